What follows belongs to an exercise in optimizing a design on an open flow for small area; a production flow would make more cautious choices. At most, simulation tests tie the RTL to the original design; equivalence was not proved. The runs stand in the order in which they began. Some may have run side by side, so a run need not build on the results above it, and the first need not be the original design. The series may have gaps, and a smaller design here may also do less where the tests do not look. The RTL of runs 2 and 10 was laid out without a check of its function. The clock cells of runs 7 to 17 come from the design's own scripts or RTL, not from TritonCTS. The clock input has no modelled driver; a real chip could not lean on it and would need a root buffer or a full tree. Power and IR drop assume default switching activity.

**constraint.sdc**
```tcl
create_clock -name core_clock -period 60.0 [get_ports {clk}]
set_input_delay 12.0000 -clock core_clock [delete_from_list [all_inputs] [get_ports {clk}]]
set_output_delay 12.0000 -clock core_clock [all_outputs]
set_load 0.01 [all_outputs]
```
**config.mk**
```make
export PLATFORM = sky130hd
export DESIGN_NAME = parking_meter
export DESIGN_NICKNAME = parking_meter
export VERILOG_FILES = /design/flow/design.v
export SDC_FILE = /design/flow/constraint.sdc
export NUM_CORES = 4
export LEC_CHECK = 0
export CAP_MARGIN = 20
export CORE_MARGIN = 2
export CORE_UTILIZATION = 40
export SLEW_MARGIN = 20
```
**run.sh**
```bash
#!/bin/bash
# synth_recipe.tcl (not shown) runs the flow's synth.tcl, then flattens the netlist and writes it again
# the make line also repeats each setting of config.mk as NAME=value (left out here)
make -C /OpenROAD-flow-scripts/flow DESIGN_CONFIG=/design/flow/config.mk WORK_HOME=/design/flow/orfs CLKGATE_MAP_FILE= SYNTH_SCRIPT=/design/flow/synth_recipe.tcl finish
```
**design.v**
```verilog
module parking_meter(clk, rst, rst1, rst2, add1, add2, add3, add4, led_seg, a1, a2, a3, a4, val1, val2, val3, val4);
    input clk, rst, rst1, rst2, add1, add2, add3, add4;
    output [6:0] led_seg;
    output a1, a2, a3, a4;
    output [3:0] val1, val2, val3, val4;
    localparam S_IDLE = 4'd0, S_P16 = 4'd1, S_P150 = 4'd2, S_A60 = 4'd3, S_A120 = 4'd4,
               S_A180 = 4'd5, S_A300 = 4'd6, S_RUN = 4'd7, S_EXP = 4'd9;
    reg [3:0] st;
    reg [6:0] cnt;
    reg [3:0] d3, d2, d1, d0;      
    reg [5:0] fc;
    reg fclk;
    reg [1:0] ap;                  
    reg first;                     
    reg blank;
    reg [3:0] dig;                 
    wire tick = (cnt == 7'd100);
    wire zero = ({d3, d2, d1, d0} == 16'd0);
    wire lt180 = (d3 == 4'd0) && ((d2 == 4'd0) || (d2 == 4'd1 && d1 < 4'd8));
    wire anyadd = add1 | add2 | add3 | add4;
    wire [3:0] addst = add1 ? S_A60 : add2 ? S_A120 : add3 ? S_A180 : S_A300;
    reg [3:0] nst;
    always @(*) begin
        case (st)
            S_IDLE:                          nst = anyadd ? addst : S_IDLE;
            S_P16, S_P150:                   nst = anyadd ? addst : S_RUN;
            S_A60, S_A120, S_A180, S_A300:   nst = S_RUN;
            S_RUN:                           nst = anyadd ? addst : (zero ? S_EXP : S_RUN);
            default:                         nst = anyadd ? addst : S_IDLE;
        endcase
    end
    always @(posedge clk) begin
        if (rst) st <= S_IDLE;
        else if (rst1) st <= S_P16;
        else if (rst2) st <= S_P150;
        else st <= nst;
    end
    always @(posedge clk) begin
        if (rst || tick) cnt <= 7'd1;
        else if (st == S_IDLE) cnt <= 7'd0;
        else if (st == S_P16 || st == S_P150) cnt <= 7'd1;
        else cnt <= cnt + 7'd1;
    end
    reg [3:0] k2, k1;
    always @(*) begin
        case (st)
            S_A60:   begin k2 = 4'd0; k1 = 4'd6; end
            S_A120:  begin k2 = 4'd1; k1 = 4'd2; end
            S_A180:  begin k2 = 4'd1; k1 = 4'd8; end
            S_A300:  begin k2 = 4'd3; k1 = 4'd0; end
            default: begin k2 = 4'd0; k1 = 4'd0; end
        endcase
    end
    wire [4:0] t1 = d1 + k1;
    wire c1 = t1 > 5'd9;
    wire [3:0] s1 = c1 ? t1 - 5'd10 : t1[3:0];
    wire [4:0] t2 = d2 + k2 + c1;
    wire c2 = t2 > 5'd9;
    wire [3:0] s2 = c2 ? t2 - 5'd10 : t2[3:0];
    wire [4:0] t3 = d3 + c2;
    wire c3 = t3 > 5'd9;
    wire [3:0] s3 = c3 ? 4'd0 : t3[3:0];
    reg [15:0] x;
    always @(*) begin
        case (st)
            S_P16:  x = 16'h0016;
            S_P150: x = 16'h0150;
            S_A60, S_A120, S_A180, S_A300: x = {s3, s2, s1, d0};
            default: x = {d3, d2, d1, d0};
        endcase
    end
    wire b0 = tick && x[3:0] == 4'd0;
    wire b1 = b0 && x[7:4] == 4'd0;
    wire b2 = b1 && x[11:8] == 4'd0;
    wire [3:0] y0 = !tick ? x[3:0] : (x[3:0] == 4'd0 ? 4'd9 : x[3:0] - 4'd1);
    wire [3:0] y1 = !b0 ? x[7:4] : (x[7:4] == 4'd0 ? 4'd9 : x[7:4] - 4'd1);
    wire [3:0] y2 = !b1 ? x[11:8] : (x[11:8] == 4'd0 ? 4'd9 : x[11:8] - 4'd1);
    wire [3:0] y3 = !b2 ? x[15:12] : x[15:12] - 4'd1;
    wire isadd = (st == S_A60 || st == S_A120 || st == S_A180 || st == S_A300);
    always @(posedge clk) begin
        if (st == S_IDLE || st == S_EXP) {d3, d2, d1, d0} <= 16'd0;
        else if (isadd && c3) {d3, d2, d1, d0} <= 16'h9999;
        else {d3, d2, d1, d0} <= {y3, y2, y1, y0};
    end
    always @(posedge clk) begin
        if (rst || st == S_EXP || fc == 6'd49) fc <= 6'd0;
        else fc <= fc + 6'd1;
        if (rst) fclk <= 1'b1;
        else if (fc == 6'd49) fclk <= ~fclk;
    end
    wire nblank = zero ? !fclk : (lt180 && d0[0]);
    wire [1:0] ap_n = first ? ap : ap + 2'd1;
    reg [3:0] seld;
    always @(*) begin
        case (ap_n)
            2'd0: seld = d3;
            2'd1: seld = d2;
            2'd2: seld = d1;
            default: seld = d0;
        endcase
    end
    always @(posedge clk) begin
        if (rst) begin
            ap <= 2'd0;
            first <= 1'b1;
            blank <= 1'b0;
            dig <= 4'd0;
        end else begin
            ap <= ap_n;
            first <= 1'b0;
            blank <= nblank;
            if (!nblank) dig <= seld;
        end
    end
    assign a1 = blank | (ap != 2'd0);
    assign a2 = blank | (ap != 2'd1);
    assign a3 = blank | (ap != 2'd2);
    assign a4 = blank | (ap != 2'd3);
    reg [6:0] seg;
    always @(*) begin
        case (dig)
            4'd0: seg = 7'b0000001;
            4'd1: seg = 7'b1001111;
            4'd2: seg = 7'b0010010;
            4'd3: seg = 7'b0000110;
            4'd4: seg = 7'b1001100;
            4'd5: seg = 7'b0100100;
            4'd6: seg = 7'b0100000;
            4'd7: seg = 7'b0001111;
            4'd8: seg = 7'b0000000;
            4'd9: seg = 7'b0000100;
            default: seg = 7'bxxxxxxx;
        endcase
    end
    assign led_seg = seg;
    assign val1 = d3;
    assign val2 = d2;
    assign val3 = d1;
    assign val4 = d0;
endmodule
```
==> results of run 1 <==
[per-layer routing]
metal | global-route usage [%] | share of wire [%]
met1 | 26.1 | 48
met2 | 32.9 | 47
met3 | 2.41 | 3.8
met4 | 3.58 | 0.88
met5 | 0 | 0
[state kept, by name, summed over array words and instances, names as in the netlist]
name and count:
blank 1, fc 6, led_seg 7, d3 4
cnt 7, dig 4, first 1, ap 2
d2 4, fclk 1, d1 4, st 4
d0 4
[synth_stat cells, drive strengths merged (10+ instances only)]
cell	count	area [um2]
nand2	32	120
o21ai	22	110
mux2i	14	140
nor2	54	203
clkbuf	13	48.8
nand3	14	70.1
xnor2	10	87.6
inv	25	93.8
dfxtp	49	981
nor3	15	75.1
ha	23	288
a21oi	29	145
[through the flow]
stage / utilization [%] / instances / power, mW
5_1_grt: 46.8 / 571 / 0.0759
4_1_cts: 46.8 / 571 / 0.0724
3_3_place_gp: 45.7 / 563 / 0.0515
2_1_floorplan: - / 439 / 0.0466
3_5_place_dp: 45.7 / 563 / 0.0518
6_report: 46.8 / 571 / 0.0721
[worst max-delay path: stages]
cell and delay, ps:
clkdlybuf4s50_1 440, nor3_1 290, nor4b_1 240, nor4bb_1 430
o21ai_0 140, o21ai_0 100, a21oi_1 90, o21a_1 170
[how the worst max path moves through the flow]
stage                           startpoint               end  slack, ps
final                                 add2  st[1]$_SDFF_PP0_      46320
after global routing                  add2  st[1]$_SDFF_PP0_      46150
after CTS                 ap[0]$_SDFF_PP0_                a3      46350
after detailed placement              add2  st[1]$_SDFF_PP0_      46030
after global placement                add2  st[1]$_SDFF_PP0_      46130
after floorplan                       add2  st[1]$_SDFF_PP0_      46740
[where the power goes]
| group | internal, mW | leakage (nW) | switching, mW | total [mW] |
|---|---|---|---|---|
| Combinational | 0.00691 | 1.13 | 0.00833 | 0.0152 |
| Sequential | 0.0338 | 0.399 | 0.00200 | 0.0358 |
| Clock | 0.00851 | 0.0423 | 0.0125 | 0.0211 |
| Total | 0.0493 | 1.58 | 0.0229 | 0.0721 |
[cell type report]
type	count	area [um2]	share of cell area (%)
Multi-Input combinational cell	345	2420	59.3
Sequential cell	49	981	24.0
Clock buffer	5	68.8	1.69
Tap cell	108	135	3.31
Clock inverter	3	26.3	0.644
Timing Repair Buffer	36	355	8.70
Inverter	25	93.8	2.30
[cell families (layout without fill, tap and decap cells)]
logic type	Yosys count	count (layout)	share of synthesized area, %
adders and majority gates	29	29	10.5
muxes	20	20	7.04
xor gates and xnor gates	19	19	4.64
DFF	49	49	27.3
AOI/OAI and AO/OA	111	111	22.1
and+or+nand+nor	166	166	23.0
buffers and inverters	45	69	5.26
==> summary.md, run 1 <==
| Metric | Value |
|---|---|
| Cell area power density | `17.7 mW/mm2` |
| CTS tree | `yes` |
| Final setup violating endpoints | `0` |
| Worst clock skew on the final layout | `7.90 ps` |
| Status | `no timing/DRC/antenna violations` |
| Post-synth top flop | `dfxtp_1` |
| Die span in x | `98.7 um` |
| Maximum clock insertion buffer count | `2` |
| Number of storage elements in the synthesis netlist | `49` |
| Via count | `3301` |
| Startpoint Class | `input pin` |
| Net count of the mapped netlist | `473` |
| Clock latency of the later-clocked register in the worst-skew pair | `310 ps` |
| Hold path endpoint | `fc[0]$_SDFF_PP0_` |
| Detail Placement HPWL | `6710 um` |
| Start point of the worst hold path | `fc[0]$_SDFF_PP0_` |
| Min-Delay Path Depth | `1` |
| Max Freq | `73.1 MHz` |
| Number of CTS-inserted buffers | `5` |
| Violation count after the first detailed-routing iteration | `170` |
| Data required time at the worst endpoint | `60210 ps` |
| Post-Route Hold Slack | `491 ps` |
| Number of port buffers | `34` |
| Worst-path clk slew | `100 ps` |
| Sinks on Clock Net | `49` |
| First-pass iteration count of the detailed router | `5` |
| Capture instance of the worst register-to-register path | `d3[2]$_SDFF_PP0_` |
| Syn. warnings | `1` |
| Critical Path AT | `13890 ps` |
| Maximum number of pins on one net before global-route repair | `24` |
| Final Instance Area | `0.00408 mm2` |
| Number of antenna violations at the first check in global routing | `0` |
| Antenna diode count | `0` |
| Maximum capacitance violations | `0` |
| Number of setup buffers added after CTS | `0` |
| Unrepaired setup endpoints after global routing | `no` |
| Setup TNS | `0 ps` |
| Synth cell types | `66` |
| Most common cell after layout, fill and taps aside | `nor2_1` |
| Die ar. | `0.00974 mm2` |
| Core outline area | `0.00872 mm2` |
| Count of boundary I/O pins | `35` |
| Vias in the first global route | `3126` |
| Actual slew at the worst max-slew pin | `919 ps` |
| Fraction of registers with async set or reset after synthesis | `0%` |
| Worst Setup Slack, final | `46320 ps` |
| Fillers | `862` |
| GP Congestion | `0.844` |
| Final Cycle Share | `22.8%` |
| Aggregate routed wire length | `8910 um` |
| Number of gates given a new drive strength after cts | `0` |
| Global-route wire length before repair | `15400 um` |
| Net count of the finished layout | `496` |
| Hold WC Path Type | `register to register` |
| R2r setup slk | `53140 ps` |
| Count of cells along the worst register-to-register path | `28` |
| FP Rows | `34` |
| WL/cell | `15.6 um` |
| Initial Util | `41.1%` |
| Number of synthesized flops with an enable pin | `0` |
| GRT Util Overall | `19.1%` |
| Total cell area at the placement stage | `0.00398 mm2` |
| Total overflow reported by the global router | `0` |
| Area Overhead vs Synth | `13.8%` |
| Post-Synthesis Mean Instance Area | `8.17 um2` |
| Deepest level of the CTS H-tree | `2` |
| Post-Place Worst Slack | `46030 ps` |
| Vertical die dimension | `98.7 um` |
| Final critical path time including I/O delays and setup | `13680 ps` |
| CP max FO | `3` |
| Endpoint class of the critical path | `register` |
| Detail Route Antenna Nets | `0` |
| Slew Limit Fails | `0` |
| WS Path Type | `input pin to register` |
| LEAKAGE | `1.58 nW` |
| Number of hold buffers added after cts | `0` |
| Portion of the post-synthesis area used by sequential elements | `27.3%` |
| Fraction of layout instances using a drive strength above 1 | `6.48%` |
| Max-Slew Margin vs Limit | `38.6%` |
| Worst IR Drop VDD | `0.00946 mV` |
| Via-per-instance ratio | `5.78` |
| Number of DRC violations after detailed routing | `0` |
| Reg2reg start | `st[1]$_SDFF_PP0_` |
| Number of cells produced by synthesis | `439` |
| Highest-count cells in the layout ignoring fill and taps | `54 x nor2_1, 49 x dfxtp_1, 34 x clkdlybuf4s50_1, 32 x nand2_1, 29 x a21oi_1` |
| Post-synthesis cell area | `0.00359 mm2` |
| Hold Vio Cnt, Final | `0` |
| CTS root buf | `clkbuf_8` |
==> inputs of run 2 (changes only) <==
==> design.v (replaced) <==
module parking_meter(clk, rst, rst1, rst2, add1, add2, add3, add4, led_seg, a1, a2, a3, a4, val1, val2, val3, val4);
    input clk, rst, rst1, rst2, add1, add2, add3, add4;
    output [6:0] led_seg;
    output a1, a2, a3, a4;
    output [3:0] val1, val2, val3, val4;
    reg [3:0] st;
    wire isadd = st[3];
    wire run   = st[2];
    wire pre   = ~st[3] & st[1];
    wire zst   = ~st[3] & ~st[2] & ~st[1];      
    wire idle  = zst & ~st[0];
    wire expd  = zst & st[0];
    wire tick, zero;
    wire [3:0] d3, d2, d1, d0;
    wire anyadd = add1 | add2 | add3 | add4;
    wire [1:0] k = add1 ? 2'd0 : add2 ? 2'd1 : add3 ? 2'd2 : 2'd3;
    always @(posedge clk) begin
        if (rst) st <= 4'b0000;
        else if (rst1) st <= 4'b0010;
        else if (rst2) st <= 4'b0011;
        else if (anyadd && !isadd) st <= {2'b10, k};
        else if (isadd || pre || (run && !zero)) st <= 4'b0100;
        else if (run) st <= 4'b0001;
        else st <= 4'b0000;
    end
    pm_tick u_tick(.clk(clk), .rst(rst), .load1(pre), .load0(idle), .tick(tick));
    pm_secs u_secs(.clk(clk), .tick(tick), .zst(zst), .pre(pre), .p150(st[0]), .isadd(isadd), .k(st[1:0]),
                   .d3(d3), .d2(d2), .d1(d1), .d0(d0), .zero(zero));
    pm_disp u_disp(.clk(clk), .rst(rst), .expd(expd), .zero(zero), .d3(d3), .d2(d2), .d1(d1), .d0(d0),
                   .led_seg(led_seg), .a1(a1), .a2(a2), .a3(a3), .a4(a4));
    assign val1 = d3;
    assign val2 = d2;
    assign val3 = d1;
    assign val4 = d0;
endmodule
module pm_tick(input clk, input rst, input load1, input load0, output tick);
    reg [6:0] cnt;
    assign tick = (cnt == 7'b1001011);
    always @(posedge clk) begin
        if (rst || tick || load1) cnt <= 7'b0000000;
        else if (load0) cnt <= 7'b1000000;
        else cnt <= {cnt[5:0], ~(cnt[6] ^ cnt[5])};
    end
endmodule
module pm_secs(input clk, input tick, input zst, input pre, input p150, input isadd, input [1:0] k,
               output reg [3:0] d3, output reg [3:0] d2, output reg [3:0] d1, output reg [3:0] d0,
               output zero);
    assign zero = ({d3, d2, d1, d0} == 16'd0);
    reg [3:0] k2, k1;
    always @(*) begin
        case (k)
            2'd0: begin k2 = 4'd0; k1 = 4'd6; end
            2'd1: begin k2 = 4'd1; k1 = 4'd2; end
            2'd2: begin k2 = 4'd1; k1 = 4'd8; end
            default: begin k2 = 4'd3; k1 = 4'd0; end
        endcase
        if (!isadd) begin k2 = 4'd0; k1 = 4'd0; end
    end
    wire [4:0] t1 = d1 + k1;
    wire c1 = t1 > 5'd9;
    wire [3:0] s1 = c1 ? t1 - 5'd10 : t1[3:0];
    wire [4:0] t2 = d2 + k2 + c1;
    wire c2 = t2 > 5'd9;
    wire [3:0] s2 = c2 ? t2 - 5'd10 : t2[3:0];
    wire c3 = c2 && d3 == 4'd9;
    wire [3:0] s3 = c2 ? d3 + 4'd1 : d3;
    wire [15:0] x = pre ? (p150 ? 16'h0150 : 16'h0016) : {s3, s2, s1, d0};
    wire b0 = tick && x[3:0] == 4'd0;
    wire b1 = b0 && x[7:4] == 4'd0;
    wire b2 = b1 && x[11:8] == 4'd0;
    wire [3:0] y0 = !tick ? x[3:0] : (x[3:0] == 4'd0 ? 4'd9 : x[3:0] - 4'd1);
    wire [3:0] y1 = !b0 ? x[7:4] : (x[7:4] == 4'd0 ? 4'd9 : x[7:4] - 4'd1);
    wire [3:0] y2 = !b1 ? x[11:8] : (x[11:8] == 4'd0 ? 4'd9 : x[11:8] - 4'd1);
    wire [3:0] y3 = !b2 ? x[15:12] : x[15:12] - 4'd1;
    always @(posedge clk) begin
        if (zst) {d3, d2, d1, d0} <= 16'd0;
        else if (c3) {d3, d2, d1, d0} <= 16'h9999;
        else {d3, d2, d1, d0} <= {y3, y2, y1, y0};
    end
endmodule
module pm_disp(input clk, input rst, input expd, input zero, input [3:0] d3, input [3:0] d2,
               input [3:0] d1, input [3:0] d0, output [6:0] led_seg, output a1, output a2,
               output a3, output a4);
    reg [5:0] fc;
    reg fclk;
    wire fwrap = (fc == 6'b001001);
    always @(posedge clk) begin
        if (rst || expd || fwrap) fc <= 6'd0;
        else fc <= {fc[4:0], ~(fc[5] ^ fc[4])};
        if (rst) fclk <= 1'b1;
        else if (fwrap) fclk <= ~fclk;
    end
    wire lt180 = (d3 == 4'd0) && ((d2 == 4'd0) || (d2 == 4'd1 && !d1[3]));
    wire nblank = zero ? !fclk : (lt180 && d0[0]);
    reg [1:0] ap;                  
    reg first;                     
    reg blank;
    reg [3:0] dig;                 
    wire [1:0] ap_n = first ? ap : ap + 2'd1;
    wire [3:0] seld = ap_n[1] ? (ap_n[0] ? d0 : d1) : (ap_n[0] ? d2 : d3);
    always @(posedge clk) begin
        if (rst) begin
            ap <= 2'd0;
            first <= 1'b1;
            blank <= 1'b0;
            dig <= 4'd0;
        end else begin
            ap <= ap_n;
            first <= 1'b0;
            blank <= nblank;
            if (!nblank) dig <= seld;
        end
    end
    assign a1 = blank | (ap != 2'd0);
    assign a2 = blank | (ap != 2'd1);
    assign a3 = blank | (ap != 2'd2);
    assign a4 = blank | (ap != 2'd3);
    assign led_seg = (dig == 4'd0) ? 7'b0000001 :
                     (dig == 4'd1) ? 7'b1001111 :
                     (dig == 4'd2) ? 7'b0010010 :
                     (dig == 4'd3) ? 7'b0000110 :
                     (dig == 4'd4) ? 7'b1001100 :
                     (dig == 4'd5) ? 7'b0100100 :
                     (dig == 4'd6) ? 7'b0100000 :
                     (dig == 4'd7) ? 7'b0001111 :
                     (dig == 4'd8) ? 7'b0000000 : 7'b0000100;
endmodule
==> flow/run.sh (new file) <==
#!/bin/bash
# ORFS layout via standard.sh, with: an area-oriented ABC script and no adder
# extraction in synthesis (registers untouched), the smallest buffer on each port,
# and a small clock tree without dummy loads.
set -euo pipefail
W=$(pwd)
export FLOW_WORK=$W
export FLOW_ABC_SCRIPT=$W/flow/area.abc
bash standard.sh \
  SYNTH_SCRIPT=$W/flow/synth.tcl \
  BUFFER_PORTS_ARGS="-buffer_cell sky130_fd_sc_hd__buf_1" \
  CTS_ARGS="-sink_clustering_enable -repair_clock_nets -dont_use_dummy_load -buf_list {sky130_fd_sc_hd__clkbuf_8}" \
  finish > standard_flow.log 2>&1
==> flow/area.abc (new file) <==
strash
&get -n
&deepsyn -T 120
&put
&get -n
&dch -f
&nf -a
&put
==> flow/synth.tcl (new file) <==
# The standard synthesis (synth_recipe.tcl, sourced below) with two changes:
# no half/full-adder extraction, and an area-oriented ABC script of our own.
proc extract_fa {args} { }
proc abc {args} {
  set i [lsearch -exact $args -script]
  if { $i >= 0 } { lset args [expr {$i + 1}] $::env(FLOW_ABC_SCRIPT) }
  set j [lsearch -exact $args -D]
  if { $j >= 0 } { set args [lreplace $args $j [expr {$j + 1}]] }
  yosys abc {*}$args
}
source $::env(FLOW_WORK)/synth_recipe.tcl
==> standard.sh (new file) <==
#!/bin/bash
# synth_recipe.tcl (not shown) runs the flow's synth.tcl, then flattens the netlist and writes it again
# the make line also repeats each setting of config.mk as NAME=value (left out here)
make -C /OpenROAD-flow-scripts/flow DESIGN_CONFIG=/design/flow/config.mk WORK_HOME=/design/flow/orfs CLKGATE_MAP_FILE= SYNTH_SCRIPT=/design/flow/synth_recipe.tcl "${@:-finish}"
--- a/config.mk
+++ b/config.mk
@@ -7,5 +7,5 @@
 export LEC_CHECK = 0
 export CAP_MARGIN = 20
 export CORE_MARGIN = 2
-export CORE_UTILIZATION = 40
+export CORE_UTILIZATION = 70
 export SLEW_MARGIN = 20
removed: run.sh
==> run 2 against run 1 <==
Register-to-register slack better by 3300 ps. Sequential cell count is 7 lower. Critical path depth is 1 lower. Die area is 63% lower. Global-route usage is 11 points higher. Maximum frequency is 0.68% higher. Worst setup slack better by 93 ps. Via count is 34% lower. Count of clock-buffer cells in the layout stayed put. Highest routed layer unchanged. Non-clock buffer count is 2 lower. Core utilization is 35 points higher.
==> summary.md, run 2 <==
| Metric | Value |
|---|---|
| Status | `no timing/DRC/antenna violations` |
| Core outline area | `0.00303 mm2 (-65%)` |
| Deepest level of the CTS H-tree | `2 (unchanged)` |
| Number of DRC violations after detailed routing | `0 (unchanged)` |
| Net count of the mapped netlist | `285 (-40%)` |
| First-pass iteration count of the detailed router | `5 (unchanged)` |
| Unrepaired setup endpoints after global routing | `no` |
| Sinks on Clock Net | `42 (-14%)` |
| R2r setup slk | `56390 ps (+3250 ps)` |
| Worst IR Drop VDD | `0.0164 mV (+73%)` |
| Synth cell types | `43 (-35%)` |
| Fraction of the mapped netlist area in compound gates | `22.3% (+0.15 points)` |
| Detail Route Antenna Nets | `0 (unchanged)` |
| Library cell with the highest instance count after synthesis | `dfxtp_1` |
| Clock latency of the later-clocked register in the worst-skew pair | `300 ps (about the same)` |
| Top cell types by occurrence after synthesis | `42 x dfxtp_1, 32 x nor2_1, 18 x nand2_1, 18 x o21ai_0, 15 x and2_0` |
| Die span in x | `60.3 um (-39%)` |
| Detail Placement HPWL | `3720 um (-45%)` |
| Hold Vio Cnt, Final | `0 (unchanged)` |
| Number of cells produced by synthesis | `277 (-37%)` |
| Hold path endpoint | `u_tick.cnt[4]$_SDFF_PP0_` |
| Min-Delay Path Depth | `1 (unchanged)` |
| Multiplexer share of the synthesized area | `1.35% (-5.7 points)` |
| Highest-count cells in the layout ignoring fill and taps | `42 x dfxtp_1, 34 x buf_1, 32 x nor2_1, 18 x nand2_1, 18 x o21ai_0` |
| Actual slew at the worst max-slew pin | `830 ps (-88.3 ps)` |
| Share of the synthesized area in the top cell type | `37.9% (+11 points)` |
| Number of storage elements in the synthesis netlist | `42 (-14%)` |
| Data required time at the worst endpoint | `48000 ps (-12210 ps)` |
| Largest cells by area after synthesis | `dfxtp_1 38%, nor2_1 5.4%, and2_0 4.2%` |
| Worst clock skew on the final layout | `12.8 ps (+4.89 ps)` |
| Max-Slew Margin vs Limit | `44.1% (+5.4 points)` |
| Endpoint class of the critical path | `output port` |
| Area Overhead vs Synth | `11.3%` |
| Number of antenna violations at the first check in global routing | `0 (unchanged)` |
| Via-per-instance ratio | `6.05 (+4.7%)` |
| Synthesized-area fraction occupied by xor and xnor cells | `5.14% (+0.50 points)` |
| Vertical die dimension | `60.3 um (-39%)` |
| Number of hold buffers added after cts | `0 (unchanged)` |
| Largest register FFs | `7` |
| Most common cell after layout, fill and taps aside | `dfxtp_1` |
| Final Instance Area | `0.00247 mm2 (-40%)` |
| Cell accounting for the most synthesized area | `dfxtp_1` |
| Arithmetic-cell share of the synthesized area counting full adders, half adders and majority gates | `0% (-11 points)` |
| Maximum capacitance violations | `0 (unchanged)` |
| CTS root buf | `clkbuf_8` |
| Post-synthesis cell area | `0.00222 mm2 (-38%)` |
| Global-route wire length before repair | `8040 um (-48%)` |
| Post-layout total power | `0.0592 mW (-18%)` |
| Slew Limit Fails | `0 (unchanged)` |
| Setup TNS | `0 ps (unchanged)` |
| Syn. warnings | `4 (+3)` |
| Start point of the worst hold path | `u_tick.cnt[3]$_SDFF_PP0_` |
| Max Freq | `73.6 MHz (+0.68%)` |
| Post-Synthesis Mean Instance Area | `8.00 um2 (-2.1%)` |
| Startpoint Class | `register` |
| Worst-path clk slew | `70 ps (-30 ps)` |
| Aggregate routed wire length | `4980 um (-44%)` |
| Non-filler cells, final | `360 (-37%)` |
| Net count of the finished layout | `326 (-34%)` |
| Reg2reg start | `st[3]$_SDFF_PP0_` |
| Initial Util | `73.2% (+32 points)` |
| Critical path launch point | `u_disp.dig[2]$_SDFFE_PP0N_` |
| LEAKAGE | `0.900 nW (-43%)` |
| Worst Setup Slack, final | `46410 ps (+92.8 ps)` |
| Via count | `2179 (-34%)` |
| Number of synthesized flops with an enable pin | `0 (unchanged)` |
| WS Path Type | `register to output port` |
| Number of CTS-inserted buffers | `5 (unchanged)` |
| Number of setup buffers added after CTS | `0 (unchanged)` |
| Post-synth top flop | `dfxtp_1` |
| Die ar. | `0.00363 mm2 (-63%)` |
| GP Congestion | `0.962 (+14%)` |
| GRT Util Overall | `30.1% (+11 points)` |
| WL/cell | `13.8 um (-11%)` |
| Portion of the post-synthesis area used by sequential elements | `37.9% (+11 points)` |
| Hold WC Path Type | `register to register` |
| Violation count after the first detailed-routing iteration | `200 (+18%)` |
| Total cell area at the placement stage | `0.00240 mm2 (-40%)` |
| Critical Path AT | `1590 ps (-12300 ps)` |
| Largest reg by FF count | `u_tick.cnt` |
| Count of boundary I/O pins | `35 (unchanged)` |
| Post-Synth Simple-Gate Area | `31.6% (+8.6 points)` |
| Final setup violating endpoints | `0 (unchanged)` |
| Cell area power density | `24.0 mW/mm2 (+36%)` |
| Count of cells along the worst register-to-register path | `10 (-64%)` |
| Vias in the first global route | `1833 (-41%)` |
| Antenna diode count | `0 (unchanged)` |
| Fraction of registers with async set or reset after synthesis | `0% (unchanged)` |
| Fraction of layout instances using a drive strength above 1 | `1.58% (-4.9 points)` |
| Largest family of logic cells by synthesized area | `simple AND/OR/NAND/NOR gates` |
| FP Rows | `20 (-41%)` |
| CP max FO | `10 (+7)` |
| Final Cycle Share | `22.7% (-0.15 points)` |
| Fillers | `224 (-74%)` |
| Number of placed cells counting well taps | `355 (-37%)` |
| Maximum number of pins on one net before global-route repair | `16 (-33%)` |
| Post-Place Worst Slack | `46580 ps (+549 ps)` |
| Number of port buffers | `34 (unchanged)` |
| Final critical path time including I/O delays and setup | `13590 ps (-92.8 ps)` |
| Maximum clock insertion buffer count | `2 (unchanged)` |
| Total overflow reported by the global router | `0 (unchanged)` |
| CTS tree | `yes` |
| Capture instance of the worst register-to-register path | `u_secs.d3[3]$_SDFF_PP0_` |
| Number of gates given a new drive strength after cts | `0 (unchanged)` |
[run 2: power by group]
part           internal, mW  switching (mW)  leakage (nW)
logic               0.00483         0.00664         0.521
clock network       0.00749         0.00844        0.0359
registers            0.0294         0.00241         0.344
total                0.0417          0.0175         0.900
[run 2: area by class of cell]
type                            count  area (um2)  area share [%]
Timing Repair Buffer               34         128            5.17
Inverter                           10        37.5            1.52
Clock buffer                        5        68.8            2.79
Tap cell                           44        55.1            2.23
Multi-Input combinational cell    225        1340            54.2
Sequential cell                    42         841            34.1
[run 2: worst max-delay path, stage by stage, from the launching register on]
cell and delay [ps]:
dfxtp_1 500, a211oi_1 120, o21a_1 130, a31oi_1 180, nand2_1 90, nand2_1 80, o21ai_0 70, buf_1 130
[run 2: how the worst max path moves through the flow]
stage | to | slack (ps) | cells past startpoint
2_1_floorplan | led_seg[1] | 46840 | 6
3_3_place_gp | u_disp.dig[3]$_SDFFE_PP0N_ | 46640 | 5
3_5_place_dp | u_disp.dig[3]$_SDFFE_PP0N_ | 46580 | 5
4_1_cts | led_seg[1] | 46420 | 7
5_1_grt | led_seg[1] | 46240 | 7
6_report | led_seg[1] | 46410 | 7
[run 2: metal layers]
layer	track usage (%)	wire length, um	up-vias
met4	10.2	97	0
met1	40.4	2280	1001
met5	0	0	-
li1	-	-	1095
met3	7.79	366	11
met2	46.7	2230	72
[run 2: stage by stage]
stage	util [%]	hold slack [ps]
6_report	81.5	460
4_1_cts	81.5	465
5_1_grt	81.5	493
3_5_place_dp	79.3	448
3_3_place_gp	79.3	439
2_1_floorplan	-	422
[run 2: cell families after synthesis]
group | Yosys count
AOI/OAI and AO/OA | 75
xor gates and xnor gates | 13
buffers and inverters | 10
DFF | 42
muxes | 3
and+or+nand+nor | 134
==> inputs of run 3 (changes only) <==
--- a/design.v
+++ b/design.v
@@ -99,29 +99,20 @@
     wire [1:0] ap_n = first ? ap : ap + 2'd1;
     wire [3:0] seld = ap_n[1] ? (ap_n[0] ? d0 : d1) : (ap_n[0] ? d2 : d3);
     always @(posedge clk) begin
-        if (rst) begin
-            ap <= 2'd0;
-            first <= 1'b1;
-            blank <= 1'b0;
-            dig <= 4'd0;
-        end else begin
-            ap <= ap_n;
-            first <= 1'b0;
-            blank <= nblank;
-            if (!nblank) dig <= seld;
-        end
+        ap <= rst ? 2'd0 : ap_n;
+        first <= rst;
+        blank <= nblank;
+        if (!nblank) dig <= seld;
     end
     assign a1 = blank | (ap != 2'd0);
     assign a2 = blank | (ap != 2'd1);
     assign a3 = blank | (ap != 2'd2);
     assign a4 = blank | (ap != 2'd3);
-    assign led_seg = (dig == 4'd0) ? 7'b0000001 :
-                     (dig == 4'd1) ? 7'b1001111 :
-                     (dig == 4'd2) ? 7'b0010010 :
-                     (dig == 4'd3) ? 7'b0000110 :
-                     (dig == 4'd4) ? 7'b1001100 :
-                     (dig == 4'd5) ? 7'b0100100 :
-                     (dig == 4'd6) ? 7'b0100000 :
-                     (dig == 4'd7) ? 7'b0001111 :
-                     (dig == 4'd8) ? 7'b0000000 : 7'b0000100;
+    assign led_seg[0] = (~dig[1] & ~dig[2] & ~dig[3]) | (dig[0] & dig[1] & dig[2]);
+    assign led_seg[1] = (dig[0] & ~dig[2] & ~dig[3]) | (dig[1] & ~dig[2]) | (dig[0] & dig[1]);
+    assign led_seg[2] = dig[0] | (~dig[1] & dig[2]);
+    assign led_seg[3] = (dig[0] & ~dig[1] & ~dig[2] & ~dig[3]) | (~dig[0] & ~dig[1] & dig[2]) | (dig[0] & dig[1] & dig[2]);
+    assign led_seg[4] = ~dig[0] & dig[1] & ~dig[2];
+    assign led_seg[5] = (dig[0] & ~dig[1] & dig[2]) | (~dig[0] & dig[1] & dig[2]);
+    assign led_seg[6] = (dig[0] & ~dig[1] & ~dig[2] & ~dig[3]) | (~dig[0] & ~dig[1] & dig[2]);
 endmodule
==> run 3 against run 2 <==
Final area decreased by 1.6%. Total power decreased by 3.1%. Still clean on timing, DRC and antenna. Critical endpoint unchanged. Highest routed layer unchanged. Area after synthesis decreased by 1.4%.
==> summary.md, run 3 <==
| Metric | Value |
|---|---|
| Detail Route Antenna Nets | `0 (unchanged)` |
| Net count of the mapped netlist | `265 (-7.0%)` |
| Maximum clock insertion buffer count | `2 (unchanged)` |
| Hold path endpoint | `u_tick.cnt[4]$_SDFF_PP0_` |
| Count of boundary I/O pins | `35 (unchanged)` |
| Antenna diode count | `0 (unchanged)` |
| Post-Route Hold Slack | `457 ps (-3.92 ps)` |
| Number of synthesized flops with an enable pin | `4 (+4)` |
| Detail Placement HPWL | `3590 um (-3.7%)` |
| Hold Vio Cnt, Final | `0 (unchanged)` |
| Number of CTS-inserted buffers | `5 (unchanged)` |
| Unrepaired setup endpoints after global routing | `no` |
| Core outline area | `0.00300 mm2 (-0.83%)` |
| Setup TNS | `0 ps (unchanged)` |
| Aggregate routed wire length | `4820 um (-3.2%)` |
| CTS tree | `yes` |
| Vias in the first global route | `1780 (-2.9%)` |
| GP Congestion | `0.870 (-9.5%)` |
| Syn. warnings | `4 (unchanged)` |
| GRT Util Overall | `29.1% (-0.96 points)` |
| Highest-count cells in the layout ignoring fill and taps | `38 x dfxtp_1, 34 x buf_1, 28 x nor2_1, 20 x nand2_1, 18 x a21oi_1` |
| Max Freq | `73.0 MHz (-0.74%)` |
| Largest reg by FF count | `u_tick.cnt` |
| Number of cells produced by synthesis | `257 (-7.2%)` |
| Final setup violating endpoints | `0 (unchanged)` |
| Number of storage elements in the synthesis netlist | `42 (unchanged)` |
| Data required time at the worst endpoint | `48000 ps (about the same)` |
| Deepest level of the CTS H-tree | `2 (unchanged)` |
| Fraction of layout instances using a drive strength above 1 | `3.37% (+1.8 points)` |
| Worst-path clk slew | `80 ps (about the same)` |
| Violation count after the first detailed-routing iteration | `95 (-53%)` |
| Cell accounting for the most synthesized area | `dfxtp_1` |
| Worst clock skew on the final layout | `21.0 ps (+8.25 ps)` |
| Portion of the post-synthesis area used by sequential elements | `40.3% (+2.4 points)` |
| Number of gates given a new drive strength after cts | `0 (unchanged)` |
| Actual slew at the worst max-slew pin | `758 ps (-71.9 ps)` |
| Vertical die dimension | `59.9 um (-0.66%)` |
| Min-Delay Path Depth | `1 (unchanged)` |
| Number of DRC violations after detailed routing | `0 (unchanged)` |
| Worst Setup Slack, final | `46310 ps (-101 ps)` |
| Final critical path time including I/O delays and setup | `13690 ps (+101 ps)` |
| Via-per-instance ratio | `6.13 (+1.2%)` |
| Library cell with the highest instance count after synthesis | `dfxtp_1` |
| Largest cells by area after synthesis | `dfxtp_1 35%, edfxtp_1 5.5%, nor2_1 4.8%` |
| Status | `no timing/DRC/antenna violations` |
| Die span in x | `59.9 um (-0.66%)` |
| First-pass iteration count of the detailed router | `5 (unchanged)` |
| Post-synth top flop | `dfxtp_1` |
| Fraction of registers with async set or reset after synthesis | `0% (unchanged)` |
| Die ar. | `0.00359 mm2 (-1.3%)` |
| Hold WC Path Type | `register to register` |
| Fillers | `220 (-1.8%)` |
| FP Rows | `20 (unchanged)` |
| Startpoint Class | `register` |
| Most common cell after layout, fill and taps aside | `dfxtp_1` |
| Largest register FFs | `7 (unchanged)` |
| Clock latency of the later-clocked register in the worst-skew pair | `300 ps (about the same)` |
| R2r setup slk | `55190 ps (-1200 ps)` |
| Synth cell types | `40 (-7.0%)` |
| Maximum capacitance violations | `0 (unchanged)` |
| WS Path Type | `register to output port` |
| Top cell types by occurrence after synthesis | `38 x dfxtp_1, 28 x nor2_1, 20 x nand2_1` |
| Post-Synthesis Mean Instance Area | `8.51 um2 (+6.3%)` |
| Via count | `2022 (-7.2%)` |
| Worst IR Drop VDD | `0.0149 mV (-8.9%)` |
| Area Overhead vs Synth | `11.2%` |
| Critical Path AT | `1690 ps (+100 ps)` |
| CTS root buf | `clkbuf_8` |
| Post-synthesis cell area | `0.00219 mm2 (-1.4%)` |
| Maximum number of pins on one net before global-route repair | `21 (+5)` |
| Number of port buffers | `34 (unchanged)` |
| CP max FO | `7 (-3)` |
| Slew Limit Fails | `0 (unchanged)` |
| WL/cell | `14.6 um (+5.6%)` |
| Total overflow reported by the global router | `0 (unchanged)` |
| Start point of the worst hold path | `u_tick.cnt[3]$_SDFF_PP0_` |
| Sinks on Clock Net | `42 (unchanged)` |
| Global-route wire length before repair | `7860 um (-2.2%)` |
| Count of cells along the worst register-to-register path | `12 (+2)` |
| Final Cycle Share | `22.8% (+0.17 points)` |
| LEAKAGE | `0.847 nW (-6.0%)` |
| Number of antenna violations at the first check in global routing | `0 (unchanged)` |
| Net count of the finished layout | `307 (-5.8%)` |
| Cell area power density | `23.6 mW/mm2 (-1.6%)` |
| Endpoint class of the critical path | `output port` |
| Reg2reg start | `st[3]$_SDFF_PP0_` |
| Number of setup buffers added after CTS | `0 (unchanged)` |
| Number of hold buffers added after cts | `0 (unchanged)` |
| Initial Util | `72.8% (-0.43 points)` |
| Share of the synthesized area in the top cell type | `34.8% (-3.1 points)` |
| Max-Slew Margin vs Limit | `49.3% (+5.3 points)` |
| Capture instance of the worst register-to-register path | `u_secs.d3[3]$_SDFF_PP0_` |
| Post-layout total power | `0.0573 mW (-3.1%)` |
| Post-Place Worst Slack | `46560 ps (-14.1 ps)` |
-- run 3: changes by cell type after synthesis, sizes merged, moves of 4 or more --
cell,before,now
a21oi,14,18
a31oi,4,8
dfxtp,42,38
edfxtp,0,4
mux4,0,4
nand2b,8,4
nor2,32,28
nor2b,13,6
o21ai,18,14
-- run 3: stage by stage --
| stage | cell area (um2) | util, % | cells |
|---|---|---|---|
| 2_1_floorplan | 2190 | - | 257 |
| 3_3_place_gp | 2350 | 78.4 | 324 |
| 3_5_place_dp | 2360 | 78.6 | 325 |
| 4_1_cts | 2430 | 80.9 | 330 |
| 5_1_grt | 2430 | 80.9 | 330 |
| 6_report | 2430 | 80.9 | 330 |
-- run 3: area by class of cell --
type	count	area (um2)	area share [%]
Clock buffer	5	68.8	2.83
Inverter	8	30.0	1.24
Multi-Input combinational cell	207	1280	52.5
Sequential cell	42	881	36.3
Tap cell	33	41.3	1.70
Timing Repair Buffer	35	133	5.46
-- run 3: cell families (layout without fill, tap and decap cells) --
family	Yosys count	count (layout)	share of synthesized area (%)
AO/OA/AOI/OAI	63	63	17.8
multiplexers	4	4	4.12
flip-flops	42	42	40.3
XOR/XNOR	14	14	5.61
buffers and inverters	8	48	1.37
AND/OR/NAND/NOR	126	126	30.8
-- run 3: routing by layer --
layer  vias to the layer above  global-route usage (%)  wire length (um)
li1                       1027                       -                 -
met1                       922                    38.1              2140
met2                        64                    49.1              2320
met3                         9                    4.76               288
met4                         0                    8.89                61
met5                         -                       0                 0
-- run 3: worst max-delay path by stage --
stage,slack [ps],end,cells after the start,startpoint
2_1_floorplan,46640,led_seg[1],3,u_disp.dig[1]$_DFFE_PN_
3_3_place_gp,46650,led_seg[1],4,u_disp.dig[1]$_DFFE_PN_
3_5_place_dp,46560,st[0]$_SDFF_PP0_,6,add2
4_1_cts,46290,led_seg[1],4,u_disp.dig[1]$_DFFE_PN_
5_1_grt,46180,led_seg[1],4,u_disp.dig[1]$_DFFE_PN_
6_report,46310,led_seg[1],4,u_disp.dig[1]$_DFFE_PN_
-- run 3: where the power goes --
group | internal [mW] | leakage, nW | switching [mW] | total (mW)
registers | 0.0295 | 0.359 | 0.00170 | 0.0313
clock network | 0.00750 | 0.0359 | 0.00860 | 0.0161
logic | 0.00401 | 0.452 | 0.00599 | 0.0100
-- run 3: worst max-delay path, cell delays in order (launching register included) --
cell and delay (ps):
edfxtp_1 470, or3_1 430, a21oi_1 240, o21a_1 140, buf_1 140
==> inputs of run 4 (changes only) <==
--- a/flow/run.sh
+++ b/flow/run.sh
@@ -9,5 +9,5 @@
 bash standard.sh \
   SYNTH_SCRIPT=$W/flow/synth.tcl \
   BUFFER_PORTS_ARGS="-buffer_cell sky130_fd_sc_hd__buf_1" \
-  CTS_ARGS="-sink_clustering_enable -repair_clock_nets -dont_use_dummy_load -buf_list {sky130_fd_sc_hd__clkbuf_8}" \
+  CTS_ARGS="-sink_clustering_enable -repair_clock_nets -dont_use_dummy_load -sink_clustering_size 50 -sink_clustering_max_diameter 300 -buf_list {sky130_fd_sc_hd__clkbuf_16}" \
   finish > standard_flow.log 2>&1
--- a/config.mk
+++ b/config.mk
@@ -7,5 +7,5 @@
 export LEC_CHECK = 0
 export CAP_MARGIN = 20
 export CORE_MARGIN = 2
-export CORE_UTILIZATION = 70
+export CORE_UTILIZATION = 85
 export SLEW_MARGIN = 20
==> run 4 against run 3 <==
The flow now stops in 3_1_place_gp_skip_io. Synthesized cell count is the same. Area after synthesis is the same.
==> summary.md, run 4 <==
| Metric | Value |
|---|---|
| Status | `did not finish` |
| Last stage reached | `3_1_place_gp_skip_io` |
| Error Message | `[ERROR GPL-0301] Utilization 101.198 % exceeds 100%.` |
| Initial Util | `89.0% (+16 points)` |
| Syn. warnings | `4 (unchanged)` |
| Library cell with the highest instance count after synthesis | `dfxtp_1` |
| Cell accounting for the most synthesized area | `dfxtp_1` |
| Number of synthesized flops with an enable pin | `4 (unchanged)` |
| Vertical die dimension | `54.7 um (-8.6%)` |
| Portion of the post-synthesis area used by sequential elements | `40.3% (unchanged)` |
| Post-Synthesis Mean Instance Area | `8.51 um2 (unchanged)` |
| Synth cell types | `40 (unchanged)` |
| Net count of the mapped netlist | `265 (unchanged)` |
| Post-synth top flop | `dfxtp_1` |
| Number of storage elements in the synthesis netlist | `42 (unchanged)` |
| Die span in x | `54.7 um (-8.6%)` |
| Top cell types by occurrence after synthesis | `38 x dfxtp_1, 28 x nor2_1, 20 x nand2_1` |
| Post-synthesis cell area | `0.00219 mm2 (unchanged)` |
| FP Rows | `18 (-10%)` |
| Share of the synthesized area in the top cell type | `34.8% (unchanged)` |
| Largest cells by area after synthesis | `dfxtp_1 35%, edfxtp_1 5.5%, nor2_1 4.8%` |
| Fraction of registers with async set or reset after synthesis | `0% (unchanged)` |
| Number of cells produced by synthesis | `257 (unchanged)` |
run 4: kinds of logic after synthesis:
logic type / synth area share (%)
compound gates: 17.8
xor+xnor: 5.61
buf+inv: 1.37
flops: 40.3
mux: 4.12
simple gates: 30.8
==> inputs of run 5 (changes only) <==
--- a/config.mk
+++ b/config.mk
@@ -7,5 +7,5 @@
 export LEC_CHECK = 0
 export CAP_MARGIN = 20
 export CORE_MARGIN = 2
-export CORE_UTILIZATION = 85
+export CORE_UTILIZATION = 75
 export SLEW_MARGIN = 20
==> run 5 against run 4 <==
The run now finishes clean. Synthesized cell count unchanged. Area after synthesis unchanged.
==> summary.md, run 5 <==
| Metric | Value |
|---|---|
| Crit. path cell count | `4` |
| Largest cells by area after synthesis | `dfxtp_1 35%, edfxtp_1 5.5%, nor2_1 4.8%` |
| Antenna diode count | `0` |
| Number of port buffers | `34` |
| Critical path cell sequence | `or3_1 > a21oi_1 > o21a_1 > buf_1` |
| Post-synthesis cell area | `0.00219 mm2 (unchanged)` |
| Startpoint Class | `register` |
| Syn. warnings | `4 (unchanged)` |
| Die ar. | `0.00336 mm2` |
| Unrepaired setup endpoints after global routing | `no` |
| Grt met3 use | `9.15%` |
| Number of antenna violations at the first check in global routing | `0` |
| FP Rows | `19 (+1)` |
| Slew Limit Fails | `0` |
| Clock latency of the later-clocked register in the worst-skew pair | `280 ps` |
| Maximum capacitance violations | `0` |
| Detail Placement HPWL | `3920 um` |
| GP Congestion | `0.948` |
| Number of synthesized flops with an enable pin | `4 (unchanged)` |
| WS Path Type | `register to output port` |
| Max stage delay cell, worst path | `edfxtp_1` |
| Number of gates given a new drive strength after cts | `0` |
| Post-layout total power | `0.0665 mW` |
| Actual slew at the worst max-slew pin | `1010 ps` |
| Library cell with the highest instance count after synthesis | `dfxtp_1` |
| Core outline area | `0.00276 mm2` |
| Highest-count cells in the layout ignoring fill and taps | `38 x dfxtp_1, 34 x buf_1, 28 x nor2_1, 20 x nand2_1, 18 x a21oi_1` |
| Most used routing layer in global routing | `met2` |
| Portion of the post-synthesis area used by sequential elements | `40.3% (unchanged)` |
| Vertical die dimension | `58.0 um (+6.0%)` |
| Via count | `2227` |
| CP max FO | `7` |
| Final setup violating endpoints | `0` |
| LEAKAGE | `0.869 nW` |
| CTS root buf | `clkbuf_16` |
| Maximum number of pins on one net before global-route repair | `21` |
| Maximum clock insertion buffer count | `2` |
| Share of the synthesized area in the top cell type | `34.8% (unchanged)` |
| Max Freq | `72.3 MHz` |
| Slowest stage delay, CP | `500 ps` |
| WP buf/inv | `1` |
| Total cell area at the placement stage | `0.00235 mm2` |
| Net count of the mapped netlist | `265 (unchanged)` |
| Net count of the finished layout | `306` |
| Fraction of registers with async set or reset after synthesis | `0% (unchanged)` |
| Met1 demand-to-capacity share in global routing | `45.0%` |
| Number of cells produced by synthesis | `257 (unchanged)` |
| Aggregate routed wire length | `5810 um` |
| First-pass iteration count of the detailed router | `5` |
| Die span in x | `58.0 um (+6.0%)` |
| Cell accounting for the most synthesized area | `dfxtp_1` |
| Global-route wire length before repair | `9660 um` |
| Area Overhead vs Synth | `13.6%` |
| Hold Vio Cnt, Final | `0` |
| Critical Path AT | `1840 ps` |
| Largest reg by FF count | `u_tick.cnt` |
| Number of setup buffers added after CTS | `0` |
| Top cell types by occurrence after synthesis | `38 x dfxtp_1, 28 x nor2_1, 20 x nand2_1` |
| CTS tree | `yes` |
| GRT Util Overall | `37.8%` |
| Worst-path clk slew | `60 ps` |
| Violation count after the first detailed-routing iteration | `187` |
| Initial Util | `79.3% (-9.8 points)` |
| Setup TNS | `0 ps` |
| Largest delay share family, worst path | `flip-flops` |
| Number of storage elements in the synthesis netlist | `42 (unchanged)` |
| Endpoint class of the critical path | `output port` |
| Largest register FFs | `7` |
| Total overflow reported by the global router | `0` |
| Most common cell after layout, fill and taps aside | `dfxtp_1` |
| Data required time at the worst endpoint | `48000 ps` |
| Cell area power density | `26.8 mW/mm2` |
| Via-per-instance ratio | `6.81` |
| Worst IR Drop VDD | `0.0330 mV` |
| Status | `no timing/DRC/antenna violations` |
| Count of cells along the worst register-to-register path | `12` |
| Sinks on Clock Net | `42` |
| Max-Slew Margin vs Limit | `31.2%` |
| Fraction of layout instances using a drive strength above 1 | `3.38%` |
| Final Instance Area | `0.00248 mm2` |
| Number of DRC violations after detailed routing | `0` |
| Post-synth top flop | `dfxtp_1` |
| Post-Synthesis Mean Instance Area | `8.51 um2 (unchanged)` |
| Worst clock skew on the final layout | `11.7 ps` |
| Final Cycle Share | `23.1%` |
| Number of hold buffers added after cts | `0` |
| Detail Route Antenna Nets | `0` |
| Deepest level of the CTS H-tree | `2` |
| Count of boundary I/O pins | `35` |
| Synth cell types | `40 (unchanged)` |
| Hold WC Path Type | `register to register` |
| Min-Delay Path Depth | `1` |
| WL/cell | `17.8 um` |
| Met2 layer usage reported by global route | `64.3%` |
| Vias in the first global route | `2132` |
| Final critical path time including I/O delays and setup | `13840 ps` |
| Number of CTS-inserted buffers | `5` |
==> run 5: cell counts after synthesis <==
Identical to the previous run, type by type.
==> run 5: worst register-to-register path, delay by kind of cell (launching register included) <==
| kind | cells | cell delay [ps] |
|---|---|---|
| compound gates | 7 | 2340 |
| simple gates | 4 | 1580 |
| xor+xnor | 1 | 310 |
| flops | 1 | 600 |
==> run 5: final timing paths <==
| check | from | end | slack (ps) |
|---|---|---|---|
| worst max-delay path | u_disp.dig[1]$_DFFE_PN_ | led_seg[1] | 46160 |
| worst min-delay path | u_tick.cnt[0]$_SDFF_PP0_ | u_tick.cnt[1]$_SDFF_PP0_ | 470 |
| worst max register to register | st[3]$_SDFF_PP0_ | u_secs.d3[3]$_SDFF_PP0_ | 55090 |
| worst min register to register | u_tick.cnt[0]$_SDFF_PP0_ | u_tick.cnt[1]$_SDFF_PP0_ | 470 |
==> run 5: power breakdown <==
group	switching, mW	internal (mW)
Clock	0.00977	0.0147
Sequential	0.00189	0.0296
Combinational	0.00655	0.00397
Total	0.0182	0.0482
==> run 5: kinds of logic after synthesis <==
kind of cell	synth area share, %
mux	4.12
simple gates	30.8
xor+xnor	5.61
compound gates	17.8
buf+inv	1.37
flops	40.3
==> run 5: final cells by class <==
cell class | count | area [um2]
Clock buffer | 5 | 125
Fill cell | 139 | 275
Timing Repair Buffer | 34 | 128
Tap cell | 31 | 38.8
Inverter | 8 | 30.0
Multi-Input combinational cell | 207 | 1280
Sequential cell | 42 | 881
==> run 5: routing by layer <==
layer,vias to the layer above,share of wire [%]
met5,-,0
met4,0,3.7
met3,39,9.2
met2,147,49
met1,1012,38
li1,1029,-
==> run 5: per-stage QoR <==
step                hold slack (ps)  setup slack, ps  util (%)  std cells
floorplan                       422            46640         -        257
global placement                424            46650      85.3        322
detailed placement              451            46500      85.3        322
CTS                             471            46170      89.8        327
global route                    494            46120      90.0        327
finish                          470            46160      90.0        327
==> inputs of run 6 (changes only) <==
--- a/flow/run.sh
+++ b/flow/run.sh
@@ -9,5 +9,5 @@
 bash standard.sh \
   SYNTH_SCRIPT=$W/flow/synth.tcl \
   BUFFER_PORTS_ARGS="-buffer_cell sky130_fd_sc_hd__buf_1" \
-  CTS_ARGS="-sink_clustering_enable -repair_clock_nets -dont_use_dummy_load -sink_clustering_size 50 -sink_clustering_max_diameter 300 -buf_list {sky130_fd_sc_hd__clkbuf_16}" \
+  CTS_ARGS="-sink_clustering_enable -repair_clock_nets -dont_use_dummy_load -buf_list {sky130_fd_sc_hd__clkbuf_8}" \
   finish > standard_flow.log 2>&1
==> flow/area.abc (replaced) <==
strash
balance
rewrite
refactor
balance
rewrite
rewrite -z
balance
refactor -z
rewrite -z
balance
balance
rewrite
refactor
balance
rewrite
rewrite -z
balance
refactor -z
rewrite -z
balance
&get -n
&deepsyn -T 60
&put
dch -f
amap
--- a/config.mk
+++ b/config.mk
@@ -7,5 +7,5 @@
 export LEC_CHECK = 0
 export CAP_MARGIN = 20
 export CORE_MARGIN = 2
-export CORE_UTILIZATION = 75
+export CORE_UTILIZATION = 70
 export SLEW_MARGIN = 20
==> run 6 against run 5 <==
Clock skew up 6.6 ps. Maximum frequency up 3.4%. Highest routed layer unchanged. Routed wire length down 15%. Cell count up 9.5%. Core utilization down 6.3 points. Critical endpoint is now led_seg[3]. Largest cell class unchanged.
==> summary.md, run 6 <==
| Metric | Value |
|---|---|
| Number of cells produced by synthesis | `286 (+11%)` |
| Maximum capacitance violations | `0 (unchanged)` |
| Die ar. | `0.00342 mm2 (+1.7%)` |
| Slew Limit Fails | `0 (unchanged)` |
| Net count of the finished layout | `337 (+10%)` |
| Largest reg by FF count | `u_tick.cnt` |
| LEAKAGE | `0.825 nW (-5.1%)` |
| Cell accounting for the most synthesized area | `dfxtp_1` |
| Core outline area | `0.00278 mm2 (+0.86%)` |
| WL/cell | `13.8 um (-22%)` |
| Fillers | `193 (+39%)` |
| Area Overhead vs Synth | `12.0%` |
| Number of storage elements in the synthesis netlist | `42 (unchanged)` |
| Number of DRC violations after detailed routing | `0 (unchanged)` |
| R2r setup slk | `55250 ps (+160 ps)` |
| Start point of the worst hold path | `u_disp.fc[0]$_SDFF_PP0_` |
| Portion of the post-synthesis area used by sequential elements | `42.4% (+2.1 points)` |
| Final setup violating endpoints | `0 (unchanged)` |
| Total overflow reported by the global router | `0 (unchanged)` |
| Global-route wire length before repair | `8370 um (-13%)` |
| Initial Util | `74.7% (-4.5 points)` |
| Max Freq | `74.7 MHz (+3.4%)` |
| Final critical path time including I/O delays and setup | `13380 ps (-455 ps)` |
| Top cell types by occurrence after synthesis | `62 x nor2_1, 45 x clkinv_1, 38 x dfxtp_1` |
| Worst-path clk slew | `80 ps (+20 ps)` |
| Hold Vio Cnt, Final | `0 (unchanged)` |
| Setup TNS | `0 ps (unchanged)` |
| Post-synthesis cell area | `0.00208 mm2 (-4.9%)` |
| Count of cells along the worst register-to-register path | `24 (+12)` |
| Maximum clock insertion buffer count | `2 (unchanged)` |
| Final Cycle Share | `22.3% (-0.76 points)` |
| Violation count after the first detailed-routing iteration | `136 (-27%)` |
| Clock latency of the later-clocked register in the worst-skew pair | `300 ps (+20 ps)` |
| Number of antenna violations at the first check in global routing | `0 (unchanged)` |
| Most common cell after layout, fill and taps aside | `nor2_1` |
| Via count | `2135 (-4.1%)` |
| Antenna diode count | `0 (unchanged)` |
| Count of boundary I/O pins | `35 (unchanged)` |
| Min-Delay Path Depth | `2 (+1)` |
| Storage cell area | `881 um2 (unchanged)` |
| Critical Path AT | `1380 ps (-460 ps)` |
| Sinks on Clock Net | `42 (unchanged)` |
| CTS tree | `yes` |
| CP max FO | `5 (-2)` |
| Vertical die dimension | `58.5 um (+0.86%)` |
| Highest-count cells in the layout ignoring fill and taps | `62 x nor2_1, 45 x clkinv_1, 38 x dfxtp_1, 34 x buf_1` |
| Data required time at the worst endpoint | `48000 ps (about the same)` |
| Aggregate routed wire length | `4940 um (-15%)` |
| Number of CTS-inserted buffers | `5 (unchanged)` |
| Post-synth top flop | `dfxtp_1` |
| Hold path endpoint | `u_disp.fc[1]$_SDFF_PP0_` |
| Largest cells by area after synthesis | `dfxtp_1 37%, nor2_1 11%, clkinv_1 8.1%` |
| Detail Placement HPWL | `3720 um (-5.2%)` |
| Worst clock skew on the final layout | `18.3 ps (+6.57 ps)` |
| Capture instance of the worst register-to-register path | `u_secs.d3[3]$_SDFF_PP0_` |
| Library cell with the highest instance count after synthesis | `nor2_1` |
| Syn. warnings | `4 (unchanged)` |
| Via-per-instance ratio | `5.96 (-12%)` |
| Number of setup buffers added after CTS | `0 (unchanged)` |
| Status | `no timing/DRC/antenna violations` |
| Largest register FFs | `7 (unchanged)` |
| GRT Util Overall | `32.1% (-5.7 points)` |
| Synth cell types | `34 (-15%)` |
| Maximum number of pins on one net before global-route repair | `14 (-33%)` |
| Fraction of registers with async set or reset after synthesis | `0% (unchanged)` |
| Worst Setup Slack, final | `46620 ps (+455 ps)` |
| Reg2reg start | `st[0]$_SDFF_PP0_` |
| Detail Route Antenna Nets | `0 (unchanged)` |
| Number of placed cells counting well taps | `353 (+9.6%)` |
| Fraction of layout instances using a drive strength above 1 | `2.14% (-1.2 points)` |
| Unrepaired setup endpoints after global routing | `no` |
| Hold WC Path Type | `register to register` |
| Endpoint class of the critical path | `output port` |
| FP Rows | `19 (unchanged)` |
| CTS root buf | `clkbuf_8` |
| Non-filler cells, final | `358 (+9.5%)` |
| Worst IR Drop VDD | `0.0241 mV (-27%)` |
| Actual slew at the worst max-slew pin | `715 ps (-291 ps)` |
| Net count of the mapped netlist | `294 (+11%)` |
| Deepest level of the CTS H-tree | `2 (unchanged)` |
| Vias in the first global route | `1941 (-9.0%)` |
| Startpoint Class | `register` |
| First-pass iteration count of the detailed router | `5 (unchanged)` |
| Cell area power density | `25.0 mW/mm2 (-6.7%)` |
| Post-Place Worst Slack | `46870 ps (+373 ps)` |
| Number of gates given a new drive strength after cts | `0 (unchanged)` |
| Number of hold buffers added after cts | `0 (unchanged)` |
| GP Congestion | `0.913 (-3.7%)` |
| Share of the synthesized area in the top cell type | `36.6% (+1.8 points)` |
| Multi-input logic area | `0.00103 mm2 (-20%)` |
| WS Path Type | `register to output port` |
| Max-Slew Margin vs Limit | `51.7% (+20 points)` |
| Number of synthesized flops with an enable pin | `4 (unchanged)` |
| Post-Synthesis Mean Instance Area | `7.27 um2 (-15%)` |
| Number of port buffers | `34 (unchanged)` |
| Die span in x | `58.5 um (+0.86%)` |
## run 6: changes by cell type in the layout (fill, tap and decap cells not counted), moves of 4 or more
cell,previous run,this run
o21ai_0,14,20
nand3_1,10,4
xnor2_1,9,0
clkinv_1,8,45
and2_0,13,0
xor2_1,5,0
a22oi_1,0,6
nor2_1,28,62
clkbuf_16,5,0
a21oi_1,18,22
mux4_2,4,0
clkbuf_8,0,5
nor3_1,11,6
## run 6: critical path, cell delays in order, from the launching register on
cell      delay [ps]
edfxtp_1         420
clkinv_1         140
o221a_1          250
o21bai_1         150
buf_1            130
## run 6: stage by stage
step	util (%)	cell area [um2]	total power, mW	hold slack, ps
floorplan	-	2080	0.0391	403
global placement	81.2	2260	0.0420	418
detailed placement	81.2	2260	0.0425	424
CTS	83.7	2330	0.0582	440
global route	83.7	2330	0.0609	460
finish	83.7	2330	0.0581	437
## run 6: kinds of logic after synthesis
group / synth area share, %
AND/OR/NAND/NOR: 25.6
AO/OA/AOI/OAI: 23.8
buffers and inverters: 8.13
flip-flops: 42.4
## run 6: worst max-delay path by stage
stage                                  from                       end  slack, ps  cells after the start
finish              u_disp.dig[0]$_DFFE_PN_                led_seg[3]      46620                      4
global route        u_disp.dig[2]$_DFFE_PN_                led_seg[1]      46520                      5
CTS                 u_disp.dig[0]$_DFFE_PN_                led_seg[3]      46620                      4
detailed placement                      rst  u_tick.cnt[0]$_SDFF_PP0_      46870                      4
global placement    u_disp.dig[0]$_DFFE_PN_                led_seg[3]      46970                      4
floorplan           u_disp.dig[0]$_DFFE_PN_                led_seg[3]      47020                      3
## run 6: layer usage
| layer | part of all wire (%) | global-route usage (%) | vias to the layer above | wire [um] |
|---|---|---|---|---|
| met1 | 41 | 40.3 | 939 | 2010 |
| met2 | 47 | 53.1 | 95 | 2340 |
| met3 | 9.0 | 6.37 | 21 | 443 |
| met5 | 0 | 0 | - | 0 |
| li1 | - | - | 1080 | - |
| met4 | 3.0 | 14.6 | 0 | 146 |
## run 6: cell type report
cell class                 instances  share of cell area [%]
sequential                        42                    37.8
inverter                          45                    7.25
timing repair buffer              36                    6.13
tap                               31                    1.67
multi-input combinational        199                    44.2
clock buffer                       5                    2.96
## run 6: power by group
part | internal (mW) | switching (mW) | leakage, nW
clock | 0.00749 | 0.00849 | 0.0359
combinational | 0.00398 | 0.00710 | 0.433
sequential | 0.0298 | 0.00131 | 0.356
total | 0.0412 | 0.0169 | 0.825
==> inputs of run 7 (changes only) <==
==> flow/run.sh (replaced) <==
#!/bin/bash
# ORFS layout via standard.sh, with: an area-oriented ABC script and no adder
# extraction in synthesis (registers untouched), the smallest buffer on each port,
# and three clock buffers in place of ORFS's clock tree (flow/cts_pre.tcl).
set -euo pipefail
W=$(pwd)
export FLOW_WORK=$W
export FLOW_ABC_SCRIPT=$W/flow/area.abc
export PRE_CTS_TCL=$W/flow/cts_pre.tcl
bash standard.sh \
  SYNTH_SCRIPT=$W/flow/synth.tcl \
  BUFFER_PORTS_ARGS="-buffer_cell sky130_fd_sc_hd__buf_1" \
  finish > standard_flow.log 2>&1
==> flow/clkbuf.tcl (new file) <==
# Drive the clock sinks through K buffers of type CB, one per group of sinks, each group
# a band of sinks sorted by x (K-means-free, simple and deterministic).
proc manual_clock_buffers {cb k} {
  set block [ord::get_db_block]
  set net [$block findNet clk]
  set sinks {}
  foreach it [$net getITerms] {
    set b [[$it getInst] getBBox]
    lappend sinks [list [expr {([$b xMin] + [$b xMax]) / 2}] [expr {([$b yMin] + [$b yMax]) / 2}] [$it getInst] [[$it getMTerm] getName]]
  }
  set sinks [lsort -integer -index 0 $sinks]
  set n [llength $sinks]
  for {set g 0} {$g < $k} {incr g} {
    set lo [expr {$g * $n / $k}]; set hi [expr {($g + 1) * $n / $k - 1}]
    set grp [lrange $sinks $lo $hi]
    set sx 0; set sy 0; set pins {}
    foreach s $grp {
      set sx [expr {$sx + [lindex $s 0]}]; set sy [expr {$sy + [lindex $s 1]}]
      lappend pins [get_pins "[[lindex $s 2] getName]/[lindex $s 3]"]
    }
    set x [expr {$sx / [llength $grp] / 1000.0}]; set y [expr {$sy / [llength $grp] / 1000.0}]
    insert_buffer -buffer_cell $cb -net clk -load_pins $pins -location [list $x $y] -buffer_name clkbuf_$g -net_name clknet_$g
  }
}
==> flow/cts_pre.tcl (new file) <==
# Runs before ORFS's CTS step: replace its clock tree with a few clock buffers that
# each drive one band of the registers straight from the clock port.
source $::env(FLOW_WORK)/flow/clkbuf.tcl
proc clock_tree_synthesis {args} {
  manual_clock_buffers sky130_fd_sc_hd__clkbuf_8 3
  set_propagated_clock [all_clocks]
}
==> run 7 against run 6 <==
Still clean. Sequential power barely moved. Synthesized cell count did not move. Sequential share of layout area rose by 0.45 points. Total power fell by 7.9%. Clock power fell by 28%. Area after synthesis did not move. Core utilization fell by 0.99 points. First-iteration DRC count fell by 21%. Maximum frequency rose by 1.1%. Cell count fell by 0.56%. Critical path depth did not move. Critical path type unchanged. Largest cell class unchanged.
==> summary.md, run 7 <==
| Metric | Value |
|---|---|
| Status | `no timing/DRC/antenna violations` |
| Number of hold buffers added after cts | `0 (unchanged)` |
| Post-synthesis cell area | `0.00208 mm2 (unchanged)` |
| Total overflow reported by the global router | `0 (unchanged)` |
| Actual slew at the worst max-slew pin | `710 ps (-5.05 ps)` |
| Detail Placement HPWL | `3720 um (unchanged)` |
| Largest reg by FF count | `u_tick.cnt` |
| Most common cell after layout, fill and taps aside | `nor2_1` |
| WS Path Type | `register to output port` |
| Syn. warnings | `4 (unchanged)` |
| Area Overhead vs Synth | `10.7%` |
| Largest cells by area after synthesis | `dfxtp_1 37%, nor2_1 11%, clkinv_1 8.1%` |
| Maximum number of pins on one net before global-route repair | `15 (+1)` |
| Worst IR Drop VDD | `0.0269 mV (+12%)` |
| Fraction of registers with async set or reset after synthesis | `0% (unchanged)` |
| Number of port buffers | `34 (unchanged)` |
| Unrepaired setup endpoints after global routing | `no` |
| Share of the synthesized area in the top cell type | `36.6% (unchanged)` |
| Antenna diode count | `0 (unchanged)` |
| Worst-path clk slew | `80 ps (about the same)` |
| FP Rows | `19 (unchanged)` |
| Fraction of layout instances using a drive strength above 1 | `1.54% (-0.60 points)` |
| Via count | `2147 (+0.56%)` |
| Non-filler cells, final | `356 (-0.56%)` |
| Detail Route Antenna Nets | `0 (unchanged)` |
| Count of cells along the worst register-to-register path | `24 (unchanged)` |
| Hold path endpoint | `u_disp.fc[4]$_SDFF_PP0_` |
| Hold Vio Cnt, Final | `0 (unchanged)` |
| Clock latency of the later-clocked register in the worst-skew pair | `150 ps (-150 ps)` |
| Reg2reg start | `st[0]$_SDFF_PP0_` |
| CP max FO | `5 (unchanged)` |
| Number of storage elements in the synthesis netlist | `42 (unchanged)` |
| Synth cell types | `34 (unchanged)` |
| GP Congestion | `0.913 (unchanged)` |
| LEAKAGE | `0.811 nW (-1.7%)` |
| Top cell types by occurrence after synthesis | `62 x nor2_1, 45 x clkinv_1, 38 x dfxtp_1` |
| WL/cell | `13.8 um (about the same)` |
| Number of placed cells counting well taps | `353 (unchanged)` |
| Final Cycle Share | `22.1% (-0.24 points)` |
| Number of cells produced by synthesis | `286 (unchanged)` |
| Net count of the mapped netlist | `294 (unchanged)` |
| Endpoint class of the critical path | `output port` |
| Violation count after the first detailed-routing iteration | `108 (-21%)` |
| GRT Util Overall | `30.8% (-1.2 points)` |
| Initial Util | `74.7% (unchanged)` |
| Portion of the post-synthesis area used by sequential elements | `42.4% (unchanged)` |
| Final critical path time including I/O delays and setup | `13240 ps (-145 ps)` |
| Number of antenna violations at the first check in global routing | `0 (unchanged)` |
| Global-route wire length before repair | `8470 um (+1.2%)` |
| Data required time at the worst endpoint | `48000 ps (about the same)` |
| Maximum capacitance violations | `0 (unchanged)` |
| Final setup violating endpoints | `0 (unchanged)` |
| Hold WC Path Type | `register to register` |
| Min-Delay Path Depth | `2 (unchanged)` |
| Post-Synthesis Mean Instance Area | `7.27 um2 (unchanged)` |
| Aggregate routed wire length | `4920 um (-0.51%)` |
| Startpoint Class | `register` |
| Net count of the finished layout | `335 (-0.59%)` |
| Max-Slew Margin vs Limit | `52.0% (+0.34 points)` |
| Die span in x | `58.5 um (unchanged)` |
| Cell area power density | `23.3 mW/mm2 (-6.8%)` |
| Max Freq | `75.6 MHz (+1.1%)` |
| Library cell with the highest instance count after synthesis | `nor2_1` |
| Count of boundary I/O pins | `35 (unchanged)` |
| First-pass iteration count of the detailed router | `5 (unchanged)` |
| Number of synthesized flops with an enable pin | `4 (unchanged)` |
| Vias in the first global route | `1940 (-0.052%)` |
| R2r setup slk | `55360 ps (+110 ps)` |
| Post-synth top flop | `dfxtp_1` |
| Vertical die dimension | `58.5 um (unchanged)` |
| Largest register FFs | `7 (unchanged)` |
| Highest-count cells in the layout ignoring fill and taps | `62 x nor2_1, 45 x clkinv_1, 38 x dfxtp_1, 34 x buf_1` |
| Critical Path AT | `1240 ps (-140 ps)` |
| Number of setup buffers added after CTS | `0 (unchanged)` |
| Number of gates given a new drive strength after cts | `0 (unchanged)` |
| Capture instance of the worst register-to-register path | `u_secs.d3[3]$_SDFF_PP0_` |
| Setup TNS | `0 ps (unchanged)` |
| Post-Route Hold Slack | `446 ps (+8.53 ps)` |
| Core outline area | `0.00278 mm2 (unchanged)` |
| Slew Limit Fails | `0 (unchanged)` |
| Number of DRC violations after detailed routing | `0 (unchanged)` |
| Start point of the worst hold path | `u_disp.fc[3]$_SDFF_PP0_` |
| Via-per-instance ratio | `6.03 (+1.1%)` |
| Die ar. | `0.00342 mm2 (unchanged)` |
| Cell accounting for the most synthesized area | `dfxtp_1` |
| Worst clock skew on the final layout | `3.46 ps (-14.8 ps)` |
| Post-layout total power | `0.0536 mW (-7.9%)` |
==> run 7: cell counts after synthesis <==
No cell type changed its count.
==> run 7: how the worst max path moves through the flow <==
stage | cells past startpoint | endpoint | start | slack, ps
after floorplan | 3 | led_seg[3] | u_disp.dig[0]$_DFFE_PN_ | 47020
after global placement | 4 | led_seg[3] | u_disp.dig[0]$_DFFE_PN_ | 46970
after detailed placement | 4 | u_tick.cnt[0]$_SDFF_PP0_ | rst | 46870
after CTS | 4 | led_seg[3] | u_disp.dig[0]$_DFFE_PN_ | 46760
after global routing | 5 | led_seg[1] | u_disp.dig[2]$_DFFE_PN_ | 46630
final | 4 | led_seg[3] | u_disp.dig[0]$_DFFE_PN_ | 46760
==> run 7: cell families (layout without fill, tap and decap cells) <==
| kind of cell | after synthesis | in the layout | share of synthesized area [%] |
|---|---|---|---|
| and+or+nand+nor | 120 | 120 | 25.6 |
| AOI/OAI and AO/OA | 79 | 79 | 23.8 |
| buffers and inverters | 45 | 84 | 8.13 |
| DFF | 42 | 42 | 42.4 |
==> run 7: metal layers <==
layer  vias to the layer above  global-route usage (%)  wire, um
met4                         0                    7.64        76
li1                       1078                       -         -
met5                         -                       0         0
met3                        12                    2.64       416
met1                       960                    39.8      2070
met2                        97                    55.5      2360
==> run 7: critical path, cell delays in order, from the launching register on <==
cell and delay [ps]:
edfxtp_1 420, clkinv_1 140, o221a_1 250, o21bai_1 150, buf_1 130
==> run 7: area by class of cell, clock buffers not listed <==
cell class	count	area, um2
Multi-Input combinational cell	199	1030
Sequential cell	42	881
Fill cell	195	480
Inverter	45	169
Timing Repair Buffer	36	143
Tap cell	31	38.8
==> run 7: where the power goes <==
group / leakage, nW / internal (mW) / switching, mW
Clock: 0.0216 / 0.00461 / 0.00686
Sequential: 0.356 / 0.0298 / 0.00133
Combinational: 0.433 / 0.00398 / 0.00702
Total: 0.811 / 0.0383 / 0.0152
==> run 7: stage by stage <==
step / utilization, % / worst slack (ps) / area [um2]
final: 82.7 / 46760 / 2300
after global routing: 82.7 / 46630 / 2300
after CTS: 82.7 / 46760 / 2300
after detailed placement: 81.2 / 46870 / 2260
after global placement: 81.2 / 46970 / 2260
after floorplan: - / 47020 / 2080
==> inputs of run 8 (changes only) <==
--- a/design.v
+++ b/design.v
@@ -37,7 +37,7 @@
     reg [6:0] cnt;
     assign tick = (cnt == 7'b1001011);
     always @(posedge clk) begin
-        if (rst || tick || load1) cnt <= 7'b0000000;
+        if (tick || load1) cnt <= 7'b0000000;
         else if (load0) cnt <= 7'b1000000;
         else cnt <= {cnt[5:0], ~(cnt[6] ^ cnt[5])};
     end
@@ -96,10 +96,10 @@
     reg first;                     
     reg blank;
     reg [3:0] dig;                 
-    wire [1:0] ap_n = first ? ap : ap + 2'd1;
+    wire [1:0] ap_n = first ? 2'd0 : ap + 2'd1;
     wire [3:0] seld = ap_n[1] ? (ap_n[0] ? d0 : d1) : (ap_n[0] ? d2 : d3);
     always @(posedge clk) begin
-        ap <= rst ? 2'd0 : ap_n;
+        ap <= ap_n;
         first <= rst;
         blank <= nblank;
         if (!nblank) dig <= seld;
--- a/flow/area.abc
+++ b/flow/area.abc
@@ -23,4 +23,4 @@
 &deepsyn -T 60
 &put
 dch -f
-amap
+amap -F 100 -A 100 -C 1000
--- a/config.mk
+++ b/config.mk
@@ -6,6 +6,6 @@
 export NUM_CORES = 4
 export LEC_CHECK = 0
 export CAP_MARGIN = 20
-export CORE_MARGIN = 2
-export CORE_UTILIZATION = 70
+export CORE_AREA = 2.3 2.72 57.5 57.12
+export DIE_AREA = 0 0 59.88 59.88
 export SLEW_MARGIN = 20
==> run 8 against run 7 <==
Largest power group unchanged. Sequential cell count did not move. Critical path type unchanged. Still clean on timing, DRC and antenna. Global-route usage fell by 3.3 points. Routed wire length shrank 7.2%. Die area is 4.8% higher.
==> summary.md, run 8 <==
| Metric | Value |
|---|---|
| Status | `no timing/DRC/antenna violations` |
| Cell accounting for the most synthesized area | `dfxtp_1` |
| Synthesized-area fraction occupied by xor and xnor cells | `0% (unchanged)` |
| Storage cell area | `881 um2 (unchanged)` |
| Multi-input logic area | `0.00100 mm2 (-2.4%)` |
| Slew Limit Fails | `0 (unchanged)` |
| Top cell types by occurrence after synthesis | `56 x nor2_1, 41 x clkinv_1, 38 x dfxtp_1` |
| Library cell with the highest instance count after synthesis | `nor2_1` |
| Syn. warnings | `4 (unchanged)` |
| CP max FO | `8 (+3)` |
| Aggregate routed wire length | `4560 um (-7.2%)` |
| Post-synth top flop | `dfxtp_1` |
| Detail Placement HPWL | `3510 um (-5.5%)` |
| WP buf/inv | `2 (unchanged)` |
| Post-synthesis cell area | `0.00204 mm2 (-1.9%)` |
| Number of hold buffers added after cts | `0 (unchanged)` |
| Vias in the first global route | `1822 (-6.1%)` |
| Total overflow reported by the global router | `0 (unchanged)` |
| Setup TNS | `0 ps (unchanged)` |
| Reg2reg start | `st[3]$_SDFF_PP0_` |
| Clock network power share | `22.0% (+0.6 points)` |
| WL/cell | `13.2 um (-4.6%)` |
| Worst IR Drop VDD | `0.0181 mV (-33%)` |
| Global-route wire length before repair | `7850 um (-7.4%)` |
| Arithmetic-cell share of the synthesized area counting full adders, half adders and majority gates | `0% (unchanged)` |
| Critical Path AT | `1360 ps (+120 ps)` |
| Detail Route Antenna Nets | `0 (unchanged)` |
| Number of DRC violations after detailed routing | `0 (unchanged)` |
| Final setup violating endpoints | `0 (unchanged)` |
| Via count | `2017 (-6.1%)` |
| Post-Synth Simple-Gate Area | `24.9% (-0.72 points)` |
| Number of cells produced by synthesis | `273 (-4.5%)` |
| Vertical die dimension | `59.9 um (+2.4%)` |
| Number of antenna violations at the first check in global routing | `0 (unchanged)` |
| Unrepaired setup endpoints after global routing | `no` |
| Clock latency of the later-clocked register in the worst-skew pair | `150 ps (about the same)` |
| Critical path launch point | `u_disp.ap[1]$_DFF_P_` |
| Slowest stage delay, CP | `450 ps (+30 ps)` |
| Final critical path time including I/O delays and setup | `13360 ps (+129 ps)` |
| Die span in x | `59.9 um (+2.4%)` |
| Fillers | `246 (+26%)` |
| Power share of the sequential group | `59.2% (+1.2 points)` |
| Fraction of registers with async set or reset after synthesis | `0% (unchanged)` |
| GRT Util Overall | `27.5% (-3.3 points)` |
| Post-Synthesis Mean Instance Area | `7.47 um2 (+2.7%)` |
| Die ar. | `0.00359 mm2 (+4.8%)` |
| Max stage delay cell, worst path | `dfxtp_1` |
| Largest delay share family, worst path | `flip-flops` |
| Number of setup buffers added after CTS | `0 (unchanged)` |
| First-pass iteration count of the detailed router | `4 (-1)` |
| Worst-path clk slew | `80 ps (about the same)` |
| Startpoint Class | `register` |
| Number of synthesized flops with an enable pin | `4 (unchanged)` |
| Portion of the post-synthesis area used by sequential elements | `43.2% (+0.83 points)` |
| R2r setup slk | `55460 ps (+100 ps)` |
| Number of port buffers | `34 (unchanged)` |
| Number of storage elements in the synthesis netlist | `42 (unchanged)` |
| Hold Vio Cnt, Final | `0 (unchanged)` |
| Cell-internal power | `0.0381 mW (-0.65%)` |
| Fraction of the mapped netlist area in compound gates | `24.3% (+0.47 points)` |
| Largest family of logic cells by synthesized area | `simple AND/OR/NAND/NOR gates` |
| Post-layout total power | `0.0530 mW (-1.1%)` |
| Critical path cell sequence | `clkinv_1 > or3_1 > buf_1` |
| Share of total power in combinational logic | `18.8% (-1.7 points)` |
| Net count of the finished layout | `323 (-3.6%)` |
| Highest-count cells in the layout ignoring fill and taps | `56 x nor2_1, 41 x clkinv_1, 38 x dfxtp_1, 34 x buf_1, 20 x o21ai_0` |
| Via-per-instance ratio | `5.83 (-3.3%)` |
| Core outline area | `0.00300 mm2 (+8.0%)` |
| Worst clock skew on the final layout | `10.9 ps (+7.44 ps)` |
| Synth cell types | `33 (-2.9%)` |
| Fraction of layout instances using a drive strength above 1 | `1.92% (+0.38 points)` |
| Max-Slew Margin vs Limit | `55.4% (+3.4 points)` |
| GP Congestion | `0.835 (-8.5%)` |
| Maximum number of pins on one net before global-route repair | `15 (unchanged)` |
| FP Rows | `20 (+1)` |
| Count of boundary I/O pins | `35 (unchanged)` |
| Net count of the mapped netlist | `281 (-4.4%)` |
| LEAKAGE | `0.798 nW (-1.5%)` |
| Max Freq | `74.8 MHz (-0.96%)` |
| Largest reg by FF count | `u_tick.cnt` |
| Violation count after the first detailed-routing iteration | `106 (-1.9%)` |
| Net switching share of the total power | `28.1% (-0.34 points)` |
| Actual slew at the worst max-slew pin | `660 ps (-49.9 ps)` |
| Area Overhead vs Synth | `11.4%` |
| Cell area power density | `23.3 mW/mm2 (+0.19%)` |
| Largest cells by area after synthesis | `dfxtp_1 37%, nor2_1 10%, clkinv_1 7.6%` |
| Share of the synthesized area in the top cell type | `37.3% (+0.72 points)` |
| Most common cell after layout, fill and taps aside | `nor2_1` |
| Maximum capacitance violations | `0 (unchanged)` |
| Antenna diode count | `0 (unchanged)` |
| Initial Util | `67.9% (-6.8 points)` |
| Switching power summed over all nets | `0.0149 mW (-2.3%)` |
| WS Path Type | `register to output port` |
| Final Cycle Share | `22.3% (+0.21 points)` |
| Largest register FFs | `7 (unchanged)` |
| Hold WC Path Type | `register to register` |
| Endpoint class of the critical path | `output port` |
| Data required time at the worst endpoint | `48000 ps (about the same)` |
| Multiplexer share of the synthesized area | `0% (unchanged)` |
| Number of gates given a new drive strength after cts | `0 (unchanged)` |
| Start point of the worst hold path | `u_tick.cnt[2]$_SDFF_PP0_` |
## run 8: cell count changes after synthesis, moves of 3 or more
cell      previous run  this run
a21oi_1             22        19
a31oi_1              6         2
clkinv_1            45        41
nand2_1             22        17
nand3_1              4         1
nor2_1              62        56
nor3_1               6         9
o221ai_1             1         4
o22ai_1              4         7
## run 8: logic make-up (layout without fill, tap and decap cells)
logic type	Yosys count	in the layout
flops	42	42
buf+inv	41	81
compound gates	78	78
simple gates	112	112
## run 8: worst reg2reg max path, stage by stage (launching register included)
cell and delay [ps]:
dfxtp_1 410, clkinv_1 170, nor2_1 180, o21ai_0 140
o21bai_1 190, nor2_1 100, a21oi_1 50, and2_0 180
o21ai_0 340, nor2_1 100, a21oi_1 230, nor2_1 70
a21oi_1 220, clkinv_1 150, o31ai_1 360, nor2_1 100
o21ai_0 240, nand2_1 130, nor2_1 210, nand2_1 120
or2_0 270, nor2_1 190, o21ai_0 110, a21oi_1 130
nor2_1 50
## run 8: layer usage
layer / share of wire (%) / vias up / global-route usage, % / routed length, um
li1: - / 1042 / - / -
met1: 45 / 902 / 35.2 / 2060
met5: 0 / - / 0 / 0
met3: 5.3 / 9 / 1.95 / 241
met2: 47 / 64 / 50.3 / 2160
met4: 2.2 / 0 / 5.71 / 99
## run 8: per-stage QoR
step / area [um2] / hold WS, ps / instances / utilization [%] / setup slack (ps)
finish: 2270 / 433 / 346 / 75.6 / 46640
global placement: 2230 / 422 / 343 / 74.3 / 46770
floorplan: 2040 / 403 / 273 / - / 46930
CTS: 2270 / 437 / 346 / 75.6 / 46630
global route: 2270 / 464 / 346 / 75.6 / 46520
detailed placement: 2230 / 424 / 343 / 74.3 / 46590
## run 8: worst paths after layout
check,to,depth (start not counted)
max,a4,3
min,u_tick.cnt[3]$_SDFF_PP0_,2
max reg2reg,u_secs.d3[3]$_SDFF_PP0_,24
min reg2reg,u_tick.cnt[3]$_SDFF_PP0_,2
## run 8: power groups by stage
| stage | logic (mW) | clock network [mW] | registers [mW] |
|---|---|---|---|
| 2_1_floorplan | 0.00693 | 0 | 0.0317 |
| 3_3_place_gp | 0.00963 | 0 | 0.0319 |
| 3_5_place_dp | 0.00991 | 0 | 0.0319 |
| 4_1_cts | 0.00996 | 0.0119 | 0.0313 |
| 5_1_grt | 0.0114 | 0.0129 | 0.0315 |
| 6_report | 0.00996 | 0.0117 | 0.0314 |
## run 8: layout make-up, clock buffers not listed
class | instances | area share [%]
Timing Repair Buffer | 37 | 6.61
Inverter | 41 | 6.78
Multi-Input combinational cell | 190 | 44.2
Tap cell | 33 | 1.82
Sequential cell | 42 | 38.8
==> inputs of run 9 (changes only) <==
==> flow/run.sh (replaced) <==
#!/bin/bash
# ORFS layout via standard.sh, with: several area-oriented ABC scripts (the smallest kept) and no adder
# extraction in synthesis (registers untouched), the smallest buffer on each port,
# and three clock buffers in place of ORFS's clock tree (flow/cts_pre.tcl).
set -euo pipefail
W=$(pwd)
export FLOW_WORK=$W
export PRE_CTS_TCL=$W/flow/cts_pre.tcl
bash standard.sh \
  SYNTH_SCRIPT=$W/flow/synth.tcl \
  BUFFER_PORTS_ARGS="-buffer_cell sky130_fd_sc_hd__buf_1" \
  finish > standard_flow.log 2>&1
==> flow/area1.abc (new file) <==
strash
balance
rewrite
refactor
balance
rewrite
rewrite -z
balance
refactor -z
rewrite -z
balance
balance
rewrite
refactor
balance
rewrite
rewrite -z
balance
refactor -z
rewrite -z
balance
&get -n
&deepsyn -T 30
&put
dch -f
amap -F 100 -A 100 -C 1000
==> flow/area2.abc (new file) <==
strash
balance
rewrite
refactor
balance
rewrite
rewrite -z
balance
refactor -z
rewrite -z
balance
balance
rewrite
refactor
balance
rewrite
rewrite -z
balance
refactor -z
rewrite -z
balance
&get -n
&deepsyn -T 30 -S 1
&put
dch -f
amap -F 100 -A 100 -C 1000
==> flow/area3.abc (new file) <==
strash
balance
rewrite
refactor
balance
rewrite
rewrite -z
balance
refactor -z
rewrite -z
balance
balance
rewrite
refactor
balance
rewrite
rewrite -z
balance
refactor -z
rewrite -z
balance
&get -n
&deepsyn -T 30 -S 2
&put
dch -f
amap -F 100 -A 100 -C 1000
==> flow/area4.abc (new file) <==
strash
balance
rewrite
refactor
balance
rewrite
rewrite -z
balance
refactor -z
rewrite -z
balance
balance
rewrite
refactor
balance
rewrite
rewrite -z
balance
refactor -z
rewrite -z
balance
dch -f
amap -F 100 -A 100 -C 1000
==> flow/area5.abc (new file) <==
strash
balance
rewrite
refactor
balance
rewrite
rewrite -z
balance
refactor -z
rewrite -z
balance
balance
rewrite
refactor
balance
rewrite
rewrite -z
balance
refactor -z
rewrite -z
balance
dch -f
amap
==> flow/area6.abc (new file) <==
strash
&get -n
&deepsyn -T 30
&put
dch -f
amap -F 100 -A 100 -C 1000
==> flow/synth.tcl (replaced) <==
# The standard synthesis (synth_recipe.tcl, sourced below) with two changes:
# no half/full-adder extraction, and technology mapping by several area-oriented ABC
# scripts (flow/area*.abc), keeping the smallest result. Registers are untouched.
proc extract_fa {args} { }
proc abc_area_of {lib} {
  set f $::env(FLOW_WORK)/abc_stat.txt
  yosys tee -q -o $f stat -liberty $lib
  set fh [open $f]; set txt [read $fh]; close $fh
  if {[regexp {Chip area for module '[^']*': ([0-9.]+)} $txt -> a]} { return $a }
  return 1e12
}
proc abc {args} {
  set j [lsearch -exact $args -D]
  if { $j >= 0 } { set args [lreplace $args $j [expr {$j + 1}]] }
  set i [lsearch -exact $args -script]
  yosys design -save flow_pre_abc
  set best 1e12
  foreach s [lsort [glob $::env(FLOW_WORK)/flow/area*.abc]] {
    yosys design -load flow_pre_abc
    lset args [expr {$i + 1}] $s
    yosys abc {*}$args
    set a [abc_area_of [lindex $args [expr {[lsearch -exact $args -liberty] + 1}]]]
    puts "flow: ABC script [file tail $s] gives area $a"
    if { $a < $best } { set best $a; yosys design -save flow_best_abc }
  }
  yosys design -load flow_best_abc
  puts "flow: kept area $best"
}
source $::env(FLOW_WORK)/synth_recipe.tcl
removed: flow/area.abc
==> run 9 against run 8 <==
Worst setup slack better by 160 ps. Sequential share of layout area is 0.41 points higher. Maximum frequency is 1.2% higher. Hold slack better by 13 ps. Critical path depth is 2 higher. Register-to-register slack better by 320 ps. Final area is 1.0% lower. Total power is 3.6% lower. Clock power hardly changed. Cell count is 0.87% lower. Critical path type unchanged. Critical endpoint is now led_seg[3]. Largest cell class unchanged. Highest routed layer unchanged.
==> summary.md, run 9 <==
| Metric | Value |
|---|---|
| Number of port buffers | `34 (unchanged)` |
| Via count | `2019 (+0.099%)` |
| Number of cells produced by synthesis | `272 (-0.37%)` |
| Non-filler cells, final | `343 (-0.87%)` |
| Worst clock skew on the final layout | `11.2 ps (+0.339 ps)` |
| Largest cells by area after synthesis | `dfxtp_1 38%, nor2_1 9.3%, clkinv_1 6.7%` |
| Portion of the post-synthesis area used by sequential elements | `43.5% (+0.29 points)` |
| Highest metal layer with signal wires | `met4` |
| Largest delay share family, worst path | `flip-flops` |
| Max Freq | `75.8 MHz (+1.2%)` |
| Startpoint Class | `register` |
| Violation count after the first detailed-routing iteration | `88 (-17%)` |
| Cell area power density | `22.7 mW/mm2 (-2.5%)` |
| Worst-path clk slew | `90 ps (about the same)` |
| Hold Vio Cnt, Final | `0 (unchanged)` |
| Synth cell types | `33 (unchanged)` |
| Max stage delay cell, worst path | `edfxtp_1` |
| Number of storage elements in the synthesis netlist | `42 (unchanged)` |
| Number of synthesized flops with an enable pin | `4 (unchanged)` |
| Die ar. | `0.00359 mm2 (unchanged)` |
| Library cell with the highest instance count after synthesis | `nor2_1` |
| Post-synth top flop | `dfxtp_1` |
| Actual slew at the worst max-slew pin | `716 ps (+55.6 ps)` |
| Unrepaired setup endpoints after global routing | `no` |
| Highest-count cells in the layout ignoring fill and taps | `50 x nor2_1, 38 x dfxtp_1, 36 x clkinv_1, 34 x buf_1, 21 x nand2_1` |
| Vertical die dimension | `59.9 um (unchanged)` |
| Critical path cell sequence | `clkinv_1 > nor3_1 > a21oi_1 > o21ai_0 > buf_1` |
| Die span in x | `59.9 um (unchanged)` |
| Global-route wire length before repair | `7200 um (-8.2%)` |
| Critical Path AT | `1200 ps (-160 ps)` |
| Storage cell area | `881 um2 (unchanged)` |
| Detail Placement HPWL | `3480 um (-0.81%)` |
| Fillers | `263 (+6.9%)` |
| Antenna diode count | `0 (unchanged)` |
| Total overflow reported by the global router | `0 (unchanged)` |
| WL/cell | `13.1 um (-0.74%)` |
| Worst IR Drop VDD | `0.0217 mV (+20%)` |
| Status | `no timing/DRC/antenna violations` |
| Routed length on met1 | `1950 um (-5.4%)` |
| Endpoint class of the critical path | `output port` |
| GP Congestion | `0.888 (+6.3%)` |
| GRT Util Overall | `25.3% (-2.2 points)` |
| Largest register FFs | `7 (unchanged)` |
| Number of placed cells counting well taps | `340 (-0.87%)` |
| Detail Route Antenna Nets | `0 (unchanged)` |
| Number of antenna violations at the first check in global routing | `0 (unchanged)` |
| Aggregate routed wire length | `4490 um (-1.6%)` |
| Maximum number of pins on one net before global-route repair | `15 (unchanged)` |
| Number of hold buffers added after cts | `0 (unchanged)` |
| Final Instance Area | `0.00225 mm2 (-1.0%)` |
| Post-Route Hold Slack | `446 ps (+13.2 ps)` |
| Post-synthesis cell area | `0.00202 mm2 (-0.68%)` |
| Number of DRC violations after detailed routing | `0 (unchanged)` |
| Hold WC Path Type | `register to register` |
| Count of boundary I/O pins | `35 (unchanged)` |
| Vias in the first global route | `1739 (-4.6%)` |
| Top cell types by occurrence after synthesis | `50 x nor2_1, 38 x dfxtp_1, 36 x clkinv_1` |
| Setup TNS | `0 ps (unchanged)` |
| Final setup violating endpoints | `0 (unchanged)` |
| Syn. warnings | `4 (unchanged)` |
| Most common cell after layout, fill and taps aside | `nor2_1` |
| Post-Synthesis Mean Instance Area | `7.44 um2 (-0.31%)` |
| Via-per-instance ratio | `5.89 (+0.97%)` |
| Maximum capacitance violations | `0 (unchanged)` |
| Fraction of layout instances using a drive strength above 1 | `1.61% (-0.30 points)` |
| Final critical path time including I/O delays and setup | `13200 ps (-163 ps)` |
| Area Overhead vs Synth | `11.0%` |
| Slew Limit Fails | `0 (unchanged)` |
| Final Cycle Share | `22.0% (-0.27 points)` |
| First-pass iteration count of the detailed router | `6 (+2)` |
| Total cell area at the placement stage | `0.00220 mm2 (-1.3%)` |
| Net count of the mapped netlist | `280 (-0.36%)` |
| WS Path Type | `register to output port` |
| Max-Slew Margin vs Limit | `51.7% (-3.8 points)` |
| Detailed route wirelength on metal2 | `2280 um (+5.7%)` |
| Clock latency of the later-clocked register in the worst-skew pair | `150 ps (about the same)` |
| Initial Util | `67.4% (-0.46 points)` |
| Post-layout total power | `0.0511 mW (-3.6%)` |
| Largest reg by FF count | `u_tick.cnt` |
| CP max FO | `5 (-3)` |
| LEAKAGE | `0.790 nW (-1.0%)` |
| Fraction of registers with async set or reset after synthesis | `0% (unchanged)` |
| Data required time at the worst endpoint | `48000 ps (about the same)` |
| Number of gates given a new drive strength after cts | `0 (unchanged)` |
| Number of setup buffers added after CTS | `0 (unchanged)` |
| FP Rows | `20 (unchanged)` |
| Slowest stage delay, CP | `360 ps (-90 ps)` |
| WP buf/inv | `2 (unchanged)` |
| Core outline area | `0.00300 mm2 (unchanged)` |
| Multi-input logic area | `0.00101 mm2 (+1.0%)` |
| Amount of wire on met3 after detailed routing | `212 um (-12%)` |
| Net count of the finished layout | `320 (-0.93%)` |
| Share of the synthesized area in the top cell type | `37.6% (+0.25 points)` |
| Cell accounting for the most synthesized area | `dfxtp_1` |
[run 9: cell types whose count changed after synthesis, moves of 2 or more]
cell      previous run  this run
o32ai_1              3         0
clkinv_1            41        36
a211oi_1             4         2
or3_1                7         5
a22oi_1              4         1
a31oi_1              2         6
nor2_1              56        50
o21a_1               2         4
o221ai_1             4         0
nand2_1             17        21
o22ai_1              7        15
o21ai_0             20        16
nor3_1               9        16
[run 9: logic make-up (layout without fill, tap and decap cells)]
kind of cell / after synthesis / count (layout) / share of synthesized area [%]
AND/OR/NAND/NOR: 117 / 117 / 26.3
AO/OA/AOI/OAI: 76 / 76 / 23.1
flip-flops: 42 / 42 / 43.5
buffers and inverters: 36 / 74 / 6.67
XOR/XNOR: 1 / 1 / 0.433
[run 9: final timing paths]
check | start | endpoint | slack (ps) | cells after the start
setup reg to reg | st[0]$_SDFF_PP0_ | u_secs.d0[1]$_SDFF_PP0_ | 55780 | 16
hold reg to reg | u_tick.cnt[3]$_SDFF_PP0_ | u_tick.cnt[4]$_SDFF_PP0_ | 450 | 2
hold / removal | u_tick.cnt[3]$_SDFF_PP0_ | u_tick.cnt[4]$_SDFF_PP0_ | 450 | 2
setup / recovery | u_disp.dig[0]$_DFFE_PN_ | led_seg[3] | 46800 | 5
[run 9: final cells by class, clock buffers not listed]
class / count / area share [%]
inverter: 36 / 6.01
multi-input combinational: 194 / 45.1
sequential: 42 / 39.2
tap: 33 / 1.84
timing repair buffer: 35 / 6.01
[run 9: routing by layer]
layer  vias up  GRT usage, %
met1       912          31.6
met4         0          3.17
met3         4          2.60
met5         -             0
met2        57          47.7
li1       1046             -
[run 9: worst min-delay path: cells and delay by family, from the launching register on]
| kind | cells | cell delay [ps] |
|---|---|---|
| and+or+nand+nor | 1 | 40 |
| DFF | 1 | 310 |
| buffers and inverters | 1 | 50 |
[run 9: power by group]
| group | internal (mW) | switching, mW |
|---|---|---|
| Clock | 0.00460 | 0.00680 |
| Sequential | 0.0297 | 0.00142 |
| Combinational | 0.00312 | 0.00539 |
| Total | 0.0375 | 0.0136 |
[run 9: through the flow]
stage	worst slack, ps	util, %
detailed placement	46650	73.3
finish	46800	74.8
global route	46590	74.8
floorplan	46910	-
global placement	46700	73.3
CTS	46780	74.7
==> inputs of run 10 (changes only) <==
--- a/design.v
+++ b/design.v
@@ -56,25 +56,22 @@
         endcase
         if (!isadd) begin k2 = 4'd0; k1 = 4'd0; end
     end
-    wire [4:0] t1 = d1 + k1;
-    wire c1 = t1 > 5'd9;
-    wire [3:0] s1 = c1 ? t1 - 5'd10 : t1[3:0];
-    wire [4:0] t2 = d2 + k2 + c1;
-    wire c2 = t2 > 5'd9;
-    wire [3:0] s2 = c2 ? t2 - 5'd10 : t2[3:0];
-    wire c3 = c2 && d3 == 4'd9;
-    wire [3:0] s3 = c2 ? d3 + 4'd1 : d3;
-    wire [15:0] x = pre ? (p150 ? 16'h0150 : 16'h0016) : {s3, s2, s1, d0};
-    wire b0 = tick && x[3:0] == 4'd0;
-    wire b1 = b0 && x[7:4] == 4'd0;
-    wire b2 = b1 && x[11:8] == 4'd0;
-    wire [3:0] y0 = !tick ? x[3:0] : (x[3:0] == 4'd0 ? 4'd9 : x[3:0] - 4'd1);
-    wire [3:0] y1 = !b0 ? x[7:4] : (x[7:4] == 4'd0 ? 4'd9 : x[7:4] - 4'd1);
-    wire [3:0] y2 = !b1 ? x[11:8] : (x[11:8] == 4'd0 ? 4'd9 : x[11:8] - 4'd1);
-    wire [3:0] y3 = !b2 ? x[15:12] : x[15:12] - 4'd1;
+    wire bw0 = tick && d0 == 4'd0;
+    wire [3:0] y0 = bw0 ? 4'd9 : d0 - {3'd0, tick};
+    wire signed [5:0] r1 = $signed({2'b0, d1}) + $signed({2'b0, k1}) - $signed({5'b0, bw0});
+    wire cy1 = r1 > 6'sd9;
+    wire bw1 = r1 < 6'sd0;
+    wire [3:0] y1 = cy1 ? r1[3:0] - 4'd10 : bw1 ? r1[3:0] + 4'd10 : r1[3:0];
+    wire signed [5:0] r2 = $signed({2'b0, d2}) + $signed({2'b0, k2}) + $signed({5'b0, cy1}) - $signed({5'b0, bw1});
+    wire cy2 = r2 > 6'sd9;
+    wire bw2 = r2 < 6'sd0;
+    wire [3:0] y2 = cy2 ? r2[3:0] - 4'd10 : bw2 ? r2[3:0] + 4'd10 : r2[3:0];
+    wire cy3 = cy2 && d3 == 4'd9;
+    wire [3:0] y3 = cy2 ? d3 + 4'd1 : bw2 ? d3 - 4'd1 : d3;
     always @(posedge clk) begin
         if (zst) {d3, d2, d1, d0} <= 16'd0;
-        else if (c3) {d3, d2, d1, d0} <= 16'h9999;
+        else if (pre) {d3, d2, d1, d0} <= p150 ? (tick ? 16'h0149 : 16'h0150) : (tick ? 16'h0015 : 16'h0016);
+        else if (cy3) {d3, d2, d1, d0} <= 16'h9999;
         else {d3, d2, d1, d0} <= {y3, y2, y1, y0};
     end
 endmodule
==> run 10 against run 9 <==
Still clean. Routed wire length shrank 2.5%. Clock power is essentially flat. Via count shrank 5.0%. Maximum frequency shrank 2.2%. Cell count shrank 4.4%. Clock skew grew 5.0 ps. Sequential power is essentially flat. Worst setup slack lost 300 ps. Register-to-register slack lost 1200 ps. Combinational power grew 26%. Die area is the same. Final area shrank 2.2%. Critical endpoint is now led_seg[6]. Largest cell class unchanged.
==> summary.md, run 10 <==
| Metric | Value |
|---|---|
| Status | `no timing/DRC/antenna violations` |
| Via-per-instance ratio | `5.85 (-0.66%)` |
| GRT Util Overall | `24.9% (-0.37 points)` |
| Cell area power density | `24.3 mW/mm2 (+6.8%)` |
| Max stage delay cell, worst path | `edfxtp_1` |
| Maximum number of pins on one net before global-route repair | `15 (unchanged)` |
| Net count of the mapped netlist | `265 (-5.4%)` |
| Highest-count cells in the layout ignoring fill and taps | `46 x nor2_1, 40 x clkinv_1, 38 x dfxtp_1, 34 x buf_1, 17 x o21ai_0` |
| Multi-input logic area | `950 um2 (-6.3%)` |
| LEAKAGE | `0.750 nW (-5.1%)` |
| GP Congestion | `0.960 (+8.1%)` |
| Synth cell types | `32 (-3.0%)` |
| Actual slew at the worst max-slew pin | `562 ps (-153 ps)` |
| Number of port buffers | `34 (unchanged)` |
| Detail Placement HPWL | `3460 um (-0.55%)` |
| Number of setup buffers added after CTS | `0 (unchanged)` |
| Clock latency of the later-clocked register in the worst-skew pair | `150 ps (about the same)` |
| Max Freq | `74.1 MHz (-2.2%)` |
| Fillers | `260 (-1.1%)` |
| Critical path cell sequence | `or3_1 > o21ai_0 > nor2b_1 > buf_1` |
| Net count of the finished layout | `305 (-4.7%)` |
| Die span in x | `59.9 um (unchanged)` |
| Worst IR Drop VDD | `0.0295 mV (+36%)` |
| Area Overhead vs Synth | `11.0% (about the same)` |
| Final critical path time including I/O delays and setup | `13500 ps (+296 ps)` |
| Detail Route Antenna Nets | `0 (unchanged)` |
| Vias in the first global route | `1656 (-4.8%)` |
| Antenna diode count | `0 (unchanged)` |
| Setup TNS | `0 ps (unchanged)` |
| Portion of the post-synthesis area used by sequential elements | `44.5% (+0.96 points)` |
| Number of antenna violations at the first check in global routing | `0 (unchanged)` |
| Initial Util | `66.0% (-1.5 points)` |
| Critical path launch point | `u_disp.dig[2]$_DFFE_PN_` |
| Final Cycle Share | `22.5% (+0.49 points)` |
| Critical Path AT | `1500 ps (+300 ps)` |
| Total overflow reported by the global router | `0 (unchanged)` |
| Via count | `1918 (-5.0%)` |
| Max-Slew Margin vs Limit | `62.2% (+11 points)` |
| Violation count after the first detailed-routing iteration | `89 (+1.1%)` |
| Post-Synthesis Mean Instance Area | `7.71 um2 (+3.5%)` |
| Number of gates given a new drive strength after cts | `0 (unchanged)` |
| Share of total power in combinational logic | `20.1% (+3.4 points)` |
| Top cell types by occurrence after synthesis | `46 x nor2_1, 40 x clkinv_1, 38 x dfxtp_1` |
| Library cell with the highest instance count after synthesis | `nor2_1` |
| Post-layout total power | `0.0534 mW (+4.5%)` |
| Reg2reg start | `u_tick.cnt[6]$_SDFF_PP0_` |
| Net switching share of the total power | `28.4% (+1.8 points)` |
| CP max FO | `6 (+1)` |
| Slowest stage delay, CP | `470 ps (+110 ps)` |
| Switching power summed over all nets | `0.0152 mW (+11%)` |
| Largest delay share family, worst path | `simple AND/OR/NAND/NOR gates` |
| Fraction of registers with async set or reset after synthesis | `0% (unchanged)` |
| Vertical die dimension | `59.9 um (unchanged)` |
| Unrepaired setup endpoints after global routing | `no` |
| Largest cells by area after synthesis | `dfxtp_1 38%, nor2_1 8.7%, clkinv_1 7.6%` |
| Final setup violating endpoints | `0 (unchanged)` |
| Data required time at the worst endpoint | `48000 ps (about the same)` |
| Endpoint class of the critical path | `output port` |
| Post-Route Hold Slack | `430 ps (-16.1 ps)` |
| Slew Limit Fails | `0 (unchanged)` |
| Share of the synthesized area in the top cell type | `38.4% (+0.83 points)` |
| Die ar. | `0.00359 mm2 (unchanged)` |
| Number of hold buffers added after cts | `0 (unchanged)` |
| Hold Vio Cnt, Final | `0 (unchanged)` |
| Worst clock skew on the final layout | `16.2 ps (+4.97 ps)` |
| WL/cell | `13.3 um (+1.9%)` |
| Start point of the worst hold path | `u_tick.cnt[0]$_SDFF_PP0_` |
| Number of cells produced by synthesis | `257 (-5.5%)` |
| WS Path Type | `register to output port` |
| Count of boundary I/O pins | `35 (unchanged)` |
| Core outline area | `0.00300 mm2 (unchanged)` |
| Number of synthesized flops with an enable pin | `4 (unchanged)` |
| Post-synth top flop | `dfxtp_1` |
| FP Rows | `20 (unchanged)` |
| Largest register FFs | `7 (unchanged)` |
| Syn. warnings | `4 (unchanged)` |
| Power share of the sequential group | `58.3% (-2.7 points)` |
| Startpoint Class | `register` |
| Aggregate routed wire length | `4370 um (-2.5%)` |
| WP buf/inv | `1 (-1)` |
| Maximum capacitance violations | `0 (unchanged)` |
| Number of DRC violations after detailed routing | `0 (unchanged)` |
| Cell-internal power | `0.0382 mW (+1.9%)` |
| Worst-path clk slew | `90 ps (about the same)` |
| Most common cell after layout, fill and taps aside | `nor2_1` |
| First-pass iteration count of the detailed router | `5 (-1)` |
| Utilization of the core after routing | `73.2% (-1.6 points)` |
| Number of storage elements in the synthesis netlist | `42 (unchanged)` |
| Cell accounting for the most synthesized area | `dfxtp_1` |
| Largest reg by FF count | `u_tick.cnt` |
| Storage cell area | `881 um2 (unchanged)` |
| Global-route wire length before repair | `7020 um (-2.6%)` |
| Post-synthesis cell area | `0.00198 mm2 (-2.2%)` |
| Clock network power share | `21.6% (-0.7 points)` |
| Fraction of layout instances using a drive strength above 1 | `1.36% (-0.26 points)` |
| Hold WC Path Type | `register to register` |
## run 10: changes by cell type after synthesis, sizes merged, moves of 5 or more
cell	change
or3	+5
nand2	-9
o22ai	-5
a31oi	-5
o221ai	+5
a211oi	+5
## run 10: cells by family after synthesis
family	share of synthesized area [%]
DFF	44.5
and+or+nand+nor	24.4
AOI/OAI and AO/OA	23.5
buffers and inverters	7.58
## run 10: worst paths after layout
check,slack (ps),cells after the start,to
worst max-delay path,46500,4,led_seg[6]
worst min-delay path,430,2,u_tick.cnt[1]$_SDFF_PP0_
worst max register to register,54610,29,u_secs.d0[2]$_SDFF_PP0_
worst min register to register,430,2,u_tick.cnt[1]$_SDFF_PP0_
## run 10: power groups by stage
| stage | sequential, mW | combinational (mW) | clock, mW |
|---|---|---|---|
| after floorplan | 0.0315 | 0.00777 | 0 |
| after global placement | 0.0316 | 0.0105 | 0 |
| after detailed placement | 0.0317 | 0.0107 | 0 |
| after CTS | 0.0311 | 0.0107 | 0.0117 |
| after global routing | 0.0313 | 0.0122 | 0.0128 |
| final | 0.0311 | 0.0107 | 0.0115 |
## run 10: area by class of cell, clock buffers not listed
cell class                      count  share of cell area, %
Multi-Input combinational cell    175                   43.2
Sequential cell                    42                   40.1
Inverter                           40                   6.83
Timing Repair Buffer               35                   6.15
Tap cell                           33                   1.88
## run 10: routing by layer
| layer | track usage, % | vias to the layer above | routed length, um |
|---|---|---|---|
| met5 | 0 | - | 0 |
| met1 | 31.4 | 844 | 1950 |
| met4 | 6.35 | 0 | 118 |
| met2 | 45.2 | 57 | 2100 |
| li1 | - | 1003 | - |
| met3 | 2.60 | 14 | 200 |
## run 10: worst register-to-register path: cells and delay by family (launching register included)
family,cells,cell delay [ps]
and+or+nand+nor,19,3230
buffers and inverters,4,770
DFF,1,370
AOI/OAI and AO/OA,6,920
## run 10: through the flow
step | setup slack, ps | instances | area (um2)
finish | 46500 | 328 | 2200
global route | 46390 | 328 | 2200
CTS | 46490 | 328 | 2200
detailed placement | 46670 | 325 | 2160
global placement | 46710 | 325 | 2160
floorplan | 46600 | 257 | 1980
==> inputs of run 11 (changes only) <==
--- a/design.v
+++ b/design.v
@@ -58,13 +58,13 @@
     end
     wire bw0 = tick && d0 == 4'd0;
     wire [3:0] y0 = bw0 ? 4'd9 : d0 - {3'd0, tick};
-    wire signed [5:0] r1 = $signed({2'b0, d1}) + $signed({2'b0, k1}) - $signed({5'b0, bw0});
-    wire cy1 = r1 > 6'sd9;
-    wire bw1 = r1 < 6'sd0;
+    wire [5:0] r1 = {2'b0, d1} + {2'b0, k1} - {5'b0, bw0};    
+    wire bw1 = r1[5];
+    wire cy1 = !r1[5] && r1 > 6'd9;
     wire [3:0] y1 = cy1 ? r1[3:0] - 4'd10 : bw1 ? r1[3:0] + 4'd10 : r1[3:0];
-    wire signed [5:0] r2 = $signed({2'b0, d2}) + $signed({2'b0, k2}) + $signed({5'b0, cy1}) - $signed({5'b0, bw1});
-    wire cy2 = r2 > 6'sd9;
-    wire bw2 = r2 < 6'sd0;
+    wire [5:0] r2 = {2'b0, d2} + {2'b0, k2} + {5'b0, cy1} - {5'b0, bw1};    
+    wire bw2 = r2[5];
+    wire cy2 = !r2[5] && r2 > 6'd9;
     wire [3:0] y2 = cy2 ? r2[3:0] - 4'd10 : bw2 ? r2[3:0] + 4'd10 : r2[3:0];
     wire cy3 = cy2 && d3 == 4'd9;
     wire [3:0] y3 = cy2 ? d3 + 4'd1 : bw2 ? d3 - 4'd1 : d3;
==> flow/area0.abc (new file) <==
strash
balance
rewrite
refactor
balance
rewrite
rewrite -z
balance
refactor -z
rewrite -z
balance
balance
rewrite
refactor
balance
rewrite
rewrite -z
balance
refactor -z
rewrite -z
balance
&get -n
&deepsyn -T 30 -S 0
&put
dch -f
amap -F 100 -A 100 -C 1000
--- a/flow/area1.abc
+++ b/flow/area1.abc
@@ -20,7 +20,7 @@
 rewrite -z
 balance
 &get -n
-&deepsyn -T 30
+&deepsyn -T 30 -S 1
 &put
 dch -f
 amap -F 100 -A 100 -C 1000
--- a/flow/area2.abc
+++ b/flow/area2.abc
@@ -20,7 +20,7 @@
 rewrite -z
 balance
 &get -n
-&deepsyn -T 30 -S 1
+&deepsyn -T 30 -S 2
 &put
 dch -f
 amap -F 100 -A 100 -C 1000
--- a/flow/area3.abc
+++ b/flow/area3.abc
@@ -20,7 +20,7 @@
 rewrite -z
 balance
 &get -n
-&deepsyn -T 30 -S 2
+&deepsyn -T 30 -S 3
 &put
 dch -f
 amap -F 100 -A 100 -C 1000
--- a/flow/area4.abc
+++ b/flow/area4.abc
@@ -19,5 +19,8 @@
 refactor -z
 rewrite -z
 balance
+&get -n
+&deepsyn -T 30 -S 4
+&put
 dch -f
 amap -F 100 -A 100 -C 1000
--- a/flow/area5.abc
+++ b/flow/area5.abc
@@ -19,5 +19,8 @@
 refactor -z
 rewrite -z
 balance
+&get -n
+&deepsyn -T 30 -S 5
+&put
 dch -f
-amap
+amap -F 100 -A 100 -C 1000
==> flow/area6.abc (replaced) <==
strash
balance
rewrite
refactor
balance
rewrite
rewrite -z
balance
refactor -z
rewrite -z
balance
balance
rewrite
refactor
balance
rewrite
rewrite -z
balance
refactor -z
rewrite -z
balance
&get -n
&deepsyn -T 30
&put
dch -f
amap
==> flow/area7.abc (new file) <==
strash
&get -n
&deepsyn -T 30
&put
dch -f
amap -F 100 -A 100 -C 1000
==> run 11 against run 10 <==
Still clean. First-iteration DRC count increased by 53%. Maximum frequency is 0.51% lower. Area after synthesis is 0.19% higher. Cell count is 1.2% higher. Worst setup slack worse by 69 ps. Sequential share of layout area decreased by 0.068 points. Routed wire length is 2.8% higher. Via count increased by 2.8%. Register-to-register slack improved by 60 ps. Hold slack got worse by 2.5 ps.
==> summary.md, run 11 <==
| Metric | Value |
|---|---|
| Status | `no timing/DRC/antenna violations` |
| Antenna diode count | `0 (unchanged)` |
| Largest family of logic cells by synthesized area | `simple AND/OR/NAND/NOR gates` |
| Clock latency of the later-clocked register in the worst-skew pair | `150 ps (about the same)` |
| Worst clock skew on the final layout | `13.1 ps (-3.14 ps)` |
| Syn. warnings | `4 (unchanged)` |
| Largest reg by FF count | `u_tick.cnt` |
| Cell accounting for the most synthesized area | `dfxtp_1` |
| Actual slew at the worst max-slew pin | `753 ps (+191 ps)` |
| Non-filler cells, final | `332 (+1.2%)` |
| Via count | `1971 (+2.8%)` |
| Max-Slew Margin vs Limit | `49.8% (-12 points)` |
| FP Rows | `20 (unchanged)` |
| Arithmetic-cell share of the synthesized area counting full adders, half adders and majority gates | `0% (unchanged)` |
| Hold WC Path Type | `register to register` |
| Largest register FFs | `7 (unchanged)` |
| Storage cell area | `881 um2 (unchanged)` |
| Post-Synth Simple-Gate Area | `24.0% (-0.49 points)` |
| Total cell area at the placement stage | `0.00216 mm2 (+0.17%)` |
| Worst-path clk slew | `90 ps (about the same)` |
| Net count of the mapped netlist | `269 (+1.5%)` |
| Final setup violating endpoints | `0 (unchanged)` |
| Number of storage elements in the synthesis netlist | `42 (unchanged)` |
| Worst Setup Slack, final | `46430 ps (-69.3 ps)` |
| Multi-input logic area | `942 um2 (-0.79%)` |
| Utilization of the core after routing | `73.3% (+0.12 points)` |
| Fillers | `256 (-1.5%)` |
| Count of boundary I/O pins | `35 (unchanged)` |
| Met2 layer usage reported by global route | `45.8% (+0.62 points)` |
| Multiplexer share of the synthesized area | `0% (unchanged)` |
| Post-synthesis cell area | `0.00198 mm2 (+0.19%)` |
| Number of port buffers | `34 (unchanged)` |
| Met1 demand-to-capacity share in global routing | `37.3% (+5.9 points)` |
| Final critical path time including I/O delays and setup | `13570 ps (+69.3 ps)` |
| Final Cycle Share | `22.6% (+0.12 points)` |
| Die span in x | `59.9 um (unchanged)` |
| Startpoint Class | `register` |
| Die ar. | `0.00359 mm2 (unchanged)` |
| Library cell with the highest instance count after synthesis | `nor2_1` |
| Initial Util | `66.1% (+0.12 points)` |
| WS Path Type | `register to output port` |
| Grt met3 use | `1.73% (-0.87 points)` |
| Largest cells by area after synthesis | `dfxtp_1 38%, nor2_1 9.5%, clkinv_1 8.1%` |
| Worst IR Drop VDD | `0.0198 mV (-33%)` |
| Synth cell types | `29 (-9.4%)` |
| Final Instance Area | `0.00220 mm2 (+0.17%)` |
| Area Overhead vs Synth | `11.0% (about the same)` |
| CP max FO | `5 (-1)` |
| Post-Synthesis Mean Instance Area | `7.60 um2 (-1.3%)` |
| Most used routing layer in global routing | `met2` |
| Number of gates given a new drive strength after cts | `0 (unchanged)` |
| WL/cell | `13.5 um (+1.5%)` |
| GRT Util Overall | `26.5% (+1.5 points)` |
| Most common cell after layout, fill and taps aside | `nor2_1` |
| Vertical die dimension | `59.9 um (unchanged)` |
| Data required time at the worst endpoint | `48000 ps (about the same)` |
| Portion of the post-synthesis area used by sequential elements | `44.4% (-0.084 points)` |
| Number of setup buffers added after CTS | `0 (unchanged)` |
| Fraction of registers with async set or reset after synthesis | `0% (unchanged)` |
| Fraction of layout instances using a drive strength above 1 | `1.34% (-0.018 points)` |
| Post-Route Hold Slack | `427 ps (-2.55 ps)` |
| Fraction of the mapped netlist area in compound gates | `23.5% (about the same)` |
| Synthesized-area fraction occupied by xor and xnor cells | `0% (unchanged)` |
| Global-route wire length before repair | `7530 um (+7.4%)` |
| Number of placed cells counting well taps | `329 (+1.2%)` |
| Aggregate routed wire length | `4490 um (+2.8%)` |
| Vias in the first global route | `1696 (+2.4%)` |
| Post-Place Worst Slack | `46610 ps (-64.2 ps)` |
| Number of cells produced by synthesis | `261 (+1.6%)` |
| Share of the synthesized area in the top cell type | `38.3% (-0.073 points)` |
| Max Freq | `73.7 MHz (-0.51%)` |
| First-pass iteration count of the detailed router | `7 (+2)` |
| Net count of the finished layout | `309 (+1.3%)` |
| Detail Route Antenna Nets | `0 (unchanged)` |
| Slew Limit Fails | `0 (unchanged)` |
| Unrepaired setup endpoints after global routing | `no` |
| Violation count after the first detailed-routing iteration | `136 (+53%)` |
| Post-layout total power | `0.0509 mW (-4.7%)` |
| Cell area power density | `23.1 mW/mm2 (-4.8%)` |
| Total overflow reported by the global router | `0 (unchanged)` |
| GP Congestion | `0.873 (-9.1%)` |
| Core outline area | `0.00300 mm2 (unchanged)` |
| Highest-count cells in the layout ignoring fill and taps | `50 x nor2_1, 43 x clkinv_1, 38 x dfxtp_1, 34 x buf_1, 19 x o21ai_0` |
| Top cell types by occurrence after synthesis | `50 x nor2_1, 43 x clkinv_1, 38 x dfxtp_1` |
| Number of hold buffers added after cts | `0 (unchanged)` |
| Maximum number of pins on one net before global-route repair | `15 (unchanged)` |
| Maximum capacitance violations | `0 (unchanged)` |
| Number of antenna violations at the first check in global routing | `0 (unchanged)` |
| Number of synthesized flops with an enable pin | `4 (unchanged)` |
| Number of DRC violations after detailed routing | `0 (unchanged)` |
| LEAKAGE | `0.772 nW (+3.0%)` |
| Critical Path AT | `1570 ps (+70 ps)` |
| Hold Vio Cnt, Final | `0 (unchanged)` |
| Setup TNS | `0 ps (unchanged)` |
| Endpoint class of the critical path | `output port` |
| Via-per-instance ratio | `5.94 (+1.5%)` |
| Post-synth top flop | `dfxtp_1` |
| Detail Placement HPWL | `3570 um (+3.1%)` |
==> run 11: path summary, 6_finish.rpt <==
path / startpoint / to / slack [ps] / depth (start not counted)
max reg2reg: u_tick.cnt[6]$_SDFF_PP0_ / u_secs.d0[1]$_SDFF_PP0_ / 54670 / 25
min: u_tick.cnt[4]$_SDFF_PP0_ / u_tick.cnt[5]$_SDFF_PP0_ / 430 / 2
max: u_disp.dig[0]$_DFFE_PN_ / led_seg[6] / 46430 / 5
min reg2reg: u_tick.cnt[4]$_SDFF_PP0_ / u_tick.cnt[5]$_SDFF_PP0_ / 430 / 2
==> run 11: cells by family (layout without fill, tap and decap cells) <==
logic type	count (synthesis)	count (layout)
AOI/OAI and AO/OA	71	71
buffers and inverters	43	81
DFF	42	42
and+or+nand+nor	105	105
==> run 11: worst max-delay path: stages, from the launching register on <==
cell	delay, ps
edfxtp_1	400
clkinv_1	150
or3_1	340
o21ai_0	200
nor2b_1	170
buf_1	160
==> run 11: area by class of cell, clock buffers not listed <==
cell class	count	share of cell area (%)
flip-flops and latches	42	40.0
multi-input cells	176	42.8
well taps	33	1.88
inverters	43	7.33
repair buffers	35	6.14
==> run 11: routing by layer <==
layer	up-vias	part of all wire, %	routed length (um)
li1	1000	-	-
met1	889	43	1930
met2	75	48	2160
met3	7	7.8	349
met4	0	1.0	46
met5	-	0	0
==> run 11: power breakdown <==
group	internal [mW]	total [mW]	switching (mW)	leakage, nW
registers	0.0295	0.0308	0.00128	0.358
logic	0.00316	0.00854	0.00538	0.393
clock network	0.00461	0.0115	0.00693	0.0216
==> inputs of run 12 (changes only) <==
--- a/flow/run.sh
+++ b/flow/run.sh
@@ -1,7 +1,7 @@
 #!/bin/bash
 # ORFS layout via standard.sh, with: several area-oriented ABC scripts (the smallest kept) and no adder
 # extraction in synthesis (registers untouched), the smallest buffer on each port,
-# and three clock buffers in place of ORFS's clock tree (flow/cts_pre.tcl).
+# and four clock buffers in place of ORFS's clock tree (flow/cts_pre.tcl).
 set -euo pipefail
 W=$(pwd)
 export FLOW_WORK=$W
==> flow/areas6.abc (new file) <==
strash
balance
rewrite
refactor
balance
rewrite
rewrite -z
balance
refactor -z
rewrite -z
balance
balance
rewrite
refactor
balance
rewrite
rewrite -z
balance
refactor -z
rewrite -z
balance
&get -n
&deepsyn -T 30 -S 6
&put
dch -f
amap -F 100 -A 100 -C 1000
==> flow/areas7.abc (new file) <==
strash
balance
rewrite
refactor
balance
rewrite
rewrite -z
balance
refactor -z
rewrite -z
balance
balance
rewrite
refactor
balance
rewrite
rewrite -z
balance
refactor -z
rewrite -z
balance
&get -n
&deepsyn -T 30 -S 7
&put
dch -f
amap -F 100 -A 100 -C 1000
==> flow/areas8.abc (new file) <==
strash
balance
rewrite
refactor
balance
rewrite
rewrite -z
balance
refactor -z
rewrite -z
balance
balance
rewrite
refactor
balance
rewrite
rewrite -z
balance
refactor -z
rewrite -z
balance
&get -n
&deepsyn -T 30 -S 8
&put
dch -f
amap -F 100 -A 100 -C 1000
==> flow/areas9.abc (new file) <==
strash
balance
rewrite
refactor
balance
rewrite
rewrite -z
balance
refactor -z
rewrite -z
balance
balance
rewrite
refactor
balance
rewrite
rewrite -z
balance
refactor -z
rewrite -z
balance
&get -n
&deepsyn -T 30 -S 9
&put
dch -f
amap -F 100 -A 100 -C 1000
==> flow/clkbuf.tcl (replaced) <==
# Drive the clock sinks through buffers of type cb: the sinks split into nx bands by x,
# each band into ny groups by y, one buffer per group at the group's centre.
proc manual_clock_buffers {cb nx ny} {
  set block [ord::get_db_block]
  set net [$block findNet clk]
  set sinks {}
  foreach it [$net getITerms] {
    set b [[$it getInst] getBBox]
    lappend sinks [list [expr {([$b xMin] + [$b xMax]) / 2}] [expr {([$b yMin] + [$b yMax]) / 2}] [$it getInst] [[$it getMTerm] getName]]
  }
  set sinks [lsort -integer -index 0 $sinks]
  set n [llength $sinks]
  set g 0
  for {set i 0} {$i < $nx} {incr i} {
    set band [lsort -integer -index 1 [lrange $sinks [expr {$i * $n / $nx}] [expr {($i + 1) * $n / $nx - 1}]]]
    set m [llength $band]
    for {set j 0} {$j < $ny} {incr j} {
      set grp [lrange $band [expr {$j * $m / $ny}] [expr {($j + 1) * $m / $ny - 1}]]
      set sx 0; set sy 0; set pins {}
      foreach s $grp {
        set sx [expr {$sx + [lindex $s 0]}]; set sy [expr {$sy + [lindex $s 1]}]
        lappend pins [get_pins "[[lindex $s 2] getName]/[lindex $s 3]"]
      }
      set x [expr {$sx / [llength $grp] / 1000.0}]; set y [expr {$sy / [llength $grp] / 1000.0}]
      insert_buffer -buffer_cell $cb -net clk -load_pins $pins -location [list $x $y] -buffer_name clkbuf_$g -net_name clknet_$g
      incr g
    }
  }
}
==> flow/cts_pre.tcl (replaced) <==
# Runs before ORFS's CTS step: replace its clock tree with four clock buffers, each
# driving one quadrant of the registers straight from the clock port.
source $::env(FLOW_WORK)/flow/clkbuf.tcl
proc clock_tree_synthesis {args} {
  manual_clock_buffers sky130_fd_sc_hd__clkbuf_4 2 2
  set_propagated_clock [all_clocks]
}
==> run 12 against run 11 <==
Worst setup slack better by 0.90 ps. Total power about the same. Critical path type unchanged. Global-route usage down 0.81 points. Largest cell class unchanged. Combinational power up 13%. Clock skew up 1.1 ps. Synthesized cell count unchanged. Highest routed layer unchanged.
==> summary.md, run 12 <==
| Metric | Value |
|---|---|
| WL/cell | `13.4 um (-1.2%)` |
| Unrepaired setup endpoints after global routing | `no` |
| Post-layout total power | `0.0509 mW (about the same)` |
| Fraction of layout instances using a drive strength above 1 | `1.34% (unchanged)` |
| Syn. warnings | `4 (unchanged)` |
| Portion of the post-synthesis area used by sequential elements | `44.4% (unchanged)` |
| R2r setup slk | `54950 ps (+280 ps)` |
| Detail Route Antenna Nets | `0 (unchanged)` |
| Number of gates given a new drive strength after cts | `0 (unchanged)` |
| Fraction of registers with async set or reset after synthesis | `0% (unchanged)` |
| Violation count after the first detailed-routing iteration | `90 (-34%)` |
| Hold Vio Cnt, Final | `0 (unchanged)` |
| Clock network power share | `19.8% (-2.9 points)` |
| Utilization of the core after routing | `72.7% (-0.62 points)` |
| Area Overhead vs Synth | `10.0%` |
| Antenna diode count | `0 (unchanged)` |
| Cell area power density | `23.3 mW/mm2 (+0.95%)` |
| Number of cells produced by synthesis | `261 (unchanged)` |
| GRT Util Overall | `25.7% (-0.81 points)` |
| Post-Route Hold Slack | `430 ps (+2.69 ps)` |
| First-pass iteration count of the detailed router | `4 (-3)` |
| Net switching share of the total power | `28.5% (+1.8 points)` |
| Largest reg by FF count | `u_tick.cnt` |
| Cell accounting for the most synthesized area | `dfxtp_1` |
| Aggregate routed wire length | `4440 um (-1.2%)` |
| WS Path Type | `register to output port` |
| FP Rows | `20 (unchanged)` |
| Worst-path clk slew | `110 ps (+20 ps)` |
| Startpoint Class | `register` |
| Worst Setup Slack, final | `46430 ps (+0.900 ps)` |
| Power share of the sequential group | `61.3% (+0.8 points)` |
| Worst IR Drop VDD | `0.0177 mV (-11%)` |
| Number of hold buffers added after cts | `0 (unchanged)` |
| Final Cycle Share | `22.6% (about the same)` |
| Detail Placement HPWL | `3530 um (-1.2%)` |
| Maximum capacitance violations | `0 (unchanged)` |
| Post-synth top flop | `dfxtp_1` |
| Number of storage elements in the synthesis netlist | `42 (unchanged)` |
| Number of port buffers | `34 (unchanged)` |
| Via-per-instance ratio | `5.90 (-0.56%)` |
| Core outline area | `0.00300 mm2 (unchanged)` |
| Total cell area at the placement stage | `0.00215 mm2 (-0.35%)` |
| Number of DRC violations after detailed routing | `0 (unchanged)` |
| Number of synthesized flops with an enable pin | `4 (unchanged)` |
| Library cell with the highest instance count after synthesis | `nor2_1` |
| Global-route wire length before repair | `7280 um (-3.4%)` |
| Vias in the first global route | `1664 (-1.9%)` |
| LEAKAGE | `0.747 nW (-3.2%)` |
| Actual slew at the worst max-slew pin | `677 ps (-76.3 ps)` |
| CP max FO | `7 (+2)` |
| Post-synthesis cell area | `0.00198 mm2 (unchanged)` |
| Die ar. | `0.00359 mm2 (unchanged)` |
| Critical path launch point | `u_disp.dig[2]$_DFFE_PN_` |
| Count of boundary I/O pins | `35 (unchanged)` |
| Reg2reg start | `u_tick.cnt[0]$_SDFF_PP0_` |
| Setup TNS | `0 ps (unchanged)` |
| Number of antenna violations at the first check in global routing | `0 (unchanged)` |
| Post-Place Worst Slack | `46630 ps (+20.8 ps)` |
| Synth cell types | `28 (-3.4%)` |
| Data required time at the worst endpoint | `48000 ps (about the same)` |
| Share of total power in combinational logic | `18.9% (+2.1 points)` |
| Die span in x | `59.9 um (unchanged)` |
| Critical Path AT | `1570 ps (about the same)` |
| Hold WC Path Type | `register to register` |
| Share of the synthesized area in the top cell type | `38.3% (unchanged)` |
| Maximum number of pins on one net before global-route repair | `12 (-3)` |
| Highest-count cells in the layout ignoring fill and taps | `47 x nor2_1, 40 x clkinv_1, 38 x dfxtp_1, 34 x buf_1, 23 x o21ai_0` |
| Number of placed cells counting well taps | `328 (-0.30%)` |
| Total overflow reported by the global router | `0 (unchanged)` |
| GP Congestion | `0.889 (+1.8%)` |
| Non-filler cells, final | `332 (unchanged)` |
| Cell-internal power | `0.0364 mW (-2.4%)` |
| Net count of the mapped netlist | `269 (unchanged)` |
| Endpoint class of the critical path | `output port` |
| Slew Limit Fails | `0 (unchanged)` |
| Most common cell after layout, fill and taps aside | `nor2_1` |
| Post-Synthesis Mean Instance Area | `7.60 um2 (unchanged)` |
| Status | `no timing/DRC/antenna violations` |
| Clock latency of the later-clocked register in the worst-skew pair | `170 ps (+20 ps)` |
| Net count of the finished layout | `309 (unchanged)` |
| Final setup violating endpoints | `0 (unchanged)` |
| Via count | `1960 (-0.56%)` |
| Number of setup buffers added after CTS | `0 (unchanged)` |
| Switching power summed over all nets | `0.0145 mW (+6.8%)` |
| Largest register FFs | `7 (unchanged)` |
| Final Instance Area | `0.00218 mm2 (-0.85%)` |
| Vertical die dimension | `59.9 um (unchanged)` |
| Max-Slew Margin vs Limit | `54.5% (+4.7 points)` |
| Worst clock skew on the final layout | `14.2 ps (+1.10 ps)` |
| Top cell types by occurrence after synthesis | `47 x nor2_1, 40 x clkinv_1, 38 x dfxtp_1` |
| Final critical path time including I/O delays and setup | `13570 ps (-0.900 ps)` |
| Max Freq | `73.7 MHz (about the same)` |
| Initial Util | `66.1% (unchanged)` |
| Largest cells by area after synthesis | `dfxtp_1 38%, nor2_1 8.9%, clkinv_1 7.6%` |
| Start point of the worst hold path | `u_tick.cnt[1]$_SDFF_PP0_` |
==> run 12: cell count changes in the layout (fill, tap and decap cells not counted), sizes merged, moves of 3 or more <==
cell    before  now
a22oi        5    2
nor2        50   47
clkinv      43   40
a21oi       11   14
a211oi      10    7
o21ai       19   23
==> run 12: critical path, cell delays in order (launching register included) <==
cell and delay (ps):
edfxtp_1 480, or3_1 420, o21ai_0 200, nor2b_1 150, buf_1 150
==> run 12: final timing paths <==
kind | cells past startpoint | to
hold / removal | 2 | u_tick.cnt[2]$_SDFF_PP0_
setup / recovery | 4 | led_seg[6]
setup reg to reg | 26 | u_secs.d2[0]$_SDFF_PP0_
hold reg to reg | 2 | u_tick.cnt[2]$_SDFF_PP0_
==> run 12: area by class of cell, clock buffers not listed <==
type                            count  area, um2
Fill cell                         257        820
Multi-Input combinational cell    179        953
Tap cell                           33       41.3
Timing Repair Buffer               34        128
Sequential cell                    42        881
Inverter                           40        150
==> run 12: cells by family after synthesis <==
group	share of synthesized area (%)
compound gates	23.4
simple gates	24.7
flops	44.4
buf+inv	7.57
==> run 12: metal layers <==
metal | GRT usage [%] | routed length (um) | vias up
met5 | 0 | 0 | -
met4 | 3.49 | 74 | 0
met3 | 3.25 | 258 | 10
met2 | 43.6 | 2060 | 60
met1 | 35.7 | 2050 | 883
li1 | - | - | 1007
==> run 12: power groups by stage <==
stage          combinational (mW)  sequential (mW)  clock [mW]
2_1_floorplan             0.00680           0.0316           0
3_3_place_gp              0.00930           0.0318           0
3_5_place_dp              0.00952           0.0318           0
4_1_cts                   0.00957           0.0312      0.0102
5_1_grt                    0.0109           0.0314      0.0113
6_report                  0.00962           0.0312      0.0101
==> inputs of run 13 (changes only) <==
--- a/design.v
+++ b/design.v
@@ -3,28 +3,26 @@
     output [6:0] led_seg;
     output a1, a2, a3, a4;
     output [3:0] val1, val2, val3, val4;
-    reg [3:0] st;
-    wire isadd = st[3];
-    wire run   = st[2];
-    wire pre   = ~st[3] & st[1];
-    wire zst   = ~st[3] & ~st[2] & ~st[1];      
-    wire idle  = zst & ~st[0];
-    wire expd  = zst & st[0];
-    wire tick, zero;
+    reg [2:0] st;
+    wire isadd = st[2];
+    wire pre   = ~st[2] & st[1];
+    wire run   = ~st[2] & ~st[1] & st[0];
+    wire idle  = ~st[2] & ~st[1] & ~st[0];
+    wire tick, zero, cnt0;
+    wire expd = run & zero & cnt0;
     wire [3:0] d3, d2, d1, d0;
     wire anyadd = add1 | add2 | add3 | add4;
     wire [1:0] k = add1 ? 2'd0 : add2 ? 2'd1 : add3 ? 2'd2 : 2'd3;
     always @(posedge clk) begin
-        if (rst) st <= 4'b0000;
-        else if (rst1) st <= 4'b0010;
-        else if (rst2) st <= 4'b0011;
-        else if (anyadd && !isadd) st <= {2'b10, k};
-        else if (isadd || pre || (run && !zero)) st <= 4'b0100;
-        else if (run) st <= 4'b0001;
-        else st <= 4'b0000;
+        if (rst) st <= 3'b000;
+        else if (rst1) st <= 3'b010;
+        else if (rst2) st <= 3'b011;
+        else if (anyadd && !isadd) st <= {1'b1, k};
+        else if (isadd || pre || (run && !expd)) st <= 3'b001;
+        else st <= 3'b000;
     end
-    pm_tick u_tick(.clk(clk), .rst(rst), .load1(pre), .load0(idle), .tick(tick));
-    pm_secs u_secs(.clk(clk), .tick(tick), .zst(zst), .pre(pre), .p150(st[0]), .isadd(isadd), .k(st[1:0]),
+    pm_tick u_tick(.clk(clk), .rst(rst), .load1(pre), .load0(idle), .tick(tick), .cnt0(cnt0));
+    pm_secs u_secs(.clk(clk), .rst(rst), .tick(tick), .pre(pre), .p150(st[0]), .isadd(isadd), .k(st[1:0]),
                    .d3(d3), .d2(d2), .d1(d1), .d0(d0), .zero(zero));
     pm_disp u_disp(.clk(clk), .rst(rst), .expd(expd), .zero(zero), .d3(d3), .d2(d2), .d1(d1), .d0(d0),
                    .led_seg(led_seg), .a1(a1), .a2(a2), .a3(a3), .a4(a4));
@@ -33,16 +31,17 @@
     assign val3 = d1;
     assign val4 = d0;
 endmodule
-module pm_tick(input clk, input rst, input load1, input load0, output tick);
+module pm_tick(input clk, input rst, input load1, input load0, output tick, output cnt0);
     reg [6:0] cnt;
     assign tick = (cnt == 7'b1001011);
+    assign cnt0 = cnt[0];
     always @(posedge clk) begin
         if (tick || load1) cnt <= 7'b0000000;
         else if (load0) cnt <= 7'b1000000;
         else cnt <= {cnt[5:0], ~(cnt[6] ^ cnt[5])};
     end
 endmodule
-module pm_secs(input clk, input tick, input zst, input pre, input p150, input isadd, input [1:0] k,
+module pm_secs(input clk, input rst, input tick, input pre, input p150, input isadd, input [1:0] k,
                output reg [3:0] d3, output reg [3:0] d2, output reg [3:0] d1, output reg [3:0] d0,
                output zero);
     assign zero = ({d3, d2, d1, d0} == 16'd0);
@@ -69,7 +68,7 @@
     wire cy3 = cy2 && d3 == 4'd9;
     wire [3:0] y3 = cy2 ? d3 + 4'd1 : bw2 ? d3 - 4'd1 : d3;
     always @(posedge clk) begin
-        if (zst) {d3, d2, d1, d0} <= 16'd0;
+        if (rst) {d3, d2, d1, d0} <= 16'd0;    
         else if (pre) {d3, d2, d1, d0} <= p150 ? (tick ? 16'h0149 : 16'h0150) : (tick ? 16'h0015 : 16'h0016);
         else if (cy3) {d3, d2, d1, d0} <= 16'h9999;
         else {d3, d2, d1, d0} <= {y3, y2, y1, y0};
==> run 13 against run 12 <==
Core utilization down 1.2 points. Area after synthesis down 1.8%. Register-to-register slack worse by 570 ps. Via count down 0.71%. Global-route usage down 1.2 points. Critical path depth unchanged. Total power up 5.5%. Sequential cell count down 1. Hold slack better by 10 ps. Combinational power up 25%. Critical path type unchanged. Largest cell class unchanged. Largest power group unchanged.
==> summary.md, run 13 <==
| Metric | Value |
|---|---|
| Detail Route Antenna Nets | `0 (unchanged)` |
| Antenna diode count | `0 (unchanged)` |
| Fraction of layout instances using a drive strength above 1 | `1.39% (+0.051 points)` |
| Final critical path time including I/O delays and setup | `13450 ps (-113 ps)` |
| Power share of the sequential group | `58.9% (-2.4 points)` |
| Global-route wire length before repair | `6930 um (-4.7%)` |
| Highest-count cells in the layout ignoring fill and taps | `43 x nor2_1, 39 x clkinv_1, 37 x dfxtp_1, 34 x buf_1, 18 x o21ai_0` |
| Critical path cell sequence | `o32ai_1 > clkinv_1 > o22ai_1 > buf_1` |
| Switching power summed over all nets | `0.0168 mW (+15%)` |
| Post-Synthesis Mean Instance Area | `7.79 um2 (+2.5%)` |
| Detailed route wirelength on metal2 | `2080 um (+1.3%)` |
| Via-per-instance ratio | `6.06 (+2.7%)` |
| Hold WC Path Type | `register to register` |
| Final setup violating endpoints | `0 (unchanged)` |
| Fraction of registers with async set or reset after synthesis | `0% (unchanged)` |
| Cell area power density | `25.0 mW/mm2 (+7.3%)` |
| Max Freq | `74.3 MHz (+0.84%)` |
| Worst clock skew on the final layout | `22.7 ps (+8.49 ps)` |
| Total overflow reported by the global router | `0 (unchanged)` |
| Syn. warnings | `4 (unchanged)` |
| Die ar. | `0.00359 mm2 (unchanged)` |
| Initial Util | `64.9% (-1.2 points)` |
| Top cell types by occurrence after synthesis | `43 x nor2_1, 39 x clkinv_1, 37 x dfxtp_1` |
| CP max FO | `6 (-1)` |
| GRT Util Overall | `24.4% (-1.2 points)` |
| Number of hold buffers added after cts | `0 (unchanged)` |
| Number of synthesized flops with an enable pin | `4 (unchanged)` |
| First-pass iteration count of the detailed router | `4 (unchanged)` |
| Worst-path clk slew | `110 ps (about the same)` |
| Largest reg by FF count | `u_tick.cnt` |
| Count of boundary I/O pins | `35 (unchanged)` |
| Die span in x | `59.9 um (unchanged)` |
| Capture instance of the worst register-to-register path | `u_secs.d1[0]$_SDFF_PP0_` |
| Net count of the mapped netlist | `258 (-4.1%)` |
| Startpoint Class | `register` |
| Slew Limit Fails | `0 (unchanged)` |
| Number of gates given a new drive strength after cts | `0 (unchanged)` |
| Start point of the worst hold path | `u_tick.cnt[2]$_SDFF_PP0_` |
| Number of antenna violations at the first check in global routing | `0 (unchanged)` |
| Post-Route Hold Slack | `440 ps (+10.3 ps)` |
| Setup TNS | `0 ps (unchanged)` |
| Data required time at the worst endpoint | `48000 ps (about the same)` |
| Portion of the post-synthesis area used by sequential elements | `44.2% (-0.20 points)` |
| Unrepaired setup endpoints after global routing | `no` |
| Count of cells along the worst register-to-register path | `26 (unchanged)` |
| Final Cycle Share | `22.4% (-0.19 points)` |
| LEAKAGE | `0.740 nW (-1.0%)` |
| Min-Delay Path Depth | `2 (unchanged)` |
| Cell accounting for the most synthesized area | `dfxtp_1` |
| Largest cells by area after synthesis | `dfxtp_1 38%, nor2_1 8.3%, clkinv_1 7.5%` |
| Via count | `1946 (-0.71%)` |
| Utilization of the core after routing | `71.5% (-1.2 points)` |
| Largest delay share family, worst path | `flip-flops` |
| Post-synth top flop | `dfxtp_1` |
| FP Rows | `20 (unchanged)` |
| Number of DRC violations after detailed routing | `0 (unchanged)` |
| Max-Slew Margin vs Limit | `33.1% (-21 points)` |
| Number of port buffers | `34 (unchanged)` |
| Vertical die dimension | `59.9 um (unchanged)` |
| Worst IR Drop VDD | `0.0191 mV (+8.2%)` |
| WP buf/inv | `2 (+1)` |
| Cell-internal power | `0.0370 mW (+1.6%)` |
| Number of setup buffers added after CTS | `0 (unchanged)` |
| Actual slew at the worst max-slew pin | `991 ps (+314 ps)` |
| Max stage delay cell, worst path | `edfxtp_1` |
| Highest metal layer with signal wires | `met4` |
| Aggregate routed wire length | `4330 um (-2.5%)` |
| Library cell with the highest instance count after synthesis | `nor2_1` |
| Detail Placement HPWL | `3310 um (-6.2%)` |
| Largest register FFs | `7 (unchanged)` |
| Routed length on met1 | `1970 um (-4.0%)` |
| GP Congestion | `0.886 (-0.34%)` |
| Net count of the finished layout | `298 (-3.6%)` |
| Area Overhead vs Synth | `10.2%` |
| Amount of wire on met3 after detailed routing | `230 um (-11%)` |
| Hold path endpoint | `u_tick.cnt[3]$_SDFF_PP0_` |
| WS Path Type | `register to output port` |
| Maximum number of pins on one net before global-route repair | `12 (unchanged)` |
| Critical Path AT | `1450 ps (-120 ps)` |
| Slowest stage delay, CP | `490 ps (about the same)` |
| Endpoint class of the critical path | `output port` |
| Most common cell after layout, fill and taps aside | `nor2_1` |
| Share of the synthesized area in the top cell type | `38.0% (-0.31 points)` |
| R2r setup slk | `54380 ps (-570 ps)` |
| Clock latency of the later-clocked register in the worst-skew pair | `180 ps (about the same)` |
| Clock network power share | `18.8% (-1.0 points)` |
| Violation count after the first detailed-routing iteration | `88 (-2.2%)` |
| Vias in the first global route | `1573 (-5.5%)` |
| Number of storage elements in the synthesis netlist | `41 (-2.4%)` |
| WL/cell | `13.5 um (+0.89%)` |
| Number of cells produced by synthesis | `250 (-4.2%)` |
| Reg2reg start | `u_tick.cnt[6]$_SDFF_PP0_` |
| Maximum capacitance violations | `0 (unchanged)` |
| Core outline area | `0.00300 mm2 (unchanged)` |
| Post-synthesis cell area | `0.00195 mm2 (-1.8%)` |
| Status | `no timing/DRC/antenna violations` |
| Hold Vio Cnt, Final | `0 (unchanged)` |
| Synth cell types | `31 (+11%)` |
| Net switching share of the total power | `31.2% (+2.7 points)` |
| Share of total power in combinational logic | `22.3% (+3.4 points)` |
-- run 13: cell types whose count changed after synthesis, sizes merged, moves of 4 or more --
cell and change:
o221ai -4, nor3 -4, nand4 +4, o21ai -5, nor2b -4, nor2 -4
-- run 13: power by group through the flow --
stage / sequential (mW) / combinational, mW / clock (mW)
3_5_place_dp: 0.0322 / 0.0118 / 0
4_1_cts: 0.0316 / 0.0119 / 0.0100
5_1_grt: 0.0320 / 0.0137 / 0.0110
3_3_place_gp: 0.0322 / 0.0117 / 0
2_1_floorplan: 0.0319 / 0.00842 / 0
6_report: 0.0316 / 0.0120 / 0.0101
-- run 13: worst max-delay path by stage --
stage | from | endpoint | slack [ps] | cells past startpoint
2_1_floorplan | u_disp.dig[2]$_DFFE_PN_ | led_seg[6] | 46820 | 4
6_report | u_disp.dig[1]$_DFFE_PN_ | led_seg[1] | 46550 | 4
5_1_grt | u_disp.dig[1]$_DFFE_PN_ | led_seg[6] | 46470 | 4
3_5_place_dp | u_disp.dig[1]$_DFFE_PN_ | led_seg[0] | 46770 | 4
3_3_place_gp | u_disp.dig[1]$_DFFE_PN_ | led_seg[0] | 46810 | 4
4_1_cts | u_disp.dig[1]$_DFFE_PN_ | led_seg[1] | 46540 | 4
-- run 13: cell type report, clock buffers not listed --
class	count	area, um2
fillers	259	856
repair buffers	34	128
multi-input cells	170	941
flip-flops and latches	41	861
well taps	33	41.3
inverters	39	146
-- run 13: metal layers --
| metal | global-route usage [%] | vias up |
|---|---|---|
| met2 | 41.9 | 61 |
| met1 | 34.0 | 890 |
| met5 | 0 | - |
| met3 | 1.73 | 5 |
| li1 | - | 990 |
| met4 | 4.44 | 0 |
-- run 13: cells by family (layout without fill, tap and decap cells) --
kind of cell	after synthesis	after routing	synth area share, %
flops	41	41	44.2
compound gates	74	74	25.0
buf+inv	39	77	7.51
simple gates	96	96	23.3
-- run 13: worst min-delay path, stage by stage (launching register included) --
cell and delay [ps]:
dfxtp_1 320, clkinv_1 50, nor2_1 40
-- run 13: per-stage QoR --
| step | total power, mW | area, um2 | setup slack (ps) | cells |
|---|---|---|---|---|
| after floorplan | 0.0403 | 1950 | 46820 | 250 |
| after global placement | 0.0439 | 2120 | 46810 | 317 |
| after detailed placement | 0.0440 | 2120 | 46770 | 317 |
| after CTS | 0.0535 | 2150 | 46540 | 321 |
| after global routing | 0.0567 | 2150 | 46470 | 321 |
| final | 0.0537 | 2150 | 46550 | 321 |
==> inputs of run 14 (changes only) <==
--- a/design.v
+++ b/design.v
@@ -8,7 +8,8 @@
     wire pre   = ~st[2] & st[1];
     wire run   = ~st[2] & ~st[1] & st[0];
     wire idle  = ~st[2] & ~st[1] & ~st[0];
-    wire tick, zero, cnt0;
+    wire tick, zero, cnt0, cnt6;
+    wire first = idle & ~cnt6 & ~cnt0;
     wire expd = run & zero & cnt0;
     wire [3:0] d3, d2, d1, d0;
     wire anyadd = add1 | add2 | add3 | add4;
@@ -21,22 +22,23 @@
         else if (isadd || pre || (run && !expd)) st <= 3'b001;
         else st <= 3'b000;
     end
-    pm_tick u_tick(.clk(clk), .rst(rst), .load1(pre), .load0(idle), .tick(tick), .cnt0(cnt0));
+    pm_tick u_tick(.clk(clk), .rst(rst), .load1(pre), .load0(idle), .tick(tick), .cnt0(cnt0), .cnt6(cnt6));
     pm_secs u_secs(.clk(clk), .rst(rst), .tick(tick), .pre(pre), .p150(st[0]), .isadd(isadd), .k(st[1:0]),
                    .d3(d3), .d2(d2), .d1(d1), .d0(d0), .zero(zero));
-    pm_disp u_disp(.clk(clk), .rst(rst), .expd(expd), .zero(zero), .d3(d3), .d2(d2), .d1(d1), .d0(d0),
+    pm_disp u_disp(.clk(clk), .rst(rst), .first(first), .expd(expd), .zero(zero), .d3(d3), .d2(d2), .d1(d1), .d0(d0),
                    .led_seg(led_seg), .a1(a1), .a2(a2), .a3(a3), .a4(a4));
     assign val1 = d3;
     assign val2 = d2;
     assign val3 = d1;
     assign val4 = d0;
 endmodule
-module pm_tick(input clk, input rst, input load1, input load0, output tick, output cnt0);
+module pm_tick(input clk, input rst, input load1, input load0, output tick, output cnt0, output cnt6);
     reg [6:0] cnt;
     assign tick = (cnt == 7'b1001011);
     assign cnt0 = cnt[0];
+    assign cnt6 = cnt[6];
     always @(posedge clk) begin
-        if (tick || load1) cnt <= 7'b0000000;
+        if (rst || tick || load1) cnt <= 7'b0000000;
         else if (load0) cnt <= 7'b1000000;
         else cnt <= {cnt[5:0], ~(cnt[6] ^ cnt[5])};
     end
@@ -74,7 +76,7 @@
         else {d3, d2, d1, d0} <= {y3, y2, y1, y0};
     end
 endmodule
-module pm_disp(input clk, input rst, input expd, input zero, input [3:0] d3, input [3:0] d2,
+module pm_disp(input clk, input rst, input first, input expd, input zero, input [3:0] d3, input [3:0] d2,
                input [3:0] d1, input [3:0] d0, output [6:0] led_seg, output a1, output a2,
                output a3, output a4);
     reg [5:0] fc;
@@ -89,14 +91,12 @@
     wire lt180 = (d3 == 4'd0) && ((d2 == 4'd0) || (d2 == 4'd1 && !d1[3]));
     wire nblank = zero ? !fclk : (lt180 && d0[0]);
     reg [1:0] ap;                  
-    reg first;                     
     reg blank;
     reg [3:0] dig;                 
     wire [1:0] ap_n = first ? 2'd0 : ap + 2'd1;
     wire [3:0] seld = ap_n[1] ? (ap_n[0] ? d0 : d1) : (ap_n[0] ? d2 : d3);
     always @(posedge clk) begin
         ap <= ap_n;
-        first <= rst;
         blank <= nblank;
         if (!nblank) dig <= seld;
     end
==> run 14 against run 13 <==
Critical endpoint is now led_seg[6]. Critical path type unchanged. Largest cell class unchanged. Area after synthesis shrank 1.2%. Critical path depth is the same. Clock power shrank 5%. Via count shrank 2.8%.
==> summary.md, run 14 <==
| Metric | Value |
|---|---|
| Post-Synthesis Mean Instance Area | `7.61 um2 (-2.3%)` |
| Endpoint class of the critical path | `output port` |
| Final Instance Area | `0.00213 mm2 (-0.70%)` |
| Worst-path clk slew | `100 ps (about the same)` |
| Net count of the finished layout | `302 (+1.3%)` |
| Synth cell types | `30 (-3.2%)` |
| Capture instance of the worst register-to-register path | `u_secs.d1[1]$_SDFF_PP0_` |
| Clock latency of the later-clocked register in the worst-skew pair | `170 ps (about the same)` |
| Aggregate routed wire length | `4240 um (-2.1%)` |
| Worst IR Drop VDD | `0.0283 mV (+48%)` |
| Violation count after the first detailed-routing iteration | `116 (+32%)` |
| Number of hold buffers added after cts | `0 (unchanged)` |
| Critical path cell sequence | `or3_1 > o21ai_0 > nor2b_1 > buf_1` |
| FP Rows | `20 (unchanged)` |
| Cell accounting for the most synthesized area | `dfxtp_1` |
| Total cell area at the placement stage | `0.00210 mm2 (-0.71%)` |
| Number of setup buffers added after CTS | `0 (unchanged)` |
| Global-route wire length before repair | `7200 um (+3.8%)` |
| Unrepaired setup endpoints after global routing | `no` |
| GP Congestion | `0.876 (-1.1%)` |
| Via count | `1892 (-2.8%)` |
| Share of the synthesized area in the top cell type | `37.4% (-0.59 points)` |
| LEAKAGE | `0.730 nW (-1.2%)` |
| Count of cells along the worst register-to-register path | `22 (-15%)` |
| Vertical die dimension | `59.9 um (unchanged)` |
| Number of antenna violations at the first check in global routing | `0 (unchanged)` |
| Post-synth top flop | `dfxtp_1` |
| Number of cells produced by synthesis | `253 (+1.2%)` |
| Worst clock skew on the final layout | `13.2 ps (-9.45 ps)` |
| Syn. warnings | `4 (unchanged)` |
| Max stage delay cell, worst path | `edfxtp_1` |
| Total overflow reported by the global router | `0 (unchanged)` |
| WP buf/inv | `1 (-1)` |
| Vias in the first global route | `1652 (+5.0%)` |
| Reg2reg start | `st[2]$_SDFF_PP0_` |
| Setup TNS | `0 ps (unchanged)` |
| Max-Slew Margin vs Limit | `47.3% (+14 points)` |
| Count of boundary I/O pins | `35 (unchanged)` |
| Number of port buffers | `34 (unchanged)` |
| Library cell with the highest instance count after synthesis | `nor2_1` |
| First-pass iteration count of the detailed router | `4 (unchanged)` |
| Number of synthesized flops with an enable pin | `4 (unchanged)` |
| Largest register FFs | `7 (unchanged)` |
| Post-synthesis cell area | `0.00193 mm2 (-1.2%)` |
| Cell area power density | `35.0 mW/mm2 (+40%)` |
| Fraction of layout instances using a drive strength above 1 | `1.71% (+0.32 points)` |
| WS Path Type | `register to output port` |
| Detail Placement HPWL | `3370 um (+1.8%)` |
| Detail Route Antenna Nets | `0 (unchanged)` |
| Die span in x | `59.9 um (unchanged)` |
| Final Cycle Share | `22.6% (+0.15 points)` |
| GRT Util Overall | `25.5% (+1.1 points)` |
| Largest cells by area after synthesis | `dfxtp_1 37%, nor2_1 9.4%, clkinv_1 6.6%` |
| Data required time at the worst endpoint | `48000 ps (about the same)` |
| Hold WC Path Type | `register to register` |
| Number of storage elements in the synthesis netlist | `40 (-2.4%)` |
| R2r setup slk | `55280 ps (+900 ps)` |
| Top cell types by occurrence after synthesis | `48 x nor2_1, 36 x dfxtp_1, 34 x clkinv_1` |
| Largest reg by FF count | `u_tick.cnt` |
| Highest-count cells in the layout ignoring fill and taps | `48 x nor2_1, 36 x dfxtp_1, 34 x clkinv_1, 34 x buf_1, 21 x o21ai_0` |
| Number of gates given a new drive strength after cts | `0 (unchanged)` |
| Hold path endpoint | `u_tick.cnt[4]$_SDFF_PP0_` |
| Initial Util | `64.1% (-0.75 points)` |
| Final critical path time including I/O delays and setup | `13540 ps (+90.6 ps)` |
| Final setup violating endpoints | `0 (unchanged)` |
| WL/cell | `13.0 um (-3.3%)` |
| Fraction of registers with async set or reset after synthesis | `0% (unchanged)` |
| Startpoint Class | `register` |
| Min-Delay Path Depth | `2 (unchanged)` |
| Net count of the mapped netlist | `261 (+1.2%)` |
| Max Freq | `73.8 MHz (-0.67%)` |
| Most common cell after layout, fill and taps aside | `nor2_1` |
| Critical Path AT | `1540 ps (+90 ps)` |
| Maximum capacitance violations | `0 (unchanged)` |
| Via-per-instance ratio | `5.82 (-4.0%)` |
| Slowest stage delay, CP | `460 ps (-30 ps)` |
| Slew Limit Fails | `0 (unchanged)` |
| CP max FO | `6 (unchanged)` |
| Actual slew at the worst max-slew pin | `778 ps (-213 ps)` |
| Area Overhead vs Synth | `10.7%` |
| Number of DRC violations after detailed routing | `0 (unchanged)` |
| Antenna diode count | `0 (unchanged)` |
| Status | `no timing/DRC/antenna violations` |
| Hold Vio Cnt, Final | `0 (unchanged)` |
| Start point of the worst hold path | `u_tick.cnt[3]$_SDFF_PP0_` |
| Portion of the post-synthesis area used by sequential elements | `43.7% (-0.52 points)` |
| Core outline area | `0.00300 mm2 (unchanged)` |
| Die ar. | `0.00359 mm2 (unchanged)` |
| Fillers | `271 (+4.6%)` |
| Largest delay share family, worst path | `simple AND/OR/NAND/NOR gates` |
| Maximum number of pins on one net before global-route repair | `11 (-1)` |
-- run 14: cell count changes after synthesis, moves of 3 or more --
| cell | previous run | this run |
|---|---|---|
| nor2b_1 | 6 | 12 |
| clkinv_1 | 39 | 34 |
| nor2_1 | 43 | 48 |
| a21oi_1 | 12 | 16 |
| nand3_1 | 3 | 7 |
| a221oi_1 | 0 | 3 |
| o21ai_0 | 18 | 21 |
| o22ai_1 | 12 | 9 |
| o32ai_1 | 4 | 1 |
-- run 14: worst max path at each step --
stage	slack, ps	cells after the start	startpoint	to
6_report	46460	4	u_disp.dig[2]$_DFFE_PN_	led_seg[6]
3_5_place_dp	46650	4	u_disp.dig[2]$_DFFE_PN_	led_seg[6]
4_1_cts	46450	4	u_disp.dig[2]$_DFFE_PN_	led_seg[6]
2_1_floorplan	46600	3	u_disp.dig[2]$_DFFE_PN_	led_seg[6]
5_1_grt	46340	5	u_disp.dig[0]$_DFFE_PN_	led_seg[6]
3_3_place_gp	46710	4	u_disp.dig[2]$_DFFE_PN_	led_seg[6]
-- run 14: logic make-up (layout without fill, tap and decap cells) --
kind of cell / Yosys count / count (layout) / synth area share [%]
simple gates: 107 / 107 / 26.0
compound gates: 72 / 72 / 23.7
flops: 40 / 40 / 43.7
buf+inv: 34 / 73 / 6.63
-- run 14: area by class of cell, clock buffers not listed --
class                      count  area, um2  share of cell area, %
inverter                      34        128                   5.99
multi-input combinational    179        957                   44.9
sequential                    40        841                   39.4
tap                           33       41.3                   1.94
timing repair buffer          35        135                   6.34
-- run 14: report_power, final --
part,switching (mW),leakage [nW],internal [mW]
Combinational,0.0185,0.371,0.0111
Clock,0.00640,0.0184,0.00320
Sequential,0.00449,0.341,0.0310
Total,0.0294,0.730,0.0453
-- run 14: tightest hold or removal path: stages, from the launching register on --
cell	delay (ps)
dfxtp_1	320
clkinv_1	50
nor2_1	40
-- run 14: metrics by stage --
step	total power [mW]	cells	worst slack [ps]	utilization, %	hold slack, ps
after floorplan	0.0569	253	46600	-	404
after global placement	0.0648	321	46710	70.0	422
after detailed placement	0.0654	321	46650	70.0	430
after CTS	0.0746	325	46450	71.0	445
after global routing	0.0807	325	46340	71.0	468
final	0.0746	325	46460	71.0	439
-- run 14: layer usage --
metal	vias to the layer above	global-route usage [%]	share of wire, %
met1	829	38.6	48
li1	996	-	-
met2	63	40.5	44
met3	4	1.73	7.3
met5	-	0	0
met4	0	4.13	1.2
==> inputs of run 15 (changes only) <==
==> flow/areas10.abc (new file) <==
strash
balance
rewrite
refactor
balance
rewrite
rewrite -z
balance
refactor -z
rewrite -z
balance
balance
rewrite
refactor
balance
rewrite
rewrite -z
balance
refactor -z
rewrite -z
balance
&get -n
&deepsyn -T 30 -S 10
&put
dch -f
amap -F 100 -A 100 -C 1000
==> flow/areas11.abc (new file) <==
strash
balance
rewrite
refactor
balance
rewrite
rewrite -z
balance
refactor -z
rewrite -z
balance
balance
rewrite
refactor
balance
rewrite
rewrite -z
balance
refactor -z
rewrite -z
balance
&get -n
&deepsyn -T 30 -S 11
&put
dch -f
amap -F 100 -A 100 -C 1000
==> flow/areas12.abc (new file) <==
strash
balance
rewrite
refactor
balance
rewrite
rewrite -z
balance
refactor -z
rewrite -z
balance
balance
rewrite
refactor
balance
rewrite
rewrite -z
balance
refactor -z
rewrite -z
balance
&get -n
&deepsyn -T 30 -S 12
&put
dch -f
amap -F 100 -A 100 -C 1000
==> flow/areas13.abc (new file) <==
strash
balance
rewrite
refactor
balance
rewrite
rewrite -z
balance
refactor -z
rewrite -z
balance
balance
rewrite
refactor
balance
rewrite
rewrite -z
balance
refactor -z
rewrite -z
balance
&get -n
&deepsyn -T 30 -S 13
&put
dch -f
amap -F 100 -A 100 -C 1000
==> flow/areas14.abc (new file) <==
strash
balance
rewrite
refactor
balance
rewrite
rewrite -z
balance
refactor -z
rewrite -z
balance
balance
rewrite
refactor
balance
rewrite
rewrite -z
balance
refactor -z
rewrite -z
balance
&get -n
&deepsyn -T 30 -S 14
&put
dch -f
amap -F 100 -A 100 -C 1000
==> flow/areas15.abc (new file) <==
strash
balance
rewrite
refactor
balance
rewrite
rewrite -z
balance
refactor -z
rewrite -z
balance
balance
rewrite
refactor
balance
rewrite
rewrite -z
balance
refactor -z
rewrite -z
balance
&get -n
&deepsyn -T 30 -S 15
&put
dch -f
amap -F 100 -A 100 -C 1000
--- a/flow/clkbuf.tcl
+++ b/flow/clkbuf.tcl
@@ -27,3 +27,21 @@
     }
   }
 }
+
+# After manual_clock_buffers: replace each buffer by the larger type big whose sinks see a
+# clock slew above limit (ns) in the placement estimate (the final layout measures ~10% more).
+proc upsize_slow_clock_buffers {big limit} {
+  set_propagated_clock [all_clocks]
+  estimate_parasitics -placement
+  foreach inst [get_cells clkbuf_*] {
+    set out [get_nets -of_objects [get_pins -of_objects $inst -filter "direction == output"]]
+    set w 0
+    foreach p [get_pins -of_objects $out -filter "direction == input"] {
+      set s [get_property $p slew_max]; if {$s > $w} { set w $s }
+    }
+    if {$w > $limit} {
+      puts "flow: [get_full_name $inst] drives a clock slew of $w ns; using $big"
+      replace_cell $inst $big
+    }
+  }
+}
==> flow/cts_pre.tcl (replaced) <==
# Runs before ORFS's CTS step: replace its clock tree with four clock buffers, each
# driving one quadrant of the registers straight from the clock port; a buffer whose
# registers would see a slow clock edge is made a size larger.
source $::env(FLOW_WORK)/flow/clkbuf.tcl
proc clock_tree_synthesis {args} {
  manual_clock_buffers sky130_fd_sc_hd__clkbuf_4 2 2
  upsize_slow_clock_buffers sky130_fd_sc_hd__clkbuf_8 0.105
}
==> run 15 against run 14 <==
Still clean on timing, DRC and antenna. Routed wire length increased by 4.2%. Register-to-register slack lost 300 ps. Die area stayed put. Worst setup slack got worse by 9.3 ps. Via count increased by 0.48%. Sequential power fell by 14%. Clock power grew 9%.
==> summary.md, run 15 <==
| Metric | Value |
|---|---|
| Final Cycle Share | `22.6% (about the same)` |
| Routed length on met1 | `2050 um (+0.99%)` |
| Number of storage elements in the synthesis netlist | `40 (unchanged)` |
| Slowest stage delay, CP | `480 ps (+20 ps)` |
| Antenna diode count | `0 (unchanged)` |
| Post-Place Worst Slack | `46500 ps (-144 ps)` |
| Library cell with the highest instance count after synthesis | `nor2_1` |
| Cell area power density | `24.6 mW/mm2 (-30%)` |
| Actual slew at the worst max-slew pin | `834 ps (+56.3 ps)` |
| WP buf/inv | `1 (unchanged)` |
| Total cell area at the placement stage | `0.00209 mm2 (-0.77%)` |
| Number of DRC violations after detailed routing | `0 (unchanged)` |
| Maximum capacitance violations | `0 (unchanged)` |
| Post-Route Hold Slack | `430 ps (-8.70 ps)` |
| Fraction of registers with async set or reset after synthesis | `0% (unchanged)` |
| First-pass iteration count of the detailed router | `4 (unchanged)` |
| Data required time at the worst endpoint | `48000 ps (about the same)` |
| Via-per-instance ratio | `5.89 (+1.1%)` |
| Clock latency of the later-clocked register in the worst-skew pair | `160 ps (about the same)` |
| Fillers | `289 (+6.6%)` |
| Max stage delay cell, worst path | `edfxtp_1` |
| Post-Synthesis Mean Instance Area | `7.61 um2 (about the same)` |
| Count of boundary I/O pins | `35 (unchanged)` |
| Via count | `1901 (+0.48%)` |
| Worst Setup Slack, final | `46450 ps (-9.30 ps)` |
| Max Freq | `73.8 MHz (about the same)` |
| Unrepaired setup endpoints after global routing | `no` |
| Vertical die dimension | `59.9 um (unchanged)` |
| Worst IR Drop VDD | `0.0116 mV (-59%)` |
| Slew Limit Fails | `0 (unchanged)` |
| Crit. path cell count | `4 (unchanged)` |
| Critical Path AT | `1550 ps (about the same)` |
| Share of the synthesized area in the top cell type | `37.6% (+0.17 points)` |
| Min-Delay Path Depth | `2 (unchanged)` |
| Aggregate routed wire length | `4420 um (+4.2%)` |
| Critical path cell sequence | `or3_1 > o21ai_0 > nor2b_1 > buf_1` |
| Worst-path clk slew | `100 ps (about the same)` |
| CP max FO | `7 (+1)` |
| Max-Slew Margin vs Limit | `43.9% (-3.4 points)` |
| GP Congestion | `0.884 (+0.90%)` |
| Top cell types by occurrence after synthesis | `44 x nor2_1, 38 x clkinv_1, 36 x dfxtp_1` |
| Highest metal layer with signal wires | `met4` |
| Fraction of layout instances using a drive strength above 1 | `1.38% (-0.33 points)` |
| Setup TNS | `0 ps (unchanged)` |
| Number of gates given a new drive strength after cts | `0 (unchanged)` |
| Count of cells along the worst register-to-register path | `21 (-4.5%)` |
| FP Rows | `20 (unchanged)` |
| Post-layout total power | `0.0522 mW (-30%)` |
| Die ar. | `0.00359 mm2 (unchanged)` |
| Violation count after the first detailed-routing iteration | `84 (-28%)` |
| Cell accounting for the most synthesized area | `dfxtp_1` |
| Final setup violating endpoints | `0 (unchanged)` |
| Largest delay share family, worst path | `simple AND/OR/NAND/NOR gates` |
| Global-route wire length before repair | `7060 um (-1.9%)` |
| Amount of wire on met3 after detailed routing | `272 um (-12%)` |
| GRT Util Overall | `25.1% (-0.45 points)` |
| Net count of the finished layout | `300 (-0.66%)` |
| Area Overhead vs Synth | `10.7% (about the same)` |
| Number of antenna violations at the first check in global routing | `0 (unchanged)` |
| Core outline area | `0.00300 mm2 (unchanged)` |
| Most common cell after layout, fill and taps aside | `nor2_1` |
| Number of cells produced by synthesis | `252 (-0.40%)` |
| Total overflow reported by the global router | `0 (unchanged)` |
| Status | `no timing/DRC/antenna violations` |
| Net count of the mapped netlist | `260 (-0.38%)` |
| WL/cell | `13.7 um (+4.8%)` |
| Post-synth top flop | `dfxtp_1` |
| Portion of the post-synthesis area used by sequential elements | `43.9% (+0.20 points)` |
| Number of hold buffers added after cts | `0 (unchanged)` |
| Largest register FFs | `7 (unchanged)` |
| Number of setup buffers added after CTS | `0 (unchanged)` |
| Final critical path time including I/O delays and setup | `13550 ps (+9.30 ps)` |
| Detail Placement HPWL | `3460 um (+2.7%)` |
| LEAKAGE | `0.725 nW (-0.73%)` |
| Vias in the first global route | `1586 (-4.0%)` |
| Synth cell types | `32 (+6.7%)` |
| Final Instance Area | `0.00212 mm2 (-0.47%)` |
| Number of synthesized flops with an enable pin | `4 (unchanged)` |
| Endpoint class of the critical path | `output port` |
| Post-synthesis cell area | `0.00192 mm2 (-0.45%)` |
| WS Path Type | `register to output port` |
| Largest reg by FF count | `u_tick.cnt` |
| Initial Util | `63.8% (-0.29 points)` |
| Number of port buffers | `34 (unchanged)` |
| Maximum number of pins on one net before global-route repair | `11 (unchanged)` |
| Worst clock skew on the final layout | `33.0 ps (+19.8 ps)` |
| Startpoint Class | `register` |
| Highest-count cells in the layout ignoring fill and taps | `44 x nor2_1, 38 x clkinv_1, 36 x dfxtp_1, 34 x buf_1, 18 x o21ai_0` |
| Hold WC Path Type | `register to register` |
| Die span in x | `59.9 um (unchanged)` |
| Detail Route Antenna Nets | `0 (unchanged)` |
| Detailed route wirelength on metal2 | `2020 um (+9.5%)` |
| Largest cells by area after synthesis | `dfxtp_1 38%, nor2_1 8.6%, clkinv_1 7.4%` |
| Hold Vio Cnt, Final | `0 (unchanged)` |
| Syn. warnings | `4 (unchanged)` |
run 15: cell count changes in the layout (fill, tap and decap cells not counted), sizes merged, moves of 4 or more:
cell,previous run,this run
nand3,7,3
a31oi,1,7
nand2,12,17
nor3,10,14
nor2,48,44
a21oi,16,10
clkinv,34,38
run 15: final timing paths:
kind | startpoint | to | slack, ps
min | u_tick.cnt[4]$_SDFF_PP0_ | u_tick.cnt[5]$_SDFF_PP0_ | 430
min reg2reg | u_tick.cnt[4]$_SDFF_PP0_ | u_tick.cnt[5]$_SDFF_PP0_ | 430
max reg2reg | u_tick.cnt[0]$_SDFF_PP0_ | u_secs.d0[1]$_SDFF_PP0_ | 54980
max | u_disp.dig[2]$_DFFE_PN_ | led_seg[6] | 46450
run 15: per-stage QoR:
step / std cells / util, %
2_1_floorplan: 252 / -
3_3_place_gp: 319 / 69.5
3_5_place_dp: 319 / 69.5
4_1_cts: 323 / 70.7
5_1_grt: 323 / 70.7
6_report: 323 / 70.7
run 15: layer usage:
metal  up-vias  track usage [%]
li1        975                -
met3         8             2.60
met5         -                0
met1       854             34.8
met4         0             3.81
met2        64             42.9
run 15: report_power, final:
part / total (mW) / internal [mW] / switching (mW)
sequential: 0.0307 / 0.0286 / 0.00219
combinational: 0.0109 / 0.00415 / 0.00674
clock: 0.0105 / 0.00392 / 0.00662
total: 0.0522 / 0.0366 / 0.0155
run 15: kinds of logic after synthesis:
logic type	count (synthesis)	share of synthesized area, %
buf+inv	38	7.44
flops	40	43.9
compound gates	65	22.2
simple gates	109	26.5
run 15: tightest hold or removal path, cell delays in order, from the launching register on:
cell and delay, ps:
dfxtp_1 310, clkinv_1 50, nor2_1 40
run 15: final cells by class, clock buffers not listed:
cell class              count  area, um2  area share, %
well taps                  33       41.3           1.95
inverters                  38        143           6.72
multi-input cells         174        933           44.0
repair buffers             34        128           6.01
flip-flops and latches     40        841           39.6
==> inputs of run 16 (changes only) <==
--- a/design.v
+++ b/design.v
@@ -67,7 +67,7 @@
     wire bw2 = r2[5];
     wire cy2 = !r2[5] && r2 > 6'd9;
     wire [3:0] y2 = cy2 ? r2[3:0] - 4'd10 : bw2 ? r2[3:0] + 4'd10 : r2[3:0];
-    wire cy3 = cy2 && d3 == 4'd9;
+    wire cy3 = cy2 && d3[3] && d3[0];    
     wire [3:0] y3 = cy2 ? d3 + 4'd1 : bw2 ? d3 - 4'd1 : d3;
     always @(posedge clk) begin
         if (rst) {d3, d2, d1, d0} <= 16'd0;    
@@ -81,10 +81,10 @@
                output a3, output a4);
     reg [5:0] fc;
     reg fclk;
-    wire fwrap = (fc == 6'b001001);
+    wire fwrap = fc[5] & fc[4] & fc[1] & fc[0];    
     always @(posedge clk) begin
         if (rst || expd || fwrap) fc <= 6'd0;
-        else fc <= {fc[4:0], ~(fc[5] ^ fc[4])};
+        else fc <= {fc[4:0], ~(fc[5] ^ fc[0])};
         if (rst) fclk <= 1'b1;
         else if (fwrap) fclk <= ~fclk;
     end
==> run 16 against run 15 <==
Still clean on timing, DRC and antenna. Die area stayed put. Total power grew 36%. Final area is 0.41% higher. Critical endpoint unchanged. Largest power group unchanged.
==> summary.md, run 16 <==
| Metric | Value |
|---|---|
| Power share of the sequential group | `48.8% (-10 points)` |
| Number of gates given a new drive strength after cts | `0 (unchanged)` |
| Max-Slew Margin vs Limit | `33.4% (-10 points)` |
| Actual slew at the worst max-slew pin | `986 ps (+152 ps)` |
| Die span in x | `59.9 um (unchanged)` |
| Post-synth top flop | `dfxtp_1` |
| Worst-path clk slew | `100 ps (about the same)` |
| Via count | `1872 (-1.5%)` |
| Critical path cell sequence | `or3_1 > o22ai_1 > nor2b_1 > buf_1` |
| Switching power summed over all nets | `0.0267 mW (+72%)` |
| Share of total power in combinational logic | `36.5% (+16 points)` |
| Cell area power density | `33.2 mW/mm2 (+35%)` |
| Post-synthesis cell area | `0.00193 mm2 (+0.46%)` |
| Largest cells by area after synthesis | `dfxtp_1 37%, nor2_1 11%, clkinv_1 7.6%` |
| Most common cell after layout, fill and taps aside | `nor2_1` |
| Net count of the finished layout | `304 (+1.3%)` |
| Antenna diode count | `0 (unchanged)` |
| Number of port buffers | `34 (unchanged)` |
| Final Instance Area | `0.00213 mm2 (+0.41%)` |
| Total overflow reported by the global router | `0 (unchanged)` |
| Slowest stage delay, CP | `440 ps (-40 ps)` |
| Count of boundary I/O pins | `35 (unchanged)` |
| Detail Placement HPWL | `3350 um (-3.0%)` |
| Number of setup buffers added after CTS | `0 (unchanged)` |
| First-pass iteration count of the detailed router | `5 (+1)` |
| Startpoint Class | `register` |
| CP max FO | `4 (-3)` |
| Portion of the post-synthesis area used by sequential elements | `43.7% (-0.20 points)` |
| Largest register FFs | `7 (unchanged)` |
| Data required time at the worst endpoint | `48000 ps (about the same)` |
| Number of storage elements in the synthesis netlist | `40 (unchanged)` |
| Hold WC Path Type | `register to register` |
| Final Cycle Share | `22.5% (-0.11 points)` |
| Area Overhead vs Synth | `10.7% (about the same)` |
| Aggregate routed wire length | `4280 um (-3.0%)` |
| Unrepaired setup endpoints after global routing | `no` |
| Vertical die dimension | `59.9 um (unchanged)` |
| Fraction of layout instances using a drive strength above 1 | `1.36% (-0.019 points)` |
| Max Freq | `74.2 MHz (+0.50%)` |
| Fillers | `277 (-4.2%)` |
| Slew Limit Fails | `0 (unchanged)` |
| Critical Path AT | `1480 ps (-70 ps)` |
| WS Path Type | `register to output port` |
| Clock network power share | `14.7% (-5.5 points)` |
| Clock latency of the later-clocked register in the worst-skew pair | `160 ps (about the same)` |
| Cell-internal power | `0.0441 mW (+20%)` |
| Worst Setup Slack, final | `46520 ps (+67.2 ps)` |
| Hold Vio Cnt, Final | `0 (unchanged)` |
| Number of hold buffers added after cts | `0 (unchanged)` |
| R2r setup slk | `52990 ps (-1990 ps)` |
| Hold path endpoint | `u_tick.cnt[5]$_SDFF_PP0_` |
| Net count of the mapped netlist | `264 (+1.5%)` |
| Largest delay share family, worst path | `simple AND/OR/NAND/NOR gates` |
| Endpoint class of the critical path | `output port` |
| Status | `no timing/DRC/antenna violations` |
| Total cell area at the placement stage | `0.00209 mm2 (+0.42%)` |
| GRT Util Overall | `25.0% (-0.079 points)` |
| Syn. warnings | `4 (unchanged)` |
| Final critical path time including I/O delays and setup | `13480 ps (-67.2 ps)` |
| WP buf/inv | `1 (unchanged)` |
| Initial Util | `64.1% (+0.29 points)` |
| Start point of the worst hold path | `u_tick.cnt[4]$_SDFF_PP0_` |
| Maximum capacitance violations | `0 (unchanged)` |
| Number of DRC violations after detailed routing | `0 (unchanged)` |
| GP Congestion | `0.936 (+6.0%)` |
| Highest-count cells in the layout ignoring fill and taps | `54 x nor2_1, 39 x clkinv_1, 36 x dfxtp_1, 34 x buf_1, 21 x o21ai_0` |
| Min-Delay Path Depth | `2 (unchanged)` |
| Vias in the first global route | `1552 (-2.1%)` |
| Via-per-instance ratio | `5.72 (-2.7%)` |
| Fraction of registers with async set or reset after synthesis | `0% (unchanged)` |
| Synth cell types | `32 (unchanged)` |
| Number of antenna violations at the first check in global routing | `0 (unchanged)` |
| Largest reg by FF count | `u_tick.cnt` |
| Die ar. | `0.00359 mm2 (unchanged)` |
| FP Rows | `20 (unchanged)` |
| Number of synthesized flops with an enable pin | `4 (unchanged)` |
| Core outline area | `0.00300 mm2 (unchanged)` |
| Maximum number of pins on one net before global-route repair | `11 (unchanged)` |
| Count of cells along the worst register-to-register path | `34 (+62%)` |
| Max stage delay cell, worst path | `edfxtp_1` |
| Net switching share of the total power | `37.7% (+7.9 points)` |
| LEAKAGE | `0.752 nW (+3.7%)` |
| Share of the synthesized area in the top cell type | `37.4% (-0.17 points)` |
| Detail Route Antenna Nets | `0 (unchanged)` |
| Reg2reg start | `u_tick.cnt[0]$_SDFF_PP0_` |
| Setup TNS | `0 ps (unchanged)` |
| Number of cells produced by synthesis | `256 (+1.6%)` |
| Capture instance of the worst register-to-register path | `u_secs.d1[2]$_SDFF_PP0_` |
| Post-Synthesis Mean Instance Area | `7.52 um2 (-1.1%)` |
| Worst IR Drop VDD | `0.0269 mV (+130%)` |
| Post-Place Worst Slack | `46430 ps (-75.0 ps)` |
| Worst clock skew on the final layout | `25.8 ps (-7.25 ps)` |
| Cell accounting for the most synthesized area | `dfxtp_1` |
| Violation count after the first detailed-routing iteration | `131 (+56%)` |
| WL/cell | `13.1 um (-4.2%)` |
| Global-route wire length before repair | `7020 um (-0.58%)` |
| Final setup violating endpoints | `0 (unchanged)` |
| Library cell with the highest instance count after synthesis | `nor2_1` |
| Top cell types by occurrence after synthesis | `54 x nor2_1, 39 x clkinv_1, 36 x dfxtp_1` |
[run 16: worst max-delay path by stage]
| stage | endpoint | cells past startpoint | slack (ps) | startpoint |
|---|---|---|---|---|
| floorplan | led_seg[6] | 3 | 46690 | u_disp.dig[1]$_DFFE_PN_ |
| global placement | u_secs.d1[2]$_SDFF_PP0_ | 9 | 46520 | rst |
| detailed placement | u_secs.d1[2]$_SDFF_PP0_ | 9 | 46430 | rst |
| CTS | led_seg[6] | 4 | 46510 | u_disp.dig[1]$_DFFE_PN_ |
| global route | led_seg[6] | 4 | 46390 | u_disp.dig[1]$_DFFE_PN_ |
| finish | led_seg[6] | 4 | 46520 | u_disp.dig[1]$_DFFE_PN_ |
[run 16: area by class of cell, clock buffers not listed]
class                           instances  area [um2]  area share, %
Multi-Input combinational cell        177         938           44.0
Sequential cell                        40         841           39.5
Inverter                               39         146           6.87
Timing Repair Buffer                   34         128           5.99
Tap cell                               33        41.3           1.94
[run 16: tightest hold or removal path, cell delays in order (launching register included)]
cell and delay, ps:
dfxtp_1 310, clkinv_1 50, nor2_1 40
[run 16: through the flow]
step / hold WS, ps / utilization [%] / std cells / power [mW]
floorplan: 402 / - / 256 / 0.0532
global placement: 414 / 69.8 / 323 / 0.0602
detailed placement: 416 / 69.8 / 323 / 0.0606
CTS: 432 / 71.0 / 327 / 0.0707
global route: 450 / 71.0 / 327 / 0.0760
finish: 430 / 71.0 / 327 / 0.0708
[run 16: cell families (layout without fill, tap and decap cells)]
group	count (synthesis)	count (layout)	share of synthesized area [%]
compound gates	65	65	22.0
buf+inv	39	77	7.60
simple gates	112	112	26.8
flops	40	40	43.7
[run 16: per-layer routing]
metal | track usage [%] | wire length (um) | vias up
met5 | 0 | 0 | -
met4 | 3.81 | 57 | 0
met3 | 2.38 | 294 | 5
met2 | 40.4 | 1890 | 64
met1 | 37.0 | 2040 | 817
li1 | - | - | 986
[run 16: power by group through the flow]
stage	sequential [mW]	combinational [mW]	clock (mW)
after CTS	0.0345	0.0257	0.0106
after floorplan	0.0348	0.0184	0
final	0.0346	0.0258	0.0104
after global routing	0.0351	0.0293	0.0116
after global placement	0.0350	0.0251	0
after detailed placement	0.0351	0.0255	0
==> inputs of run 17 (changes only) <==
--- a/design.v
+++ b/design.v
@@ -13,7 +13,7 @@
     wire expd = run & zero & cnt0;
     wire [3:0] d3, d2, d1, d0;
     wire anyadd = add1 | add2 | add3 | add4;
-    wire [1:0] k = add1 ? 2'd0 : add2 ? 2'd1 : add3 ? 2'd2 : 2'd3;
+    wire [1:0] k = add1 ? 2'b01 : add2 ? 2'b11 : add3 ? 2'b10 : 2'b00;
     always @(posedge clk) begin
         if (rst) st <= 3'b000;
         else if (rst1) st <= 3'b010;
@@ -50,9 +50,9 @@
     reg [3:0] k2, k1;
     always @(*) begin
         case (k)
-            2'd0: begin k2 = 4'd0; k1 = 4'd6; end
-            2'd1: begin k2 = 4'd1; k1 = 4'd2; end
-            2'd2: begin k2 = 4'd1; k1 = 4'd8; end
+            2'b01: begin k2 = 4'd0; k1 = 4'd6; end
+            2'b11: begin k2 = 4'd1; k1 = 4'd2; end
+            2'b10: begin k2 = 4'd1; k1 = 4'd8; end
             default: begin k2 = 4'd3; k1 = 4'd0; end
         endcase
         if (!isadd) begin k2 = 4'd0; k1 = 4'd0; end
@@ -67,7 +67,7 @@
     wire bw2 = r2[5];
     wire cy2 = !r2[5] && r2 > 6'd9;
     wire [3:0] y2 = cy2 ? r2[3:0] - 4'd10 : bw2 ? r2[3:0] + 4'd10 : r2[3:0];
-    wire cy3 = cy2 && d3[3] && d3[0];    
+    wire cy3 = cy2 && d3 == 4'd9;
     wire [3:0] y3 = cy2 ? d3 + 4'd1 : bw2 ? d3 - 4'd1 : d3;
     always @(posedge clk) begin
         if (rst) {d3, d2, d1, d0} <= 16'd0;    
@@ -81,10 +81,10 @@
                output a3, output a4);
     reg [5:0] fc;
     reg fclk;
-    wire fwrap = fc[5] & fc[4] & fc[1] & fc[0];    
+    wire fwrap = (fc == 6'b001001);
     always @(posedge clk) begin
         if (rst || expd || fwrap) fc <= 6'd0;
-        else fc <= {fc[4:0], ~(fc[5] ^ fc[0])};
+        else fc <= {fc[4:0], ~(fc[5] ^ fc[4])};
         if (rst) fclk <= 1'b1;
         else if (fwrap) fclk <= ~fclk;
     end
==> run 17 against run 16 <==
Highest routed layer unchanged. Synthesized cell count is the same. Largest cell class unchanged. Worst setup slack lost 69 ps. Largest power group unchanged. Total power shrank 1.4%. Critical endpoint unchanged. Critical path depth is the same. Clock skew grew 9.1 ps. Final area grew 1.5%.
==> summary.md, run 17 <==
| Metric | Value |
|---|---|
| Status | `no timing/DRC/antenna violations` |
| Number of DRC violations after detailed routing | `0 (unchanged)` |
| Maximum capacitance violations | `0 (unchanged)` |
| Total overflow reported by the global router | `0 (unchanged)` |
| GRT Util Overall | `26.7% (+1.7 points)` |
| GP Congestion | `0.851 (-9.2%)` |
| Die span in x | `59.9 um (unchanged)` |
| Worst-path clk slew | `110 ps (about the same)` |
| Vertical die dimension | `59.9 um (unchanged)` |
| Initial Util | `64.9% (+0.79 points)` |
| Multi-input logic area | `958 um2 (+2.1%)` |
| Synth cell types | `31 (-3.1%)` |
| Clock latency of the later-clocked register in the worst-skew pair | `170 ps (about the same)` |
| Most common cell after layout, fill and taps aside | `nor2_1` |
| Post-Route Hold Slack | `431 ps (+1.31 ps)` |
| Cell accounting for the most synthesized area | `dfxtp_1` |
| Post-synth top flop | `dfxtp_1` |
| Worst clock skew on the final layout | `34.8 ps (+9.09 ps)` |
| Critical Path AT | `1550 ps (+70 ps)` |
| Aggregate routed wire length | `4590 um (+7.1%)` |
| Unrepaired setup endpoints after global routing | `no` |
| Number of gates given a new drive strength after cts | `0 (unchanged)` |
| Final critical path time including I/O delays and setup | `13550 ps (+69.5 ps)` |
| Area Overhead vs Synth | `10.9%` |
| Syn. warnings | `4 (unchanged)` |
| Number of antenna violations at the first check in global routing | `0 (unchanged)` |
| Max-Slew Margin vs Limit | `49.2% (+16 points)` |
| WL/cell | `14.0 um (+6.8%)` |
| Number of synthesized flops with an enable pin | `4 (unchanged)` |
| First-pass iteration count of the detailed router | `6 (+1)` |
| Largest cells by area after synthesis | `dfxtp_1 37%, nor2_1 9.4%, clkinv_1 7.7%` |
| Via-per-instance ratio | `6.00 (+4.8%)` |
| Share of the synthesized area in the top cell type | `37.0% (-0.46 points)` |
| Antenna diode count | `0 (unchanged)` |
| Vias in the first global route | `1611 (+3.8%)` |
| Slew Limit Fails | `0 (unchanged)` |
| Fraction of registers with async set or reset after synthesis | `0% (unchanged)` |
| Largest reg by FF count | `u_tick.cnt` |
| Post-synthesis cell area | `0.00195 mm2 (+1.2%)` |
| Setup TNS | `0 ps (unchanged)` |
| Hold WC Path Type | `register to register` |
| LEAKAGE | `0.725 nW (-3.6%)` |
| Highest-count cells in the layout ignoring fill and taps | `49 x nor2_1, 40 x clkinv_1, 36 x dfxtp_1, 34 x buf_1, 19 x o21ai_0` |
| Largest register FFs | `7 (unchanged)` |
| Post-Synthesis Mean Instance Area | `7.61 um2 (+1.2%)` |
| Number of cells produced by synthesis | `256 (unchanged)` |
| Fraction of layout instances using a drive strength above 1 | `1.69% (+0.33 points)` |
| Number of port buffers | `34 (unchanged)` |
| Detail Placement HPWL | `3580 um (+6.6%)` |
| Portion of the post-synthesis area used by sequential elements | `43.1% (-0.53 points)` |
| Library cell with the highest instance count after synthesis | `nor2_1` |
| Final Cycle Share | `22.6% (+0.12 points)` |
| Actual slew at the worst max-slew pin | `751 ps (-236 ps)` |
| Number of hold buffers added after cts | `0 (unchanged)` |
| FP Rows | `20 (unchanged)` |
| Number of setup buffers added after CTS | `0 (unchanged)` |
| Final setup violating endpoints | `0 (unchanged)` |
| Die ar. | `0.00359 mm2 (unchanged)` |
| Storage cell area | `841 um2 (unchanged)` |
| Fillers | `264 (-4.7%)` |
| Detail Route Antenna Nets | `0 (unchanged)` |
| Data required time at the worst endpoint | `48000 ps (about the same)` |
| WS Path Type | `register to output port` |
| Endpoint class of the critical path | `output port` |
| Net count of the finished layout | `305 (+0.33%)` |
| Top cell types by occurrence after synthesis | `49 x nor2_1, 40 x clkinv_1, 36 x dfxtp_1` |
| Number of storage elements in the synthesis netlist | `40 (unchanged)` |
| Max Freq | `73.8 MHz (-0.51%)` |
| Net count of the mapped netlist | `264 (unchanged)` |
| Hold Vio Cnt, Final | `0 (unchanged)` |
| CP max FO | `7 (+3)` |
| Startpoint Class | `register` |
| Core outline area | `0.00300 mm2 (unchanged)` |
| Cell area power density | `32.3 mW/mm2 (-2.8%)` |
| Count of boundary I/O pins | `35 (unchanged)` |
| Via count | `1967 (+5.1%)` |
| Maximum number of pins on one net before global-route repair | `11 (unchanged)` |
| Global-route wire length before repair | `7530 um (+7.4%)` |
| Worst IR Drop VDD | `0.0204 mV (-24%)` |
| Violation count after the first detailed-routing iteration | `141 (+7.6%)` |
run 17: cell types whose count changed after synthesis, sizes merged, moves of 3 or more:
cell,change
or2,-3
or4,-3
nor2,-5
o22ai,+3
nor4,+4
run 17: stage by stage:
step / setup WS (ps) / util [%] / std cells / total power [mW] / cell area [um2]
after floorplan: 46580 / - / 256 / 0.0520 / 1950
after global placement: 46680 / 70.8 / 324 / 0.0588 / 2130
after detailed placement: 46640 / 70.8 / 324 / 0.0594 / 2130
after CTS: 46440 / 72.0 / 328 / 0.0696 / 2160
after global routing: 46290 / 72.0 / 328 / 0.0745 / 2160
final: 46450 / 72.0 / 328 / 0.0698 / 2160
run 17: per-layer routing:
layer / GRT usage, % / share of wire [%] / vias up
li1: - / - / 1010
met1: 41.8 / 48 / 872
met2: 42.2 / 44 / 78
met3: 1.08 / 7.4 / 7
met4: 2.54 / 1.4 / 0
met5: 0 / 0 / -
run 17: final timing paths:
path / from / end / slack [ps] / cells past startpoint
setup / recovery: u_disp.dig[2]$_DFFE_PN_ / led_seg[6] / 46450 / 4
hold / removal: u_tick.cnt[1]$_SDFF_PP0_ / u_tick.cnt[2]$_SDFF_PP0_ / 430 / 2
setup reg to reg: u_tick.cnt[0]$_SDFF_PP0_ / u_secs.d0[1]$_SDFF_PP0_ / 53090 / 31
hold reg to reg: u_tick.cnt[1]$_SDFF_PP0_ / u_tick.cnt[2]$_SDFF_PP0_ / 430 / 2
run 17: critical path, stage by stage, from the launching register on:
cell and delay [ps]:
edfxtp_1 480, or3_1 420, o21ai_0 180, nor2b_1 140, buf_1 150
run 17: cell type report, clock buffers not listed:
type | count | share of cell area, %
Inverter | 40 | 6.94
Multi-Input combinational cell | 176 | 44.3
Timing Repair Buffer | 35 | 6.25
Tap cell | 33 | 1.91
Sequential cell | 40 | 38.9
run 17: report_power, final:
group          internal, mW  switching [mW]
Sequential           0.0303         0.00417
Clock               0.00392         0.00669
Combinational       0.00908          0.0157
run 17: cell families after synthesis:
logic type	Yosys count	synth area share (%)
AND/OR/NAND/NOR	105	25.0
AO/OA/AOI/OAI	71	24.1
flip-flops	40	43.1
buffers and inverters	40	7.70

## port drivers added, routing unchanged
The flow's constraints put no driver on any port. The routed layouts listed below were extracted and timed again, unchanged, in two steps. Step 1 assumes that a clkbuf_16 drives the clock port and a buf_2 every other input. Step 2 also shifts input and output timing later by t, the mid clock arrival at the registers, as if the neighbouring blocks saw the same clock. Slacks: ideal / step 1 / step 2; pairs: ideal / step 1.
| run | shift t [ns] | setup WS [ns] | hold slack, ns | worst data-port slew with drivers (ns) |
|---|---|---|---|---|
| run 1 | 0.337 | 46.317 / 46.317 / 45.985 | 0.491 / 0.491 / 0.491 | 0.03 |
| run 2 | 0.316 | 46.410 / 46.384 / 46.529 | 0.460 / 0.460 / 0.460 | 0.03 |
| run 3 | 0.312 | 46.309 / 46.284 / 46.555 | 0.457 / 0.457 / 0.457 | 0.03 |
| run 5 | 0.306 | 46.165 / 46.135 / 46.441 | 0.470 / 0.470 / 0.470 | 0.03 |
| run 6 | 0.314 | 46.620 / 46.595 / 46.843 | 0.437 / 0.437 / 0.437 | 0.03 |
| run 7 | 0.186 | 46.765 / 46.724 / 46.855 | 0.446 / 0.446 / 0.446 | 0.03 |
| run 8 | 0.193 | 46.636 / 46.589 / 46.618 | 0.433 / 0.433 / 0.433 | 0.03 |
| run 9 | 0.190 | 46.799 / 46.755 / 46.663 | 0.446 / 0.446 / 0.446 | 0.03 |
| run 10 | 0.190 | 46.503 / 46.458 / 46.648 | 0.430 / 0.430 / 0.430 | 0.03 |
| run 11 | 0.190 | 46.434 / 46.389 / 46.578 | 0.427 / 0.427 / 0.427 | 0.03 |
| run 12 | 0.208 | 46.435 / 46.391 / 46.598 | 0.430 / 0.430 / 0.430 | 0.03 |
| run 13 | 0.212 | 46.548 / 46.503 / 46.715 | 0.440 / 0.440 / 0.440 | 0.03 |
| run 14 | 0.209 | 46.457 / 46.410 / 46.619 | 0.439 / 0.439 / 0.439 | 0.03 |
| run 15 | 0.197 | 46.448 / 46.399 / 46.538 | 0.430 / 0.430 / 0.430 | 0.03 |
| run 16 | 0.198 | 46.515 / 46.464 / 46.385 | 0.430 / 0.430 / 0.430 | 0.03 |
| run 17 | 0.194 | 46.446 / 46.400 / 46.594 | 0.431 / 0.431 / 0.431 | 0.03 |
After both steps every run listed still meets setup and hold. The setup slack of run 1, which loses most, moves by 0.000 ns with the drivers and by -0.332 ns with both steps.
